Context: an optimization exercise on an open-source flow, tuned for small area. The choices shown serve that exercise and are no tape-out recipe.
RTL that was checked went through simulation tests only; none was proved equivalent to the original.
Order is by start time. A run may have started before the one above it ended, and the first run may already hold edits.
Some runs may be left out. An edit can pass the tests and still lose a function that they never use.
For run 11, only the layout was checked, not whether the RTL still works.
No activity file was given, so power comes from the tool's default toggle rates.

**flow/config.mk**
```make
export PLATFORM = sky130hd
export DESIGN_NAME = fpu
export DESIGN_NICKNAME = fpu
export VERILOG_FILES = /design/flow/design.v
export SDC_FILE = /design/flow/constraint.sdc
export NUM_CORES = 4
export LEC_CHECK = 0
export CAP_MARGIN = 20
export CORE_MARGIN = 2
export CORE_UTILIZATION = 40
export SLEW_MARGIN = 20
```
**flow/constraint.sdc**
```tcl
create_clock -name core_clock -period 10.0 [get_ports {clock100KHz}]
set_input_delay 2.0000 -clock core_clock [delete_from_list [all_inputs] [get_ports {clock100KHz}]]
set_output_delay 2.0000 -clock core_clock [all_outputs]
set_load 0.01 [all_outputs]
```
**flow/design.v**
```verilog
module fpu(
    input  logic [31:0] op_A_in, 
    input  logic [31:0] op_B_in,
    input  logic clock100KHz, 
    input  logic reset, 
    output logic [31:0] data_out, 
    output logic [3:0]  status_out
);
    typedef enum logic [2:0] { 
        MOD_EXPO, 
        OPERACAO, 
        AR_EXPO, 
        ARREDONDA, 
        PARA_STATUS 
    } state_t;
    state_t current_state;
    logic [5:0]   expA, expB, exp_result, exp_dif;
    assign exp_dif = (expA > expB) ? (expA - expB) : (expB - expA);
    logic [24:0]  mant_result;
    logic [25:0]  mantA, mantB, mantA_shifted, mantB_shifted;
    logic [26:0]  mant_result_temp;
    logic         sinalA, sinalB, sinal_result;
    logic         bit_overflow, bit_inexact, bit_underflow;
    assign sinalA = op_A_in[31]; 
    assign expA   = op_A_in[30:25]; 
    assign mantA  = (expA == 6'd0) ? {1'b0, op_A_in[24:0]} : {1'b1, op_A_in[24:0]};  
    assign sinalB = op_B_in[31]; 
    assign expB   = op_B_in[30:25]; 
    assign mantB  = (expB == 6'd0) ? {1'b0, op_B_in[24:0]} : {1'b1, op_B_in[24:0]};  
    always @(posedge clock100KHz or negedge reset) begin
        if (!reset) begin
            current_state     <= MOD_EXPO;
            bit_inexact       <= 1'b0;
            bit_overflow      <= 1'b0;
            bit_underflow     <= 1'b0;
            sinal_result      <= 1'b0;
            status_out        <= 4'b0;
            exp_result        <= 6'b0;
            mant_result       <= 25'b0;
            mantA_shifted     <= 26'b0;
            mantB_shifted     <= 26'b0;
            mant_result_temp  <= 27'b0;
            data_out          <= 32'b0;
        end else begin
            case (current_state)
                MOD_EXPO: begin  
                    if (op_A_in == 32'd0 && op_B_in == 32'd0) begin  
                        data_out     <= 32'd0;
                        status_out   <= 4'b0001;  
                        current_state <= MOD_EXPO;
                    end else begin 
                        bit_overflow  <= 1'b0;
                        bit_inexact   <= 1'b0;
                        bit_underflow <= 1'b0;
                        if (expA > expB) begin
                            if (exp_dif > 6'd26) begin  
                                mantB_shifted <= 26'd0;  
                                mantA_shifted <= mantA;
                                exp_result    <= expA;
                                if (mantB != 0) bit_inexact <= 1'b1;  
                            end else begin
                                mantB_shifted <= mantB >> exp_dif;
                                mantA_shifted <= mantA;
                                exp_result    <= expA;
                                for (int i = 0; i < 26; i++) begin
                                    if (i < exp_dif && mantB[i]) bit_inexact <= 1'b1;
                                end
                            end
                        end else if (expB > expA) begin
                            if (exp_dif > 6'd26) begin
                                mantA_shifted <= 26'd0;
                                mantB_shifted <= mantB;
                                exp_result    <= expB;
                                if (mantA != 0) bit_inexact <= 1'b1;
                            end else begin
                                mantA_shifted <= mantA >> exp_dif;
                                mantB_shifted <= mantB;
                                exp_result    <= expB;
                                for (int i = 0; i < 26; i++) begin
                                    if (i < exp_dif && mantA[i]) bit_inexact <= 1'b1;
                                end
                            end
                        end else begin  
                            mantA_shifted <= mantA;
                            mantB_shifted <= mantB;
                            exp_result    <= expA;
                        end
                        current_state <= OPERACAO;
                    end
                end
                OPERACAO: begin  
                    if (sinalA == sinalB) begin  
                        mant_result_temp <= mantA_shifted + mantB_shifted;
                        sinal_result      <= sinalA;
                    end else begin  
                        if (mantA_shifted >= mantB_shifted) begin  
                            mant_result_temp <= mantA_shifted - mantB_shifted;
                            sinal_result      <= sinalA;
                        end else begin  
                            mant_result_temp <= mantB_shifted - mantA_shifted;
                            sinal_result      <= sinalB;
                        end
                    end
                    current_state <= AR_EXPO;
                end
                AR_EXPO: begin  
                    if (mant_result_temp == 27'd0) begin  
                        mant_result <= 25'd0;
                        exp_result  <= 6'd0;
                        current_state <= PARA_STATUS;
                    end else if (exp_result >= 6'd63) begin  
                        bit_overflow     <= 1'b1;
                        mant_result_temp <= 27'd0;
                        current_state    <= PARA_STATUS;
                    end else if (mant_result_temp[26]) begin 
                        mant_result_temp <= mant_result_temp >> 1;
                        exp_result       <= exp_result + 1;
                        current_state    <= AR_EXPO;  
                    end else if (mant_result_temp[25] == 0) begin 
                        if (exp_result == 6'd0) begin  
                            mant_result_temp <= 27'd0;
                            bit_underflow    <= 1'b1; 
                            current_state    <= PARA_STATUS;
                        end else begin  
                            mant_result_temp <= mant_result_temp << 1;
                            exp_result       <= exp_result - 1;
                            current_state    <= AR_EXPO;
                        end
                    end else begin
                        mant_result   <= mant_result_temp[24:0];  
                        current_state <= ARREDONDA;
                    end
                end
                ARREDONDA: begin  
                    if (mant_result_temp[0]) begin  
                        bit_inexact <= 1'b1; 
                        mant_result <= mant_result + 1;
                        if (mant_result + 1 == 25'b1000000000000000000000000) begin  
                            mant_result <= (mant_result + 1) >> 1;
                            if (exp_result == 6'd63) begin
                                bit_overflow <= 1'b1; 
                            end else begin
                                exp_result <= exp_result + 1;
                            end
                        end else begin
                            mant_result <= mant_result + 1;
                        end
                    end
                    current_state <= PARA_STATUS;
                end
                PARA_STATUS: begin  
                    if (bit_overflow) begin
                        data_out   <= 32'd0;
                        status_out <= 4'b0100;
                    end else if (bit_underflow) begin
                        data_out   <= 32'd0;
                        status_out <= 4'b1000;
                    end else begin 
                        data_out   <= {sinal_result, exp_result, mant_result};
                        if (bit_inexact)
                            status_out <= 4'b0010;
                        else
                            status_out <= 4'b0001;
                    end
                    current_state <= MOD_EXPO;
                end
            endcase
        end
    end
endmodule
```
**flow/run.sh**
```bash
#!/bin/bash
# synth_recipe.tcl (not shown) runs the flow's synth.tcl, then flattens the netlist and writes it again
# the make line also repeats each setting of config.mk as NAME=value (left out here)
make -C /OpenROAD-flow-scripts/flow DESIGN_CONFIG=/design/flow/config.mk WORK_HOME=/design/flow/orfs CLKGATE_MAP_FILE= SYNTH_SCRIPT=/design/flow/synth_recipe.tcl finish
```
==> impl_metrics.yaml, run 1 <==
status:
  outcome: "timing/DRC/antenna clean"
global_route:
  grt_pass1_vias: 15480
  track_usage_pct: 28.83
  grt_max_degree: 96
  grt_first_pass_wirelength_um: 92530
  gr-total-overflow: 0
  antenna_found_initial: 1
clocking:
  root_buffer: "clkbuf_16"
  clockBufferDepth: 2
  cts_made_buffers: 17
  clkTransAtPathRegs_ns: 0.08
  postCtsHoldBufs: 0
  cts_resized: 0
  clk_latency_ns: 0.45
  h-tree-depth: 4
  cts_setup_buffers: 0
  cts_tree: "built"
  cts_sinks: 153
floorplan:
  die_h_um: 201.2
  initial_core_util_pct: 40.42
  io-pin-count: 102
  fp.dieW_um: 201.2
  row_count: 72
  coreArea_sq_mm: 0.03847
  dieArea_sq_mm: 0.04046
sta:
  tns_ns: 0
  hold_viol: 0
  fin_worst_skew_ns: 0.01979
  drv_slew: 0
  slew_headroom_pct: 25.55
  final.setup.worst_slack_ns: 3.128
  rsz0062_at_grt: "no"
  max_freq_ghz: 0.1455
  setup_viol: 0
  fin_crit_sh_pct: 68.72
  worst_slew_pin_slew_ns: 1.113
  min_period_ns: 6.872
setup_path:
  critical_path_class: "input port to register"
  crit_path_end: "mantA_shifted[11]"
  path_max_fanout: 18
  rr_startpoint: "mantA_shifted[1]"
  required_ns: 10.31
  cp-start-kind: "input port"
  ff2ff_setup_slack_ns: 5.36
  endpoint_kind: "register"
  startpoint: "op_A_in[25]"
  reg2reg_to: "mant_result_temp[24]"
  arrival_ns: 7.18
  rr_worst_depth: 14
  max_stage_delay_ns: 0.89
  slowest_stage: "ha_1"
  worstPathCellList: "clkdlybuf4s50_1 > inv_1 > ha_1 > nand4_1 > o22ai_4 > nor2_8 > mux2i_4 > xor2_1 > nor2_1 > buf_4 > nand3_1 > o22ai_1 > a211oi_1 > a21oi_1"
logic_synthesis:
  yosysSeqAreaShare_pct: 24.63
  netlist_instances: 1943
  synthFlopType: "dfrtp_1"
  syn_nets: 2107
  synth_top_family_by_area: "compound AO/OA/AOI/OAI gates"
  synth.most_common_cell: "a21oi_1"
  synthXorXnorAreaFrac_pct: 1.642
  synth_top_cell_by_area: "dfrtp_1"
  synthAdderAreaFrac_pct: 8.128
  ys_seq_elements: 153
  synth_edf_count: 0
  synth-compound-area-share_pct: 30.86
  synthSimpleGateAreaFrac_pct: 18.19
  synth_top_area_share_pct: 24.63
  syn-mean-instance-area_sq_um: 8.002
  yosys_warnings: 1
  synth-async-reset-ratio_pct: 100.0
  synthesis.area_sq_mm: 0.01555
  synth_commonest_cells: "a21oi_1, nand2_1, nor2_1"
  ys_top_cells_by_area: "dfrtp_1, ha_1, a21oi_1, mux4_2, o21ai_0"
  ys_types: 100
  muxShareOfSynthArea_pct: 10.09
layout:
  diodes: 0
  final_nets: 2120
  drive_gt1_share_pct: 8.075
  syn_to_final_growth_pct: 12.91
  nFillCells: 3899
route:
  drt_iter0_drc: 1680
  vias: 16000
  wl_per_cell_um: 23.63
  ant_nets: 0
  routed_wl_um: 58760
  drc: 0
  drt_first_pass_iters: 6
  routed_via_density: 6.431
worst_hold_path:
  hold_class: "register to register"
place:
  place_hpwl_um: 44160
  routabilityCongestion: 0.9617
  io_buffer_count: 101
  dpl_worst_slack_ns: 2.755
pwr:
  ir_worst_vdd_uv: 171.7
  p_per_area_mw_per_mm2: 347.8
  p_leak_nw: 7.222
run:
  cap_violations: 0
[through the flow]
step / utilization, % / hold slack (ns) / power, mW / area [sq um] / instances
3_3_place_gp: 43.93 / 0.4698 / 5.262 / 16900 / 2455
3_5_place_dp: 43.93 / 0.4707 / 5.287 / 16900 / 2455
4_1_cts: 45.63 / 0.4863 / 6.045 / 17550 / 2487
5_1_grt: 45.63 / 0.5280 / 6.583 / 17550 / 2487
2_1_floorplan: - / 0.4590 / 4.049 / 15550 / 1943
6_report: 45.63 / 0.4839 / 6.105 / 17550 / 2487
[worst min path at each step]
stage                       startpoint            end  slack (ns)  cells past startpoint
after global routing      data_out[14]   data_out[14]        0.53                      1
after global placement    data_out[25]   data_out[25]        0.47                      2
after floorplan            bit_inexact  status_out[0]        0.46                      1
after detailed placement  data_out[26]   data_out[26]        0.47                      2
after CTS                 data_out[26]   data_out[26]        0.49                      2
final                     data_out[26]   data_out[26]        0.48                      2
[sequential cells by signal, summed over array words and instances, names as in the netlist, 3 cells and up]
| register | count |
|---|---|
| mantA_shifted | 26 |
| mant_result_temp | 27 |
| status_out | 4 |
| mant_result | 25 |
| exp_result | 6 |
| data_out | 32 |
| mantB_shifted | 26 |
| current_state | 3 |
[critical path, delay by kind of cell]
family / cells / cell delay, ns
AO/OA/AOI/OAI: 4 / 0.88
XOR/XNOR: 1 / 0.89
adder cells (fa/ha/maj): 1 / 0.89
buffers and inverters: 3 / 0.93
multiplexers: 1 / 0.27
AND/OR/NAND/NOR: 4 / 1.30
[area by class of cell]
class                           count  area [sq um]  area share, %
Multi-Input combinational cell   1543         10770          61.37
Sequential cell                   153          3829          21.81
Timing Repair Buffer              131          1237          7.049
Tap cell                          518         648.1          3.692
Clock buffer                       17         425.4          2.423
Inverter                          110         412.9          2.352
Clock inverter                     15         229.0          1.304
[cell families (layout without fill, tap and decap cells)]
family / after synthesis / count (layout)
and+or+nand+nor: 584 / 584
buffers and inverters: 247 / 273
DFF: 153 / 153
muxes: 100 / 100
adders and majority gates: 98 / 98
xor gates and xnor gates: 27 / 27
AOI/OAI and AO/OA: 734 / 734
[power breakdown]
part / switching, mW / internal, mW
sequential: 0.400 / 0.905
clock: 0.315 / 0.429
combinational: 2.50 / 1.55
[cell usage in the layout (no fill, tap or decap), drive strengths merged, types with 23 or more instances in the layout]
cell and n:
mux4 44, mux2i 52, a21oi 212, o22ai 41, a211oi 26, a221oi 29, a21o 29, nand3 40
buf 31, nor3 46, nand2 168, a22o 34, and3 23, ha 93, inv 117, clkdlybuf4s50 100
a22oi 30, nor4 34, nand4 25, o21ai 173, nor2 169, dfrtp 153
[layer usage]
layer | up-vias | GRT usage (%) | part of all wire (%)
li1 | 7299 | - | -
met1 | 7779 | 40.06 | 43
met2 | 766 | 45.63 | 46
met3 | 149 | 3.628 | 7.2
met4 | 2 | 11.40 | 3.8
met5 | - | 0 | 0.017
==> inputs of run 2 (changes only) <==
==> flow/design.v (replaced) <==
module fpu(
    input  logic [31:0] op_A_in,
    input  logic [31:0] op_B_in,
    input  logic clock100KHz,
    input  logic reset,
    output logic [31:0] data_out,
    output logic [3:0]  status_out
);
    function automatic logic [6:0] add6(input logic [5:0] a, input logic [5:0] b, input logic ci);
        logic [6:0] s;
        logic       c;
        c = ci;
        for (int n = 0; n < 6; n++) begin
            s[n] = a[n] ^ b[n] ^ c;
            c    = (a[n] & b[n]) | (c & (a[n] ^ b[n]));
        end
        s[6] = c;
        add6 = s;
    endfunction
    function automatic logic [4:0] inc26(input logic [4:0] a);
        inc26 = (a == 5'd25) ? 5'd0 : a + 5'd1;
    endfunction
    logic        sA, sB;
    logic [5:0]  eA, eB;
    logic [31:0] mA, mB;
    assign sA = op_A_in[31];
    assign eA = op_A_in[30:25];
    assign mA = {6'd0, eA != 6'd0, op_A_in[24:0]};
    assign sB = op_B_in[31];
    assign eB = op_B_in[30:25];
    assign mB = {6'd0, eB != 6'd0, op_B_in[24:0]};
    logic [6:0] x;
    logic       bt, big;
    logic [5:0] y;
    assign x   = add6(eB, ~eA, 1'b0);
    assign bt  = x[6];
    assign y   = bt ? x[5:0] : ~x[5:0];
    assign big = y[5] | (y[4] & y[3] & (y[2] | y[1] | (y[0] & bt)));
    logic bl;
    always_ff @(posedge clock100KHz)
        bl <= bt;
    logic [5:0] eL;
    assign eL = bl ? eB : eA;
    logic sub;
    assign sub = sA ^ sB;
    logic [4:0] i;
    always_ff @(posedge clock100KHz or negedge reset)
        if (!reset) i <= 5'd0;
        else        i <= inc26(i);
    logic first, last;
    assign first = (i == 5'd0);
    assign last  = (i == 5'd25);
    logic [4:0] j;
    logic       jw, wrap;
    always_ff @(posedge clock100KHz) begin
        if ((bt && i == 5'd24) || (!bt && last)) j <= big ? 5'd0 : y[4:0];
        else                                     j <= inc26(j);
        jw <= ~last & (jw | (j == 5'd25));
    end
    assign wrap = jw | big;
    logic [4:0] iA, iB;
    logic       bA, bB, lb, sb, sbit, stk;
    assign iA = bl ? j : i;
    assign iB = bl ? i : j;
    assign bA = mA[iA];
    assign bB = mB[iB];
    assign lb = bl ? bB : bA;
    assign sb = bl ? bA : bB;
    assign sbit = sb & ~wrap;
    assign stk  = sb & wrap;
    logic cy, cin, s, cyn, t26;
    assign cin = first ? 1'b0 : cy;
    assign s   = lb ^ sbit ^ cin;
    assign cyn = (cin & ((lb ^ sub) | sbit)) | ((lb ^ sub) & sbit);
    assign t26 = ~sub & cyn;
    always_ff @(posedge clock100KHz)
        cy <= cyn;
    logic seen, sn, tn;
    assign sn = first ? 1'b0 : seen;
    assign tn = s ^ sn;
    always_ff @(posedge clock100KHz)
        seen <= sn | s;
    logic [4:0] p;
    logic       nz, st, ng, spc;
    logic t;
    assign t = ng ? tn : s;
    logic [5:0] pm;
    logic [6:0] er7;
    logic       ovf, unf, kill;
    assign pm   = {1'b0, p} - 6'd25;
    assign er7  = add6(eL, pm, spc);
    assign ovf  = nz & ((eL == 6'd63) | (p == 5'd26 & eL == 6'd62));
    assign unf  = nz & pm[5] & ~er7[6];
    assign kill = ovf | unf;
    logic [4:0] pp_acc, pp_nxt, pn_acc, pn_nxt, p_new;
    logic       nz_acc, nz_nxt, st_acc, st_nxt, k0;
    assign pp_nxt = (s  | first) ? i : pp_acc;
    assign pn_nxt = (tn | first) ? i : pn_acc;
    assign p_new  = t26 ? 5'd26 : (sub & cyn) ? pn_nxt : pp_nxt;
    assign nz_nxt = (first ? 1'b0 : nz_acc) | s | (last & t26);
    assign st_nxt = (first ? 1'b0 : st_acc) | stk | (k0 & t);
    always_ff @(posedge clock100KHz) begin
        pp_acc <= pp_nxt;
        pn_acc <= pn_nxt;
        nz_acc <= nz_nxt;
        st_acc <= st_nxt;
    end
    always_ff @(posedge clock100KHz)
        if (last) begin
            ng <= sub & cyn;
            p  <= p_new;
            nz <= nz_nxt;
            st <= st_nxt;
        end
    logic [4:0] k;
    assign k0 = (k == 5'd0);
    always_ff @(posedge clock100KHz)
        if (last) k <= t26 ? 5'd25 : 5'd25 - p_new;
        else      k <= inc26(k);
    logic rc, ceff;
    assign ceff = first ? 1'b0 : rc;
    always_ff @(posedge clock100KHz)
        rc <= k0 ? t : (ceff & t);
    logic [24:1] f;
    logic        spc_now, pend;
    assign spc_now = ceff & ~t;
    always_ff @(posedge clock100KHz) begin
        for (int n = 1; n < 23; n++)
            if (k == n) f[n] <= (t ^ ceff) & ~kill;
        if (k == 5'd23) pend <= t ^ ceff;
        if (k == 5'd24) begin
            f[23] <= (pend | spc_now) & ~kill;
            f[24] <= t & ~ceff & ~kill;
            spc   <= spc_now;
        end
    end
    logic sr;
    assign sr = (ng ^ bl) ? sB : sA;
    assign data_out   = {sr & ~kill, (nz & ~kill) ? er7[5:0] : 6'd0, f, 1'b0};
    assign status_out = ovf ? 4'b0100 : unf ? 4'b1000 : st ? 4'b0010 : 4'b0001;
endmodule
--- a/flow/config.mk
+++ b/flow/config.mk
@@ -5,6 +5,7 @@
 export SDC_FILE = /design/flow/constraint.sdc
 export NUM_CORES = 4
 export LEC_CHECK = 0
+export ABC_AREA = 1
 export CAP_MARGIN = 20
 export CORE_MARGIN = 2
 export CORE_UTILIZATION = 40
==> run 2 against run 1 <==
Effect of this change:
- still clean
- cell count shrank 66%
- setup slack lost 1.3 ns
- power shrank 79%
- sequential cell count shrank 87
- die area shrank 70%
- sequential power shrank 68%
- sequential share of layout area grew 6.6 points
- clock power shrank 58%
- combinational power shrank 86%
- global-route usage shrank 9.4 points
- non-clock buffer count shrank 29
- critical path type is now input port to output pin
- highest routed layer is now met4
==> impl_metrics.yaml, run 2 <==
status:
  outcome: "timing/DRC/antenna clean"
place:
  place_hpwl_um: 8910
  dpl_worst_slack_ns: 1.892
  routabilityCongestion: 0.8545
  io_buffer_count: 100
  placedCellCount: 826
layout:
  multi_input_comb_area_sq_mm: 0.002280
  syn_to_final_growth_pct: 31.33
  largest_reg_flops: 24
  mostFrequentLayoutCells: "nand2_1, inv_1, clkdlybuf4s50_1"
  drive_gt1_share_pct: 8.262
  mostFrequentLayoutCell: "nand2_1"
  diodes: 0
  final_nets: 793
  regMostFlops: "f"
  nFillCells: 1058
  final-seq-area_sq_mm: 0.001687
  fin_cells: 842
pwr:
  comb_power_share_pct: 43.7
  ir_worst_vdd_uv: 141.2
  seqPwrFrac_pct: 32.3
  intPower_mw: 0.7856
  swShare_pct: 39.74
  p_per_area_mw_per_mm2: 219.6
  clock_power_share_pct: 24.1
  power.switching_mw: 0.5180
  p_total_mw: 1.304
  p_leak_nw: 2.794
global_route:
  gr-total-overflow: 0
  grt_first_pass_wirelength_um: 18210
  antenna_found_initial: 0
  track_usage_pct: 19.45
  grt_pass1_vias: 3852
  grt_max_degree: 37
clocking:
  cts_sinks: 66
  cts_setup_buffers: 0
  clkTransAtPathRegs_ns: 0.05
  postCtsHoldBufs: 0
  clockBufferDepth: 2
  cts_resized: 0
  h-tree-depth: 3
  cts_tree: "built"
  root_buffer: "clkbuf_16"
  cts_made_buffers: 9
  clk_latency_ns: 0.33
logic_synthesis:
  synth_commonest_cells: "nand2_1, inv_1, nand3_1"
  netlist_instances: 594
  syn_nets: 690
  yosys_warnings: 1
  synthesis.area_sq_mm: 0.004521
  ys_top_cells_by_area: "edfxtp_1, dfxtp_1, nand2_1, inv_1, nand3_1"
  synthFlopType: "edfxtp_1"
  synth_top_area_share_pct: 22.59
  ys_seq_elements: 66
  synth_edf_count: 34
  synth.most_common_cell: "nand2_1"
  synth_top_cell_by_area: "edfxtp_1"
  syn-mean-instance-area_sq_um: 7.610
  yosysSeqAreaShare_pct: 37.31
  ys_types: 37
  synth-async-reset-ratio_pct: 7.576
sta:
  rsz0062_at_grt: "no"
  max_freq_ghz: 0.1229
  hold_viol: 0
  hold-worst-slack_ns: 0.4509
  setup_viol: 0
  final.setup.worst_slack_ns: 1.862
  worst_slew_pin_slew_ns: 0.7197
  fin_worst_skew_ns: 0.007288
  slew_headroom_pct: 51.97
  drv_slew: 0
  min_period_ns: 8.138
  fin_crit_sh_pct: 81.38
  tns_ns: 0
setup_path:
  rr_startpoint: "bl"
  cp-start-kind: "input port"
  critical_path_class: "input port to output pin"
  endpoint_kind: "output pin"
  arrival_ns: 6.14
  required_ns: 8.00
  path_max_fanout: 5
  startpoint: "op_B_in[25]"
floorplan:
  row_count: 38
  initial_core_util_pct: 41.34
  dieArea_sq_mm: 0.01217
  io-pin-count: 102
  die_h_um: 110.3
  coreArea_sq_mm: 0.01094
  fp.dieW_um: 110.3
route:
  routed_via_density: 4.850
  drc: 0
  drt_iter0_drc: 229
  drt_first_pass_iters: 5
  ant_nets: 0
  routed_wl_um: 11010
  wl_per_cell_um: 13.08
  vias: 4084
run:
  cap_violations: 0
worst_hold_path:
  min_from: "pn_acc[2]"
  hold_class: "register to register"
run 2: path summary, 6_finish.rpt:
check                               endpoint  slack, ns  depth (start not counted)
worst max-delay path            data_out[31]       1.86                         17
min in group asynchronous               i[0]       1.90                          1
worst min register to register     pn_acc[2]       0.45                          2
worst max register to register         f[18]       5.72                         19
max in group asynchronous               i[4]       7.91                          1
worst min-delay path               pn_acc[2]       0.45                          2
run 2: metal layers:
metal	share of wire (%)	global-route usage, %	up-vias
met5	0	0	-
met4	0.65	4.107	0
met3	5.4	4.233	4
met2	45	30.06	93
met1	49	28.09	1897
li1	-	-	2090
run 2: worst max-delay path, stage by stage:
cell and delay (ns):
clkdlybuf4s50_1 0.44, or2_2 0.30, o21ai_0 0.14, inv_1 0.09, fa_1 0.38, fa_1 0.36, inv_1 0.08, fa_1 0.15
inv_1 0.05, fa_1 0.37, fa_1 0.41, fa_1 0.38, nor2_1 0.17, nor2_1 0.08, inv_1 0.19, a21oi_1 0.06
clkdlybuf4s50_1 0.48
run 2: kinds of logic after synthesis:
kind of cell	count (synthesis)	synth area share (%)
AO/OA/AOI/OAI	53	6.781
XOR/XNOR	15	2.906
adder cells (fa/ha/maj)	30	10.13
buffers and inverters	136	12.45
flip-flops	66	37.31
other	1	0.08295
AND/OR/NAND/NOR	293	30.34
run 2: power by group through the flow:
stage	Combinational, mW	Sequential (mW)	Clock [mW]
after floorplan	0.398	0.421	0
after global placement	0.554	0.424	0
after detailed placement	0.569	0.425	0
after CTS	0.573	0.421	0.321
after global routing	0.652	0.427	0.334
final	0.569	0.420	0.314
run 2: final cells by class:
cell class / count / area share, %
multi-input cells: 392 / 38.40
inverters: 126 / 8.051
clock buffers: 9 / 3.793
flip-flops and latches: 66 / 28.41
clock inverters: 7 / 1.286
well taps: 140 / 2.950
repair buffers: 102 / 17.11
run 2: through the flow:
stage          utilization, %  instance area, sq um
2_1_floorplan               -                  4521
3_3_place_gp            51.51                  5633
3_5_place_dp            51.51                  5633
4_1_cts                 54.27                  5934
5_1_grt                 54.29                  5937
6_report                54.29                  5937
==> inputs of run 3 (changes only) <==
==> flow/flow/run.sh (new file) <==
#!/bin/bash
# The standard layout (standard synthesis included, unchanged), except
# that the buffer placed on every input and output port is the smallest one,
# sky130_fd_sc_hd__buf_1, instead of the one the resizer picks by default.
set -euo pipefail
export BUFFER_PORTS_ARGS="-buffer_cell sky130_fd_sc_hd__buf_1"
bash standard.sh > standard.log 2>&1
==> flow/standard.sh (new file) <==
#!/bin/bash
# synth_recipe.tcl (not shown) runs the flow's synth.tcl, then flattens the netlist and writes it again
# the make line also repeats each setting of config.mk as NAME=value (left out here)
make -C /OpenROAD-flow-scripts/flow DESIGN_CONFIG=/design/flow/config.mk WORK_HOME=/design/flow/orfs CLKGATE_MAP_FILE= SYNTH_SCRIPT=/design/flow/synth_recipe.tcl "${@:-finish}"
removed: flow/run.sh
==> run 3 against run 2 <==
Effect of this change:
- still clean on timing, DRC and antenna
- global-route usage down 1.2 points
- non-clock buffer count unchanged
- combinational power down 6.5%
- cell count unchanged
- clock power up 8.3%
- first-iteration DRC count down 6.6%
- sequential power about the same
==> impl_metrics.yaml, run 3 <==
status:
  outcome: "timing/DRC/antenna clean"
floorplan:
  dieArea_sq_mm: 0.01217
  die_h_um: 110.3
  fp.dieW_um: 110.3
  row_count: 38
  initial_core_util_pct: 41.34
  coreArea_sq_mm: 0.01094
  io-pin-count: 102
route:
  routed_wl_um: 10400
  drt_first_pass_iters: 5
  wl_per_cell_um: 12.35
  drt_iter0_drc: 214
  vias: 4012
  ant_nets: 0
  drc: 0
  routed_via_density: 4.765
layout:
  mostFrequentLayoutCells: "nand2_1, inv_1, buf_1"
  largest_reg_flops: 24
  utilization_pct: 48.79
  final_nets: 793
  syn_to_final_growth_pct: 18.02
  diodes: 0
  drive_gt1_share_pct: 8.405
  mostFrequentLayoutCell: "nand2_1"
  regMostFlops: "f"
setup_path:
  cp-start-kind: "input port"
  endpoint_kind: "output pin"
  required_ns: 8.00
  startpoint: "op_B_in[25]"
  path_max_fanout: 5
  arrival_ns: 5.46
  rr_worst_depth: 19
  critical_path_class: "input port to output pin"
  ff2ff_setup_slack_ns: 5.75
  reg2reg_to: "f[17]"
  rr_startpoint: "bl"
  crit_path_end: "data_out[31]"
sta:
  fin_crit_sh_pct: 74.55
  tns_ns: 0
  fin_worst_skew_ns: 0.009495
  rsz0062_at_grt: "no"
  slew_headroom_pct: 52.68
  min_period_ns: 7.455
  worst_slew_pin_slew_ns: 0.7090
  setup_viol: 0
  max_freq_ghz: 0.1341
  drv_slew: 0
  hold_viol: 0
place:
  io_buffer_count: 100
  routabilityCongestion: 0.8700
  place_hpwl_um: 8299
global_route:
  gr-total-overflow: 0
  grt_max_degree: 37
  grt_first_pass_wirelength_um: 17350
  track_usage_pct: 18.27
  antenna_found_initial: 0
  grt_use_met2_pct: 29.54
  grt_use_met1_pct: 25.39
  grt-busiest-layer: "met2"
  grt_pass1_vias: 3897
  use_met3_pct: 3.586
logic_synthesis:
  synth_edf_count: 34
  yosysSeqAreaShare_pct: 37.31
  yosys_warnings: 1
  syn_nets: 690
  ys_types: 37
  ys_seq_elements: 66
  synth_top_cell_by_area: "edfxtp_1"
  synth_top_area_share_pct: 22.59
  synthesis.area_sq_mm: 0.004521
  synthFlopType: "edfxtp_1"
  synth_commonest_cells: "nand2_1, inv_1, nand3_1"
  ys_top_cells_by_area: "edfxtp_1, dfxtp_1, nand2_1, inv_1, nand3_1"
  synth-async-reset-ratio_pct: 7.576
  synth.most_common_cell: "nand2_1"
  syn-mean-instance-area_sq_um: 7.610
  netlist_instances: 594
clocking:
  root_buffer: "clkbuf_16"
  cts_made_buffers: 9
  postCtsHoldBufs: 0
  cts_resized: 0
  clk_latency_ns: 0.33
  clockBufferDepth: 2
  h-tree-depth: 3
  clkTransAtPathRegs_ns: 0.06
  cts_setup_buffers: 0
  cts_tree: "built"
  cts_sinks: 66
pwr:
  p_per_area_mw_per_mm2: 242.1
  p_total_mw: 1.292
  ir_worst_vdd_uv: 91.90
  p_leak_nw: 2.535
worst_hold_path:
  min_from: "pn_acc[2]"
  hold_class: "register to register"
run:
  cap_violations: 0
==> run 3: cell types whose count changed in the layout (fill, tap and decap cells not counted), sizes merged <==
cell and change:
bufinv +1, buf +100, clkdlybuf4s50 -100, inv -1
==> run 3: cell type report <==
cell class                      instances  area [sq um]
Clock buffer                            9         225.2
Clock inverter                          7         100.1
Fill cell                            1137          5600
Inverter                              126         478.0
Multi-Input combinational cell        392          2280
Sequential cell                        66          1687
Tap cell                              140         175.2
Timing Repair Buffer                  102         390.4
==> run 3: where the power goes <==
part           internal, mW  switching [mW]  leakage, nW
registers             0.380          0.0385        0.583
clock network         0.220           0.120        0.160
logic                 0.175           0.357         1.79
==> run 3: metrics by stage <==
| stage | instances | instance area, sq um | setup WS [ns] | hold slack [ns] |
|---|---|---|---|---|
| 3_5_place_dp | 826 | 5007 | 2.349 | 0.4404 |
| 6_report | 842 | 5335 | 2.545 | 0.4519 |
| 3_3_place_gp | 826 | 5007 | 2.657 | 0.4297 |
| 4_1_cts | 842 | 5333 | 2.550 | 0.4506 |
| 5_1_grt | 842 | 5335 | 2.253 | 0.4716 |
| 2_1_floorplan | 594 | 4521 | 3.061 | 0.4158 |
==> run 3: worst min-delay path by stage <==
stage,to,slack (ns),cells past startpoint
floorplan,pn_acc[2],0.42,2
global placement,pn_acc[2],0.43,2
detailed placement,pn_acc[2],0.44,2
CTS,jw,0.45,2
global route,pn_acc[2],0.47,2
finish,pn_acc[2],0.45,2
==> run 3: worst max-delay path, stage by stage <==
cell and delay [ns]:
buf_1 0.10, or2_2 0.29, o21ai_0 0.16, inv_1 0.10
fa_1 0.39, fa_1 0.37, inv_1 0.08, fa_1 0.15
inv_1 0.05, fa_1 0.37, fa_1 0.39, fa_1 0.38
nor2_1 0.16, nor2_1 0.08, inv_1 0.19, a21oi_1 0.07
buf_1 0.13
==> run 3: cell families after synthesis <==
group	synth area share, %
AOI/OAI and AO/OA	6.781
xor gates and xnor gates	2.906
adders and majority gates	10.13
buffers and inverters	12.45
DFF	37.31
other	0.08295
and+or+nand+nor	30.34
==> run 3: per-layer routing <==
layer	vias up	part of all wire, %	routed length (um)
li1	2090	-	-
met1	1825	49	5069
met2	90	45	4668
met3	7	5.5	574
met4	0	0.79	82
met5	-	0	0
==> inputs of run 4 (changes only) <==
==> flow/flow/run.sh (replaced) <==
#!/bin/bash
set -euo pipefail
rm -rf scripts
cp -r "$FLOW_HOME/scripts" scripts
cp flow/abc_area.script scripts/abc_area.script
export SCRIPTS_DIR="$PWD/scripts"
export BUFFER_PORTS_ARGS="-buffer_cell sky130_fd_sc_hd__buf_1"
bash standard.sh > standard.log 2>&1
==> flow/flow/abc_area.script (new file) <==
strash; dc2; dch -f; amap -m; topo
==> run 4 against run 3 <==
Effect of this change:
- cell count is 24% lower
- fmax is 0.87% higher
- power is 10% lower
- synthesized cell count is 30% lower
- non-clock buffer count is 2 lower
- critical path depth is 10 higher
- area after synthesis is 16% lower
- clock skew is 0.0027 ns higher
- clock power is 28% lower
- global-route usage hardly changed
- critical path type is now input port to register
- largest cell class unchanged
- largest power group unchanged
==> impl_metrics.yaml, run 4 <==
status:
  outcome: "timing/DRC/antenna clean"
sta:
  setup_viol: 0
  slew_headroom_pct: 32.17
  hold_viol: 0
  fin_crit_sh_pct: 73.91
  max_freq_ghz: 0.1353
  rsz0062_at_grt: "no"
  fin_worst_skew_ns: 0.01219
  drv_slew: 0
  min_period_ns: 7.391
  tns_ns: 0
  worst_slew_pin_slew_ns: 1.018
clocking:
  clockBufferDepth: 2
  root_buffer: "clkbuf_8"
  clkTransAtPathRegs_ns: 0.08
  postCtsHoldBufs: 0
  cts_resized: 0
  cts_made_buffers: 9
  cts_sinks: 66
  cts_tree: "built"
  h-tree-depth: 3
  clk_latency_ns: 0.34
  cts_setup_buffers: 0
layout:
  utilization_pct: 48.95
  drive_gt1_share_pct: 3.008
  syn_to_final_growth_pct: 18.98
  final_area_sq_mm: 0.004502
  diodes: 0
  fin_cells: 643
  mostFrequentLayoutCells: "buf_1, clkinv_1, nor2_1"
  final_nets: 623
  mostFrequentLayoutCell: "buf_1"
  largest_reg_flops: 24
  regMostFlops: "f"
global_route:
  antenna_found_initial: 0
  grt_first_pass_wirelength_um: 14690
  gr-total-overflow: 0
  track_usage_pct: 18.24
  grt_pass1_vias: 3147
  grt_max_degree: 24
logic_synthesis:
  netlist_instances: 418
  synthFlopType: "edfxtp_1"
  synth_top_area_share_pct: 26.98
  synth_top_cell_by_area: "edfxtp_1"
  ys_seq_elements: 66
  synth_commonest_cells: "clkinv_1, nor2_1, o22ai_1"
  synthesis.area_sq_mm: 0.003784
  yosys_warnings: 1
  syn_nets: 514
  synth-async-reset-ratio_pct: 7.576
  yosysSeqAreaShare_pct: 44.58
  syn-mean-instance-area_sq_um: 9.052
  synth_edf_count: 34
  synth.most_common_cell: "clkinv_1"
  ys_types: 37
  ys_top_cells_by_area: "edfxtp_1, dfxtp_1, o22ai_1, clkinv_1, ha_1"
setup_path:
  arrival_ns: 7.66
  required_ns: 10.27
  rr_startpoint: "bl"
  critical_path_class: "input port to register"
  startpoint: "op_A_in[25]"
  cp-start-kind: "input port"
  path_max_fanout: 10
  endpoint_kind: "register"
route:
  ant_nets: 0
  drt_iter0_drc: 109
  wl_per_cell_um: 14.14
  drt_first_pass_iters: 4
  drc: 0
  vias: 3407
  routed_wl_um: 9089
  routed_via_density: 5.299
floorplan:
  fp.dieW_um: 101.3
  io-pin-count: 102
  die_h_um: 101.3
  row_count: 35
  initial_core_util_pct: 41.14
  dieArea_sq_mm: 0.01025
  coreArea_sq_mm: 0.009196
place:
  place_area_sq_mm: 0.004283
  place_hpwl_um: 7256
  io_buffer_count: 100
  routabilityCongestion: 0.8907
  placedCellCount: 627
worst_hold_path:
  min_from: "pn_acc[0]"
  hold_class: "register to register"
run:
  cap_violations: 0
pwr:
  p_leak_nw: 1.568
  p_per_area_mw_per_mm2: 257.9
  ir_worst_vdd_uv: 134.0
==> run 4: critical path: stages <==
cell and delay, ns:
buf_1 0.08, clkinv_1 0.09, ha_1 0.22, fa_1 0.37, clkinv_1 0.06, fa_1 0.18, fa_1 0.17, clkinv_1 0.07
fa_1 0.37, fa_1 0.53, a21oi_1 0.24, nor2_1 0.07, a21o_1 0.17, o221ai_1 0.23, nor3_1 0.14, o21ai_0 0.55
ha_1 0.36, nor2_1 0.34, clkinv_1 0.18, o22ai_1 0.23, o22ai_1 0.14, nor2_1 0.19, clkinv_1 0.11, o21ai_0 0.21
o21ai_0 0.11, a21oi_1 0.14, o21bai_1 0.11
==> run 4: per-layer routing <==
metal / up-vias / part of all wire (%) / global-route usage [%]
met4: 0 / 1.4 / 7.484
li1: 1738 / - / -
met2: 99 / 46 / 29.24
met3: 12 / 4.8 / 2.346
met5: - / 0 / 0
met1: 1558 / 48 / 25.05
==> run 4: power breakdown <==
part	internal, mW	switching [mW]
registers	0.382	0.0379
clock network	0.141	0.104
logic	0.166	0.330
==> run 4: path summary, 6_finish.rpt <==
check,to,cells past startpoint,slack (ns)
setup / recovery,k[4],27,2.61
hold / removal,pn_acc[0],2,0.47
setup reg to reg,k[4],23,3.12
hold reg to reg,pn_acc[0],2,0.47
max in group asynchronous,i[0],1,8.31
min in group asynchronous,i[3],1,1.48
==> run 4: cells by family (layout without fill, tap and decap cells) <==
group | Yosys count | in the layout | synth area share (%)
AOI/OAI and AO/OA | 124 | 124 | 21.26
xor gates and xnor gates | 1 | 1 | 0.2315
adders and majority gates | 30 | 30 | 12.10
buffers and inverters | 72 | 186 | 7.341
DFF | 66 | 66 | 44.58
muxes | 1 | 1 | 0.2646
other | 1 | 1 | 0.09911
and+or+nand+nor | 123 | 123 | 14.12
==> run 4: cell type report <==
class	count	area, sq um
Clock buffer	10	127.6
Clock inverter	6	88.84
Fill cell	927	4695
Inverter	70	262.8
Multi-Input combinational cell	280	1822
Sequential cell	66	1687
Tap cell	111	138.9
Timing Repair Buffer	100	375.4
==> run 4: metrics by stage <==
| step | setup slack, ns | hold slack (ns) | power (mW) |
|---|---|---|---|
| floorplan | 3.047 | 0.4337 | 0.7794 |
| finish | 2.609 | 0.4694 | 1.161 |
| detailed placement | 2.028 | 0.4589 | 0.9218 |
| global placement | 2.376 | 0.4500 | 0.9071 |
| global route | 1.858 | 0.5165 | 1.258 |
| CTS | 2.444 | 0.4778 | 1.167 |
==> inputs of run 5 (changes only) <==
--- a/flow/flow/run.sh
+++ b/flow/flow/run.sh
@@ -5,4 +5,5 @@
 cp flow/abc_area.script scripts/abc_area.script
 export SCRIPTS_DIR="$PWD/scripts"
 export BUFFER_PORTS_ARGS="-buffer_cell sky130_fd_sc_hd__buf_1"
+export CTS_ARGS="-sink_clustering_enable -repair_clock_nets -buf_list sky130_fd_sc_hd__clkbuf_4 -root_buf sky130_fd_sc_hd__clkbuf_4 -dont_use_dummy_load"
 bash standard.sh > standard.log 2>&1
==> run 5 against run 4 <==
Effect of this change:
- die area stayed put
- hold slack better by 0.0021 ns
- setup slack better by 0.026 ns
- sequential power about the same
- critical path depth fell by 11
- critical endpoint is now data_out[31]
- largest power group unchanged
- highest routed layer unchanged
- routed wire length down 0.52%
==> impl_metrics.yaml, run 5 <==
pwr:
  p_leak_nw: 1.507
  ir_worst_vdd_uv: 122.4
  p_per_area_mw_per_mm2: 238.7
logic_synthesis:
  netlist_instances: 418
  synth_top_cell_by_area: "edfxtp_1"
  synthFlopType: "edfxtp_1"
  synth-async-reset-ratio_pct: 7.576
  synthesis.area_sq_mm: 0.003784
  synth.most_common_cell: "clkinv_1"
  synth_edf_count: 34
  ys_seq_elements: 66
  syn_nets: 514
  yosysSeqAreaShare_pct: 44.58
  syn-mean-instance-area_sq_um: 9.052
  synth_commonest_cells: "clkinv_1, nor2_1, o22ai_1"
  synth_top_area_share_pct: 26.98
  ys_top_cells_by_area: "edfxtp_1, dfxtp_1, o22ai_1, clkinv_1, ha_1"
  ys_types: 37
  yosys_warnings: 1
clocking:
  clkTransAtPathRegs_ns: 0.08
  cts_tree: "built"
  clk_latency_ns: 0.42
  root_buffer: "clkbuf_4"
  clockBufferDepth: 2
  postCtsHoldBufs: 0
  cts_setup_buffers: 0
  h-tree-depth: 3
  cts_sinks: 66
  cts_resized: 0
  cts_made_buffers: 9
route:
  wl_per_cell_um: 14.22
  ant_nets: 0
  drt_iter0_drc: 106
  drt_first_pass_iters: 4
  vias: 3400
  routed_via_density: 5.346
  routed_wl_um: 9042
  drc: 0
sta:
  fin_worst_skew_ns: 0.05257
  worst_slew_pin_slew_ns: 1.017
  min_period_ns: 7.366
  drv_slew: 0
  tns_ns: 0
  slew_headroom_pct: 32.18
  final.setup.worst_slack_ns: 2.634
  max_freq_ghz: 0.1358
  fin_crit_sh_pct: 73.66
  rsz0062_at_grt: "no"
  hold_viol: 0
  setup_viol: 0
global_route:
  gr-total-overflow: 0
  antenna_found_initial: 0
  grt_first_pass_wirelength_um: 14710
  grt_pass1_vias: 3125
  grt_max_degree: 24
  track_usage_pct: 18.23
run:
  cap_violations: 0
worst_hold_path:
  hold_class: "register to register"
layout:
  diodes: 0
  nFillCells: 946
  mostFrequentLayoutCells: "buf_1, clkinv_1, nor2_1"
  mostFrequentLayoutCell: "buf_1"
  largest_reg_flops: 24
  final-seq-area_sq_mm: 0.001687
  multi_input_comb_area_sq_mm: 0.001822
  drive_gt1_share_pct: 1.905
  syn_to_final_growth_pct: 15.05
  final_nets: 623
  regMostFlops: "f"
setup_path:
  endpoint_kind: "output pin"
  path_max_fanout: 7
  cp-start-kind: "input port"
  required_ns: 8.00
  critical_path_class: "input port to output pin"
  ff2ff_setup_slack_ns: 3.08
  arrival_ns: 5.37
place:
  dpl_worst_slack_ns: 2.028
  io_buffer_count: 100
  place_hpwl_um: 7256
  routabilityCongestion: 0.8907
floorplan:
  fp.dieW_um: 101.3
  coreArea_sq_mm: 0.009196
  initial_core_util_pct: 41.14
  row_count: 35
  die_h_um: 101.3
  io-pin-count: 102
  dieArea_sq_mm: 0.01025
status:
  outcome: "timing/DRC/antenna clean"
[run 5: cell types whose count changed in the layout (fill, tap and decap cells not counted)]
cell        before  now
inv_6            1    0
clkbuf_1         1    0
bufinv_16        2    0
clkinv_2         1    0
clkbuf_8         9    0
clkinvlp_4       2    0
clkbuf_4         0    9
[run 5: worst paths after layout]
| check | cells past startpoint | startpoint | endpoint |
|---|---|---|---|
| min | 2 | pn_acc[0] | pn_acc[0] |
| min reg2reg | 2 | pn_acc[0] | pn_acc[0] |
| max | 16 | op_B_in[25] | data_out[31] |
| max in group asynchronous | 1 | reset | i[4] |
| max reg2reg | 22 | bl | k[4] |
| min in group asynchronous | 1 | reset | i[3] |
[run 5: where the power goes]
group / switching [mW] / internal [mW]
Clock: 0.0822 / 0.0417
Combinational: 0.329 / 0.166
Sequential: 0.0375 / 0.382
Total: 0.449 / 0.590
[run 5: worst max-delay path: stages]
cell and delay, ns:
buf_1 0.11, nand2_1 0.08, o21ai_0 0.19, fa_1 0.46, fa_1 0.38, clkinv_1 0.06
fa_1 0.15, clkinv_1 0.07, fa_1 0.38, fa_1 0.39, fa_1 0.39, nor2_1 0.14
a21oi_1 0.15, clkinv_1 0.20, nor2_1 0.08, buf_1 0.13
[run 5: per-layer routing]
metal	share of wire, %	global-route usage [%]	routed length [um]	vias up
met3	5.2	2.415	470	16
met2	45	29.29	4109	94
met1	47	24.97	4283	1561
li1	-	-	-	1729
met4	2.0	7.380	179	0
met5	0	0	0	-
[run 5: area by class of cell]
class	instances	area share, %
inverters	70	6.036
clock buffers	9	1.552
repair buffers	100	8.623
multi-input cells	280	41.85
flip-flops and latches	66	38.75
well taps	111	3.191
[run 5: kinds of logic (layout without fill, tap and decap cells)]
kind of cell / count (synthesis) / count (layout) / share of synthesized area [%]
flip-flops: 66 / 66 / 44.58
XOR/XNOR: 1 / 1 / 0.2315
buffers and inverters: 72 / 179 / 7.341
multiplexers: 1 / 1 / 0.2646
adder cells (fa/ha/maj): 30 / 30 / 12.10
other: 1 / 1 / 0.09911
AO/OA/AOI/OAI: 124 / 124 / 21.26
AND/OR/NAND/NOR: 123 / 123 / 14.12
[run 5: through the flow]
stage	hold WS [ns]	std cells	utilization [%]	area [sq um]	total power, mW
6_report	0.4714	636	47.33	4353	1.039
5_1_grt	0.5210	636	47.33	4353	1.134
4_1_cts	0.4796	636	47.31	4350	1.043
3_5_place_dp	0.4589	627	46.57	4283	0.9218
3_3_place_gp	0.4500	627	46.57	4283	0.9071
2_1_floorplan	0.4337	418	-	3784	0.7794
==> inputs of run 6 (changes only) <==
==> flow/flow/run.sh (replaced) <==
#!/bin/bash
set -euo pipefail
rm -rf scripts
cp -r "$FLOW_HOME/scripts" scripts
cp flow/abc_area.script scripts/abc_area.script
export SCRIPTS_DIR="$PWD/scripts"
export BUFFER_PORTS_ARGS="-buffer_cell sky130_fd_sc_hd__buf_1"
export CTS_ARGS="-sink_clustering_enable -repair_clock_nets -buf_list sky130_fd_sc_hd__clkbuf_4 -root_buf sky130_fd_sc_hd__clkbuf_4 -sink_clustering_size 6 -dont_use_dummy_load"
bash standard.sh > standard.log 2>&1
==> run 6 against run 5 <==
Effect of this change:
- largest cell class unchanged
- sequential cell count is the same
- area after synthesis is the same
- die area is the same
- still clean
- register-to-register slack is essentially flat
==> impl_metrics.yaml, run 6 <==
status:
  outcome: "timing/DRC/antenna clean"
sta:
  min_period_ns: 7.366
  worst_slew_pin_slew_ns: 1.017
  slew_headroom_pct: 32.18
  tns_ns: 0
  hold_viol: 0
  fin_worst_skew_ns: 0.05257
  drv_slew: 0
  rsz0062_at_grt: "no"
  setup_viol: 0
  fin_crit_sh_pct: 73.66
  max_freq_ghz: 0.1358
setup_path:
  rr_startpoint: "bl"
  path_max_fanout: 7
  endpoint_kind: "output pin"
  arrival_ns: 5.37
  worstPathCellList: "buf_1 > nand2_1 > o21ai_0 > fa_1 > fa_1 > clkinv_1 > fa_1 > clkinv_1 > fa_1 > fa_1 > fa_1 > nor2_1 > a21oi_1 > clkinv_1 > nor2_1 > buf_1"
  startpoint: "op_B_in[25]"
  cp_num_buf_inv: 5
  rr_worst_depth: 22
  crit_cells: 16
  cp-start-kind: "input port"
  slowest_stage: "fa_1"
  ff2ff_setup_slack_ns: 3.08
  reg2reg_to: "k[4]"
  path_common_cell: "fa_1"
  required_ns: 8.00
  max_stage_delay_ns: 0.46
  cp_top_family: "adder cells"
  critical_path_class: "input port to output pin"
  crit_path_end: "data_out[31]"
logic_synthesis:
  synth_edf_count: 34
  synthSimpleGateAreaFrac_pct: 14.12
  synth_top_area_share_pct: 26.98
  ys_types: 37
  synth-async-reset-ratio_pct: 7.576
  synth_top_cell_by_area: "edfxtp_1"
  muxShareOfSynthArea_pct: 0.2646
  synth_top_family_by_area: "compound AO/OA/AOI/OAI gates"
  synthAdderAreaFrac_pct: 12.10
  synth_commonest_cells: "clkinv_1, nor2_1, o22ai_1"
  synthXorXnorAreaFrac_pct: 0.2315
  syn_nets: 514
  yosysSeqAreaShare_pct: 44.58
  netlist_instances: 418
  synth-compound-area-share_pct: 21.26
  synth.most_common_cell: "clkinv_1"
  synthFlopType: "edfxtp_1"
  yosys_warnings: 1
  syn-mean-instance-area_sq_um: 9.052
  synthesis.area_sq_mm: 0.003784
  ys_top_cells_by_area: "edfxtp_1, dfxtp_1, o22ai_1, clkinv_1, ha_1"
  ys_seq_elements: 66
route:
  vias: 3400
  drt_iter0_drc: 106
  wl_per_cell_um: 14.22
  drt_first_pass_iters: 4
  routed_wl_um: 9042
  drc: 0
  ant_nets: 0
  routed_via_density: 5.346
clocking:
  h-tree-depth: 3
  cts_setup_buffers: 0
  clk_latency_ns: 0.42
  clkTransAtPathRegs_ns: 0.08
  postCtsHoldBufs: 0
  cts_resized: 0
  root_buffer: "clkbuf_4"
  clockBufferDepth: 2
  cts_tree: "built"
  cts_sinks: 66
  cts_made_buffers: 9
global_route:
  antenna_found_initial: 0
  gr-total-overflow: 0
  track_usage_pct: 18.23
  grt_max_degree: 24
  grt_pass1_vias: 3125
  grt_first_pass_wirelength_um: 14710
place:
  routabilityCongestion: 0.8907
  place_hpwl_um: 7256
  io_buffer_count: 100
layout:
  diodes: 0
  nFillCells: 946
  mostFrequentLayoutCells: "buf_1, clkinv_1, nor2_1"
  mostFrequentLayoutCell: "buf_1"
  regMostFlops: "f"
  syn_to_final_growth_pct: 15.05
  drive_gt1_share_pct: 1.905
  largest_reg_flops: 24
  utilization_pct: 47.33
  final_nets: 623
floorplan:
  fp.dieW_um: 101.3
  initial_core_util_pct: 41.14
  dieArea_sq_mm: 0.01025
  io-pin-count: 102
  die_h_um: 101.3
  row_count: 35
  coreArea_sq_mm: 0.009196
pwr:
  p_leak_nw: 1.507
  p_per_area_mw_per_mm2: 238.7
  ir_worst_vdd_uv: 122.4
run:
  cap_violations: 0
worst_hold_path:
  hold_class: "register to register"
## run 6: routing by layer
metal	vias to the layer above	track usage, %	share of wire (%)
li1	1729	-	-
met1	1561	24.97	47
met2	94	29.29	45
met3	16	2.415	5.2
met4	0	7.380	2.0
met5	-	0	0
## run 6: area by class of cell
type / instances / area [sq um] / share of cell area, %
well taps: 111 / 138.9 / 3.191
clock buffers: 9 / 67.56 / 1.552
inverters: 70 / 262.8 / 6.036
repair buffers: 100 / 375.4 / 8.623
flip-flops and latches: 66 / 1687 / 38.75
multi-input cells: 280 / 1822 / 41.85
## run 6: stage by stage
step / total power [mW] / area (sq um) / setup WS [ns] / hold WS (ns) / instances
5_1_grt: 1.134 / 4353 / 1.928 / 0.5210 / 636
3_5_place_dp: 0.9218 / 4283 / 2.028 / 0.4589 / 627
3_3_place_gp: 0.9071 / 4283 / 2.376 / 0.4500 / 627
2_1_floorplan: 0.7794 / 3784 / 3.047 / 0.4337 / 418
4_1_cts: 1.043 / 4350 / 2.495 / 0.4796 / 636
6_report: 1.039 / 4353 / 2.634 / 0.4714 / 636
## run 6: logic make-up (layout without fill, tap and decap cells)
group / after synthesis / in the layout
and+or+nand+nor: 123 / 123
DFF: 66 / 66
other: 1 / 1
buffers and inverters: 72 / 179
xor gates and xnor gates: 1 / 1
adders and majority gates: 30 / 30
AOI/OAI and AO/OA: 124 / 124
muxes: 1 / 1
## run 6: worst min path at each step
stage	start	endpoint	slack (ns)	cells past startpoint
6_report	pn_acc[0]	pn_acc[0]	0.47	2
5_1_grt	pn_acc[0]	pn_acc[0]	0.52	2
4_1_cts	pn_acc[0]	pn_acc[0]	0.48	2
3_5_place_dp	pn_acc[0]	pn_acc[0]	0.46	2
3_3_place_gp	pn_acc[0]	pn_acc[0]	0.45	2
2_1_floorplan	pn_acc[3]	pn_acc[3]	0.43	2
## run 6: power by group
part           leakage (nW)  internal (mW)  switching [mW]
clock                0.0414         0.0417          0.0822
combinational         0.881          0.166           0.329
sequential            0.585          0.382          0.0375
## run 6: worst reg2reg max path, stage by stage (launching register included)
cell	delay, ns
dfxtp_1	0.81
clkinv_1	0.60
o22ai_1	0.94
clkinv_1	0.57
o221ai_1	0.31
o21ai_0	0.13
o221ai_1	0.16
o211ai_1	0.12
o21a_1	0.14
o22ai_1	0.26
o21ai_0	0.16
o21ai_0	0.56
ha_1	0.36
nor2_1	0.36
clkinv_1	0.19
o22ai_1	0.23
o22ai_1	0.14
nor2_1	0.19
clkinv_1	0.11
o21ai_0	0.22
o21ai_0	0.12
a21oi_1	0.14
o21bai_1	0.11
==> inputs of run 7 (changes only) <==
==> flow/flow/run.sh (replaced) <==
#!/bin/bash
set -euo pipefail
rm -rf scripts
cp -r "$FLOW_HOME/scripts" scripts
cp flow/abc_area.script scripts/abc_area.script
export SCRIPTS_DIR="$PWD/scripts"
export BUFFER_PORTS_ARGS="-buffer_cell sky130_fd_sc_hd__buf_1"
export CTS_ARGS="-sink_clustering_enable -repair_clock_nets -buf_list sky130_fd_sc_hd__clkbuf_8 -root_buf sky130_fd_sc_hd__clkbuf_8 -dont_use_dummy_load"
bash standard.sh > standard.log 2>&1
==> run 7 against run 6 <==
Effect of this change:
- power is 3.9% higher
- sequential power hardly changed
- via count is 1.1% lower
- design area is 1.3% higher
- critical path depth is 11 higher
==> impl_metrics.yaml, run 7 <==
sta:
  fin_worst_skew_ns: 0.03201
  fin_crit_sh_pct: 74.09
  worst_slew_pin_slew_ns: 1.017
  hold_viol: 0
  rsz0062_at_grt: "no"
  hold-worst-slack_ns: 0.4667
  drv_slew: 0
  tns_ns: 0
  slew_headroom_pct: 32.18
  max_freq_ghz: 0.1350
  setup_viol: 0
  min_period_ns: 7.409
logic_synthesis:
  muxShareOfSynthArea_pct: 0.2646
  netlist_instances: 418
  synth_top_area_share_pct: 26.98
  ys_top_cells_by_area: "edfxtp_1, dfxtp_1, o22ai_1, clkinv_1, ha_1"
  synth_commonest_cells: "clkinv_1, nor2_1, o22ai_1"
  synth.most_common_cell: "clkinv_1"
  yosysSeqAreaShare_pct: 44.58
  syn-mean-instance-area_sq_um: 9.052
  synth-compound-area-share_pct: 21.26
  synth-async-reset-ratio_pct: 7.576
  synthXorXnorAreaFrac_pct: 0.2315
  ys_seq_elements: 66
  synthAdderAreaFrac_pct: 12.10
  synth_top_cell_by_area: "edfxtp_1"
  synth_top_family_by_area: "compound AO/OA/AOI/OAI gates"
  ys_types: 37
  synthesis.area_sq_mm: 0.003784
  yosys_warnings: 1
  synth_edf_count: 34
  synthFlopType: "edfxtp_1"
  syn_nets: 514
  synthSimpleGateAreaFrac_pct: 14.12
floorplan:
  io-pin-count: 102
  die_h_um: 101.3
  initial_core_util_pct: 41.14
  row_count: 35
  fp.dieW_um: 101.3
  coreArea_sq_mm: 0.009196
  dieArea_sq_mm: 0.01025
place:
  io_buffer_count: 100
  place_hpwl_um: 7256
  routabilityCongestion: 0.8907
  place_area_sq_mm: 0.004283
clocking:
  cts_tree: "built"
  postCtsHoldBufs: 0
  cts_setup_buffers: 0
  cts_sinks: 66
  clockBufferDepth: 2
  cts_made_buffers: 9
  cts_resized: 0
  root_buffer: "clkbuf_8"
  clkTransAtPathRegs_ns: 0.07
  h-tree-depth: 3
  clk_latency_ns: 0.35
layout:
  mostFrequentLayoutCell: "buf_1"
  largest_reg_flops: 24
  final_nets: 623
  mostFrequentLayoutCells: "buf_1, clkinv_1, nor2_1"
  regMostFlops: "f"
  drive_gt1_share_pct: 1.905
  final_area_sq_mm: 0.004409
  syn_to_final_growth_pct: 16.53
  utilization_pct: 47.95
  diodes: 0
route:
  routed_via_density: 5.288
  drt_iter0_drc: 110
  ant_nets: 0
  wl_per_cell_um: 14.18
  drc: 0
  drt_first_pass_iters: 4
  vias: 3363
  routed_wl_um: 9020
pwr:
  power.switching_mw: 0.4508
  swShare_pct: 41.75
  p_total_mw: 1.080
  p_leak_nw: 1.530
  seqPwrFrac_pct: 38.9
  ir_worst_vdd_uv: 115.0
  p_per_area_mw_per_mm2: 244.8
  clock_power_share_pct: 15.3
  intPower_mw: 0.6288
  comb_power_share_pct: 45.8
global_route:
  gr-total-overflow: 0
  antenna_found_initial: 0
  grt_max_degree: 24
  grt_first_pass_wirelength_um: 14740
  grt_pass1_vias: 3136
  track_usage_pct: 18.27
setup_path:
  ff2ff_setup_slack_ns: 3.07
  max_stage_delay_ns: 0.58
  crit_path_end: "k[4]"
  rr_worst_depth: 23
  required_ns: 10.27
  reg2reg_to: "k[4]"
  rr_startpoint: "bl"
  slowest_stage: "o21ai_0"
  cp-start-kind: "input port"
  arrival_ns: 7.68
  endpoint_kind: "register"
  critical_path_class: "input port to register"
  startpoint: "op_A_in[25]"
  path_max_fanout: 10
run:
  cap_violations: 0
status:
  outcome: "timing/DRC/antenna clean"
worst_hold_path:
  hold_class: "register to register"
## run 7: cell count changes in the layout (fill, tap and decap cells not counted)
cell,previous run,this run
clkbuf_4,9,0
clkbuf_8,0,9
## run 7: how the worst min path moves through the flow
stage | from | to | cells after the start
floorplan | pn_acc[3] | pn_acc[3] | 2
global placement | pn_acc[0] | pn_acc[0] | 2
detailed placement | pn_acc[0] | pn_acc[0] | 2
CTS | pn_acc[0] | pn_acc[0] | 2
global route | pn_acc[0] | pn_acc[0] | 2
finish | pn_acc[0] | pn_acc[0] | 2
## run 7: cell type report
cell class	instances	area [sq um]
fill	937	4787
inverter	70	262.8
clock buffer	9	123.9
timing repair buffer	100	375.4
sequential	66	1687
tap	111	138.9
multi-input combinational	280	1822
## run 7: routing by layer
metal | up-vias | global-route usage (%) | wire, um
met3 | 13 | 2.622 | 427
met1 | 1533 | 24.92 | 4262
met2 | 87 | 29.34 | 4171
met4 | 0 | 7.380 | 159
met5 | - | 0 | 0
li1 | 1730 | - | -
## run 7: kinds of logic (layout without fill, tap and decap cells)
| family | count (synthesis) | after routing |
|---|---|---|
| adders and majority gates | 30 | 30 |
| and+or+nand+nor | 123 | 123 |
| DFF | 66 | 66 |
| other | 1 | 1 |
| muxes | 1 | 1 |
| xor gates and xnor gates | 1 | 1 |
| buffers and inverters | 72 | 179 |
| AOI/OAI and AO/OA | 124 | 124 |
## run 7: stage by stage
step / setup WS [ns] / instances
2_1_floorplan: 3.047 / 418
3_3_place_gp: 2.376 / 627
3_5_place_dp: 2.028 / 627
4_1_cts: 2.424 / 636
5_1_grt: 1.847 / 636
6_report: 2.591 / 636
## run 7: power groups by stage
stage	Sequential, mW	Combinational [mW]	Clock (mW)
2_1_floorplan	0.423	0.356	0
3_3_place_gp	0.425	0.482	0
3_5_place_dp	0.427	0.495	0
4_1_cts	0.421	0.497	0.170
5_1_grt	0.431	0.568	0.179
6_report	0.420	0.494	0.165
## run 7: worst max-delay path: cells and delay by family
kind                       cells  cell delay, ns
AOI/OAI and AO/OA             10            2.16
adders and majority gates      7            2.19
buffers and inverters          6            0.59
and+or+nand+nor                4            0.74
==> inputs of run 8 (changes only) <==
==> flow/flow/run.sh (replaced) <==
#!/bin/bash
set -euo pipefail
rm -rf scripts
cp -r "$FLOW_HOME/scripts" scripts
cp flow/abc_area.script scripts/abc_area.script
export SCRIPTS_DIR="$PWD/scripts"
export BUFFER_PORTS_ARGS="-buffer_cell sky130_fd_sc_hd__buf_1"
export CTS_ARGS="-sink_clustering_enable -repair_clock_nets -buf_list {sky130_fd_sc_hd__clkbuf_4 sky130_fd_sc_hd__clkbuf_8} -dont_use_dummy_load"
bash standard.sh > standard.log 2>&1
==> run 8 against run 7 <==
Effect of this change:
- synthesized cell count is the same
- via count did not move
- area after synthesis unchanged
- sequential share of layout area stayed put
- clock power is essentially flat
- utilization did not move
- first-iteration DRC count unchanged
- routed wire length stayed put
- register-to-register slack is essentially flat
- power did not move
==> impl_metrics.yaml, run 8 <==
status:
  outcome: "timing/DRC/antenna clean"
clocking:
  cts_sinks: 66
  cts_resized: 0
  root_buffer: "clkbuf_8"
  clkTransAtPathRegs_ns: 0.07
  clk_latency_ns: 0.35
  clockBufferDepth: 2
  cts_made_buffers: 9
  cts_setup_buffers: 0
  cts_tree: "built"
  postCtsHoldBufs: 0
  h-tree-depth: 3
layout:
  final_nets: 623
  drive_gt1_share_pct: 1.905
  final_area_sq_mm: 0.004409
  regMostFlops: "f"
  mostFrequentLayoutCells: "buf_1, clkinv_1, nor2_1"
  diodes: 0
  mostFrequentLayoutCell: "buf_1"
  syn_to_final_growth_pct: 16.53
  largest_reg_flops: 24
logic_synthesis:
  synth_commonest_cells: "clkinv_1, nor2_1, o22ai_1"
  synthFlopType: "edfxtp_1"
  ys_types: 37
  netlist_instances: 418
  synth_edf_count: 34
  yosys_warnings: 1
  syn_nets: 514
  syn-mean-instance-area_sq_um: 9.052
  synthesis.area_sq_mm: 0.003784
  synth.most_common_cell: "clkinv_1"
  ys_seq_elements: 66
  ys_top_cells_by_area: "edfxtp_1, dfxtp_1, o22ai_1, clkinv_1, ha_1"
  synth-async-reset-ratio_pct: 7.576
  synth_top_cell_by_area: "edfxtp_1"
  yosysSeqAreaShare_pct: 44.58
  synth_top_area_share_pct: 26.98
route:
  ant_nets: 0
  vias: 3363
  routed_via_density: 5.288
  drc: 0
  drt_first_pass_iters: 4
  drt_iter0_drc: 110
  routed_wl_um: 9020
  wl_per_cell_um: 14.18
setup_path:
  arrival_ns: 7.68
  max_stage_delay_ns: 0.58
  path_max_fanout: 10
  slowest_stage: "o21ai_0"
  reg2reg_to: "k[4]"
  required_ns: 10.27
  ff2ff_setup_slack_ns: 3.07
  crit_path_end: "k[4]"
  endpoint_kind: "register"
  rr_worst_depth: 23
  critical_path_class: "input port to register"
  rr_startpoint: "bl"
  cp-start-kind: "input port"
  startpoint: "op_A_in[25]"
sta:
  fin_worst_skew_ns: 0.03201
  rsz0062_at_grt: "no"
  max_freq_ghz: 0.1350
  worst_slew_pin_slew_ns: 1.017
  hold_viol: 0
  min_period_ns: 7.409
  setup_viol: 0
  fin_crit_sh_pct: 74.09
  drv_slew: 0
  tns_ns: 0
  slew_headroom_pct: 32.18
pwr:
  p_total_mw: 1.080
  p_leak_nw: 1.530
  ir_worst_vdd_uv: 115.0
  p_per_area_mw_per_mm2: 244.8
place:
  place_area_sq_mm: 0.004283
  io_buffer_count: 100
  routabilityCongestion: 0.8907
  place_hpwl_um: 7256
global_route:
  grt_pass1_vias: 3136
  gr-total-overflow: 0
  grt_max_degree: 24
  antenna_found_initial: 0
  track_usage_pct: 18.27
  grt_first_pass_wirelength_um: 14740
worst_hold_path:
  hold_class: "register to register"
  hold_depth: 2
floorplan:
  die_h_um: 101.3
  row_count: 35
  io-pin-count: 102
  fp.dieW_um: 101.3
  initial_core_util_pct: 41.14
  dieArea_sq_mm: 0.01025
  coreArea_sq_mm: 0.009196
run:
  cap_violations: 0
## run 8: cell counts after synthesis
Identical to the previous run, type by type.
## run 8: where the power goes
group / internal, mW / total, mW / leakage, nW / switching, mW
registers: 0.383 / 0.420 / 0.585 / 0.0375
logic: 0.166 / 0.494 / 0.881 / 0.328
clock network: 0.0799 / 0.165 / 0.0647 / 0.0853
total: 0.629 / 1.08 / 1.53 / 0.451
## run 8: layer usage
layer,GRT usage (%),wire length (um)
met4,7.380,159
met2,29.34,4171
met3,2.622,427
met5,0,0
met1,24.92,4262
## run 8: kinds of logic after synthesis
kind of cell	count (synthesis)	share of synthesized area, %
other cells	1	0.09911
compound gates	124	21.26
simple gates	123	14.12
flops	66	44.58
fa+ha+maj	30	12.10
buf+inv	72	7.341
mux	1	0.2646
xor+xnor	1	0.2315
## run 8: worst min path at each step
stage                     startpoint   endpoint  slack [ns]
after floorplan            pn_acc[3]  pn_acc[3]        0.43
final                      pn_acc[0]  pn_acc[0]        0.47
after CTS                  pn_acc[0]  pn_acc[0]        0.47
after global placement     pn_acc[0]  pn_acc[0]        0.45
after detailed placement   pn_acc[0]  pn_acc[0]        0.46
after global routing       pn_acc[0]  pn_acc[0]        0.51
## run 8: cell type report
type	instances	area (sq um)
Clock buffer	9	123.9
Fill cell	937	4787
Inverter	70	262.8
Multi-Input combinational cell	280	1822
Sequential cell	66	1687
Tap cell	111	138.9
Timing Repair Buffer	100	375.4
## run 8: critical path, delay by kind of cell
family,cells,cell delay (ns)
buffers and inverters,6,0.59
and+or+nand+nor,4,0.74
AOI/OAI and AO/OA,10,2.16
adders and majority gates,7,2.19
## run 8: stage by stage
step	cells	setup slack (ns)	hold WS [ns]	utilization [%]
after floorplan	418	3.047	0.4337	-
after global placement	627	2.376	0.4500	46.57
after detailed placement	627	2.028	0.4589	46.57
after CTS	636	2.424	0.4739	47.92
after global routing	636	1.847	0.5132	47.95
final	636	2.591	0.4667	47.95
==> inputs of run 9 (changes only) <==
==> flow/flow/run.sh (replaced) <==
#!/bin/bash
set -euo pipefail
rm -rf scripts
cp -r "$FLOW_HOME/scripts" scripts
cp flow/abc_area.script scripts/abc_area.script
export SCRIPTS_DIR="$PWD/scripts"
export BUFFER_PORTS_ARGS="-buffer_cell sky130_fd_sc_hd__buf_1"
export CTS_ARGS="-sink_clustering_enable -repair_clock_nets -buf_list sky130_fd_sc_hd__clkbuf_4 -root_buf sky130_fd_sc_hd__clkbuf_4 -sink_clustering_size 8 -sink_clustering_max_diameter 30 -dont_use_dummy_load"
bash standard.sh > standard.log 2>&1
==> run 9 against run 8 <==
Effect of this change:
- area after synthesis unchanged
- power shrank 3.8%
- utilization fell by 0.61 points
- first-iteration DRC count shrank 3.6%
- sequential cell count stayed put
- critical path depth fell by 11
- setup slack improved by 0.043 ns
- clock skew increased by 0.021 ns
- sequential share of layout area rose by 0.49 points
- sequential power about the same
- clock-buffer cell count stayed put
- fmax grew 0.58%
- critical endpoint is now data_out[31]
==> impl_metrics.yaml, run 9 <==
route:
  drt_iter0_drc: 106
  vias: 3400
  ant_nets: 0
  wl_met3_um: 470
  routed_via_density: 5.346
  dr_wl_met2_um: 4109
  drc: 0
  wl_per_cell_um: 14.22
  routed_wl_um: 9042
  top_layer: "met4"
  drt_first_pass_iters: 4
  met1_length_um: 4283
sta:
  hold_viol: 0
  drv_slew: 0
  max_freq_ghz: 0.1358
  tns_ns: 0
  hold-worst-slack_ns: 0.4714
  setup_viol: 0
  fin_worst_skew_ns: 0.05257
  worst_slew_pin_slew_ns: 1.017
  rsz0062_at_grt: "no"
  slew_headroom_pct: 32.18
  min_period_ns: 7.366
  fin_crit_sh_pct: 73.66
logic_synthesis:
  synthFlopType: "edfxtp_1"
  synth_top_area_share_pct: 26.98
  synth_edf_count: 34
  ys_seq_elements: 66
  syn-mean-instance-area_sq_um: 9.052
  synth_top_cell_by_area: "edfxtp_1"
  ys_top_cells_by_area: "edfxtp_1, dfxtp_1, o22ai_1, clkinv_1, ha_1"
  yosysSeqAreaShare_pct: 44.58
  syn_nets: 514
  synth.most_common_cell: "clkinv_1"
  yosys_warnings: 1
  synth_commonest_cells: "clkinv_1, nor2_1, o22ai_1"
  ys_types: 37
  synthesis.area_sq_mm: 0.003784
  netlist_instances: 418
  synth-async-reset-ratio_pct: 7.576
layout:
  mostFrequentLayoutCells: "buf_1, clkinv_1, nor2_1"
  fin_cells: 636
  nFillCells: 946
  multi_input_comb_area_sq_mm: 0.001822
  syn_to_final_growth_pct: 15.05
  utilization_pct: 47.33
  largest_reg_flops: 24
  regMostFlops: "f"
  diodes: 0
  mostFrequentLayoutCell: "buf_1"
  final_nets: 623
  final-seq-area_sq_mm: 0.001687
  drive_gt1_share_pct: 1.905
setup_path:
  max_stage_delay_ns: 0.46
  rr_startpoint: "bl"
  worstPathCellList: "buf_1 > nand2_1 > o21ai_0 > fa_1 > fa_1 > clkinv_1 > fa_1 > clkinv_1 > fa_1 > fa_1 > fa_1 > nor2_1 > a21oi_1 > clkinv_1 > nor2_1 > buf_1"
  critical_path_class: "input port to output pin"
  cp_top_family: "adder cells"
  endpoint_kind: "output pin"
  arrival_ns: 5.37
  rr_worst_depth: 22
  slowest_stage: "fa_1"
  required_ns: 8.00
  reg2reg_to: "k[4]"
  ff2ff_setup_slack_ns: 3.08
  cp-start-kind: "input port"
  path_common_cell: "fa_1"
  cp_num_buf_inv: 5
  path_max_fanout: 7
floorplan:
  fp.dieW_um: 101.3
  coreArea_sq_mm: 0.009196
  row_count: 35
  dieArea_sq_mm: 0.01025
  die_h_um: 101.3
  io-pin-count: 102
  initial_core_util_pct: 41.14
clocking:
  clk_latency_ns: 0.42
  postCtsHoldBufs: 0
  cts_sinks: 66
  cts_resized: 0
  clkTransAtPathRegs_ns: 0.08
  root_buffer: "clkbuf_4"
  h-tree-depth: 3
  cts_made_buffers: 9
  cts_setup_buffers: 0
  cts_tree: "built"
  clockBufferDepth: 2
place:
  io_buffer_count: 100
  routabilityCongestion: 0.8907
  place_hpwl_um: 7256
  placedCellCount: 627
pwr:
  power.switching_mw: 0.4489
  ir_worst_vdd_uv: 122.4
  comb_power_share_pct: 47.7
  clock_power_share_pct: 11.9
  p_total_mw: 1.039
  seqPwrFrac_pct: 40.4
  p_leak_nw: 1.507
  p_per_area_mw_per_mm2: 238.7
  intPower_mw: 0.5901
  swShare_pct: 43.20
global_route:
  grt_max_degree: 24
  grt_first_pass_wirelength_um: 14710
  gr-total-overflow: 0
  grt_pass1_vias: 3125
  track_usage_pct: 18.23
  antenna_found_initial: 0
run:
  cap_violations: 0
status:
  outcome: "timing/DRC/antenna clean"
worst_hold_path:
  hold_end: "pn_acc[0]"
  hold_depth: 2
  hold_class: "register to register"
  min_from: "pn_acc[0]"
==> run 9: cell counts after synthesis <==
Identical to the previous run, type by type.
==> run 9: worst max path at each step <==
stage                      from      endpoint  slack (ns)  cells past startpoint
floorplan           op_A_in[25]         f[10]        3.05                     20
global placement    op_A_in[25]         f[17]        2.38                     21
detailed placement  op_A_in[25]         f[17]        2.03                     21
CTS                 op_A_in[25]          f[7]        2.50                     22
global route        op_A_in[25]          k[4]        1.93                     27
finish              op_B_in[25]  data_out[31]        2.63                     16
==> run 9: power groups by stage <==
stage	Sequential [mW]	Clock (mW)	Combinational, mW
floorplan	0.423	0	0.356
global placement	0.425	0	0.482
detailed placement	0.427	0	0.495
CTS	0.420	0.126	0.497
global route	0.430	0.136	0.569
finish	0.419	0.124	0.496
==> run 9: final cells by class <==
| class | count | share of cell area [%] |
|---|---|---|
| inverters | 70 | 6.036 |
| flip-flops and latches | 66 | 38.75 |
| multi-input cells | 280 | 41.85 |
| repair buffers | 100 | 8.623 |
| well taps | 111 | 3.191 |
| clock buffers | 9 | 1.552 |
==> run 9: metrics by stage <==
step                      setup slack (ns)  cell area [sq um]
after floorplan                      3.047               3784
after global placement               2.376               4283
after detailed placement             2.028               4283
after CTS                            2.495               4350
after global routing                 1.928               4353
final                                2.634               4353
==> run 9: layer usage <==
metal / up-vias / global-route usage, %
met5: - / 0
met4: 0 / 7.380
met3: 16 / 2.415
met2: 94 / 29.29
met1: 1561 / 24.97
li1: 1729 / -
==> run 9: kinds of logic after synthesis <==
| logic type | Yosys count | synth area share (%) |
|---|---|---|
| buf+inv | 72 | 7.341 |
| simple gates | 123 | 14.12 |
| xor+xnor | 1 | 0.2315 |
| flops | 66 | 44.58 |
| mux | 1 | 0.2646 |
| other cells | 1 | 0.09911 |
| compound gates | 124 | 21.26 |
| fa+ha+maj | 30 | 12.10 |
==> run 9: tightest hold or removal path, cell delays in order (launching register included) <==
cell and delay, ns:
dfxtp_1 0.31, o22ai_1 0.09, clkinv_1 0.05
==> inputs of run 10 (changes only) <==
--- a/flow/design.v
+++ b/flow/design.v
@@ -37,8 +37,7 @@
     assign y   = bt ? x[5:0] : ~x[5:0];
     assign big = y[5] | (y[4] & y[3] & (y[2] | y[1] | (y[0] & bt)));
     logic bl;
-    always_ff @(posedge clock100KHz)
-        bl <= bt;
+    assign bl = bt;
     logic [5:0] eL;
     assign eL = bl ? eB : eA;
     logic sub;
@@ -82,6 +81,7 @@
         seen <= sn | s;
     logic [4:0] p;
     logic       nz, st, ng, spc;
+    assign nz = ~(p == 5'd31);           
     logic t;
     assign t = ng ? tn : s;
     logic [5:0] pm;
@@ -93,29 +93,26 @@
     assign unf  = nz & pm[5] & ~er7[6];
     assign kill = ovf | unf;
     logic [4:0] pp_acc, pp_nxt, pn_acc, pn_nxt, p_new;
-    logic       nz_acc, nz_nxt, st_acc, st_nxt, k0;
-    assign pp_nxt = (s  | first) ? i : pp_acc;
-    assign pn_nxt = (tn | first) ? i : pn_acc;
+    logic       st_acc, st_nxt, k0;
+    assign pp_nxt = s  ? i : first ? 5'd31 : pp_acc;
+    assign pn_nxt = tn ? i : first ? 5'd31 : pn_acc;
     assign p_new  = t26 ? 5'd26 : (sub & cyn) ? pn_nxt : pp_nxt;
-    assign nz_nxt = (first ? 1'b0 : nz_acc) | s | (last & t26);
     assign st_nxt = (first ? 1'b0 : st_acc) | stk | (k0 & t);
     always_ff @(posedge clock100KHz) begin
         pp_acc <= pp_nxt;
         pn_acc <= pn_nxt;
-        nz_acc <= nz_nxt;
         st_acc <= st_nxt;
     end
     always_ff @(posedge clock100KHz)
         if (last) begin
             ng <= sub & cyn;
             p  <= p_new;
-            nz <= nz_nxt;
             st <= st_nxt;
         end
     logic [4:0] k;
     assign k0 = (k == 5'd0);
     always_ff @(posedge clock100KHz)
-        if (last) k <= t26 ? 5'd25 : 5'd25 - p_new;
+        if (last) k <= (p_new[4] & p_new[3] & p_new[1]) ? 5'd25 : 5'd25 - p_new;    
         else      k <= inc26(k);
     logic rc, ceff;
     assign ceff = first ? 1'b0 : rc;
==> flow/flow/run.sh (replaced) <==
#!/bin/bash
set -euo pipefail
rm -rf scripts
cp -r "$FLOW_HOME/scripts" scripts
cp flow/abc_area.script scripts/abc_area.script
export SCRIPTS_DIR="$PWD/scripts"
export BUFFER_PORTS_ARGS="-buffer_cell sky130_fd_sc_hd__buf_1"
export CTS_ARGS="-sink_clustering_enable -repair_clock_nets -buf_list sky130_fd_sc_hd__clkbuf_8 -root_buf sky130_fd_sc_hd__clkbuf_8 -dont_use_dummy_load"
bash standard.sh > standard.log 2>&1
==> run 10 against run 9 <==
Effect of this change:
- via count decreased by 1.0%
- setup slack worse by 2.0 ns
- clock-buffer cell count did not move
- sequential cell count down 3
- hold slack improved by 0.013 ns
- die area fell by 1.2%
==> impl_metrics.yaml, run 10 <==
global_route:
  track_usage_pct: 18.52
  grt_max_degree: 25
  grt_first_pass_wirelength_um: 14920
  grt_pass1_vias: 3276
  gr-total-overflow: 0
  antenna_found_initial: 0
worst_hold_path:
  min_from: "pp_acc[0]"
  hold_class: "register to register"
layout:
  mostFrequentLayoutCells: "buf_1, clkinv_1, nor2_1"
  nFillCells: 883
  drive_gt1_share_pct: 3.422
  mostFrequentLayoutCell: "buf_1"
  largest_reg_flops: 24
  fin_cells: 637
  final_nets: 626
  final_area_sq_mm: 0.004427
  diodes: 0
  utilization_pct: 48.37
  syn_to_final_growth_pct: 18.49
  regMostFlops: "f"
floorplan:
  die_h_um: 100.6
  initial_core_util_pct: 40.82
  fp.dieW_um: 100.6
  io-pin-count: 102
  row_count: 35
  coreArea_sq_mm: 0.009153
  dieArea_sq_mm: 0.01013
route:
  routed_wl_um: 8885
  drc: 0
  drt_iter0_drc: 169
  drt_first_pass_iters: 5
  wl_per_cell_um: 13.95
  vias: 3366
  ant_nets: 0
  routed_via_density: 5.284
place:
  place_area_sq_mm: 0.004303
  dpl_worst_slack_ns: 0.5708
  io_buffer_count: 100
  place_hpwl_um: 6993
  routabilityCongestion: 0.8441
  placedCellCount: 628
logic_synthesis:
  syn-mean-instance-area_sq_um: 9.112
  netlist_instances: 410
  synth-async-reset-ratio_pct: 7.937
  ys_top_cells_by_area: "edfxtp_1, dfxtp_1, ha_1, o22ai_1, clkinv_1"
  synthesis.area_sq_mm: 0.003736
  synth_edf_count: 33
  synth.most_common_cell: "clkinv_1"
  yosysSeqAreaShare_pct: 43.27
  syn_nets: 508
  synth_top_area_share_pct: 26.52
  synth_top_cell_by_area: "edfxtp_1"
  yosys_warnings: 1
  synthFlopType: "edfxtp_1"
  ys_seq_elements: 63
  synth_commonest_cells: "clkinv_1, nor2_1, o22ai_1"
  ys_types: 37
clocking:
  cts_setup_buffers: 0
  cts_tree: "built"
  h-tree-depth: 3
  clkTransAtPathRegs_ns: 0.05
  cts_resized: 0
  cts_sinks: 63
  clk_latency_ns: 0.33
  root_buffer: "clkbuf_8"
  cts_made_buffers: 9
  postCtsHoldBufs: 0
  clockBufferDepth: 2
setup_path:
  path_common_cell: "fa_1"
  slowest_stage: "fa_1"
  cp-start-kind: "input port"
  rr_startpoint: "i[0]"
  arrival_ns: 7.40
  worstPathCellList: "buf_1 > clkinv_1 > ha_1 > fa_1 > fa_1 > fa_1 > fa_1 > fa_1 > clkinv_1 > o22ai_1 > fa_1 > clkinv_1 > fa_1 > fa_1 > fa_1 > clkinv_1 > fa_1 > fa_1 > nor2b_1 > or2_0 > or2_0 > nor2b_1 > buf_1"
  startpoint: "op_A_in[25]"
  max_stage_delay_ns: 0.44
  path_max_fanout: 6
  required_ns: 8.00
  critical_path_class: "input port to output pin"
  endpoint_kind: "output pin"
sta:
  final.setup.worst_slack_ns: 0.5995
  setup_viol: 0
  max_freq_ghz: 0.1064
  slew_headroom_pct: 46.49
  fin_worst_skew_ns: 0.01816
  drv_slew: 0
  worst_slew_pin_slew_ns: 0.7824
  min_period_ns: 9.400
  rsz0062_at_grt: "no"
  tns_ns: 0
  hold_viol: 0
  fin_crit_sh_pct: 94.00
pwr:
  p_per_area_mw_per_mm2: 235.3
  p_leak_nw: 1.530
  ir_worst_vdd_uv: 112.6
status:
  outcome: "timing/DRC/antenna clean"
run:
  cap_violations: 0
## run 10: changes by cell type after synthesis, sizes merged, moves of 5 or more
cell / previous run / this run
a21oi: 14 / 6
nor2b: 5 / 12
o32ai: 2 / 9
and3: 6 / 1
o21ai: 25 / 30
nand2: 31 / 26
## run 10: kinds of logic (layout without fill, tap and decap cells)
logic type / count (synthesis) / count (layout) / synth area share (%)
other: 1 / 1 / 0.1004
adders and majority gates: 32 / 32 / 12.93
DFF: 63 / 63 / 43.27
and+or+nand+nor: 121 / 121 / 14.50
AOI/OAI and AO/OA: 123 / 123 / 21.80
buffers and inverters: 69 / 185 / 7.133
muxes: 1 / 1 / 0.2679
## run 10: worst max-delay path, delay by kind of cell
family / cells / cell delay, ns
AO/OA/AOI/OAI: 1 / 0.12
adder cells (fa/ha/maj): 12 / 3.89
buffers and inverters: 6 / 0.59
AND/OR/NAND/NOR: 4 / 0.80
## run 10: report_power, final
group          internal (mW)  switching [mW]
logic                  0.173           0.310
clock network         0.0799          0.0809
registers              0.362          0.0358
total                  0.615           0.427
## run 10: layout make-up
| type | instances | area [sq um] | share of cell area [%] |
|---|---|---|---|
| flip-flops and latches | 63 | 1617 | 36.52 |
| repair buffers | 109 | 442.9 | 10.01 |
| well taps | 111 | 138.9 | 3.137 |
| inverters | 67 | 251.5 | 5.681 |
| multi-input cells | 278 | 1853 | 41.86 |
| clock buffers | 9 | 123.9 | 2.798 |
## run 10: per-layer routing
layer / track usage, % / up-vias / wire (um)
met4: 6.744 / 0 / 52
met3: 3.745 / 6 / 378
met5: 0 / - / 0
met2: 29.64 / 67 / 4128
li1: - / 1743 / -
met1: 24.90 / 1550 / 4326
## run 10: through the flow
stage | hold slack [ns] | power, mW
2_1_floorplan | 0.4473 | 0.7460
3_3_place_gp | 0.4681 | 0.8737
3_5_place_dp | 0.4718 | 0.8859
4_1_cts | 0.4857 | 1.049
5_1_grt | 0.4983 | 1.138
6_report | 0.4843 | 1.042
## run 10: path summary, 6_finish.rpt
kind                            cells past startpoint            to  slack (ns)
worst max register to register                     21          k[4]        4.93
max in group asynchronous                           1          i[2]        8.28
worst max-delay path                               23  data_out[27]        0.60
min in group asynchronous                           1          i[0]        1.52
worst min register to register                      2     pp_acc[0]        0.48
worst min-delay path                                2     pp_acc[0]        0.48
==> inputs of run 11 (changes only) <==
--- a/flow/design.v
+++ b/flow/design.v
@@ -18,7 +18,7 @@
         add6 = s;
     endfunction
     function automatic logic [4:0] inc26(input logic [4:0] a);
-        inc26 = (a == 5'd25) ? 5'd0 : a + 5'd1;
+        inc26 = (a[4] & a[3] & a[0]) ? 5'd0 : a + 5'd1;
     endfunction
     logic        sA, sB;
     logic [5:0]  eA, eB;
@@ -48,13 +48,13 @@
         else        i <= inc26(i);
     logic first, last;
     assign first = (i == 5'd0);
-    assign last  = (i == 5'd25);
+    assign last  = i[4] & i[3] & i[0];    
     logic [4:0] j;
     logic       jw, wrap;
     always_ff @(posedge clock100KHz) begin
         if ((bt && i == 5'd24) || (!bt && last)) j <= big ? 5'd0 : y[4:0];
         else                                     j <= inc26(j);
-        jw <= ~last & (jw | (j == 5'd25));
+        jw <= ~last & (jw | (j[4] & j[3] & j[0]));
     end
     assign wrap = jw | big;
     logic [4:0] iA, iB;
@@ -124,7 +124,7 @@
     always_ff @(posedge clock100KHz) begin
         for (int n = 1; n < 23; n++)
             if (k == n) f[n] <= (t ^ ceff) & ~kill;
-        if (k == 5'd23) pend <= t ^ ceff;
+        pend <= t ^ ceff;
         if (k == 5'd24) begin
             f[23] <= (pend | spc_now) & ~kill;
             f[24] <= t & ~ceff & ~kill;
==> run 11 against run 10 <==
Effect of this change:
- still clean on timing, DRC and antenna
- setup slack got worse by 0.014 ns
- fmax is 0.15% lower
- first-iteration DRC count decreased by 7.7%
- hold slack better by 0.0041 ns
- sequential cell count stayed put
- design area fell by 1.6%
- critical path type unchanged
- critical endpoint unchanged
- highest routed layer unchanged
==> impl_metrics.yaml, run 11 <==
run:
  cap_violations: 0
sta:
  fin_crit_sh_pct: 94.14
  max_freq_ghz: 0.1062
  slew_headroom_pct: 46.08
  fin_worst_skew_ns: 0.02723
  drv_slew: 0
  min_period_ns: 9.414
  setup_viol: 0
  rsz0062_at_grt: "no"
  hold_viol: 0
  tns_ns: 0
  worst_slew_pin_slew_ns: 0.8088
floorplan:
  coreArea_sq_mm: 0.008806
  die_h_um: 99.92
  initial_core_util_pct: 41.79
  dieArea_sq_mm: 0.009983
  io-pin-count: 102
  row_count: 34
  fp.dieW_um: 99.92
global_route:
  grt_first_pass_wirelength_um: 14840
  gr-total-overflow: 0
  grt_max_degree: 29
  track_usage_pct: 18.70
  antenna_found_initial: 0
  grt_pass1_vias: 3074
route:
  wl_met3_um: 452
  ant_nets: 0
  routed_wl_um: 8927
  drt_first_pass_iters: 4
  wl_per_cell_um: 14.21
  drt_iter0_drc: 156
  vias: 3281
  met1_length_um: 4373
  dr_wl_met2_um: 4059
  routed_via_density: 5.225
  top_layer: "met4"
  drc: 0
layout:
  mostFrequentLayoutCells: "buf_1, clkinv_1, nor2_1"
  mostFrequentLayoutCell: "buf_1"
  diodes: 0
  final_area_sq_mm: 0.004355
  syn_to_final_growth_pct: 18.36
  final_nets: 618
  regMostFlops: "f"
  utilization_pct: 49.46
  drive_gt1_share_pct: 3.269
  fin_cells: 628
  largest_reg_flops: 24
logic_synthesis:
  synthesis.area_sq_mm: 0.003680
  synth_commonest_cells: "clkinv_1, nor2_1, o22ai_1"
  synth-compound-area-share_pct: 22.48
  synth_top_family_by_area: "compound AO/OA/AOI/OAI gates"
  synth.most_common_cell: "clkinv_1"
  muxShareOfSynthArea_pct: 0.2720
  synthAdderAreaFrac_pct: 12.44
  synthSimpleGateAreaFrac_pct: 13.80
  synthFlopType: "edfxtp_1"
  ys_types: 34
  ys_seq_elements: 63
  synth_edf_count: 32
  netlist_instances: 406
  synth-async-reset-ratio_pct: 7.937
  yosys_warnings: 1
  syn_nets: 502
  synth_top_cell_by_area: "edfxtp_1"
  syn-mean-instance-area_sq_um: 9.063
  synthXorXnorAreaFrac_pct: 0
  yosysSeqAreaShare_pct: 43.66
  ys_top_cells_by_area: "edfxtp_1, dfxtp_1, o22ai_1, clkinv_1, ha_1"
  synth_top_area_share_pct: 26.11
clocking:
  cts_resized: 0
  cts_made_buffers: 9
  postCtsHoldBufs: 0
  h-tree-depth: 3
  clk_latency_ns: 0.34
  cts_tree: "built"
  cts_setup_buffers: 0
  cts_sinks: 63
  root_buffer: "clkbuf_8"
  clkTransAtPathRegs_ns: 0.05
  clockBufferDepth: 2
setup_path:
  reg2reg_to: "k[4]"
  crit_path_end: "data_out[27]"
  required_ns: 8.00
  critical_path_class: "input port to output pin"
  arrival_ns: 7.41
  endpoint_kind: "output pin"
  cp_top_family: "adder cells"
  worstPathCellList: "buf_1 > clkinv_1 > ha_1 > fa_1 > fa_1 > fa_1 > fa_1 > fa_1 > clkinv_1 > a21oi_1 > fa_1 > clkinv_1 > fa_1 > clkinv_1 > fa_1 > fa_1 > fa_1 > clkinv_1 > fa_1 > nor2b_1 > or2_0 > or2_0 > nor2b_1 > buf_1"
  crit_cells: 24
  rr_startpoint: "j[0]"
  ff2ff_setup_slack_ns: 4.80
  max_stage_delay_ns: 0.40
  cp_num_buf_inv: 7
  path_max_fanout: 6
  slowest_stage: "fa_1"
  startpoint: "op_A_in[25]"
  rr_worst_depth: 21
  cp-start-kind: "input port"
  path_common_cell: "fa_1"
place:
  place_area_sq_mm: 0.004232
  place_hpwl_um: 6990
  placedCellCount: 619
  routabilityCongestion: 0.8831
  io_buffer_count: 100
worst_hold_path:
  hold_class: "register to register"
pwr:
  p_leak_nw: 1.513
  p_per_area_mw_per_mm2: 232.6
  ir_worst_vdd_uv: 118.3
status:
  outcome: "timing/DRC/antenna clean"
## run 11: cell types whose count changed after synthesis, moves of 3 or more
cell / change
a21oi_1: +8
nor2_1: +4
a22oi_1: -3
nand2_1: -3
## run 11: cells by family after synthesis
logic type,after synthesis
compound gates,127
fa+ha+maj,30
buf+inv,69
flops,63
mux,1
other cells,1
simple gates,115
## run 11: routing by layer
| metal | vias to the layer above | global-route usage (%) |
|---|---|---|
| li1 | 1718 | - |
| met1 | 1472 | 26.61 |
| met2 | 87 | 28.69 |
| met3 | 4 | 3.691 |
| met4 | 0 | 6.322 |
| met5 | - | 0 |
## run 11: worst min path at each step
| stage | from | to | slack [ns] | cells after the start |
|---|---|---|---|---|
| floorplan | pn_acc[0] | pn_acc[0] | 0.45 | 2 |
| global placement | pp_acc[2] | pp_acc[2] | 0.47 | 2 |
| detailed placement | pn_acc[0] | pn_acc[0] | 0.47 | 2 |
| CTS | pn_acc[0] | pn_acc[0] | 0.49 | 2 |
| global route | pn_acc[0] | pn_acc[0] | 0.51 | 2 |
| finish | pp_acc[2] | pp_acc[2] | 0.49 | 2 |
## run 11: where the power goes
group | total, mW | switching, mW | internal, mW
logic | 0.456 | 0.298 | 0.158
registers | 0.394 | 0.0317 | 0.362
clock network | 0.163 | 0.0829 | 0.0799
total | 1.01 | 0.413 | 0.600
## run 11: worst register-to-register path, delay by kind of cell, from the launching register on
family | cells | cell delay [ns]
AND/OR/NAND/NOR | 4 | 0.67
buffers and inverters | 4 | 0.82
adder cells (fa/ha/maj) | 1 | 0.41
AO/OA/AOI/OAI | 12 | 2.74
flip-flops | 1 | 0.44
## run 11: metrics by stage
stage,power (mW),hold WS [ns],setup WS [ns]
after floorplan,0.7216,0.4473,0.3687
final,1.013,0.4884,0.5857
after CTS,1.021,0.4888,0.6067
after detailed placement,0.8532,0.4714,0.5615
after global placement,0.8396,0.4689,0.7974
after global routing,1.103,0.5079,0.1844
## run 11: area by class of cell
| type | count | area, sq um |
|---|---|---|
| Fill cell | 871 | 4451 |
| Sequential cell | 63 | 1607 |
| Timing Repair Buffer | 108 | 435.4 |
| Clock buffer | 9 | 123.9 |
| Multi-Input combinational cell | 274 | 1807 |
| Tap cell | 108 | 135.1 |
| Inverter | 66 | 247.7 |
==> inputs of run 12 (changes only) <==
--- a/flow/design.v
+++ b/flow/design.v
@@ -37,7 +37,8 @@
     assign y   = bt ? x[5:0] : ~x[5:0];
     assign big = y[5] | (y[4] & y[3] & (y[2] | y[1] | (y[0] & bt)));
     logic bl;
-    assign bl = bt;
+    always_ff @(posedge clock100KHz)
+        bl <= bt;
     logic [5:0] eL;
     assign eL = bl ? eB : eA;
     logic sub;
==> run 12 against run 11 <==
Effect of this change:
- area after synthesis is 1.1% higher
- register-to-register slack worse by 1.5 ns
- cell count is 0.32% higher
- sequential power hardly changed
- combinational power is 7.5% lower
- power is 3.5% lower
- clock power hardly changed
- sequential share of layout area is 0.38 points higher
- non-clock buffer count is 5 lower
- critical path depth is 10 lower
- critical path type unchanged
- largest cell class unchanged
==> impl_metrics.yaml, run 12 <==
route:
  routed_via_density: 5.349
  routed_wl_um: 8838
  drc: 0
  drt_iter0_drc: 233
  wl_per_cell_um: 14.03
  vias: 3370
  drt_first_pass_iters: 5
  ant_nets: 0
floorplan:
  coreArea_sq_mm: 0.009109
  fp.dieW_um: 100.4
  io-pin-count: 102
  initial_core_util_pct: 40.84
  dieArea_sq_mm: 0.01009
  die_h_um: 100.4
  row_count: 35
global_route:
  track_usage_pct: 18.72
  antenna_found_initial: 0
  grt_max_degree: 23
  gr-total-overflow: 0
  grt_pass1_vias: 3166
  grt_first_pass_wirelength_um: 14760
place:
  io_buffer_count: 100
  place_area_sq_mm: 0.004238
  placedCellCount: 621
  routabilityCongestion: 0.8513
  place_hpwl_um: 6908
clocking:
  cts_setup_buffers: 0
  cts_resized: 0
  root_buffer: "clkbuf_8"
  clk_latency_ns: 0.34
  postCtsHoldBufs: 0
  cts_tree: "built"
  cts_sinks: 64
  clockBufferDepth: 2
  h-tree-depth: 3
  cts_made_buffers: 9
  clkTransAtPathRegs_ns: 0.06
layout:
  largest_reg_flops: 24
  nFillCells: 900
  diodes: 0
  mostFrequentLayoutCells: "buf_1, clkinv_1, nor2_1"
  drive_gt1_share_pct: 2.505
  mostFrequentLayoutCell: "buf_1"
  utilization_pct: 47.91
  regMostFlops: "f"
  final_area_sq_mm: 0.004364
  final_nets: 616
  syn_to_final_growth_pct: 17.32
  fin_cells: 630
  final-seq-area_sq_mm: 0.001627
  multi_input_comb_area_sq_mm: 0.001810
logic_synthesis:
  synth_top_cell_by_area: "edfxtp_1"
  synth_edf_count: 32
  synthFlopType: "edfxtp_1"
  ys_top_cells_by_area: "edfxtp_1, dfxtp_1, clkinv_1, o221ai_1, ha_1"
  yosysSeqAreaShare_pct: 43.73
  synth_commonest_cells: "clkinv_1, nor2_1, o22ai_1"
  netlist_instances: 410
  ys_types: 35
  syn-mean-instance-area_sq_um: 9.073
  ys_seq_elements: 64
  synth_top_area_share_pct: 25.83
  synth-async-reset-ratio_pct: 7.813
  yosys_warnings: 1
  syn_nets: 505
  synth.most_common_cell: "clkinv_1"
  synthesis.area_sq_mm: 0.003720
setup_path:
  worstPathCellList: "buf_1 > o22ai_1 > fa_1 > clkinv_1 > fa_1 > fa_1 > fa_1 > fa_1 > fa_1 > a21oi_1 > or2_0 > or2_0 > nor2b_1 > buf_1"
  cp-start-kind: "input port"
  required_ns: 8.00
  max_stage_delay_ns: 0.42
  endpoint_kind: "output pin"
  critical_path_class: "input port to output pin"
  slowest_stage: "or2_0"
  arrival_ns: 5.77
  path_common_cell: "fa_1"
  path_max_fanout: 7
sta:
  fin_crit_sh_pct: 77.71
  worst_slew_pin_slew_ns: 1.011
  hold_viol: 0
  fin_worst_skew_ns: 0.01894
  rsz0062_at_grt: "no"
  drv_slew: 0
  tns_ns: 0
  slew_headroom_pct: 32.61
  min_period_ns: 7.771
  setup_viol: 0
  max_freq_ghz: 0.1287
worst_hold_path:
  hold_class: "register to register"
pwr:
  p_per_area_mw_per_mm2: 223.9
  ir_worst_vdd_uv: 140.7
  p_leak_nw: 1.481
run:
  cap_violations: 0
status:
  outcome: "timing/DRC/antenna clean"
[run 12: cell count changes after synthesis, moves of 3 or more]
cell      change
nand3_1      +10
o221ai_1      +7
clkinv_1      +5
o22ai_1       -7
nor3_1        -3
nor2_1        -7
nand2_1       +3
[run 12: stage by stage]
step | setup slack (ns) | total power [mW] | hold slack [ns]
4_1_cts | 2.088 | 0.9794 | 0.4814
5_1_grt | 1.822 | 1.070 | 0.5025
3_3_place_gp | 2.037 | 0.8060 | 0.4782
3_5_place_dp | 1.664 | 0.8152 | 0.4661
2_1_floorplan | 2.525 | 0.6918 | 0.4473
6_report | 2.229 | 0.9773 | 0.4802
[run 12: critical path, delay by kind of cell]
| kind | cells | cell delay (ns) |
|---|---|---|
| AO/OA/AOI/OAI | 2 | 0.47 |
| adder cells (fa/ha/maj) | 6 | 2.18 |
| AND/OR/NAND/NOR | 3 | 0.82 |
| buffers and inverters | 3 | 0.30 |
[run 12: final timing paths]
check / start / end / slack [ns] / cells past startpoint
hold / removal: pn_acc[0] / pn_acc[0] / 0.48 / 2
setup / recovery: op_A_in[25] / data_out[29] / 2.23 / 14
max in group asynchronous: reset / i[2] / 8.27 / 1
setup reg to reg: bl / f[19] / 3.34 / 19
hold reg to reg: pn_acc[0] / pn_acc[0] / 0.48 / 2
min in group asynchronous: reset / i[3] / 1.52 / 1
[run 12: power by group]
group,internal (mW),total (mW),switching [mW],leakage (nW)
sequential,0.358,0.392,0.0332,0.568
clock,0.0800,0.164,0.0837,0.0647
combinational,0.144,0.422,0.277,0.848
[run 12: kinds of logic (layout without fill, tap and decap cells)]
| group | count (synthesis) | in the layout | synth area share [%] |
|---|---|---|---|
| AND/OR/NAND/NOR | 119 | 119 | 14.30 |
| multiplexers | 1 | 1 | 0.2691 |
| flip-flops | 64 | 64 | 43.73 |
| other | 1 | 1 | 0.1008 |
| adder cells (fa/ha/maj) | 29 | 29 | 11.97 |
| AO/OA/AOI/OAI | 122 | 122 | 21.97 |
| buffers and inverters | 74 | 183 | 7.669 |
[run 12: area by class of cell]
cell class                      count  area share (%)
Multi-Input combinational cell    272           41.49
Timing Repair Buffer              103           9.117
Inverter                           71           6.107
Clock buffer                        9           2.838
Sequential cell                    64           37.27
Tap cell                          111           3.182
[run 12: layer usage]
metal  GRT usage, %  up-vias  routed length (um)
met5              0        -                   0
met2          28.70       84                4024
li1               -     1713                   -
met4          6.533        0                 129
met1          26.42     1561                4375
met3          3.760       12                 309
==> inputs of run 13 (changes only) <==
--- a/flow/config.mk
+++ b/flow/config.mk
@@ -8,5 +8,5 @@
 export ABC_AREA = 1
 export CAP_MARGIN = 20
 export CORE_MARGIN = 2
-export CORE_UTILIZATION = 40
+export CORE_UTILIZATION = 60
 export SLEW_MARGIN = 20
==> run 13 against run 12 <==
Effect of this change:
- still clean on timing, DRC and antenna
- sequential power about the same
- combinational power about the same
- first-iteration DRC count down 34%
- via count up 1.7%
- clock power about the same
- power up 0.27%
- critical path depth unchanged
- utilization up 24 points
- largest cell class unchanged
==> impl_metrics.yaml, run 13 <==
clocking:
  cts_setup_buffers: 0
  h-tree-depth: 3
  clkTransAtPathRegs_ns: 0.06
  cts_tree: "built"
  cts_made_buffers: 9
  cts_resized: 0
  clockBufferDepth: 2
  postCtsHoldBufs: 0
  cts_sinks: 64
  clk_latency_ns: 0.34
  root_buffer: "clkbuf_8"
setup_path:
  cp_num_buf_inv: 3
  cp_top_family: "adder cells"
  path_max_fanout: 7
  critical_path_class: "input port to output pin"
  endpoint_kind: "output pin"
  worstPathCellList: "buf_1 > o22ai_1 > fa_1 > clkinv_1 > fa_1 > fa_1 > fa_1 > fa_1 > fa_1 > a21oi_1 > or2_0 > or2_0 > nor2b_1 > buf_1"
  slowest_stage: "or2_0"
  required_ns: 8.00
  arrival_ns: 5.87
  max_stage_delay_ns: 0.44
  cp-start-kind: "input port"
  path_common_cell: "fa_1"
logic_synthesis:
  ys_types: 35
  synth_top_family_by_area: "compound AO/OA/AOI/OAI gates"
  syn-mean-instance-area_sq_um: 9.073
  synth_top_cell_by_area: "edfxtp_1"
  synthAdderAreaFrac_pct: 11.97
  synth.most_common_cell: "clkinv_1"
  netlist_instances: 410
  yosys_warnings: 1
  synth_top_area_share_pct: 25.83
  synth_edf_count: 32
  ys_seq_elements: 64
  syn_nets: 505
  synthXorXnorAreaFrac_pct: 0
  synthesis.area_sq_mm: 0.003720
  ys_top_cells_by_area: "edfxtp_1, dfxtp_1, clkinv_1, o221ai_1, ha_1"
  yosysSeqAreaShare_pct: 43.73
  muxShareOfSynthArea_pct: 0.2691
  synthFlopType: "edfxtp_1"
  synth-async-reset-ratio_pct: 7.813
  synth_commonest_cells: "clkinv_1, nor2_1, o22ai_1"
  synthSimpleGateAreaFrac_pct: 14.30
  synth-compound-area-share_pct: 21.96
pwr:
  seqPwrFrac_pct: 40.2
  intPower_mw: 0.5802
  power.switching_mw: 0.3997
  comb_power_share_pct: 43.3
  ir_worst_vdd_uv: 186.7
  swShare_pct: 40.79
  clock_power_share_pct: 16.6
  p_leak_nw: 1.476
  p_per_area_mw_per_mm2: 227.3
global_route:
  gr-total-overflow: 0
  grt_max_degree: 23
  grt_pass1_vias: 3109
  grt_first_pass_wirelength_um: 14030
  track_usage_pct: 27.63
  antenna_found_initial: 0
place:
  dpl_worst_slack_ns: 1.164
  routabilityCongestion: 0.9598
  io_buffer_count: 100
  placedCellCount: 584
  place_hpwl_um: 6662
layout:
  regMostFlops: "f"
  syn_to_final_growth_pct: 15.91
  final_nets: 615
  largest_reg_flops: 24
  multi_input_comb_area_sq_mm: 0.001810
  mostFrequentLayoutCells: "buf_1, clkinv_1, nor2_1"
  diodes: 0
  nFillCells: 501
  fin_cells: 593
  mostFrequentLayoutCell: "buf_1"
  drive_gt1_share_pct: 2.317
  final-seq-area_sq_mm: 0.001627
route:
  drt_first_pass_iters: 4
  vias: 3426
  drc: 0
  wl_per_cell_um: 14.68
  ant_nets: 0
  drt_iter0_drc: 153
  routed_wl_um: 8705
  routed_via_density: 5.777
sta:
  tns_ns: 0
  fin_crit_sh_pct: 78.67
  worst_slew_pin_slew_ns: 1.023
  slew_headroom_pct: 31.77
  hold_viol: 0
  rsz0062_at_grt: "no"
  setup_viol: 0
  min_period_ns: 7.867
  max_freq_ghz: 0.1271
  fin_worst_skew_ns: 0.01958
  drv_slew: 0
  final.setup.worst_slack_ns: 2.133
  hold-worst-slack_ns: 0.4868
floorplan:
  die_h_um: 82.74
  initial_core_util_pct: 62.46
  fp.dieW_um: 82.74
  coreArea_sq_mm: 0.005956
  row_count: 28
  io-pin-count: 102
  dieArea_sq_mm: 0.006846
worst_hold_path:
  hold_class: "register to register"
status:
  outcome: "timing/DRC/antenna clean"
run:
  cap_violations: 0
run 13: through the flow:
| step | cell area (sq um) | power (mW) | util, % |
|---|---|---|---|
| after global routing | 4312 | 1.063 | 72.40 |
| after detailed placement | 4185 | 0.8135 | 70.27 |
| after floorplan | 3720 | 0.6918 | - |
| after CTS | 4309 | 0.9771 | 72.35 |
| after global placement | 4185 | 0.7950 | 70.27 |
| final | 4312 | 0.9799 | 72.40 |
run 13: logic make-up after synthesis:
group,Yosys count
flip-flops,64
AND/OR/NAND/NOR,119
multiplexers,1
buffers and inverters,74
other,1
adder cells (fa/ha/maj),29
AO/OA/AOI/OAI,122
run 13: metal layers:
layer / vias to the layer above / GRT usage [%] / share of wire [%]
li1: 1720 / - / -
met1: 1568 / 39.23 / 48
met2: 128 / 41.77 / 44
met3: 10 / 7.935 / 6.5
met4: 0 / 7.049 / 1.1
met5: - / 0 / 0
run 13: layout make-up:
| cell class | instances | area share (%) |
|---|---|---|
| Multi-Input combinational cell | 272 | 41.99 |
| Tap cell | 75 | 2.176 |
| Timing Repair Buffer | 102 | 9.054 |
| Inverter | 71 | 6.181 |
| Clock buffer | 9 | 2.873 |
| Sequential cell | 64 | 37.72 |
run 13: path summary, 6_finish.rpt:
path	start	to	slack, ns	cells after the start
setup / recovery	op_A_in[25]	data_out[27]	2.13	14
max in group asynchronous	reset	i[1]	8.29	1
min in group asynchronous	reset	i[4]	1.50	1
hold / removal	pn_acc[2]	pn_acc[2]	0.49	2
setup reg to reg	bl	f[1]	3.07	17
hold reg to reg	pn_acc[2]	pn_acc[2]	0.49	2
run 13: worst min-delay path: cells and delay by family, from the launching register on:
| kind | cells | cell delay [ns] |
|---|---|---|
| flops | 1 | 0.31 |
| compound gates | 1 | 0.10 |
| buf+inv | 1 | 0.05 |
run 13: power groups by stage:
stage	Sequential (mW)	Combinational (mW)	Clock (mW)
finish	0.394	0.424	0.162
global route	0.400	0.486	0.176
CTS	0.393	0.418	0.166
detailed placement	0.398	0.416	0
global placement	0.396	0.399	0
floorplan	0.395	0.297	0
==> inputs of run 14 (changes only) <==
--- a/flow/design.v
+++ b/flow/design.v
@@ -80,40 +80,41 @@
     assign tn = s ^ sn;
     always_ff @(posedge clock100KHz)
         seen <= sn | s;
-    logic [4:0] p;
-    logic       nz, st, ng, spc;
-    assign nz = ~(p == 5'd31);           
+    logic [4:0] off;
+    logic       nz, rs, st, ng, spc;
+    assign nz = ~(off == 5'd26);
+    assign rs = (off == 5'd31);
     logic t;
     assign t = ng ? tn : s;
-    logic [5:0] pm;
+    logic [5:0] v;
     logic [6:0] er7;
     logic       ovf, unf, kill;
-    assign pm   = {1'b0, p} - 6'd25;
-    assign er7  = add6(eL, pm, spc);
-    assign ovf  = nz & ((eL == 6'd63) | (p == 5'd26 & eL == 6'd62));
-    assign unf  = nz & pm[5] & ~er7[6];
+    assign v    = spc ? {5'd0, off[0]} : ~{off[4] & rs, off};
+    assign er7  = add6(eL, v, 1'b1);
+    assign ovf  = nz & ((eL == 6'd63) | (rs & eL == 6'd62));
+    assign unf  = nz & ~rs & ~spc & ~er7[6];
     assign kill = ovf | unf;
-    logic [4:0] pp_acc, pp_nxt, pn_acc, pn_nxt, p_new;
+    logic [4:0] zp_acc, zp_nxt, zn_acc, zn_nxt, off_new;
     logic       st_acc, st_nxt, k0;
-    assign pp_nxt = s  ? i : first ? 5'd31 : pp_acc;
-    assign pn_nxt = tn ? i : first ? 5'd31 : pn_acc;
-    assign p_new  = t26 ? 5'd26 : (sub & cyn) ? pn_nxt : pp_nxt;
+    assign zp_nxt  = s  ? 5'd0 : first ? 5'd1 : zp_acc + 5'd1;
+    assign zn_nxt  = tn ? 5'd0 : first ? 5'd1 : zn_acc + 5'd1;
+    assign off_new = t26 ? 5'd31 : (sub & cyn) ? zn_nxt : zp_nxt;
     assign st_nxt = (first ? 1'b0 : st_acc) | stk | (k0 & t);
     always_ff @(posedge clock100KHz) begin
-        pp_acc <= pp_nxt;
-        pn_acc <= pn_nxt;
+        zp_acc <= zp_nxt;
+        zn_acc <= zn_nxt;
         st_acc <= st_nxt;
     end
     always_ff @(posedge clock100KHz)
         if (last) begin
             ng <= sub & cyn;
-            p  <= p_new;
+            off <= off_new;
             st <= st_nxt;
         end
     logic [4:0] k;
     assign k0 = (k == 5'd0);
     always_ff @(posedge clock100KHz)
-        if (last) k <= (p_new[4] & p_new[3] & p_new[1]) ? 5'd25 : 5'd25 - p_new;    
+        if (last) k <= (off_new[4] & off_new[3] & off_new[1]) ? 5'd25 : off_new;    
         else      k <= inc26(k);
     logic rc, ceff;
     assign ceff = first ? 1'b0 : rc;
--- a/flow/config.mk
+++ b/flow/config.mk
@@ -8,5 +8,5 @@
 export ABC_AREA = 1
 export CAP_MARGIN = 20
 export CORE_MARGIN = 2
-export CORE_UTILIZATION = 60
+export CORE_UTILIZATION = 40
 export SLEW_MARGIN = 20
==> run 14 against run 13 <==
Effect of this change:
- clock power is essentially flat
- setup slack gained 0.051 ns
- utilization shrank 24 points
- fmax grew 0.65%
- sequential cell count is the same
- critical path type unchanged
- via count shrank 3.5%
- die area grew 43%
- clock skew grew 0.00096 ns
- highest routed layer unchanged
- sequential power is essentially flat
- area after synthesis shrank 2.8%
==> impl_metrics.yaml, run 14 <==
logic_synthesis:
  synthFlopType: "edfxtp_1"
  ys_seq_elements: 64
  syn_nets: 491
  netlist_instances: 399
  synth_edf_count: 32
  syn-mean-instance-area_sq_um: 9.066
  ys_top_cells_by_area: "edfxtp_1, dfxtp_1, o22ai_1, nor2_1, clkinv_1"
  synth.most_common_cell: "nor2_1"
  yosys_warnings: 1
  yosysSeqAreaShare_pct: 44.97
  ys_types: 37
  synth_top_area_share_pct: 26.57
  synthesis.area_sq_mm: 0.003617
  synth_commonest_cells: "nor2_1, clkinv_1, o22ai_1"
  synth-async-reset-ratio_pct: 7.813
  synth_top_cell_by_area: "edfxtp_1"
setup_path:
  arrival_ns: 5.82
  path_max_fanout: 7
  endpoint_kind: "output pin"
  required_ns: 8.00
  cp-start-kind: "input port"
  critical_path_class: "input port to output pin"
clocking:
  cts_made_buffers: 9
  postCtsHoldBufs: 0
  h-tree-depth: 3
  clkTransAtPathRegs_ns: 0.06
  clk_latency_ns: 0.34
  cts_resized: 0
  root_buffer: "clkbuf_8"
  cts_setup_buffers: 0
  cts_tree: "built"
  clockBufferDepth: 2
  cts_sinks: 64
route:
  drt_iter0_drc: 153
  drc: 0
  routed_wl_um: 8615
  drt_first_pass_iters: 5
  routed_via_density: 5.386
  wl_per_cell_um: 14.03
  vias: 3307
  ant_nets: 0
sta:
  worst_slew_pin_slew_ns: 0.9901
  fin_worst_skew_ns: 0.02054
  hold_viol: 0
  fin_crit_sh_pct: 78.16
  setup_viol: 0
  hold-worst-slack_ns: 0.4743
  tns_ns: 0
  slew_headroom_pct: 34.00
  drv_slew: 0
  max_freq_ghz: 0.1279
  rsz0062_at_grt: "no"
  min_period_ns: 7.816
pwr:
  swShare_pct: 39.81
  p_total_mw: 0.9554
  comb_power_share_pct: 42.0
  p_per_area_mw_per_mm2: 225.2
  intPower_mw: 0.5750
  ir_worst_vdd_uv: 99.40
  p_leak_nw: 1.449
  seqPwrFrac_pct: 41.2
  clock_power_share_pct: 16.8
  power.switching_mw: 0.3804
status:
  outcome: "timing/DRC/antenna clean"
layout:
  mostFrequentLayoutCell: "buf_1"
  final-seq-area_sq_mm: 0.001627
  final_nets: 600
  regMostFlops: "f"
  mostFrequentLayoutCells: "buf_1, nor2_1, clkinv_1"
  diodes: 0
  syn_to_final_growth_pct: 17.30
  multi_input_comb_area_sq_mm: 0.001768
  nFillCells: 870
  largest_reg_flops: 24
  drive_gt1_share_pct: 2.174
global_route:
  grt_pass1_vias: 3177
  track_usage_pct: 18.26
  gr-total-overflow: 0
  antenna_found_initial: 0
  grt_first_pass_wirelength_um: 14480
  grt_max_degree: 23
worst_hold_path:
  hold_class: "register to register"
floorplan:
  initial_core_util_pct: 41.28
  fp.dieW_um: 99.10
  io-pin-count: 102
  die_h_um: 99.10
  dieArea_sq_mm: 0.009820
  coreArea_sq_mm: 0.008763
  row_count: 34
place:
  io_buffer_count: 100
  routabilityCongestion: 0.7944
  place_hpwl_um: 6826
run:
  cap_violations: 0
==> run 14: cell types whose count changed after synthesis, moves of 6 or more <==
cell / delta
o21ai_0: -16
clkinv_1: -16
nor2_1: +12
o221ai_1: -8
o22ai_1: +6
==> run 14: kinds of logic after synthesis <==
group	after synthesis	synth area share, %
multiplexers	1	0.2767
AO/OA/AOI/OAI	111	20.48
buffers and inverters	58	6.226
other	1	0.1037
XOR/XNOR	1	0.2422
adder cells (fa/ha/maj)	26	11.07
flip-flops	64	44.97
AND/OR/NAND/NOR	137	16.64
==> run 14: per-layer routing <==
metal / vias to the layer above / wire length (um) / GRT usage (%)
li1: 1686 / - / -
met1: 1522 / 4115 / 25.99
met2: 91 / 3899 / 28.07
met3: 8 / 522 / 4.989
met4: 0 / 78 / 4.110
met5: - / 0 / 0
==> run 14: area by class of cell <==
cell class	count	share of cell area (%)
inverters	55	4.866
repair buffers	101	9.024
well taps	108	3.185
clock buffers	9	2.919
flip-flops and latches	64	38.34
multi-input cells	277	41.67
==> run 14: metrics by stage <==
stage,setup WS [ns],cells,cell area [sq um],utilization (%)
finish,2.184,614,4243,48.42
global route,1.992,614,4243,48.42
CTS,2.260,614,4240,48.39
detailed placement,1.894,605,4116,46.97
global placement,2.148,605,4116,46.97
floorplan,2.960,399,3617,-
==> run 14: final timing paths <==
kind,from,depth (start not counted),end,slack [ns]
max,op_A_in[25],16,data_out[28],2.18
min,seen,2,seen,0.47
max reg2reg,bl,21,k[2],3.11
min reg2reg,seen,2,seen,0.47
max in group asynchronous,reset,1,i[4],8.26
min in group asynchronous,reset,1,i[1],1.52
==> run 14: critical path, stage by stage <==
cell and delay, ns:
buf_1 0.08, o22ai_1 0.24, ha_1 0.21, clkinv_1 0.07
fa_1 0.37, fa_1 0.38, fa_1 0.37, clkinv_1 0.06
fa_1 0.16, clkinv_1 0.07, fa_1 0.35, nor4_1 0.30
or2_0 0.54, or2_0 0.37, nor2b_1 0.09, buf_1 0.14
==> run 14: power groups by stage <==
stage	logic (mW)	clock network [mW]	registers, mW
finish	0.401	0.161	0.393
global route	0.459	0.175	0.399
CTS	0.399	0.166	0.393
detailed placement	0.397	0	0.398
global placement	0.391	0	0.398
floorplan	0.282	0	0.395
==> inputs of run 15 (changes only) <==
--- a/flow/design.v
+++ b/flow/design.v
@@ -80,41 +80,40 @@
     assign tn = s ^ sn;
     always_ff @(posedge clock100KHz)
         seen <= sn | s;
-    logic [4:0] off;
-    logic       nz, rs, st, ng, spc;
-    assign nz = ~(off == 5'd26);
-    assign rs = (off == 5'd31);
+    logic [4:0] p;
+    logic       nz, st, ng, spc;
+    assign nz = ~(p == 5'd31);           
     logic t;
     assign t = ng ? tn : s;
-    logic [5:0] v;
+    logic [5:0] pm;
     logic [6:0] er7;
     logic       ovf, unf, kill;
-    assign v    = spc ? {5'd0, off[0]} : ~{off[4] & rs, off};
-    assign er7  = add6(eL, v, 1'b1);
-    assign ovf  = nz & ((eL == 6'd63) | (rs & eL == 6'd62));
-    assign unf  = nz & ~rs & ~spc & ~er7[6];
+    assign pm   = {1'b0, p} - 6'd25;
+    assign er7  = add6(eL, pm, spc);
+    assign ovf  = nz & ((eL == 6'd63) | (p == 5'd26 & eL == 6'd62));
+    assign unf  = nz & pm[5] & ~er7[6];
     assign kill = ovf | unf;
-    logic [4:0] zp_acc, zp_nxt, zn_acc, zn_nxt, off_new;
+    logic [4:0] pp_acc, pp_nxt, pn_acc, pn_nxt, p_new;
     logic       st_acc, st_nxt, k0;
-    assign zp_nxt  = s  ? 5'd0 : first ? 5'd1 : zp_acc + 5'd1;
-    assign zn_nxt  = tn ? 5'd0 : first ? 5'd1 : zn_acc + 5'd1;
-    assign off_new = t26 ? 5'd31 : (sub & cyn) ? zn_nxt : zp_nxt;
+    assign pp_nxt = s  ? i : first ? 5'd31 : pp_acc;
+    assign pn_nxt = tn ? i : first ? 5'd31 : pn_acc;
+    assign p_new  = t26 ? 5'd26 : (sub & cyn) ? pn_nxt : pp_nxt;
     assign st_nxt = (first ? 1'b0 : st_acc) | stk | (k0 & t);
     always_ff @(posedge clock100KHz) begin
-        zp_acc <= zp_nxt;
-        zn_acc <= zn_nxt;
+        pp_acc <= pp_nxt;
+        pn_acc <= pn_nxt;
         st_acc <= st_nxt;
     end
     always_ff @(posedge clock100KHz)
         if (last) begin
             ng <= sub & cyn;
-            off <= off_new;
+            p  <= p_new;
             st <= st_nxt;
         end
     logic [4:0] k;
     assign k0 = (k == 5'd0);
     always_ff @(posedge clock100KHz)
-        if (last) k <= (off_new[4] & off_new[3] & off_new[1]) ? 5'd25 : off_new;    
+        if (last) k <= (p_new[4] & p_new[3] & p_new[1]) ? 5'd25 : 5'd25 - p_new;    
         else      k <= inc26(k);
     logic rc, ceff;
     assign ceff = first ? 1'b0 : rc;
==> flow/flow/run.sh (replaced) <==
#!/bin/bash
set -euo pipefail
rm -rf scripts
cp -r "$FLOW_HOME/scripts" scripts
cp flow/abc_area.script scripts/abc_area.script
export SCRIPTS_DIR="$PWD/scripts"
export BUFFER_PORTS_ARGS="-buffer_cell sky130_fd_sc_hd__buf_1"
export CTS_ARGS="-sink_clustering_enable -repair_clock_nets -buf_list sky130_fd_sc_hd__clkbuf_4 -root_buf sky130_fd_sc_hd__clkbuf_4 -dont_use_dummy_load"
bash standard.sh > standard.log 2>&1
--- a/flow/config.mk
+++ b/flow/config.mk
@@ -8,5 +8,5 @@
 export ABC_AREA = 1
 export CAP_MARGIN = 20
 export CORE_MARGIN = 2
-export CORE_UTILIZATION = 40
+export CORE_UTILIZATION = 60
 export SLEW_MARGIN = 20
==> run 15 against run 14 <==
Effect of this change:
- register-to-register slack worse by 0.07 ns
- global-route usage is 8.8 points higher
- cell count is 3.4% lower
- utilization is 23 points higher
- hold slack better by 0.024 ns
- setup slack worse by 0.022 ns
- synthesized cell count is 2.8% higher
- sequential share of layout area is 0.11 points lower
- critical endpoint is now data_out[27]
- largest power group unchanged
==> impl_metrics.yaml, run 15 <==
route:
  routed_via_density: 5.710
  wl_per_cell_um: 14.54
  drt_iter0_drc: 181
  drc: 0
  drt_first_pass_iters: 4
  ant_nets: 0
  routed_wl_um: 8621
  vias: 3386
sta:
  drv_slew: 0
  tns_ns: 0
  hold_viol: 0
  final.setup.worst_slack_ns: 2.162
  fin_crit_sh_pct: 78.38
  slew_headroom_pct: 32.08
  setup_viol: 0
  fin_worst_skew_ns: 0.02935
  rsz0062_at_grt: "no"
  min_period_ns: 7.838
  max_freq_ghz: 0.1276
  worst_slew_pin_slew_ns: 1.019
setup_path:
  crit_path_end: "data_out[27]"
  required_ns: 8.00
  reg2reg_to: "f[1]"
  rr_worst_depth: 17
  critical_path_class: "input port to output pin"
  rr_startpoint: "bl"
  cp-start-kind: "input port"
  path_max_fanout: 7
  endpoint_kind: "output pin"
  startpoint: "op_A_in[25]"
  arrival_ns: 5.84
  ff2ff_setup_slack_ns: 3.04
logic_synthesis:
  ys_seq_elements: 64
  ys_top_cells_by_area: "edfxtp_1, dfxtp_1, clkinv_1, o221ai_1, ha_1"
  synth.most_common_cell: "clkinv_1"
  yosysSeqAreaShare_pct: 43.73
  syn-mean-instance-area_sq_um: 9.073
  synth_commonest_cells: "clkinv_1, nor2_1, o22ai_1"
  synthesis.area_sq_mm: 0.003720
  yosys_warnings: 1
  synth_edf_count: 32
  synthFlopType: "edfxtp_1"
  ys_types: 35
  syn_nets: 505
  synth_top_area_share_pct: 25.83
  netlist_instances: 410
  synth-async-reset-ratio_pct: 7.813
  synth_top_cell_by_area: "edfxtp_1"
place:
  dpl_worst_slack_ns: 1.164
  place_area_sq_mm: 0.004185
  routabilityCongestion: 0.9598
  place_hpwl_um: 6662
  io_buffer_count: 100
layout:
  diodes: 0
  drive_gt1_share_pct: 2.317
  final_area_sq_mm: 0.004255
  largest_reg_flops: 24
  nFillCells: 503
  mostFrequentLayoutCell: "buf_1"
  final-seq-area_sq_mm: 0.001627
  mostFrequentLayoutCells: "buf_1, clkinv_1, nor2_1"
  regMostFlops: "f"
  final_nets: 615
  multi_input_comb_area_sq_mm: 0.001810
  syn_to_final_growth_pct: 14.40
status:
  outcome: "timing/DRC/antenna clean"
floorplan:
  fp.dieW_um: 82.74
  io-pin-count: 102
  initial_core_util_pct: 62.46
  coreArea_sq_mm: 0.005956
  dieArea_sq_mm: 0.006846
  die_h_um: 82.74
  row_count: 28
clocking:
  root_buffer: "clkbuf_4"
  clk_latency_ns: 0.39
  cts_setup_buffers: 0
  cts_tree: "built"
  postCtsHoldBufs: 0
  cts_sinks: 64
  clockBufferDepth: 2
  clkTransAtPathRegs_ns: 0.10
  cts_made_buffers: 9
  h-tree-depth: 3
  cts_resized: 0
pwr:
  p_leak_nw: 1.453
  ir_worst_vdd_uv: 166.8
  p_per_area_mw_per_mm2: 219.4
  p_total_mw: 0.9338
global_route:
  track_usage_pct: 27.07
  gr-total-overflow: 0
  grt_pass1_vias: 3096
  grt_max_degree: 23
  antenna_found_initial: 0
  grt_first_pass_wirelength_um: 13860
run:
  cap_violations: 0
worst_hold_path:
  hold_class: "register to register"
[run 15: changes by cell type in the layout (fill, tap and decap cells not counted), moves of 5 or more]
cell and delta:
clkbuf_4 +9, clkbuf_8 -9, clkinv_1 +16, nand2_1 -5, nand3_1 +5, nor2_1 -12, nor3_1 -5, o21ai_0 +15
o221ai_1 +8, o22ai_1 -6, o32ai_1 +5
[run 15: final cells by class]
cell class                 count  share of cell area (%)
multi-input combinational    272                   42.55
sequential                    64                   38.22
timing repair buffer         102                   9.174
inverter                      71                   6.263
tap                           75                   2.205
clock buffer                   9                   1.588
[run 15: worst min-delay path by stage]
stage,from,slack [ns],cells past startpoint,end
after floorplan,pn_acc[0],0.45,2,pn_acc[0]
after detailed placement,pn_acc[2],0.47,2,pn_acc[2]
after global placement,pn_acc[2],0.46,2,pn_acc[2]
final,pn_acc[2],0.50,2,pn_acc[2]
after global routing,pn_acc[2],0.53,2,pn_acc[2]
after CTS,pn_acc[2],0.49,2,pn_acc[2]
[run 15: layer usage]
layer  GRT usage, %  vias to the layer above  part of all wire (%)
met3          6.304                       10                   5.9
met4          7.049                        0                   1.1
li1               -                     1716                     -
met2          41.13                      125                    44
met1          39.14                     1535                    49
met5              0                        -                     0
[run 15: cell families after synthesis]
group	Yosys count	synth area share, %
compound gates	122	21.97
fa+ha+maj	29	11.97
buf+inv	74	7.669
flops	64	43.73
mux	1	0.2691
other cells	1	0.1008
simple gates	119	14.30
[run 15: critical path: stages]
cell and delay (ns):
buf_1 0.11, o22ai_1 0.31, fa_1 0.25, clkinv_1 0.07
fa_1 0.39, fa_1 0.39, fa_1 0.39, fa_1 0.39
fa_1 0.36, a21oi_1 0.20, or2_0 0.42, or2_0 0.34
nor2b_1 0.09, buf_1 0.13
[run 15: power breakdown]
part           switching, mW  total (mW)  internal [mW]
combinational          0.281       0.423          0.142
clock                 0.0758       0.118         0.0418
sequential            0.0351       0.393          0.358
[run 15: metrics by stage]
stage | hold WS (ns) | util, % | instances
finish | 0.4978 | 71.45 | 593
CTS | 0.4896 | 71.41 | 593
global placement | 0.4643 | 70.27 | 584
floorplan | 0.4473 | - | 410
detailed placement | 0.4660 | 70.27 | 584
global route | 0.5275 | 71.45 | 593
==> inputs of run 16 (changes only) <==
--- a/flow/design.v
+++ b/flow/design.v
@@ -80,40 +80,41 @@
     assign tn = s ^ sn;
     always_ff @(posedge clock100KHz)
         seen <= sn | s;
-    logic [4:0] p;
-    logic       nz, st, ng, spc;
-    assign nz = ~(p == 5'd31);           
+    logic [4:0] off;
+    logic       nz, rs, st, ng, spc;
+    assign nz = ~(off == 5'd26);
+    assign rs = (off == 5'd31);
     logic t;
     assign t = ng ? tn : s;
-    logic [5:0] pm;
+    logic [5:0] v;
     logic [6:0] er7;
     logic       ovf, unf, kill;
-    assign pm   = {1'b0, p} - 6'd25;
-    assign er7  = add6(eL, pm, spc);
-    assign ovf  = nz & ((eL == 6'd63) | (p == 5'd26 & eL == 6'd62));
-    assign unf  = nz & pm[5] & ~er7[6];
+    assign v    = spc ? {5'd0, off[0]} : ~{off[4] & rs, off};
+    assign er7  = add6(eL, v, 1'b1);
+    assign ovf  = nz & ((eL == 6'd63) | (rs & eL == 6'd62));
+    assign unf  = nz & ~rs & ~spc & ~er7[6];
     assign kill = ovf | unf;
-    logic [4:0] pp_acc, pp_nxt, pn_acc, pn_nxt, p_new;
+    logic [4:0] zp_acc, zp_nxt, zn_acc, zn_nxt, off_new;
     logic       st_acc, st_nxt, k0;
-    assign pp_nxt = s  ? i : first ? 5'd31 : pp_acc;
-    assign pn_nxt = tn ? i : first ? 5'd31 : pn_acc;
-    assign p_new  = t26 ? 5'd26 : (sub & cyn) ? pn_nxt : pp_nxt;
+    assign zp_nxt  = s  ? 5'd0 : first ? 5'd1 : zp_acc + 5'd1;
+    assign zn_nxt  = tn ? 5'd0 : first ? 5'd1 : zn_acc + 5'd1;
+    assign off_new = t26 ? 5'd31 : (sub & cyn) ? zn_nxt : zp_nxt;
     assign st_nxt = (first ? 1'b0 : st_acc) | stk | (k0 & t);
     always_ff @(posedge clock100KHz) begin
-        pp_acc <= pp_nxt;
-        pn_acc <= pn_nxt;
+        zp_acc <= zp_nxt;
+        zn_acc <= zn_nxt;
         st_acc <= st_nxt;
     end
     always_ff @(posedge clock100KHz)
         if (last) begin
             ng <= sub & cyn;
-            p  <= p_new;
+            off <= off_new;
             st <= st_nxt;
         end
     logic [4:0] k;
     assign k0 = (k == 5'd0);
     always_ff @(posedge clock100KHz)
-        if (last) k <= (p_new[4] & p_new[3] & p_new[1]) ? 5'd25 : 5'd25 - p_new;    
+        if (last) k <= (off_new[4] & off_new[3] & off_new[1]) ? 5'd25 : off_new;    
         else      k <= inc26(k);
     logic rc, ceff;
     assign ceff = first ? 1'b0 : rc;
==> run 16 against run 15 <==
Effect of this change:
- cell count fell by 2.2%
- area after synthesis fell by 2.8%
- sequential power barely moved
- critical path depth rose by 2
- clock skew rose by 0.0067 ns
- via count fell by 0.35%
- design area fell by 2.8%
- highest routed layer unchanged
==> impl_metrics.yaml, run 16 <==
global_route:
  grt_first_pass_wirelength_um: 14120
  track_usage_pct: 27.97
  antenna_found_initial: 0
  grt_max_degree: 23
  gr-total-overflow: 0
  grt_pass1_vias: 3081
route:
  drc: 0
  routed_wl_um: 8772
  drt_iter0_drc: 232
  wl_per_cell_um: 15.12
  routed_via_density: 5.817
  drt_first_pass_iters: 5
  vias: 3374
  ant_nets: 0
logic_synthesis:
  synth_commonest_cells: "nor2_1, clkinv_1, o22ai_1"
  netlist_instances: 399
  synth.most_common_cell: "nor2_1"
  synth-async-reset-ratio_pct: 7.813
  ys_seq_elements: 64
  syn-mean-instance-area_sq_um: 9.066
  yosysSeqAreaShare_pct: 44.97
  yosys_warnings: 1
  synth_edf_count: 32
  synthFlopType: "edfxtp_1"
  synth_top_cell_by_area: "edfxtp_1"
  synthesis.area_sq_mm: 0.003617
  ys_top_cells_by_area: "edfxtp_1, dfxtp_1, o22ai_1, nor2_1, clkinv_1"
  syn_nets: 491
  ys_types: 37
  synth_top_area_share_pct: 26.57
clocking:
  cts_setup_buffers: 0
  postCtsHoldBufs: 0
  cts_sinks: 64
  root_buffer: "clkbuf_4"
  cts_tree: "built"
  clockBufferDepth: 2
  cts_made_buffers: 9
  clkTransAtPathRegs_ns: 0.09
  h-tree-depth: 3
  cts_resized: 0
  clk_latency_ns: 0.41
setup_path:
  reg2reg_to: "f[7]"
  required_ns: 8.00
  endpoint_kind: "output pin"
  ff2ff_setup_slack_ns: 2.95
  arrival_ns: 5.88
  critical_path_class: "input port to output pin"
  rr_worst_depth: 20
  rr_startpoint: "bl"
  cp-start-kind: "input port"
  startpoint: "op_A_in[25]"
  path_max_fanout: 7
  crit_path_end: "data_out[30]"
pwr:
  seqPwrFrac_pct: 42.8
  p_per_area_mw_per_mm2: 221.4
  swShare_pct: 41.51
  power.switching_mw: 0.3803
  p_leak_nw: 1.420
  intPower_mw: 0.5358
  ir_worst_vdd_uv: 175.7
  clock_power_share_pct: 13.3
  comb_power_share_pct: 43.9
floorplan:
  io-pin-count: 102
  coreArea_sq_mm: 0.005886
  dieArea_sq_mm: 0.006666
  fp.dieW_um: 81.65
  row_count: 28
  die_h_um: 81.65
  initial_core_util_pct: 61.46
place:
  place_area_sq_mm: 0.004068
  placedCellCount: 571
  io_buffer_count: 100
  place_hpwl_um: 6848
  routabilityCongestion: 0.9199
sta:
  hold_viol: 0
  max_freq_ghz: 0.1270
  fin_crit_sh_pct: 78.77
  tns_ns: 0
  fin_worst_skew_ns: 0.03606
  worst_slew_pin_slew_ns: 1.024
  min_period_ns: 7.877
  setup_viol: 0
  drv_slew: 0
  rsz0062_at_grt: "no"
  slew_headroom_pct: 31.73
layout:
  diodes: 0
  regMostFlops: "f"
  fin_cells: 580
  mostFrequentLayoutCells: "buf_1, nor2_1, clkinv_1"
  drive_gt1_share_pct: 1.980
  final_nets: 599
  final_area_sq_mm: 0.004138
  syn_to_final_growth_pct: 14.39
  largest_reg_flops: 24
  mostFrequentLayoutCell: "buf_1"
status:
  outcome: "timing/DRC/antenna clean"
worst_hold_path:
  hold_class: "register to register"
run:
  cap_violations: 0
## run 16: cell types whose count changed in the layout (fill, tap and decap cells not counted), moves of 6 or more
cell | previous run | this run
o22ai_1 | 33 | 39
o21ai_0 | 29 | 14
clkinv_1 | 71 | 55
nor2_1 | 47 | 59
o221ai_1 | 26 | 18
## run 16: logic make-up (layout without fill, tap and decap cells)
group | Yosys count | after routing | share of synthesized area, %
simple gates | 137 | 137 | 16.64
compound gates | 111 | 111 | 20.48
flops | 64 | 64 | 44.97
buf+inv | 58 | 164 | 6.226
fa+ha+maj | 26 | 26 | 11.07
other cells | 1 | 1 | 0.1037
xor+xnor | 1 | 1 | 0.2422
mux | 1 | 1 | 0.2767
## run 16: worst min path at each step
stage	start	to	slack [ns]	depth (start not counted)
after floorplan	seen	seen	0.44	2
after global placement	seen	seen	0.45	2
after detailed placement	seen	seen	0.46	2
after CTS	seen	seen	0.49	2
after global routing	zp_acc[4]	zp_acc[4]	0.53	1
final	seen	seen	0.49	2
## run 16: area by class of cell
cell class,instances,area (sq um)
multi-input combinational,277,1768
fill,464,1748
sequential,64,1627
timing repair buffer,100,375.4
inverter,55,206.4
tap,75,93.84
clock buffer,9,67.56
## run 16: critical path: stages
cell,delay [ns]
buf_1,0.09
o22ai_1,0.28
ha_1,0.21
clkinv_1,0.07
fa_1,0.38
fa_1,0.39
fa_1,0.41
clkinv_1,0.07
fa_1,0.17
clkinv_1,0.09
fa_1,0.38
nor4_1,0.27
or2_0,0.48
or2_0,0.36
nor2b_1,0.08
buf_1,0.14
## run 16: stage by stage
step	hold WS, ns	power [mW]	setup WS (ns)	utilization, %
after floorplan	0.4384	0.6762	2.960	-
after global placement	0.4514	0.7789	2.128	69.11
after detailed placement	0.4645	0.7931	1.776	69.11
after CTS	0.4882	0.9125	2.178	70.26
after global routing	0.5276	0.9897	1.777	70.30
final	0.4859	0.9161	2.123	70.30
## run 16: metal layers
| metal | routed length (um) | vias up | global-route usage [%] |
|---|---|---|---|
| li1 | - | 1675 | - |
| met1 | 3826 | 1529 | 36.76 |
| met2 | 4159 | 153 | 47.30 |
| met3 | 623 | 17 | 4.396 |
| met4 | 163 | 0 | 9.667 |
| met5 | 0 | - | 0 |
## run 16: power by group through the flow
stage | sequential (mW) | combinational (mW) | clock [mW]
6_report | 0.392 | 0.402 | 0.122
5_1_grt | 0.399 | 0.457 | 0.133
4_1_cts | 0.392 | 0.398 | 0.123
3_5_place_dp | 0.398 | 0.395 | 0
3_3_place_gp | 0.396 | 0.383 | 0
2_1_floorplan | 0.395 | 0.282 | 0
==> inputs of run 17 (changes only) <==
==> flow/flow/run.sh (replaced) <==
#!/bin/bash
set -euo pipefail
rm -rf scripts
cp -r "$FLOW_HOME/scripts" scripts
cp flow/abc_area.script scripts/abc_area.script
export SCRIPTS_DIR="$PWD/scripts"
export BUFFER_PORTS_ARGS="-buffer_cell sky130_fd_sc_hd__buf_1"
export CTS_ARGS="-sink_clustering_enable -repair_clock_nets -buf_list sky130_fd_sc_hd__clkbuf_8 -root_buf sky130_fd_sc_hd__clkbuf_4 -dont_use_dummy_load"
bash standard.sh > standard.log 2>&1
==> run 17 against run 16 <==
Effect of this change:
- synthesized cell count did not move
- utilization did not move
- hold slack is the same
- design area stayed put
- non-clock buffer count did not move
- via count unchanged
- critical path type unchanged
- critical endpoint unchanged
- largest cell class unchanged
- largest power group unchanged
==> impl_metrics.yaml, run 17 <==
pwr:
  ir_worst_vdd_uv: 175.7
  clock_power_share_pct: 13.3
  intPower_mw: 0.5358
  comb_power_share_pct: 43.9
  swShare_pct: 41.51
  p_per_area_mw_per_mm2: 221.4
  seqPwrFrac_pct: 42.8
  p_leak_nw: 1.420
  power.switching_mw: 0.3803
logic_synthesis:
  ys_types: 37
  syn-mean-instance-area_sq_um: 9.066
  ys_seq_elements: 64
  synth-async-reset-ratio_pct: 7.813
  syn_nets: 491
  synth_top_area_share_pct: 26.57
  yosysSeqAreaShare_pct: 44.97
  netlist_instances: 399
  ys_top_cells_by_area: "edfxtp_1, dfxtp_1, o22ai_1, nor2_1, clkinv_1"
  synthFlopType: "edfxtp_1"
  synth.most_common_cell: "nor2_1"
  synthesis.area_sq_mm: 0.003617
  synth_edf_count: 32
  synth_top_cell_by_area: "edfxtp_1"
  yosys_warnings: 1
  synth_commonest_cells: "nor2_1, clkinv_1, o22ai_1"
layout:
  drive_gt1_share_pct: 1.980
  diodes: 0
  largest_reg_flops: 24
  fin_cells: 580
  final_nets: 599
  syn_to_final_growth_pct: 14.39
  mostFrequentLayoutCell: "buf_1"
  final_area_sq_mm: 0.004138
  regMostFlops: "f"
  mostFrequentLayoutCells: "buf_1, nor2_1, clkinv_1"
clocking:
  cts_setup_buffers: 0
  clkTransAtPathRegs_ns: 0.09
  cts_made_buffers: 9
  postCtsHoldBufs: 0
  root_buffer: "clkbuf_4"
  cts_resized: 0
  cts_sinks: 64
  clockBufferDepth: 2
  cts_tree: "built"
  clk_latency_ns: 0.41
  h-tree-depth: 3
route:
  vias: 3374
  drt_first_pass_iters: 5
  wl_per_cell_um: 15.12
  routed_via_density: 5.817
  routed_wl_um: 8772
  drt_iter0_drc: 232
  ant_nets: 0
  drc: 0
sta:
  fin_worst_skew_ns: 0.03606
  fin_crit_sh_pct: 78.77
  rsz0062_at_grt: "no"
  tns_ns: 0
  worst_slew_pin_slew_ns: 1.024
  setup_viol: 0
  drv_slew: 0
  max_freq_ghz: 0.1270
  slew_headroom_pct: 31.73
  hold_viol: 0
  min_period_ns: 7.877
place:
  place_area_sq_mm: 0.004068
  place_hpwl_um: 6848
  io_buffer_count: 100
  placedCellCount: 571
  routabilityCongestion: 0.9199
setup_path:
  path_max_fanout: 7
  required_ns: 8.00
  arrival_ns: 5.88
  critical_path_class: "input port to output pin"
  rr_worst_depth: 20
  cp-start-kind: "input port"
  endpoint_kind: "output pin"
status:
  outcome: "timing/DRC/antenna clean"
floorplan:
  io-pin-count: 102
  die_h_um: 81.65
  coreArea_sq_mm: 0.005886
  fp.dieW_um: 81.65
  dieArea_sq_mm: 0.006666
  initial_core_util_pct: 61.46
  row_count: 28
global_route:
  grt_max_degree: 23
  grt_first_pass_wirelength_um: 14120
  track_usage_pct: 27.97
  gr-total-overflow: 0
  grt_pass1_vias: 3081
  antenna_found_initial: 0
worst_hold_path:
  hold_depth: 2
  hold_class: "register to register"
run:
  cap_violations: 0
run 17: kinds of logic after synthesis:
family                     count (synthesis)  synth area share (%)
and+or+nand+nor                          137                 16.64
xor gates and xnor gates                   1                0.2422
other                                      1                0.1037
muxes                                      1                0.2767
adders and majority gates                 26                 11.07
buffers and inverters                     58                 6.226
DFF                                       64                 44.97
AOI/OAI and AO/OA                        111                 20.48
run 17: cell type report:
class	count	area, sq um
multi-input combinational	277	1768
sequential	64	1627
timing repair buffer	100	375.4
inverter	55	206.4
clock buffer	9	67.56
fill	464	1748
tap	75	93.84
run 17: worst paths after layout:
check | start | endpoint | slack, ns
setup / recovery | op_A_in[25] | data_out[30] | 2.12
hold / removal | seen | seen | 0.49
setup reg to reg | bl | f[7] | 2.95
hold reg to reg | seen | seen | 0.49
max in group asynchronous | reset | i[4] | 8.32
min in group asynchronous | reset | i[1] | 1.46
run 17: critical path, cell delays in order:
cell and delay (ns):
buf_1 0.09, o22ai_1 0.28, ha_1 0.21, clkinv_1 0.07
fa_1 0.38, fa_1 0.39, fa_1 0.41, clkinv_1 0.07
fa_1 0.17, clkinv_1 0.09, fa_1 0.38, nor4_1 0.27
or2_0 0.48, or2_0 0.36, nor2b_1 0.08, buf_1 0.14
run 17: power groups by stage:
| stage | clock (mW) | combinational [mW] | sequential [mW] |
|---|---|---|---|
| floorplan | 0 | 0.282 | 0.395 |
| global placement | 0 | 0.383 | 0.396 |
| detailed placement | 0 | 0.395 | 0.398 |
| CTS | 0.123 | 0.398 | 0.392 |
| global route | 0.133 | 0.457 | 0.399 |
| finish | 0.122 | 0.402 | 0.392 |
run 17: per-layer routing:
metal  vias up  wire length (um)  track usage [%]
met1      1529              3826            36.76
met5         -                 0                0
met3        17               623            4.396
met2       153              4159            47.30
met4         0               163            9.667
li1       1675                 -                -
run 17: through the flow:
stage	hold slack (ns)	power [mW]	utilization [%]	setup slack, ns
after global placement	0.4514	0.7789	69.11	2.128
after CTS	0.4882	0.9125	70.26	2.178
final	0.4859	0.9161	70.30	2.123
after detailed placement	0.4645	0.7931	69.11	1.776
after global routing	0.5276	0.9897	70.30	1.777
after floorplan	0.4384	0.6762	-	2.960
==> inputs of run 18 (changes only) <==
==> flow/flow/run.sh (replaced) <==
#!/bin/bash
set -euo pipefail
rm -rf scripts
cp -r "$FLOW_HOME/scripts" scripts
cp flow/abc_area.script scripts/abc_area.script
export SCRIPTS_DIR="$PWD/scripts"
export BUFFER_PORTS_ARGS="-buffer_cell sky130_fd_sc_hd__buf_1"
export CTS_ARGS="-sink_clustering_enable -repair_clock_nets -buf_list sky130_fd_sc_hd__clkbuf_4 -root_buf sky130_fd_sc_hd__clkbuf_4 -sink_clustering_size 4 -sink_clustering_max_diameter 20 -balance_levels -dont_use_dummy_load"
bash standard.sh > standard.log 2>&1
==> run 18 against run 17 <==
Effect of this change:
- still clean
- register-to-register slack about the same
- design area stayed put
- via count unchanged
- cell count unchanged
- fmax unchanged
- first-iteration DRC count unchanged
==> impl_metrics.yaml, run 18 <==
layout:
  final_nets: 599
  nFillCells: 464
  mostFrequentLayoutCells: "buf_1, nor2_1, clkinv_1"
  syn_to_final_growth_pct: 14.39
  diodes: 0
  mostFrequentLayoutCell: "buf_1"
  regMostFlops: "f"
  drive_gt1_share_pct: 1.980
  largest_reg_flops: 24
global_route:
  track_usage_pct: 27.97
  grt_first_pass_wirelength_um: 14120
  antenna_found_initial: 0
  grt_pass1_vias: 3081
  gr-total-overflow: 0
  grt_max_degree: 23
worst_hold_path:
  hold_end: "seen"
  hold_depth: 2
  hold_class: "register to register"
  min_from: "seen"
setup_path:
  critical_path_class: "input port to output pin"
  endpoint_kind: "output pin"
  path_max_fanout: 7
  cp-start-kind: "input port"
  ff2ff_setup_slack_ns: 2.95
  arrival_ns: 5.88
  startpoint: "op_A_in[25]"
  rr_startpoint: "bl"
  rr_worst_depth: 20
  required_ns: 8.00
  reg2reg_to: "f[7]"
pwr:
  p_total_mw: 0.9161
  swShare_pct: 41.51
  p_per_area_mw_per_mm2: 221.4
  seqPwrFrac_pct: 42.8
  power.switching_mw: 0.3803
  clock_power_share_pct: 13.3
  comb_power_share_pct: 43.9
  p_leak_nw: 1.420
  intPower_mw: 0.5358
  ir_worst_vdd_uv: 175.7
sta:
  hold_viol: 0
  fin_worst_skew_ns: 0.03606
  fin_crit_sh_pct: 78.77
  tns_ns: 0
  rsz0062_at_grt: "no"
  setup_viol: 0
  worst_slew_pin_slew_ns: 1.024
  max_freq_ghz: 0.1270
  slew_headroom_pct: 31.73
  min_period_ns: 7.877
  drv_slew: 0
logic_synthesis:
  syn-mean-instance-area_sq_um: 9.066
  synth_commonest_cells: "nor2_1, clkinv_1, o22ai_1"
  synth.most_common_cell: "nor2_1"
  yosysSeqAreaShare_pct: 44.97
  yosys_warnings: 1
  synth-async-reset-ratio_pct: 7.813
  synth_top_cell_by_area: "edfxtp_1"
  synthFlopType: "edfxtp_1"
  ys_seq_elements: 64
  synth_edf_count: 32
  ys_top_cells_by_area: "edfxtp_1, dfxtp_1, o22ai_1, nor2_1, clkinv_1"
  synthesis.area_sq_mm: 0.003617
  netlist_instances: 399
  syn_nets: 491
  synth_top_area_share_pct: 26.57
  ys_types: 37
route:
  wl_per_cell_um: 15.12
  drc: 0
  drt_iter0_drc: 232
  ant_nets: 0
  routed_via_density: 5.817
  routed_wl_um: 8772
  vias: 3374
  drt_first_pass_iters: 5
status:
  outcome: "timing/DRC/antenna clean"
clocking:
  cts_tree: "built"
  clk_latency_ns: 0.41
  clkTransAtPathRegs_ns: 0.09
  clockBufferDepth: 2
  cts_made_buffers: 9
  cts_setup_buffers: 0
  postCtsHoldBufs: 0
  h-tree-depth: 3
  cts_sinks: 64
  root_buffer: "clkbuf_4"
  cts_resized: 0
floorplan:
  dieArea_sq_mm: 0.006666
  row_count: 28
  initial_core_util_pct: 61.46
  coreArea_sq_mm: 0.005886
  fp.dieW_um: 81.65
  die_h_um: 81.65
  io-pin-count: 102
place:
  routabilityCongestion: 0.9199
  io_buffer_count: 100
  place_hpwl_um: 6848
run:
  cap_violations: 0
==> run 18: logic make-up (layout without fill, tap and decap cells) <==
group | Yosys count | in the layout | synth area share (%)
and+or+nand+nor | 137 | 137 | 16.64
other | 1 | 1 | 0.1037
DFF | 64 | 64 | 44.97
xor gates and xnor gates | 1 | 1 | 0.2422
muxes | 1 | 1 | 0.2767
adders and majority gates | 26 | 26 | 11.07
buffers and inverters | 58 | 164 | 6.226
AOI/OAI and AO/OA | 111 | 111 | 20.48
==> run 18: how the worst max path moves through the flow <==
stage              endpoint  cells after the start
3_3_place_gp          f[10]                     23
4_1_cts               f[11]                     23
2_1_floorplan         f[10]                     22
5_1_grt        data_out[28]                     16
3_5_place_dp           f[6]                     23
6_report       data_out[30]                     16
==> run 18: power by group through the flow <==
| stage | clock [mW] | sequential (mW) | combinational [mW] |
|---|---|---|---|
| 5_1_grt | 0.133 | 0.399 | 0.457 |
| 6_report | 0.122 | 0.392 | 0.402 |
| 3_5_place_dp | 0 | 0.398 | 0.395 |
| 4_1_cts | 0.123 | 0.392 | 0.398 |
| 3_3_place_gp | 0 | 0.396 | 0.383 |
| 2_1_floorplan | 0 | 0.395 | 0.282 |
==> run 18: critical path: stages <==
cell and delay (ns):
buf_1 0.09, o22ai_1 0.28, ha_1 0.21, clkinv_1 0.07
fa_1 0.38, fa_1 0.39, fa_1 0.41, clkinv_1 0.07
fa_1 0.17, clkinv_1 0.09, fa_1 0.38, nor4_1 0.27
or2_0 0.48, or2_0 0.36, nor2b_1 0.08, buf_1 0.14
==> run 18: routing by layer <==
layer,vias to the layer above,share of wire [%],global-route usage [%]
li1,1675,-,-
met1,1529,44,36.76
met2,153,47,47.30
met3,17,7.1,4.396
met4,0,1.9,9.667
met5,-,0,0
==> run 18: area by class of cell <==
type | instances | area, sq um | share of cell area [%]
clock buffer | 9 | 67.56 | 1.633
inverter | 55 | 206.4 | 4.989
multi-input combinational | 277 | 1768 | 42.73
sequential | 64 | 1627 | 39.31
tap | 75 | 93.84 | 2.268
timing repair buffer | 100 | 375.4 | 9.072
==> run 18: stage by stage <==
stage / hold slack (ns) / worst slack (ns) / std cells / cell area (sq um) / util [%]
detailed placement: 0.4645 / 1.776 / 571 / 4068 / 69.11
floorplan: 0.4384 / 2.960 / 399 / 3617 / -
finish: 0.4859 / 2.123 / 580 / 4138 / 70.30
global placement: 0.4514 / 2.128 / 571 / 4068 / 69.11
global route: 0.5276 / 1.777 / 580 / 4138 / 70.30
CTS: 0.4882 / 2.178 / 580 / 4135 / 70.26
==> inputs of run 19 (changes only) <==
==> flow/flow/run.sh (replaced) <==
#!/bin/bash
set -euo pipefail
rm -rf scripts
cp -r "$FLOW_HOME/scripts" scripts
cp flow/abc_area.script scripts/abc_area.script
export SCRIPTS_DIR="$PWD/scripts"
export BUFFER_PORTS_ARGS="-buffer_cell sky130_fd_sc_hd__buf_1"
export CTS_ARGS="-sink_clustering_enable -repair_clock_nets -buf_list sky130_fd_sc_hd__clkbuf_4 -root_buf sky130_fd_sc_hd__clkbuf_4 -sink_buffer_max_cap_derate 0.5 -dont_use_dummy_load"
bash standard.sh > standard.log 2>&1
==> run 19 against run 18 <==
Effect of this change:
- still clean on timing, DRC and antenna
- first-iteration DRC count stayed put
- register-to-register slack about the same
- power did not move
- cell count did not move
- design area did not move
- global-route usage unchanged
- setup slack unchanged
- hold slack unchanged
- fmax unchanged
- utilization is the same
- sequential cell count stayed put
- critical endpoint unchanged
- largest cell class unchanged
- largest power group unchanged
==> impl_metrics.yaml, run 19 <==
clocking:
  cts_setup_buffers: 0
  clockBufferDepth: 2
  cts_tree: "built"
  cts_sinks: 64
  cts_made_buffers: 9
  root_buffer: "clkbuf_4"
  postCtsHoldBufs: 0
  clk_latency_ns: 0.41
  clkTransAtPathRegs_ns: 0.09
  cts_resized: 0
  h-tree-depth: 3
layout:
  multi_input_comb_area_sq_mm: 0.001768
  regMostFlops: "f"
  final-seq-area_sq_mm: 0.001627
  diodes: 0
  drive_gt1_share_pct: 1.980
  mostFrequentLayoutCells: "buf_1, nor2_1, clkinv_1"
  syn_to_final_growth_pct: 14.39
  nFillCells: 464
  mostFrequentLayoutCell: "buf_1"
  largest_reg_flops: 24
  final_nets: 599
route:
  vias: 3374
  drc: 0
  routed_wl_um: 8772
  wl_per_cell_um: 15.12
  drt_iter0_drc: 232
  routed_via_density: 5.817
  ant_nets: 0
  drt_first_pass_iters: 5
sta:
  slew_headroom_pct: 31.73
  final.setup.worst_slack_ns: 2.123
  rsz0062_at_grt: "no"
  drv_slew: 0
  hold_viol: 0
  setup_viol: 0
  min_period_ns: 7.877
  hold-worst-slack_ns: 0.4859
  max_freq_ghz: 0.1270
  fin_worst_skew_ns: 0.03606
  tns_ns: 0
  worst_slew_pin_slew_ns: 1.024
  fin_crit_sh_pct: 78.77
global_route:
  grt_pass1_vias: 3081
  track_usage_pct: 27.97
  grt_first_pass_wirelength_um: 14120
  grt_max_degree: 23
  antenna_found_initial: 0
  gr-total-overflow: 0
setup_path:
  arrival_ns: 5.88
  critical_path_class: "input port to output pin"
  rr_worst_depth: 20
  required_ns: 8.00
  rr_startpoint: "bl"
  startpoint: "op_A_in[25]"
  cp-start-kind: "input port"
  path_max_fanout: 7
  crit_path_end: "data_out[30]"
  ff2ff_setup_slack_ns: 2.95
  endpoint_kind: "output pin"
  reg2reg_to: "f[7]"
logic_synthesis:
  ys_types: 37
  synthesis.area_sq_mm: 0.003617
  synth_top_area_share_pct: 26.57
  synth.most_common_cell: "nor2_1"
  synth_top_cell_by_area: "edfxtp_1"
  syn_nets: 491
  synth_commonest_cells: "nor2_1, clkinv_1, o22ai_1"
  synth-async-reset-ratio_pct: 7.813
  ys_top_cells_by_area: "edfxtp_1, dfxtp_1, o22ai_1, nor2_1, clkinv_1"
  synthFlopType: "edfxtp_1"
  syn-mean-instance-area_sq_um: 9.066
  netlist_instances: 399
  yosysSeqAreaShare_pct: 44.97
  ys_seq_elements: 64
  yosys_warnings: 1
  synth_edf_count: 32
place:
  routabilityCongestion: 0.9199
  dpl_worst_slack_ns: 1.776
  place_hpwl_um: 6848
  io_buffer_count: 100
floorplan:
  row_count: 28
  io-pin-count: 102
  dieArea_sq_mm: 0.006666
  fp.dieW_um: 81.65
  coreArea_sq_mm: 0.005886
  initial_core_util_pct: 61.46
  die_h_um: 81.65
pwr:
  p_per_area_mw_per_mm2: 221.4
  p_leak_nw: 1.420
  ir_worst_vdd_uv: 175.7
  seqPwrFrac_pct: 42.8
  swShare_pct: 41.51
  p_total_mw: 0.9161
  comb_power_share_pct: 43.9
  clock_power_share_pct: 13.3
  power.switching_mw: 0.3803
  intPower_mw: 0.5358
status:
  outcome: "timing/DRC/antenna clean"
worst_hold_path:
  hold_class: "register to register"
run:
  cap_violations: 0
run 19: cell counts after synthesis:
Identical to the previous run, type by type.
run 19: layout make-up:
| cell class | count | share of cell area, % |
|---|---|---|
| Timing Repair Buffer | 100 | 9.072 |
| Multi-Input combinational cell | 277 | 42.73 |
| Tap cell | 75 | 2.268 |
| Inverter | 55 | 4.989 |
| Sequential cell | 64 | 39.31 |
| Clock buffer | 9 | 1.633 |
run 19: power groups by stage:
stage,Combinational [mW],Clock [mW],Sequential [mW]
after CTS,0.398,0.123,0.392
after floorplan,0.282,0,0.395
final,0.402,0.122,0.392
after detailed placement,0.395,0,0.398
after global routing,0.457,0.133,0.399
after global placement,0.383,0,0.396
run 19: worst max-delay path, stage by stage:
cell and delay, ns:
buf_1 0.09, o22ai_1 0.28, ha_1 0.21, clkinv_1 0.07
fa_1 0.38, fa_1 0.39, fa_1 0.41, clkinv_1 0.07
fa_1 0.17, clkinv_1 0.09, fa_1 0.38, nor4_1 0.27
or2_0 0.48, or2_0 0.36, nor2b_1 0.08, buf_1 0.14
run 19: metrics by stage:
| step | area (sq um) | std cells | utilization, % |
|---|---|---|---|
| 6_report | 4138 | 580 | 70.30 |
| 5_1_grt | 4138 | 580 | 70.30 |
| 4_1_cts | 4135 | 580 | 70.26 |
| 3_5_place_dp | 4068 | 571 | 69.11 |
| 3_3_place_gp | 4068 | 571 | 69.11 |
| 2_1_floorplan | 3617 | 399 | - |
run 19: cell families (layout without fill, tap and decap cells):
family | count (synthesis) | count (layout) | synth area share, %
simple gates | 137 | 137 | 16.64
compound gates | 111 | 111 | 20.48
flops | 64 | 64 | 44.97
buf+inv | 58 | 164 | 6.226
fa+ha+maj | 26 | 26 | 11.07
other cells | 1 | 1 | 0.1037
xor+xnor | 1 | 1 | 0.2422
mux | 1 | 1 | 0.2767
run 19: how the worst min path moves through the flow:
stage                     startpoint   endpoint  slack (ns)  depth (start not counted)
after floorplan                 seen       seen        0.44                          2
after global placement          seen       seen        0.45                          2
after detailed placement        seen       seen        0.46                          2
after CTS                       seen       seen        0.49                          2
after global routing       zp_acc[4]  zp_acc[4]        0.53                          1
final                           seen       seen        0.49                          2
run 19: per-layer routing:
metal,vias to the layer above,global-route usage [%],share of wire (%)
met4,0,9.667,1.9
met3,17,4.396,7.1
met5,-,0,0
li1,1675,-,-
met2,153,47.30,47
met1,1529,36.76,44
==> inputs of run 20 (changes only) <==
==> flow/flow/run.sh (replaced) <==
#!/bin/bash
set -euo pipefail
rm -rf scripts
cp -r "$FLOW_HOME/scripts" scripts
cp flow/abc_area.script scripts/abc_area.script
export SCRIPTS_DIR="$PWD/scripts"
export BUFFER_PORTS_ARGS="-buffer_cell sky130_fd_sc_hd__buf_1"
export CTS_ARGS="-sink_clustering_enable -repair_clock_nets -buf_list sky130_fd_sc_hd__clkbuf_4 -root_buf sky130_fd_sc_hd__clkbuf_8 -dont_use_dummy_load"
bash standard.sh > standard.log 2>&1
==> run 20 against run 19 <==
Effect of this change:
- still clean
- die area unchanged
- fmax grew 0.32%
- design area is 1.4% higher
- non-clock buffer count stayed put
- critical path type unchanged
- largest power group unchanged
==> impl_metrics.yaml, run 20 <==
status:
  outcome: "timing/DRC/antenna clean"
sta:
  max_freq_ghz: 0.1274
  drv_slew: 0
  fin_worst_skew_ns: 0.02171
  hold_viol: 0
  fin_crit_sh_pct: 78.51
  rsz0062_at_grt: "no"
  tns_ns: 0
  worst_slew_pin_slew_ns: 1.013
  slew_headroom_pct: 32.48
  setup_viol: 0
  min_period_ns: 7.851
setup_path:
  max_stage_delay_ns: 0.47
  critical_path_class: "input port to output pin"
  required_ns: 8.00
  worstPathCellList: "buf_1 > o22ai_1 > ha_1 > clkinv_1 > fa_1 > fa_1 > fa_1 > clkinv_1 > fa_1 > clkinv_1 > fa_1 > nor4_1 > or2_0 > or2_0 > nor2b_1 > buf_1"
  path_common_cell: "fa_1"
  cp-start-kind: "input port"
  arrival_ns: 5.85
  cp_num_buf_inv: 5
  cp_top_family: "adder cells"
  endpoint_kind: "output pin"
  path_max_fanout: 7
  crit_cells: 16
  rr_worst_depth: 20
  slowest_stage: "or2_0"
route:
  drt_iter0_drc: 281
  routed_via_density: 5.757
  drc: 0
  routed_wl_um: 8740
  ant_nets: 0
  vias: 3339
  drt_first_pass_iters: 4
  wl_per_cell_um: 15.07
global_route:
  track_usage_pct: 28.02
  grt_pass1_vias: 3058
  grt_max_degree: 23
  grt_first_pass_wirelength_um: 14110
  gr-total-overflow: 0
  antenna_found_initial: 0
run:
  cap_violations: 0
floorplan:
  initial_core_util_pct: 61.46
  die_h_um: 81.65
  dieArea_sq_mm: 0.006666
  io-pin-count: 102
  coreArea_sq_mm: 0.005886
  fp.dieW_um: 81.65
  row_count: 28
logic_synthesis:
  synthesis.area_sq_mm: 0.003617
  synth_edf_count: 32
  synth_top_area_share_pct: 26.57
  synth.most_common_cell: "nor2_1"
  synth-compound-area-share_pct: 20.48
  synthSimpleGateAreaFrac_pct: 16.64
  synth_commonest_cells: "nor2_1, clkinv_1, o22ai_1"
  synthFlopType: "edfxtp_1"
  synthXorXnorAreaFrac_pct: 0.2421
  synth-async-reset-ratio_pct: 7.813
  synth_top_cell_by_area: "edfxtp_1"
  ys_types: 37
  ys_top_cells_by_area: "edfxtp_1, dfxtp_1, o22ai_1, nor2_1, clkinv_1"
  ys_seq_elements: 64
  netlist_instances: 399
  yosysSeqAreaShare_pct: 44.97
  muxShareOfSynthArea_pct: 0.2767
  syn-mean-instance-area_sq_um: 9.066
  syn_nets: 491
  synthAdderAreaFrac_pct: 11.07
  synth_top_family_by_area: "compound AO/OA/AOI/OAI gates"
  yosys_warnings: 1
clocking:
  cts_setup_buffers: 0
  h-tree-depth: 3
  cts_resized: 0
  cts_sinks: 64
  clockBufferDepth: 2
  postCtsHoldBufs: 0
  clkTransAtPathRegs_ns: 0.06
  cts_tree: "built"
  cts_made_buffers: 9
  root_buffer: "clkbuf_8"
  clk_latency_ns: 0.33
place:
  io_buffer_count: 100
  placedCellCount: 571
  routabilityCongestion: 0.9199
  place_hpwl_um: 6848
layout:
  fin_cells: 580
  drive_gt1_share_pct: 1.980
  mostFrequentLayoutCells: "buf_1, nor2_1, clkinv_1"
  mostFrequentLayoutCell: "buf_1"
  utilization_pct: 71.26
  regMostFlops: "f"
  syn_to_final_growth_pct: 15.95
  diodes: 0
  largest_reg_flops: 24
  final_nets: 599
worst_hold_path:
  hold_depth: 2
  hold_class: "register to register"
pwr:
  ir_worst_vdd_uv: 165.2
  p_leak_nw: 1.444
  p_per_area_mw_per_mm2: 229.0
run 20: cell counts after synthesis:
No cell type changed its count.
run 20: kinds of logic after synthesis:
kind of cell | after synthesis
other | 1
AND/OR/NAND/NOR | 137
multiplexers | 1
flip-flops | 64
adder cells (fa/ha/maj) | 26
AO/OA/AOI/OAI | 111
buffers and inverters | 58
XOR/XNOR | 1
run 20: final timing paths:
kind                        startpoint      endpoint  slack [ns]
min reg2reg                       seen          seen        0.48
min in group asynchronous        reset          i[1]        1.54
max reg2reg                         bl         f[11]        2.95
min                               seen          seen        0.48
max                        op_A_in[25]  data_out[30]        2.15
max in group asynchronous        reset          i[4]        8.24
run 20: cell type report:
class | count | area, sq um
flip-flops and latches | 64 | 1627
clock buffers | 9 | 123.9
well taps | 75 | 93.84
repair buffers | 100 | 375.4
inverters | 55 | 206.4
multi-input cells | 277 | 1768
fillers | 457 | 1692
run 20: through the flow:
step,setup slack [ns],area [sq um],power (mW),hold slack [ns]
after global routing,1.833,4194,1.034,0.5213
after CTS,2.119,4192,0.9552,0.4806
after detailed placement,1.776,4068,0.7931,0.4645
after floorplan,2.960,3617,0.6762,0.4384
after global placement,2.128,4068,0.7789,0.4514
final,2.149,4194,0.9603,0.4759
run 20: worst reg2reg max path, delay by kind of cell (launching register included):
family                   cells  cell delay [ns]
AO/OA/AOI/OAI               11             3.02
buffers and inverters        4             1.62
AND/OR/NAND/NOR              4             0.98
flip-flops                   1             0.78
adder cells (fa/ha/maj)      1             0.33
run 20: where the power goes:
part	internal (mW)	total, mW	switching (mW)
Clock	0.0802	0.165	0.0847
Sequential	0.355	0.392	0.0374
Combinational	0.140	0.403	0.263
run 20: layer usage:
layer / vias up / track usage (%) / part of all wire [%]
met4: 0 / 7.333 / 0.84
met5: - / 0 / 0
met1: 1518 / 36.62 / 45
met3: 10 / 6.044 / 6.4
li1: 1673 / - / -
met2: 138 / 47.54 / 48
==> inputs of run 21 (changes only) <==
==> flow/flow/run.sh (replaced) <==
#!/bin/bash
set -euo pipefail
rm -rf scripts
cp -r "$FLOW_HOME/scripts" scripts
cp flow/abc_area.script scripts/abc_area.script
export SCRIPTS_DIR="$PWD/scripts"
export BUFFER_PORTS_ARGS="-buffer_cell sky130_fd_sc_hd__buf_1"
export CTS_ARGS="-sink_clustering_enable -repair_clock_nets -buf_list sky130_fd_sc_hd__clkbuf_4 -root_buf sky130_fd_sc_hd__clkbuf_4 -dont_use_dummy_load"
bash standard.sh > standard.log 2>&1
--- a/flow/config.mk
+++ b/flow/config.mk
@@ -8,5 +8,5 @@
 export ABC_AREA = 1
 export CAP_MARGIN = 20
 export CORE_MARGIN = 2
-export CORE_UTILIZATION = 60
+export CORE_UTILIZATION = 70
 export SLEW_MARGIN = 20
==> run 21 against run 20 <==
Effect of this change:
- sequential share of layout area rose by 0.52 points
- still clean on timing, DRC and antenna
- fmax up 3.0%
- largest cell class unchanged
- non-clock buffer count increased by 1
- critical endpoint is now data_out[28]
- highest routed layer unchanged
- clock-buffer cell count is the same
- critical path type unchanged
- sequential power is essentially flat
==> impl_metrics.yaml, run 21 <==
layout:
  diodes: 0
  syn_to_final_growth_pct: 14.42
  nFillCells: 336
  mostFrequentLayoutCell: "buf_1"
  regMostFlops: "f"
  final_nets: 600
  largest_reg_flops: 24
  drive_gt1_share_pct: 2.174
  mostFrequentLayoutCells: "buf_1, nor2_1, clkinv_1"
  fin_cells: 576
  utilization_pct: 82.08
route:
  drc: 0
  ant_nets: 0
  vias: 3419
  routed_via_density: 5.936
  routed_wl_um: 8280
  wl_per_cell_um: 14.38
  drt_iter0_drc: 229
  drt_first_pass_iters: 5
sta:
  tns_ns: 0
  fin_worst_skew_ns: 0.04420
  min_period_ns: 7.624
  rsz0062_at_grt: "no"
  hold_viol: 0
  fin_crit_sh_pct: 76.24
  max_freq_ghz: 0.1312
  slew_headroom_pct: 38.67
  setup_viol: 0
  drv_slew: 0
  hold-worst-slack_ns: 0.5022
  worst_slew_pin_slew_ns: 0.9199
logic_synthesis:
  ys_seq_elements: 64
  synth_edf_count: 32
  synthesis.area_sq_mm: 0.003617
  synth_top_area_share_pct: 26.57
  yosysSeqAreaShare_pct: 44.97
  synth-async-reset-ratio_pct: 7.813
  synth_top_cell_by_area: "edfxtp_1"
  yosys_warnings: 1
  syn-mean-instance-area_sq_um: 9.066
  syn_nets: 491
  netlist_instances: 399
  synth.most_common_cell: "nor2_1"
  ys_top_cells_by_area: "edfxtp_1, dfxtp_1, o22ai_1, nor2_1, clkinv_1"
  synth_commonest_cells: "nor2_1, clkinv_1, o22ai_1"
  ys_types: 37
  synthFlopType: "edfxtp_1"
floorplan:
  fp.dieW_um: 75.89
  dieArea_sq_mm: 0.005759
  initial_core_util_pct: 71.74
  row_count: 26
  io-pin-count: 102
  coreArea_sq_mm: 0.005042
  die_h_um: 75.89
global_route:
  grt_first_pass_wirelength_um: 13120
  grt_pass1_vias: 2978
  gr-total-overflow: 0
  grt_max_degree: 23
  track_usage_pct: 31.10
  antenna_found_initial: 0
place:
  place_hpwl_um: 6611
  routabilityCongestion: 0.9272
  placedCellCount: 567
  io_buffer_count: 100
pwr:
  p_total_mw: 0.9115
  clock_power_share_pct: 12.9
  ir_worst_vdd_uv: 183.3
  p_leak_nw: 1.425
  p_per_area_mw_per_mm2: 220.2
  intPower_mw: 0.5369
  seqPwrFrac_pct: 43.2
  swShare_pct: 41.09
  comb_power_share_pct: 44.0
  power.switching_mw: 0.3746
clocking:
  postCtsHoldBufs: 0
  h-tree-depth: 3
  clockBufferDepth: 2
  cts_resized: 0
  clkTransAtPathRegs_ns: 0.09
  cts_made_buffers: 9
  root_buffer: "clkbuf_4"
  clk_latency_ns: 0.42
  cts_sinks: 64
  cts_tree: "built"
  cts_setup_buffers: 0
setup_path:
  critical_path_class: "input port to output pin"
  arrival_ns: 5.62
  path_max_fanout: 7
  max_stage_delay_ns: 0.47
  cp_num_buf_inv: 5
  cp_top_family: "adder cells"
  endpoint_kind: "output pin"
  slowest_stage: "or2_0"
  required_ns: 8.00
  path_common_cell: "fa_1"
  ff2ff_setup_slack_ns: 3.22
  cp-start-kind: "input port"
  worstPathCellList: "buf_1 > o22ai_1 > ha_1 > clkinv_1 > fa_1 > fa_1 > fa_1 > clkinv_1 > fa_1 > clkinv_1 > fa_1 > nor4_1 > or2_0 > or2_0 > nor2b_1 > buf_1"
status:
  outcome: "timing/DRC/antenna clean"
worst_hold_path:
  hold_class: "register to register"
run:
  cap_violations: 0
-- run 21: cell type report --
cell class / count / area (sq um) / share of cell area, %
Sequential cell: 64 / 1627 / 39.30
Timing Repair Buffer: 101 / 382.9 / 9.250
Tap cell: 70 / 87.58 / 2.116
Clock buffer: 9 / 67.56 / 1.632
Multi-Input combinational cell: 277 / 1768 / 42.71
Inverter: 55 / 206.4 / 4.988
-- run 21: worst paths after layout --
path | startpoint | end | cells past startpoint
worst max-delay path | op_A_in[25] | data_out[28] | 16
worst min-delay path | st_acc | st_acc | 2
worst max register to register | bl | f[3] | 20
worst min register to register | st_acc | st_acc | 2
max in group asynchronous | reset | i[2] | 1
min in group asynchronous | reset | i[3] | 1
-- run 21: logic make-up after synthesis --
kind of cell | count (synthesis) | synth area share (%)
buffers and inverters | 58 | 6.226
muxes | 1 | 0.2767
and+or+nand+nor | 137 | 16.64
adders and majority gates | 26 | 11.07
xor gates and xnor gates | 1 | 0.2422
other | 1 | 0.1037
AOI/OAI and AO/OA | 111 | 20.48
DFF | 64 | 44.97
-- run 21: power by group through the flow --
stage / registers, mW / clock network [mW] / logic [mW]
global placement: 0.395 / 0 / 0.377
CTS: 0.392 / 0.119 / 0.393
floorplan: 0.395 / 0 / 0.282
detailed placement: 0.398 / 0 / 0.390
finish: 0.394 / 0.117 / 0.401
global route: 0.400 / 0.128 / 0.450
-- run 21: worst register-to-register path, delay by kind of cell (launching register included) --
kind,cells,cell delay [ns]
adders and majority gates,1,0.32
DFF,1,0.78
buffers and inverters,4,1.58
AOI/OAI and AO/OA,11,2.88
and+or+nand+nor,4,0.93
-- run 21: metrics by stage --
step / setup WS, ns / area [sq um]
finish: 2.376 / 4139
global route: 1.987 / 4139
CTS: 2.366 / 4136
detailed placement: 1.952 / 4069
global placement: 2.254 / 4069
floorplan: 2.960 / 3617
-- run 21: metal layers --
metal	routed length, um	share of wire [%]	track usage, %
met5	0	0	0
met1	3496	42	40.73
met3	687	8.3	8.201
met2	3956	48	50.00
met4	138	1.7	11.31
==> inputs of run 22 (changes only) <==
--- a/flow/config.mk
+++ b/flow/config.mk
@@ -8,5 +8,5 @@
 export ABC_AREA = 1
 export CAP_MARGIN = 20
 export CORE_MARGIN = 2
-export CORE_UTILIZATION = 70
+export CORE_UTILIZATION = 80
 export SLEW_MARGIN = 20
==> run 22 against run 21 <==
Effect of this change:
- the run now fails in global placement
- synthesized cell count unchanged
- area after synthesis unchanged
==> impl_metrics.yaml, run 22 <==
logic_synthesis:
  ys_types: 37
  yosysSeqAreaShare_pct: 44.97
  syn_nets: 491
  synth-async-reset-ratio_pct: 7.813
  syn-mean-instance-area_sq_um: 9.066
  synth_commonest_cells: "nor2_1, clkinv_1, o22ai_1"
  yosys_warnings: 1
  netlist_instances: 399
  ys_seq_elements: 64
  ys_top_cells_by_area: "edfxtp_1, dfxtp_1, o22ai_1, nor2_1, clkinv_1"
  synthesis.area_sq_mm: 0.003617
  synth.most_common_cell: "nor2_1"
  synth_edf_count: 32
  synth_top_area_share_pct: 26.57
  synth_top_cell_by_area: "edfxtp_1"
  synthFlopType: "edfxtp_1"
floorplan:
  fp.dieW_um: 71.24
  die_h_um: 71.24
  initial_core_util_pct: 83.07
  row_count: 24
  io-pin-count: 102
status:
  error: "[ERROR GPL-0301] Utilization 101.054 % exceeds 100%."
  outcome: "did not finish"
  stop_stage: "global placement"
place:
  io_buffer_count: 100
==> run 22: cell families after synthesis <==
family                     synth area share (%)
other                                    0.1037
and+or+nand+nor                           16.64
muxes                                    0.2767
DFF                                       44.97
buffers and inverters                     6.226
adders and majority gates                 11.07
xor gates and xnor gates                 0.2422
AOI/OAI and AO/OA                         20.48
==> inputs of run 23 (changes only) <==
--- a/flow/design.v
+++ b/flow/design.v
@@ -111,11 +111,12 @@
             off <= off_new;
             st <= st_nxt;
         end
-    logic [4:0] k;
+    logic [4:0] k, ko;
+    logic [6:0] ks;
     assign k0 = (k == 5'd0);
-    always_ff @(posedge clock100KHz)
-        if (last) k <= (off_new[4] & off_new[3] & off_new[1]) ? 5'd25 : off_new;    
-        else      k <= inc26(k);
+    assign ko = (off[4] & off[3] & off[1]) ? 5'd25 : off;    
+    assign ks = add6({1'b0, i}, {1'b0, ko}, 1'b0);
+    assign k  = (ks[5] | (ks[4] & ks[3] & (ks[2] | ks[1]))) ? ks[4:0] + 5'd6 : ks[4:0];
     logic rc, ceff;
     assign ceff = first ? 1'b0 : rc;
     always_ff @(posedge clock100KHz)
--- a/flow/config.mk
+++ b/flow/config.mk
@@ -8,5 +8,5 @@
 export ABC_AREA = 1
 export CAP_MARGIN = 20
 export CORE_MARGIN = 2
-export CORE_UTILIZATION = 80
+export CORE_UTILIZATION = 60
 export SLEW_MARGIN = 20
==> run 23 against run 22 <==
Effect of this change:
- now clean on timing, DRC and antenna
- synthesized cell count is 0.75% lower
- area after synthesis is 1.3% lower
==> impl_metrics.yaml, run 23 <==
status:
  outcome: "timing/DRC/antenna clean"
clocking:
  cts_tree: "built"
  cts_resized: 0
  clkTransAtPathRegs_ns: 0.08
  clk_latency_ns: 0.40
  root_buffer: "clkbuf_4"
  clockBufferDepth: 2
  h-tree-depth: 3
  cts_setup_buffers: 0
  cts_sinks: 59
  cts_made_buffers: 9
  postCtsHoldBufs: 0
sta:
  slew_headroom_pct: 41.66
  rsz0062_at_grt: "no"
  setup_viol: 0
  max_freq_ghz: 0.1305
  drv_slew: 0
  fin_crit_sh_pct: 76.60
  hold_viol: 0
  worst_slew_pin_slew_ns: 0.8751
  min_period_ns: 7.660
  tns_ns: 0
  fin_worst_skew_ns: 0.02318
setup_path:
  rr_worst_depth: 17
  path_max_fanout: 7
  critical_path_class: "input port to output pin"
  startpoint: "op_A_in[25]"
  crit_path_end: "data_out[29]"
  rr_startpoint: "bl"
  required_ns: 8.00
  cp-start-kind: "input port"
  arrival_ns: 5.66
  ff2ff_setup_slack_ns: 3.66
  reg2reg_to: "f[17]"
  endpoint_kind: "output pin"
logic_synthesis:
  syn_nets: 490
  ys_types: 35
  ys_seq_elements: 59
  synthFlopType: "edfxtp_1"
  ys_top_cells_by_area: "edfxtp_1, dfxtp_1, fa_1, o22ai_1, nor2_1"
  netlist_instances: 396
  synth-async-reset-ratio_pct: 8.475
  synth_top_area_share_pct: 26.91
  synth_commonest_cells: "nor2_1, clkinv_1, o22ai_1"
  yosysSeqAreaShare_pct: 42.75
  syn-mean-instance-area_sq_um: 9.017
  synth_top_cell_by_area: "edfxtp_1"
  synthesis.area_sq_mm: 0.003571
  synth.most_common_cell: "nor2_1"
  synth_edf_count: 32
  yosys_warnings: 1
route:
  routed_wl_um: 8315
  routed_via_density: 5.676
  ant_nets: 0
  drt_iter0_drc: 196
  drc: 0
  vias: 3281
  drt_first_pass_iters: 5
  wl_per_cell_um: 14.39
global_route:
  grt_first_pass_wirelength_um: 13390
  grt_max_degree: 24
  track_usage_pct: 26.92
  grt_pass1_vias: 2954
  gr-total-overflow: 0
  antenna_found_initial: 0
layout:
  syn_to_final_growth_pct: 14.79
  largest_reg_flops: 24
  drive_gt1_share_pct: 2.187
  mostFrequentLayoutCell: "buf_1"
  mostFrequentLayoutCells: "buf_1, nor2_1, clkinv_1"
  final_nets: 599
  regMostFlops: "f"
  final_area_sq_mm: 0.004099
  diodes: 0
floorplan:
  fp.dieW_um: 81.15
  io-pin-count: 102
  initial_core_util_pct: 61.04
  die_h_um: 81.15
  row_count: 28
  dieArea_sq_mm: 0.006585
  coreArea_sq_mm: 0.005851
place:
  place_hpwl_um: 6496
  routabilityCongestion: 0.8810
  place_area_sq_mm: 0.004029
  io_buffer_count: 100
worst_hold_path:
  hold_class: "register to register"
  min_from: "st_acc"
pwr:
  p_leak_nw: 1.413
  p_per_area_mw_per_mm2: 175.2
  p_total_mw: 0.7183
  ir_worst_vdd_uv: 115.1
run:
  cap_violations: 0
==> run 23: cell types whose count changed after synthesis, sizes merged, moves of 2 or more <==
cell,change
o31ai,+2
nor3,-3
a21oi,-3
dfxtp,-5
o22a,+4
a221oi,+4
fa,+4
o22ai,+2
a211oi,+4
a22oi,-3
o21ai,+4
o221ai,-6
ha,-2
==> run 23: how the worst min path moves through the flow <==
stage / endpoint / depth (start not counted)
detailed placement: st_acc / 2
finish: st_acc / 2
global placement: zp_acc[0] / 1
global route: st_acc / 2
CTS: zp_acc[0] / 1
floorplan: st_acc / 2
==> run 23: cell type report <==
| class | instances | area, sq um |
|---|---|---|
| Multi-Input combinational cell | 279 | 1822 |
| Inverter | 55 | 206.4 |
| Tap cell | 75 | 93.84 |
| Sequential cell | 59 | 1526 |
| Timing Repair Buffer | 101 | 382.9 |
| Fill cell | 512 | 1752 |
| Clock buffer | 9 | 67.56 |
==> run 23: per-layer routing <==
| metal | up-vias | part of all wire, % | track usage (%) |
|---|---|---|---|
| li1 | 1665 | - | - |
| met1 | 1481 | 44 | 34.92 |
| met2 | 124 | 48 | 44.63 |
| met3 | 11 | 6.7 | 7.778 |
| met4 | 0 | 1.2 | 6.780 |
| met5 | - | 0 | 0 |
==> run 23: kinds of logic after synthesis <==
logic type / synth area share (%)
flops: 42.75
buf+inv: 6.307
compound gates: 21.34
simple gates: 16.47
other cells: 0.1050
fa+ha+maj: 12.75
mux: 0.2803
==> run 23: critical path, cell delays in order <==
cell,delay [ns]
buf_1,0.09
o22ai_1,0.28
ha_1,0.22
fa_1,0.17
clkinv_1,0.07
fa_1,0.38
fa_1,0.39
fa_1,0.40
fa_1,0.37
nor4_1,0.20
or2_0,0.48
or2_0,0.36
nor2b_1,0.09
buf_1,0.14
==> run 23: report_power, final <==
group / switching (mW) / internal, mW
clock: 0.0748 / 0.0417
combinational: 0.169 / 0.105
sequential: 0.0231 / 0.305
==> run 23: per-stage QoR <==
step | utilization, % | setup slack (ns) | std cells | hold slack, ns
floorplan | - | 2.782 | 396 | 0.4390
global placement | 68.86 | 2.075 | 569 | 0.4729
detailed placement | 68.86 | 1.775 | 569 | 0.4647
CTS | 70.02 | 2.217 | 578 | 0.4897
global route | 70.06 | 2.016 | 578 | 0.5118
finish | 70.06 | 2.340 | 578 | 0.4938
==> inputs of run 24 (changes only) <==
==> flow/flow/run.sh (replaced) <==
#!/bin/bash
# The standard layout (standard.sh, with its standard synthesis script)
# with these changes to how the layout is made:
#  - adders are left to ABC too, instead of being mapped to the platform's
#    full- and half-adder cells first (ADDER_MAP_FILE empty).
#  - the buffer placed on every input and output port is the smallest one,
#    sky130_fd_sc_hd__buf_1.
#  - the clock tree is built from sky130_fd_sc_hd__clkbuf_4 without dummy
#    loads (all registers still get their clock through the tree's buffers).
# make's full output goes to standard.log; ORFS keeps each step's log under
# orfs/logs/.
set -euo pipefail
rm -rf scripts
cp -r "$FLOW_HOME/scripts" scripts
cp flow/abc_area.script scripts/abc_area.script
export SCRIPTS_DIR="$PWD/scripts"
export ADDER_MAP_FILE=
export BUFFER_PORTS_ARGS="-buffer_cell sky130_fd_sc_hd__buf_1"
export CTS_ARGS="-sink_clustering_enable -repair_clock_nets -buf_list sky130_fd_sc_hd__clkbuf_4 -root_buf sky130_fd_sc_hd__clkbuf_4 -dont_use_dummy_load"
bash standard.sh > standard.log 2>&1
==> run 24 against run 23 <==
Effect of this change:
- still clean
- via count up 11%
- sequential power is essentially flat
- global-route usage rose by 2.0 points
- register-to-register slack worse by 0.25 ns
- clock-buffer cell count unchanged
- cell count rose by 5.5%
- synthesized cell count grew 8.3%
- area after synthesis shrank 3.2%
- setup slack better by 0.15 ns
- routed wire length is 4.3% higher
- combinational power rose by 7%
- die area is 3.0% lower
- critical path type is now input port to register
- critical endpoint is now f[18]
- largest cell class unchanged
==> impl_metrics.yaml, run 24 <==
logic_synthesis:
  synth_commonest_cells: "nor2_1, clkinv_1, o21ai_0"
  synth-async-reset-ratio_pct: 8.475
  synth_top_cell_by_area: "edfxtp_1"
  synthesis.area_sq_mm: 0.003458
  yosys_warnings: 1
  syn-mean-instance-area_sq_um: 8.061
  syn_nets: 495
  synth.most_common_cell: "nor2_1"
  synthFlopType: "edfxtp_1"
  synth_top_area_share_pct: 27.79
  netlist_instances: 429
  yosysSeqAreaShare_pct: 44.14
  ys_seq_elements: 59
  ys_top_cells_by_area: "edfxtp_1, dfxtp_1, nor2_1, o22ai_1, o21ai_0"
  ys_types: 38
  synth_edf_count: 32
sta:
  rsz0062_at_grt: "no"
  slew_headroom_pct: 34.71
  tns_ns: 0
  drv_slew: 0
  setup_viol: 0
  fin_crit_sh_pct: 75.09
  fin_worst_skew_ns: 0.03492
  hold_viol: 0
  hold-worst-slack_ns: 0.4630
  max_freq_ghz: 0.1332
  min_period_ns: 7.509
  worst_slew_pin_slew_ns: 0.9793
clocking:
  cts_made_buffers: 9
  cts_resized: 0
  cts_setup_buffers: 0
  cts_tree: "built"
  clkTransAtPathRegs_ns: 0.09
  h-tree-depth: 3
  root_buffer: "clkbuf_4"
  clockBufferDepth: 2
  cts_sinks: 59
  clk_latency_ns: 0.42
  postCtsHoldBufs: 0
place:
  io_buffer_count: 100
  place_area_sq_mm: 0.003924
  place_hpwl_um: 6768
  placedCellCount: 601
  routabilityCongestion: 0.9567
layout:
  largest_reg_flops: 24
  regMostFlops: "f"
  multi_input_comb_area_sq_mm: 0.001732
  final_nets: 606
  final_area_sq_mm: 0.003994
  fin_cells: 610
  mostFrequentLayoutCells: "buf_1, nor2_1, clkinv_1"
  nFillCells: 483
  drive_gt1_share_pct: 2.230
  mostFrequentLayoutCell: "buf_1"
  utilization_pct: 72.09
  final-seq-area_sq_mm: 0.001526
  syn_to_final_growth_pct: 15.48
  diodes: 0
route:
  wl_per_cell_um: 14.21
  drt_iter0_drc: 210
  drt_first_pass_iters: 5
  routed_wl_um: 8669
  routed_via_density: 5.954
  drc: 0
  ant_nets: 0
  vias: 3632
setup_path:
  cp_num_buf_inv: 4
  max_stage_delay_ns: 0.59
  cp_top_family: "compound AO/OA/AOI/OAI gates"
  required_ns: 10.11
  path_common_cell: "nand2_1"
  cp-start-kind: "input port"
  endpoint_kind: "register"
  arrival_ns: 7.62
  critical_path_class: "input port to register"
  path_max_fanout: 22
  slowest_stage: "o21ai_0"
floorplan:
  initial_core_util_pct: 62.42
  die_h_um: 79.92
  coreArea_sq_mm: 0.005540
  io-pin-count: 102
  row_count: 27
  dieArea_sq_mm: 0.006387
  fp.dieW_um: 79.92
pwr:
  comb_power_share_pct: 39.6
  p_per_area_mw_per_mm2: 185.6
  seqPwrFrac_pct: 44.7
  intPower_mw: 0.4584
  clock_power_share_pct: 15.7
  p_leak_nw: 1.307
  power.switching_mw: 0.2828
  ir_worst_vdd_uv: 151.8
  swShare_pct: 38.16
global_route:
  track_usage_pct: 28.90
  grt_pass1_vias: 3251
  grt_max_degree: 23
  gr-total-overflow: 0
  grt_first_pass_wirelength_um: 14370
  antenna_found_initial: 0
worst_hold_path:
  hold_class: "register to register"
run:
  cap_violations: 0
status:
  outcome: "timing/DRC/antenna clean"
-- run 24: cell count changes in the layout (fill, tap and decap cells not counted), moves of 5 or more --
cell and change:
o21ai_0 +20, nor2b_1 -7, nor2_1 +24, fa_1 -14, a22oi_1 +10, clkinv_1 -5, o21a_1 +6, a21oi_1 +6
nor4_1 +5, o22ai_1 -8, a31oi_1 -6, ha_1 -14
-- run 24: kinds of logic (layout without fill, tap and decap cells) --
family                 count (synthesis)  count (layout)  share of synthesized area [%]
AND/OR/NAND/NOR                      165             165                          20.69
buffers and inverters                 52             161                          5.861
other                                  1               1                         0.1084
multiplexers                           1               1                         0.2894
AO/OA/AOI/OAI                        151             151                          28.91
flip-flops                            59              59                          44.14
-- run 24: worst paths after layout --
kind / startpoint / end / slack, ns / cells past startpoint
setup / recovery: op_A_in[26] / f[18] / 2.49 / 26
hold / removal: st_acc / st_acc / 0.46 / 1
setup reg to reg: bl / f[18] / 3.41 / 17
hold reg to reg: st_acc / st_acc / 0.46 / 1
max in group asynchronous: reset / i[0] / 8.28 / 1
min in group asynchronous: reset / i[3] / 1.46 / 1
-- run 24: area by class of cell --
cell class / count / area share [%]
Timing Repair Buffer: 102 / 9.774
Tap cell: 72 / 2.256
Multi-Input combinational cell: 318 / 43.36
Clock buffer: 9 / 1.692
Inverter: 50 / 4.699
Sequential cell: 59 / 38.22
-- run 24: power by group through the flow --
stage,combinational (mW),sequential (mW),clock [mW]
after global placement,0.280,0.336,0
final,0.293,0.331,0.116
after global routing,0.331,0.335,0.125
after detailed placement,0.288,0.337,0
after floorplan,0.213,0.332,0
after CTS,0.289,0.331,0.117
-- run 24: worst reg2reg max path: stages, from the launching register on --
cell and delay, ns:
dfxtp_1 0.73, clkinv_1 0.66, o22ai_1 0.95, clkinv_1 0.58, o22ai_1 0.31, o21ai_0 0.14
o221a_1 0.27, o32ai_1 0.42, o22ai_1 0.21, o21ai_0 0.27, nor2_1 0.07, a21oi_1 0.26
nand2_1 0.11, o21a_1 0.18, o22ai_1 0.27, and3_1 0.25, nor2_1 0.08, nor2_2 0.55
-- run 24: layer usage --
metal	global-route usage (%)	vias to the layer above	wire [um]	part of all wire (%)
met5	0	-	0	0
met4	10.51	0	161	1.9
met3	6.900	14	729	8.4
met2	46.08	151	3976	46
met1	38.37	1641	3802	44
li1	-	1826	-	-
-- run 24: metrics by stage --
stage          setup WS (ns)  power [mW]
5_1_grt                1.813      0.7913
3_3_place_gp           2.317      0.6152
4_1_cts                2.213      0.7371
2_1_floorplan          3.286      0.5457
6_report               2.491      0.7412
3_5_place_dp           1.819      0.6244
==> inputs of run 25 (changes only) <==
--- a/flow/design.v
+++ b/flow/design.v
@@ -121,14 +121,18 @@
     assign ceff = first ? 1'b0 : rc;
     always_ff @(posedge clock100KHz)
         rc <= k0 ? t : (ceff & t);
+    logic [3:0] klo;
+    logic [6:0] khi;
+    assign klo = 4'd1 << k[1:0];
+    assign khi = 7'd1 << k[4:2];
     logic [24:1] f;
     logic        spc_now, pend;
     assign spc_now = ceff & ~t;
     always_ff @(posedge clock100KHz) begin
         for (int n = 1; n < 23; n++)
-            if (k == n) f[n] <= (t ^ ceff) & ~kill;
+            if (klo[n % 4] & khi[n / 4]) f[n] <= (t ^ ceff) & ~kill;
         pend <= t ^ ceff;
-        if (k == 5'd24) begin
+        if (klo[0] & khi[6]) begin
             f[23] <= (pend | spc_now) & ~kill;
             f[24] <= t & ~ceff & ~kill;
             spc   <= spc_now;
==> run 25 against run 24 <==
Effect of this change:
- global-route usage decreased by 0.45 points
- setup slack gained 0.19 ns
- utilization decreased by 0.60 points
- sequential power rose by 1%
- critical path depth decreased by 10
- clock power hardly changed
- area after synthesis shrank 1.4%
- still clean on timing, DRC and antenna
- critical endpoint is now data_out[29]
- cell count decreased by 1.5%
- first-iteration DRC count up 43%
- routed wire length down 1.3%
- sequential cell count is the same
- largest cell class unchanged
- combinational power is 3% lower
==> impl_metrics.yaml, run 25 <==
floorplan:
  coreArea_sq_mm: 0.005507
  die_h_um: 79.37
  fp.dieW_um: 79.37
  io-pin-count: 102
  initial_core_util_pct: 61.90
  row_count: 27
  dieArea_sq_mm: 0.006300
place:
  placedCellCount: 592
  routabilityCongestion: 0.8778
  place_hpwl_um: 6623
  io_buffer_count: 100
sta:
  setup_viol: 0
  fin_worst_skew_ns: 0.04356
  tns_ns: 0
  worst_slew_pin_slew_ns: 1.056
  rsz0062_at_grt: "no"
  fin_crit_sh_pct: 73.21
  slew_headroom_pct: 29.57
  drv_slew: 0
  hold-worst-slack_ns: 0.4659
  hold_viol: 0
  max_freq_ghz: 0.1366
  min_period_ns: 7.321
route:
  drt_first_pass_iters: 5
  routed_via_density: 5.804
  wl_per_cell_um: 14.24
  dr_wl_met2_um: 3931
  vias: 3488
  routed_wl_um: 8556
  top_layer: "met4"
  drt_iter0_drc: 301
  wl_met3_um: 642
  ant_nets: 0
  met1_length_um: 3872
  drc: 0
logic_synthesis:
  ys_types: 37
  synth_commonest_cells: "nor2_1, clkinv_1, o21ai_0"
  synth_top_area_share_pct: 28.19
  ys_top_cells_by_area: "edfxtp_1, dfxtp_1, nor2_1, o21ai_0, o221ai_1"
  synth.most_common_cell: "nor2_1"
  syn-mean-instance-area_sq_um: 8.096
  synth-async-reset-ratio_pct: 8.475
  netlist_instances: 421
  yosys_warnings: 1
  synth_edf_count: 32
  synthFlopType: "edfxtp_1"
  syn_nets: 487
  ys_seq_elements: 59
  synth_top_cell_by_area: "edfxtp_1"
  yosysSeqAreaShare_pct: 44.79
  synthesis.area_sq_mm: 0.003408
layout:
  mostFrequentLayoutCells: "buf_1, nor2_1, clkinv_1"
  final_nets: 597
  fin_cells: 601
  nFillCells: 465
  diodes: 0
  mostFrequentLayoutCell: "buf_1"
  multi_input_comb_area_sq_mm: 0.001700
  drive_gt1_share_pct: 2.079
  final-seq-area_sq_mm: 0.001526
  regMostFlops: "f"
  syn_to_final_growth_pct: 15.49
  largest_reg_flops: 24
setup_path:
  ff2ff_setup_slack_ns: 2.91
  startpoint: "op_B_in[26]"
  crit_path_end: "data_out[29]"
  cp-start-kind: "input port"
  required_ns: 8.00
  rr_worst_depth: 18
  reg2reg_to: "f[14]"
  rr_startpoint: "bl"
  path_max_fanout: 7
  arrival_ns: 5.32
  critical_path_class: "input port to output pin"
  endpoint_kind: "output pin"
run:
  cap_violations: 0
global_route:
  grt_first_pass_wirelength_um: 14060
  track_usage_pct: 28.45
  gr-total-overflow: 0
  grt_max_degree: 23
  antenna_found_initial: 0
  grt_pass1_vias: 3092
clocking:
  clk_latency_ns: 0.41
  cts_made_buffers: 9
  clockBufferDepth: 2
  h-tree-depth: 3
  root_buffer: "clkbuf_4"
  cts_setup_buffers: 0
  cts_sinks: 59
  cts_resized: 0
  postCtsHoldBufs: 0
  cts_tree: "built"
  clkTransAtPathRegs_ns: 0.08
worst_hold_path:
  hold_class: "register to register"
status:
  outcome: "timing/DRC/antenna clean"
pwr:
  ir_worst_vdd_uv: 233.5
  p_leak_nw: 1.285
  p_per_area_mw_per_mm2: 186.0
  p_total_mw: 0.7322
run 25: cell types whose count changed after synthesis, moves of 3 or more:
cell,change
a31oi_1,+3
o221ai_1,+9
clkinv_1,-5
a22oi_1,-3
a21oi_1,+4
o221a_1,-3
o21ai_0,-3
o22ai_1,-5
o32ai_1,-4
run 25: cells by family after synthesis:
logic type / share of synthesized area [%]
buffers and inverters: 5.396
flip-flops: 44.79
AO/OA/AOI/OAI: 27.83
other: 0.1100
multiplexers: 0.2937
AND/OR/NAND/NOR: 21.59
run 25: where the power goes:
part,internal [mW],switching (mW),total (mW)
logic,0.101,0.182,0.283
registers,0.313,0.0225,0.335
clock network,0.0418,0.0723,0.114
total,0.456,0.277,0.732
run 25: stage by stage:
step	utilization [%]	cell area (sq um)	setup WS [ns]
detailed placement	70.21	3866	2.246
global route	71.48	3936	1.990
finish	71.48	3936	2.679
CTS	71.44	3934	2.576
floorplan	-	3408	3.524
global placement	70.21	3866	2.584
run 25: how the worst min path moves through the flow:
stage / endpoint / start / slack (ns) / cells past startpoint
floorplan: st_acc / st_acc / 0.43 / 1
global placement: st_acc / st_acc / 0.44 / 1
global route: st_acc / st_acc / 0.49 / 1
detailed placement: st_acc / st_acc / 0.45 / 1
finish: st_acc / st_acc / 0.47 / 1
CTS: st_acc / st_acc / 0.47 / 1
run 25: layout make-up:
type	instances	share of cell area, %
flip-flops and latches	59	38.78
clock buffers	9	1.716
well taps	72	2.289
inverters	45	4.291
repair buffers	101	9.727
multi-input cells	315	43.20
run 25: routing by layer:
| layer | vias up | track usage, % |
|---|---|---|
| met5 | - | 0 |
| met4 | 0 | 8.276 |
| met3 | 14 | 5.543 |
| met2 | 154 | 46.95 |
| met1 | 1524 | 38.29 |
| li1 | 1796 | - |
run 25: critical path, cell delays in order:
cell and delay (ns):
buf_1 0.10, clkinv_1 0.12, o22ai_1 0.36, o21ai_0 0.19, nor2_1 0.17, a21oi_1 0.08, nor2_1 0.16, a21oi_1 0.08
nor2_1 0.19, a21oi_1 0.09, o21ai_0 0.30, nor3_1 0.12, or2_0 0.44, or2_0 0.41, a211oi_1 0.31, buf_1 0.18
==> inputs of run 26 (changes only) <==
--- a/flow/flow/run.sh
+++ b/flow/flow/run.sh
@@ -16,5 +16,5 @@
 export SCRIPTS_DIR="$PWD/scripts"
 export ADDER_MAP_FILE=
 export BUFFER_PORTS_ARGS="-buffer_cell sky130_fd_sc_hd__buf_1"
-export CTS_ARGS="-sink_clustering_enable -repair_clock_nets -buf_list sky130_fd_sc_hd__clkbuf_4 -root_buf sky130_fd_sc_hd__clkbuf_4 -dont_use_dummy_load"
+export CTS_ARGS="-sink_clustering_enable -repair_clock_nets -buf_list sky130_fd_sc_hd__clkbuf_4 -root_buf sky130_fd_sc_hd__clkbuf_8 -tree_buf sky130_fd_sc_hd__clkbuf_4 -dont_use_dummy_load"
 bash standard.sh > standard.log 2>&1
==> run 26 against run 25 <==
Effect of this change:
- still clean on timing, DRC and antenna
- sequential power about the same
- hold slack worse by 0.0032 ns
- global-route usage up 0.29 points
- clock-buffer cell count unchanged
- cell count unchanged
- register-to-register slack worse by 0.03 ns
- via count up 0.37%
- critical path depth unchanged
- critical path type unchanged
- critical endpoint unchanged
- largest cell class unchanged
==> impl_metrics.yaml, run 26 <==
setup_path:
  required_ns: 8.00
  startpoint: "op_B_in[26]"
  rr_startpoint: "bl"
  rr_worst_depth: 18
  cp-start-kind: "input port"
  crit_cells: 16
  cp_top_family: "simple AND/OR/NAND/NOR gates"
  crit_path_end: "data_out[29]"
  slowest_stage: "or2_0"
  arrival_ns: 5.34
  critical_path_class: "input port to output pin"
  path_max_fanout: 7
  reg2reg_to: "f[14]"
  ff2ff_setup_slack_ns: 2.88
  endpoint_kind: "output pin"
  worstPathCellList: "buf_1 > clkinv_1 > o22ai_1 > o21ai_0 > nor2_1 > a21oi_1 > nor2_1 > a21oi_1 > nor2_1 > a21oi_1 > o21ai_0 > nor3_1 > or2_0 > or2_0 > a211oi_1 > buf_1"
  max_stage_delay_ns: 0.43
  cp_num_buf_inv: 3
global_route:
  track_usage_pct: 28.74
  antenna_found_initial: 0
  gr-total-overflow: 0
  grt_first_pass_wirelength_um: 14140
  grt_pass1_vias: 3109
  grt_max_degree: 23
clocking:
  cts_made_buffers: 9
  cts_setup_buffers: 0
  cts_resized: 0
  cts_tree: "built"
  postCtsHoldBufs: 0
  cts_sinks: 59
  clkTransAtPathRegs_ns: 0.06
  clk_latency_ns: 0.33
  h-tree-depth: 3
  root_buffer: "clkbuf_8"
  clockBufferDepth: 2
layout:
  diodes: 0
  mostFrequentLayoutCell: "buf_1"
  final_nets: 597
  final_area_sq_mm: 0.003993
  drive_gt1_share_pct: 2.079
  largest_reg_flops: 24
  regMostFlops: "f"
  fin_cells: 601
  mostFrequentLayoutCells: "buf_1, nor2_1, clkinv_1"
  syn_to_final_growth_pct: 17.14
pwr:
  p_per_area_mw_per_mm2: 194.0
  power.switching_mw: 0.2808
  comb_power_share_pct: 36.5
  swShare_pct: 36.24
  seqPwrFrac_pct: 43.4
  ir_worst_vdd_uv: 183.3
  p_leak_nw: 1.308
  clock_power_share_pct: 20.1
  intPower_mw: 0.4940
route:
  drt_iter0_drc: 269
  routed_wl_um: 8572
  wl_per_cell_um: 14.26
  routed_via_density: 5.825
  ant_nets: 0
  vias: 3501
  drt_first_pass_iters: 5
  drc: 0
place:
  place_hpwl_um: 6623
  placedCellCount: 592
  place_area_sq_mm: 0.003866
  routabilityCongestion: 0.8778
  io_buffer_count: 100
logic_synthesis:
  ys_seq_elements: 59
  syn_nets: 487
  synth_top_cell_by_area: "edfxtp_1"
  synth_commonest_cells: "nor2_1, clkinv_1, o21ai_0"
  synth_edf_count: 32
  ys_top_cells_by_area: "edfxtp_1, dfxtp_1, nor2_1, o21ai_0, o221ai_1"
  ys_types: 37
  synth.most_common_cell: "nor2_1"
  synthFlopType: "edfxtp_1"
  synth_top_area_share_pct: 28.19
  yosysSeqAreaShare_pct: 44.79
  netlist_instances: 421
  syn-mean-instance-area_sq_um: 8.096
  yosys_warnings: 1
  synthesis.area_sq_mm: 0.003408
  synth-async-reset-ratio_pct: 8.475
floorplan:
  io-pin-count: 102
  coreArea_sq_mm: 0.005507
  row_count: 27
  dieArea_sq_mm: 0.006300
  initial_core_util_pct: 61.90
  fp.dieW_um: 79.37
  die_h_um: 79.37
sta:
  tns_ns: 0
  rsz0062_at_grt: "no"
  slew_headroom_pct: 29.14
  setup_viol: 0
  hold_viol: 0
  drv_slew: 0
  fin_worst_skew_ns: 0.02408
  min_period_ns: 7.337
  max_freq_ghz: 0.1363
  worst_slew_pin_slew_ns: 1.055
  fin_crit_sh_pct: 73.37
worst_hold_path:
  hold_depth: 1
  hold_class: "register to register"
status:
  outcome: "timing/DRC/antenna clean"
run:
  cap_violations: 0
==> run 26: cell counts after synthesis <==
No cell type changed its count.
==> run 26: cells by family after synthesis <==
family	Yosys count	synth area share [%]
multiplexers	1	0.2937
buffers and inverters	47	5.396
flip-flops	59	44.79
AND/OR/NAND/NOR	168	21.59
AO/OA/AOI/OAI	145	27.83
other	1	0.1100
==> run 26: per-layer routing <==
metal	global-route usage, %	vias up	share of wire (%)
met2	47.12	167	46
met3	5.543	13	8.2
li1	-	1802	-
met4	9.828	0	1.4
met1	38.36	1519	44
met5	0	-	0
==> run 26: per-stage QoR <==
step	power, mW	setup slack [ns]	util [%]	hold slack (ns)
after floorplan	0.5433	3.524	-	0.4286
after global placement	0.6088	2.584	70.21	0.4444
after detailed placement	0.6172	2.246	70.21	0.4472
after CTS	0.7720	2.527	72.46	0.4626
after global routing	0.8299	1.933	72.51	0.4890
final	0.7748	2.663	72.51	0.4626
==> run 26: area by class of cell <==
cell class | instances | area [sq um]
tap | 72 | 90.09
inverter | 45 | 168.9
clock buffer | 9 | 123.9
sequential | 59 | 1526
timing repair buffer | 101 | 382.9
fill | 452 | 1514
multi-input combinational | 315 | 1700
==> run 26: power by group through the flow <==
| stage | combinational (mW) | sequential, mW | clock, mW |
|---|---|---|---|
| finish | 0.283 | 0.336 | 0.156 |
| global route | 0.320 | 0.340 | 0.169 |
| CTS | 0.279 | 0.335 | 0.158 |
| detailed placement | 0.277 | 0.340 | 0 |
| global placement | 0.270 | 0.339 | 0 |
| floorplan | 0.209 | 0.335 | 0 |
==> run 26: worst min path at each step <==
stage,start,endpoint
3_5_place_dp,st_acc,st_acc
2_1_floorplan,st_acc,st_acc
4_1_cts,st_acc,st_acc
5_1_grt,st_acc,st_acc
3_3_place_gp,st_acc,st_acc
6_report,st_acc,st_acc
==> inputs of run 27 (changes only) <==
--- a/flow/flow/run.sh
+++ b/flow/flow/run.sh
@@ -16,5 +16,5 @@
 export SCRIPTS_DIR="$PWD/scripts"
 export ADDER_MAP_FILE=
 export BUFFER_PORTS_ARGS="-buffer_cell sky130_fd_sc_hd__buf_1"
-export CTS_ARGS="-sink_clustering_enable -repair_clock_nets -buf_list sky130_fd_sc_hd__clkbuf_4 -root_buf sky130_fd_sc_hd__clkbuf_8 -tree_buf sky130_fd_sc_hd__clkbuf_4 -dont_use_dummy_load"
+export CTS_ARGS="-sink_clustering_enable -repair_clock_nets -buf_list sky130_fd_sc_hd__clkbuf_4 -root_buf sky130_fd_sc_hd__clkbuf_4 -distance_between_buffers 25 -dont_use_dummy_load"
 bash standard.sh > standard.log 2>&1
==> run 27 against run 26 <==
Effect of this change:
- setup slack improved by 0.0075 ns
- fmax is 0.10% higher
- still clean on timing, DRC and antenna
- critical path type unchanged
- power is 0.81% lower
- critical path depth is the same
==> impl_metrics.yaml, run 27 <==
pwr:
  clock_power_share_pct: 19.4
  swShare_pct: 37.14
  p_per_area_mw_per_mm2: 193.0
  p_leak_nw: 1.312
  intPower_mw: 0.4830
  seqPwrFrac_pct: 43.6
  power.switching_mw: 0.2854
  ir_worst_vdd_uv: 234.4
  comb_power_share_pct: 36.9
logic_synthesis:
  synthesis.area_sq_mm: 0.003408
  synth_top_area_share_pct: 28.19
  ys_types: 37
  synth-async-reset-ratio_pct: 8.475
  synth_edf_count: 32
  ys_top_cells_by_area: "edfxtp_1, dfxtp_1, nor2_1, o21ai_0, o221ai_1"
  syn_nets: 487
  ys_seq_elements: 59
  synth_top_cell_by_area: "edfxtp_1"
  synth_commonest_cells: "nor2_1, clkinv_1, o21ai_0"
  syn-mean-instance-area_sq_um: 8.096
  netlist_instances: 421
  yosys_warnings: 1
  synthFlopType: "edfxtp_1"
  synth.most_common_cell: "nor2_1"
  yosysSeqAreaShare_pct: 44.79
route:
  routed_wl_um: 8653
  drt_first_pass_iters: 5
  routed_via_density: 5.824
  vias: 3535
  wl_per_cell_um: 14.26
  drt_iter0_drc: 323
  ant_nets: 0
  drc: 0
setup_path:
  path_max_fanout: 7
  rr_worst_depth: 18
  startpoint: "op_B_in[26]"
  arrival_ns: 5.33
  worstPathCellList: "buf_1 > clkinv_1 > o22ai_1 > o21ai_0 > nor2_1 > a21oi_1 > nor2_1 > a21oi_1 > nor2_1 > a21oi_1 > o21ai_0 > nor3_1 > or2_0 > or2_0 > a211oi_1 > buf_1"
  cp-start-kind: "input port"
  reg2reg_to: "f[14]"
  critical_path_class: "input port to output pin"
  required_ns: 8.00
  cp_top_family: "simple AND/OR/NAND/NOR gates"
  cp_num_buf_inv: 3
  rr_startpoint: "bl"
  max_stage_delay_ns: 0.44
  crit_cells: 16
  slowest_stage: "or2_0"
  endpoint_kind: "output pin"
  ff2ff_setup_slack_ns: 2.85
  crit_path_end: "data_out[29]"
sta:
  fin_crit_sh_pct: 73.29
  max_freq_ghz: 0.1364
  drv_slew: 0
  setup_viol: 0
  fin_worst_skew_ns: 0.04380
  tns_ns: 0
  rsz0062_at_grt: "no"
  hold-worst-slack_ns: 0.4659
  slew_headroom_pct: 28.81
  worst_slew_pin_slew_ns: 1.068
  hold_viol: 0
  final.setup.worst_slack_ns: 2.671
  min_period_ns: 7.329
place:
  io_buffer_count: 100
  placedCellCount: 592
  routabilityCongestion: 0.8778
  place_hpwl_um: 6623
  place_area_sq_mm: 0.003866
  dpl_worst_slack_ns: 2.246
clocking:
  cts_resized: 0
  clockBufferDepth: 4
  cts_made_buffers: 15
  clkTransAtPathRegs_ns: 0.08
  cts_sinks: 59
  cts_setup_buffers: 0
  postCtsHoldBufs: 0
  root_buffer: "clkbuf_4"
  clk_latency_ns: 0.58
  h-tree-depth: 3
  cts_tree: "built"
layout:
  final_nets: 603
  nFillCells: 464
  regMostFlops: "f"
  final_area_sq_mm: 0.003981
  fin_cells: 607
  largest_reg_flops: 24
  syn_to_final_growth_pct: 16.81
  drive_gt1_share_pct: 3.178
  mostFrequentLayoutCell: "buf_1"
  mostFrequentLayoutCells: "buf_1, nor2_1, clkinv_1"
  diodes: 0
global_route:
  grt_first_pass_wirelength_um: 14260
  track_usage_pct: 28.98
  gr-total-overflow: 0
  grt_pass1_vias: 3157
  antenna_found_initial: 0
  grt_max_degree: 23
floorplan:
  die_h_um: 79.37
  initial_core_util_pct: 61.90
  row_count: 27
  io-pin-count: 102
  coreArea_sq_mm: 0.005507
  fp.dieW_um: 79.37
  dieArea_sq_mm: 0.006300
worst_hold_path:
  hold_class: "register to register"
status:
  outcome: "timing/DRC/antenna clean"
run:
  cap_violations: 0
-- run 27: cell counts after synthesis --
No cell type changed its count.
-- run 27: logic make-up (layout without fill, tap and decap cells) --
kind of cell,count (synthesis),in the layout,share of synthesized area (%)
other,1,1,0.1100
and+or+nand+nor,168,168,21.59
buffers and inverters,47,161,5.396
muxes,1,1,0.2937
DFF,59,59,44.79
AOI/OAI and AO/OA,145,145,27.83
-- run 27: per-layer routing --
layer / routed length [um] / vias up / track usage [%]
li1: - / 1812 / -
met1: 3865 / 1548 / 38.29
met2: 3973 / 155 / 46.86
met3: 647 / 20 / 5.656
met4: 166 / 0 / 12.07
met5: 0 / - / 0
-- run 27: area by class of cell --
cell class	instances	area (sq um)	share of cell area (%)
sequential	59	1526	38.34
timing repair buffer	101	382.9	9.617
clock buffer	15	112.6	2.828
inverter	45	168.9	4.243
tap	72	90.09	2.263
multi-input combinational	315	1700	42.71
-- run 27: worst min path at each step --
stage                      start     end  slack, ns  cells past startpoint
after global routing      st_acc  st_acc       0.49                      1
after floorplan           st_acc  st_acc       0.43                      1
final                     st_acc  st_acc       0.47                      1
after detailed placement  st_acc  st_acc       0.45                      1
after global placement    st_acc  st_acc       0.44                      1
after CTS                 st_acc  st_acc       0.47                      1
-- run 27: per-stage QoR --
stage / total power [mW] / util (%)
detailed placement: 0.6172 / 70.21
global route: 0.8256 / 72.30
finish: 0.7685 / 72.30
floorplan: 0.5433 / -
global placement: 0.6088 / 70.21
CTS: 0.7666 / 72.26
-- run 27: power groups by stage --
stage | clock network [mW] | registers [mW] | logic (mW)
CTS | 0.153 | 0.335 | 0.279
detailed placement | 0 | 0.340 | 0.277
global placement | 0 | 0.339 | 0.270
finish | 0.149 | 0.335 | 0.284
floorplan | 0 | 0.335 | 0.209
global route | 0.165 | 0.340 | 0.320
==> inputs of run 28 (changes only) <==
--- a/flow/flow/run.sh
+++ b/flow/flow/run.sh
@@ -16,5 +16,5 @@
 export SCRIPTS_DIR="$PWD/scripts"
 export ADDER_MAP_FILE=
 export BUFFER_PORTS_ARGS="-buffer_cell sky130_fd_sc_hd__buf_1"
-export CTS_ARGS="-sink_clustering_enable -repair_clock_nets -buf_list sky130_fd_sc_hd__clkbuf_4 -root_buf sky130_fd_sc_hd__clkbuf_4 -distance_between_buffers 25 -dont_use_dummy_load"
+export CTS_ARGS="-sink_clustering_enable -repair_clock_nets -buf_list sky130_fd_sc_hd__clkbuf_4 -root_buf sky130_fd_sc_hd__clkbuf_4 -dont_use_dummy_load"
 bash standard.sh > standard.log 2>&1
--- a/flow/config.mk
+++ b/flow/config.mk
@@ -8,5 +8,5 @@
 export ABC_AREA = 1
 export CAP_MARGIN = 20
 export CORE_MARGIN = 2
-export CORE_UTILIZATION = 60
+export CORE_UTILIZATION = 50
 export SLEW_MARGIN = 20
==> run 28 against run 27 <==
Effect of this change:
- power down 4.1%
- combinational power about the same
- first-iteration DRC count fell by 42%
- cell count grew 0.66%
- clock skew grew 0.0096 ns
- routed wire length fell by 1.5%
- synthesized cell count is the same
- sequential power about the same
- via count down 2.2%
- register-to-register slack gained 0.69 ns
- critical path type is now input port to register
- largest power group unchanged
- highest routed layer unchanged
==> impl_metrics.yaml, run 28 <==
layout:
  regMostFlops: "f"
  final_nets: 599
  drive_gt1_share_pct: 2.448
  mostFrequentLayoutCell: "buf_1"
  diodes: 0
  largest_reg_flops: 24
  syn_to_final_growth_pct: 16.23
  mostFrequentLayoutCells: "buf_1, nor2_1, clkinv_1"
  nFillCells: 618
clocking:
  cts_resized: 0
  clkTransAtPathRegs_ns: 0.07
  clk_latency_ns: 0.42
  root_buffer: "clkbuf_4"
  cts_setup_buffers: 0
  cts_tree: "built"
  cts_made_buffers: 9
  cts_sinks: 59
  postCtsHoldBufs: 0
  h-tree-depth: 3
  clockBufferDepth: 2
setup_path:
  path_max_fanout: 22
  endpoint_kind: "register"
  required_ns: 10.09
  critical_path_class: "input port to register"
  arrival_ns: 7.34
  cp-start-kind: "input port"
route:
  routed_wl_um: 8526
  ant_nets: 0
  routed_via_density: 5.656
  drt_iter0_drc: 188
  drt_first_pass_iters: 4
  drc: 0
  wl_per_cell_um: 13.95
  vias: 3456
pwr:
  clock_power_share_pct: 15.7
  seqPwrFrac_pct: 45.5
  p_leak_nw: 1.295
  p_per_area_mw_per_mm2: 186.0
  swShare_pct: 37.77
  ir_worst_vdd_uv: 136.0
  intPower_mw: 0.4584
  power.switching_mw: 0.2783
  comb_power_share_pct: 38.8
sta:
  fin_worst_skew_ns: 0.05338
  drv_slew: 0
  max_freq_ghz: 0.1378
  slew_headroom_pct: 36.80
  rsz0062_at_grt: "no"
  min_period_ns: 7.255
  hold_viol: 0
  worst_slew_pin_slew_ns: 0.9407
  fin_crit_sh_pct: 72.55
  tns_ns: 0
  final.setup.worst_slack_ns: 2.745
  setup_viol: 0
  hold-worst-slack_ns: 0.4651
logic_synthesis:
  synthesis.area_sq_mm: 0.003408
  synth.most_common_cell: "nor2_1"
  synth-async-reset-ratio_pct: 8.475
  netlist_instances: 421
  synthFlopType: "edfxtp_1"
  synth_top_area_share_pct: 28.19
  synth_commonest_cells: "nor2_1, clkinv_1, o21ai_0"
  syn_nets: 487
  yosys_warnings: 1
  syn-mean-instance-area_sq_um: 8.096
  synth_top_cell_by_area: "edfxtp_1"
  synth_edf_count: 32
  ys_top_cells_by_area: "edfxtp_1, dfxtp_1, nor2_1, o21ai_0, o221ai_1"
  ys_seq_elements: 59
  ys_types: 37
  yosysSeqAreaShare_pct: 44.79
floorplan:
  coreArea_sq_mm: 0.006681
  row_count: 30
  initial_core_util_pct: 51.01
  io-pin-count: 102
  fp.dieW_um: 86.56
  dieArea_sq_mm: 0.007493
  die_h_um: 86.56
global_route:
  grt_first_pass_wirelength_um: 13700
  grt_pass1_vias: 3027
  gr-total-overflow: 0
  antenna_found_initial: 0
  track_usage_pct: 23.25
  grt_max_degree: 23
status:
  outcome: "timing/DRC/antenna clean"
place:
  dpl_worst_slack_ns: 2.201
  routabilityCongestion: 0.9354
  io_buffer_count: 100
  place_hpwl_um: 6519
worst_hold_path:
  hold_class: "register to register"
run:
  cap_violations: 0
==> run 28: cell counts after synthesis <==
No cell type changed its count.
==> run 28: layer usage <==
metal  wire, um  track usage [%]
met1       4062            32.54
met5          0                0
met4         99            7.670
met3        524            4.762
met2       3840            36.15
==> run 28: worst paths after layout <==
| kind | from | end | slack (ns) | cells after the start |
|---|---|---|---|---|
| setup / recovery | op_A_in[26] | f[2] | 2.74 | 26 |
| hold / removal | st_acc | st_acc | 0.47 | 1 |
| setup reg to reg | bl | f[2] | 3.54 | 19 |
| hold reg to reg | st_acc | st_acc | 0.47 | 1 |
| max in group asynchronous | reset | i[0] | 8.27 | 1 |
| min in group asynchronous | reset | i[3] | 1.47 | 1 |
==> run 28: critical path: stages <==
cell      delay [ns]
buf_1           0.12
clkinv_1        0.07
a22oi_1         0.09
nand2_1         0.10
o21ai_0         0.11
nand2_1         0.08
o21ai_0         0.10
nand2_1         0.09
o21ai_0         0.10
nand2_1         0.08
o21ai_0         0.12
o21ai_0         0.65
clkinv_1        0.34
nand2_1         0.14
o21ai_0         0.13
a311oi_1        0.31
a21oi_1         0.07
o21ai_0         0.18
nor3_1          0.14
o21ai_0         0.70
clkinv_1        0.21
o21a_1          0.30
o22ai_1         0.27
and3_1          0.25
nor2_1          0.08
nor2_2          0.53
==> run 28: through the flow <==
step	cell area, sq um	power [mW]	cells	util (%)
5_1_grt	3961	0.7935	611	59.29
3_3_place_gp	3884	0.6138	601	58.13
6_report	3961	0.7367	611	59.29
3_5_place_dp	3884	0.6188	601	58.13
4_1_cts	3951	0.7333	610	59.14
2_1_floorplan	3408	0.5433	421	-
==> run 28: kinds of logic after synthesis <==
family | after synthesis | synth area share (%)
simple gates | 168 | 21.59
compound gates | 145 | 27.83
flops | 59 | 44.79
buf+inv | 47 | 5.396
mux | 1 | 0.2937
other cells | 1 | 0.1100
==> run 28: power by group through the flow <==
stage	sequential (mW)	clock [mW]	combinational, mW
6_report	0.335	0.115	0.286
5_1_grt	0.340	0.126	0.328
2_1_floorplan	0.335	0	0.209
4_1_cts	0.335	0.117	0.281
3_3_place_gp	0.339	0	0.275
3_5_place_dp	0.340	0	0.278
==> run 28: area by class of cell <==
type | count | area, sq um | area share [%]
Clock buffer | 9 | 67.56 | 1.706
Inverter | 45 | 168.9 | 4.264
Multi-Input combinational cell | 315 | 1700 | 42.92
Timing Repair Buffer | 103 | 397.9 | 10.04
Tap cell | 80 | 100.1 | 2.527
Sequential cell | 59 | 1526 | 38.53
==> inputs of run 29 (changes only) <==
--- a/flow/flow/run.sh
+++ b/flow/flow/run.sh
@@ -16,5 +16,5 @@
 export SCRIPTS_DIR="$PWD/scripts"
 export ADDER_MAP_FILE=
 export BUFFER_PORTS_ARGS="-buffer_cell sky130_fd_sc_hd__buf_1"
-export CTS_ARGS="-sink_clustering_enable -repair_clock_nets -buf_list sky130_fd_sc_hd__clkbuf_4 -root_buf sky130_fd_sc_hd__clkbuf_4 -dont_use_dummy_load"
+export CTS_ARGS="-sink_clustering_enable -repair_clock_nets -buf_list sky130_fd_sc_hd__clkbuf_4 -root_buf sky130_fd_sc_hd__clkbuf_4 -sink_clustering_levels 1 -sink_clustering_size 6 -dont_use_dummy_load"
 bash standard.sh > standard.log 2>&1
--- a/flow/config.mk
+++ b/flow/config.mk
@@ -8,5 +8,5 @@
 export ABC_AREA = 1
 export CAP_MARGIN = 20
 export CORE_MARGIN = 2
-export CORE_UTILIZATION = 50
+export CORE_UTILIZATION = 60
 export SLEW_MARGIN = 20
==> run 29 against run 28 <==
Effect of this change:
- routed wire length is 0.35% higher
- clock power hardly changed
- design area is 0.63% lower
- cell count is 1.6% lower
- first-iteration DRC count is 60% higher
- global-route usage is 5.2 points higher
- utilization is 12 points higher
- sequential share of layout area is 0.24 points higher
==> impl_metrics.yaml, run 29 <==
setup_path:
  cp_top_family: "simple AND/OR/NAND/NOR gates"
  arrival_ns: 5.32
  max_stage_delay_ns: 0.44
  worstPathCellList: "buf_1 > clkinv_1 > o22ai_1 > o21ai_0 > nor2_1 > a21oi_1 > nor2_1 > a21oi_1 > nor2_1 > a21oi_1 > o21ai_0 > nor3_1 > or2_0 > or2_0 > a211oi_1 > buf_1"
  endpoint_kind: "output pin"
  path_max_fanout: 7
  critical_path_class: "input port to output pin"
  required_ns: 8.00
  cp-start-kind: "input port"
  cp_num_buf_inv: 3
  slowest_stage: "or2_0"
pwr:
  p_per_area_mw_per_mm2: 186.0
  ir_worst_vdd_uv: 233.5
  p_leak_nw: 1.285
  comb_power_share_pct: 38.7
  swShare_pct: 37.79
  clock_power_share_pct: 15.6
  power.switching_mw: 0.2767
  seqPwrFrac_pct: 45.8
  intPower_mw: 0.4555
logic_synthesis:
  synth_top_area_share_pct: 28.19
  ys_types: 37
  synth_commonest_cells: "nor2_1, clkinv_1, o21ai_0"
  synthesis.area_sq_mm: 0.003408
  synth_edf_count: 32
  ys_top_cells_by_area: "edfxtp_1, dfxtp_1, nor2_1, o21ai_0, o221ai_1"
  synth-async-reset-ratio_pct: 8.475
  synth.most_common_cell: "nor2_1"
  netlist_instances: 421
  ys_seq_elements: 59
  syn-mean-instance-area_sq_um: 8.096
  synth_top_cell_by_area: "edfxtp_1"
  synthFlopType: "edfxtp_1"
  yosysSeqAreaShare_pct: 44.79
  yosys_warnings: 1
  syn_nets: 487
layout:
  final_area_sq_mm: 0.003936
  utilization_pct: 71.48
  syn_to_final_growth_pct: 15.49
  largest_reg_flops: 24
  drive_gt1_share_pct: 2.079
  nFillCells: 465
  diodes: 0
  mostFrequentLayoutCell: "buf_1"
  regMostFlops: "f"
  mostFrequentLayoutCells: "buf_1, nor2_1, clkinv_1"
  final_nets: 597
clocking:
  cts_sinks: 59
  cts_made_buffers: 9
  cts_setup_buffers: 0
  clkTransAtPathRegs_ns: 0.08
  postCtsHoldBufs: 0
  clockBufferDepth: 2
  root_buffer: "clkbuf_4"
  h-tree-depth: 3
  cts_tree: "built"
  cts_resized: 0
  clk_latency_ns: 0.41
worst_hold_path:
  hold_class: "register to register"
global_route:
  antenna_found_initial: 0
  grt_pass1_vias: 3092
  grt_first_pass_wirelength_um: 14060
  grt-busiest-layer: "met2"
  grt_use_met2_pct: 46.95
  grt_max_degree: 23
  track_usage_pct: 28.45
  grt_use_met1_pct: 38.29
  use_met3_pct: 5.543
  gr-total-overflow: 0
route:
  drt_first_pass_iters: 5
  ant_nets: 0
  drc: 0
  wl_per_cell_um: 14.24
  drt_iter0_drc: 301
  vias: 3488
  routed_via_density: 5.804
  routed_wl_um: 8556
floorplan:
  dieArea_sq_mm: 0.006300
  coreArea_sq_mm: 0.005507
  initial_core_util_pct: 61.90
  io-pin-count: 102
  die_h_um: 79.37
  fp.dieW_um: 79.37
  row_count: 27
sta:
  setup_viol: 0
  max_freq_ghz: 0.1366
  tns_ns: 0
  fin_crit_sh_pct: 73.21
  rsz0062_at_grt: "no"
  drv_slew: 0
  min_period_ns: 7.321
  worst_slew_pin_slew_ns: 1.056
  hold_viol: 0
  slew_headroom_pct: 29.57
  fin_worst_skew_ns: 0.04356
run:
  cap_violations: 0
status:
  outcome: "timing/DRC/antenna clean"
place:
  place_hpwl_um: 6623
  place_area_sq_mm: 0.003866
  routabilityCongestion: 0.8778
  io_buffer_count: 100
==> run 29: cell type report <==
class / count / area, sq um / share of cell area, %
multi-input combinational: 315 / 1700 / 43.20
sequential: 59 / 1526 / 38.78
timing repair buffer: 101 / 382.9 / 9.727
inverter: 45 / 168.9 / 4.291
tap: 72 / 90.09 / 2.289
clock buffer: 9 / 67.56 / 1.716
==> run 29: metal layers <==
layer  share of wire, %  routed length, um
met2                 46               3931
met5                  0                  0
met4                1.3                109
met1                 45               3872
met3                7.5                642
==> run 29: worst register-to-register path, delay by kind of cell, from the launching register on <==
family / cells / cell delay, ns
flip-flops: 1 / 0.74
AND/OR/NAND/NOR: 4 / 0.99
buffers and inverters: 3 / 1.46
AO/OA/AOI/OAI: 11 / 3.61
==> run 29: worst paths after layout <==
check                                 start           end  slack, ns  cells past startpoint
worst max-delay path            op_B_in[26]  data_out[29]       2.68                     16
worst min-delay path                 st_acc        st_acc       0.47                      1
worst max register to register           bl         f[14]       2.91                     18
worst min register to register       st_acc        st_acc       0.47                      1
max in group asynchronous             reset          i[4]       8.29                      1
min in group asynchronous             reset          i[2]       1.48                      1
==> run 29: cell families after synthesis <==
| logic type | count (synthesis) | share of synthesized area (%) |
|---|---|---|
| AND/OR/NAND/NOR | 168 | 21.59 |
| AO/OA/AOI/OAI | 145 | 27.83 |
| flip-flops | 59 | 44.79 |
| buffers and inverters | 47 | 5.396 |
| multiplexers | 1 | 0.2937 |
| other | 1 | 0.1100 |
==> run 29: through the flow <==
step | hold WS [ns] | setup WS, ns | power (mW) | cells
floorplan | 0.4286 | 3.524 | 0.5433 | 421
global placement | 0.4444 | 2.584 | 0.6088 | 592
detailed placement | 0.4472 | 2.246 | 0.6172 | 592
CTS | 0.4681 | 2.576 | 0.7276 | 601
global route | 0.4871 | 1.990 | 0.7851 | 601
finish | 0.4659 | 2.679 | 0.7322 | 601
==> run 29: power by group through the flow <==
stage	clock (mW)	combinational, mW	sequential [mW]
finish	0.114	0.283	0.335
global route	0.125	0.320	0.340
CTS	0.114	0.279	0.335
detailed placement	0	0.277	0.340
global placement	0	0.270	0.339
floorplan	0	0.209	0.335
==> inputs of run 30 (changes only) <==
--- a/flow/flow/run.sh
+++ b/flow/flow/run.sh
@@ -16,5 +16,5 @@
 export SCRIPTS_DIR="$PWD/scripts"
 export ADDER_MAP_FILE=
 export BUFFER_PORTS_ARGS="-buffer_cell sky130_fd_sc_hd__buf_1"
-export CTS_ARGS="-sink_clustering_enable -repair_clock_nets -buf_list sky130_fd_sc_hd__clkbuf_4 -root_buf sky130_fd_sc_hd__clkbuf_4 -sink_clustering_levels 1 -sink_clustering_size 6 -dont_use_dummy_load"
+export CTS_ARGS="-repair_clock_nets -buf_list sky130_fd_sc_hd__clkbuf_4 -root_buf sky130_fd_sc_hd__clkbuf_4 -dont_use_dummy_load"
 bash standard.sh > standard.log 2>&1
==> run 30 against run 29 <==
Effect of this change:
- still clean
- clock-buffer cell count unchanged
- fmax is the same
- area after synthesis unchanged
- sequential cell count did not move
- clock skew stayed put
- non-clock buffer count stayed put
- combinational power is essentially flat
- critical endpoint unchanged
- largest cell class unchanged
- largest power group unchanged
- highest routed layer unchanged
==> impl_metrics.yaml, run 30 <==
layout:
  syn_to_final_growth_pct: 15.49
  drive_gt1_share_pct: 2.079
  largest_reg_flops: 24
  diodes: 0
  final_area_sq_mm: 0.003936
  regMostFlops: "f"
  mostFrequentLayoutCell: "buf_1"
  final_nets: 597
  mostFrequentLayoutCells: "buf_1, nor2_1, clkinv_1"
pwr:
  power.switching_mw: 0.2767
  p_leak_nw: 1.285
  ir_worst_vdd_uv: 233.5
  seqPwrFrac_pct: 45.8
  swShare_pct: 37.79
  p_per_area_mw_per_mm2: 186.0
  comb_power_share_pct: 38.7
  clock_power_share_pct: 15.6
  intPower_mw: 0.4555
worst_hold_path:
  hold_class: "register to register"
  hold_end: "st_acc"
  hold_depth: 1
  min_from: "st_acc"
setup_path:
  slowest_stage: "or2_0"
  cp-start-kind: "input port"
  critical_path_class: "input port to output pin"
  rr_startpoint: "bl"
  ff2ff_setup_slack_ns: 2.91
  reg2reg_to: "f[14]"
  endpoint_kind: "output pin"
  max_stage_delay_ns: 0.44
  rr_worst_depth: 18
  arrival_ns: 5.32
  worstPathCellList: "buf_1 > clkinv_1 > o22ai_1 > o21ai_0 > nor2_1 > a21oi_1 > nor2_1 > a21oi_1 > nor2_1 > a21oi_1 > o21ai_0 > nor3_1 > or2_0 > or2_0 > a211oi_1 > buf_1"
  path_max_fanout: 7
  required_ns: 8.00
floorplan:
  io-pin-count: 102
  row_count: 27
  die_h_um: 79.37
  dieArea_sq_mm: 0.006300
  initial_core_util_pct: 61.90
  coreArea_sq_mm: 0.005507
  fp.dieW_um: 79.37
logic_synthesis:
  synth-async-reset-ratio_pct: 8.475
  syn_nets: 487
  syn-mean-instance-area_sq_um: 8.096
  synthFlopType: "edfxtp_1"
  synth.most_common_cell: "nor2_1"
  synth_top_cell_by_area: "edfxtp_1"
  synthesis.area_sq_mm: 0.003408
  synth_edf_count: 32
  yosys_warnings: 1
  synth_commonest_cells: "nor2_1, clkinv_1, o21ai_0"
  synth_top_area_share_pct: 28.19
  ys_top_cells_by_area: "edfxtp_1, dfxtp_1, nor2_1, o21ai_0, o221ai_1"
  yosysSeqAreaShare_pct: 44.79
  ys_types: 37
  netlist_instances: 421
  ys_seq_elements: 59
clocking:
  cts_resized: 0
  postCtsHoldBufs: 0
  h-tree-depth: 3
  root_buffer: "clkbuf_4"
  cts_sinks: 59
  cts_setup_buffers: 0
  clockBufferDepth: 2
  clk_latency_ns: 0.41
  cts_tree: "built"
  cts_made_buffers: 9
  clkTransAtPathRegs_ns: 0.08
status:
  outcome: "timing/DRC/antenna clean"
sta:
  rsz0062_at_grt: "no"
  hold_viol: 0
  min_period_ns: 7.321
  slew_headroom_pct: 29.57
  setup_viol: 0
  max_freq_ghz: 0.1366
  drv_slew: 0
  worst_slew_pin_slew_ns: 1.056
  hold-worst-slack_ns: 0.4659
  fin_crit_sh_pct: 73.21
  fin_worst_skew_ns: 0.04356
  tns_ns: 0
route:
  ant_nets: 0
  vias: 3488
  drc: 0
  drt_first_pass_iters: 5
  drt_iter0_drc: 301
  routed_wl_um: 8556
  routed_via_density: 5.804
  wl_per_cell_um: 14.24
global_route:
  antenna_found_initial: 0
  gr-total-overflow: 0
  grt_first_pass_wirelength_um: 14060
  track_usage_pct: 28.45
  grt_pass1_vias: 3092
  grt_max_degree: 23
place:
  place_hpwl_um: 6623
  place_area_sq_mm: 0.003866
  io_buffer_count: 100
  routabilityCongestion: 0.8778
run:
  cap_violations: 0
-- run 30: worst max path at each step --
stage | from | end | slack (ns)
floorplan | op_B_in[26] | f[10] | 3.52
global placement | op_A_in[26] | f[13] | 2.58
detailed placement | op_A_in[26] | f[14] | 2.25
CTS | op_A_in[26] | f[14] | 2.58
global route | op_A_in[26] | f[14] | 1.99
finish | op_B_in[26] | data_out[29] | 2.68
-- run 30: through the flow --
| stage | power [mW] | setup WS [ns] | instances | utilization (%) |
|---|---|---|---|---|
| CTS | 0.7276 | 2.576 | 601 | 71.44 |
| finish | 0.7322 | 2.679 | 601 | 71.48 |
| floorplan | 0.5433 | 3.524 | 421 | - |
| detailed placement | 0.6172 | 2.246 | 592 | 70.21 |
| global placement | 0.6088 | 2.584 | 592 | 70.21 |
| global route | 0.7851 | 1.990 | 601 | 71.48 |
-- run 30: cell families (layout without fill, tap and decap cells) --
logic type	count (synthesis)	after routing	synth area share, %
muxes	1	1	0.2937
and+or+nand+nor	168	168	21.59
AOI/OAI and AO/OA	145	145	27.83
other	1	1	0.1100
DFF	59	59	44.79
buffers and inverters	47	155	5.396
-- run 30: area by class of cell --
class | instances | area (sq um)
multi-input combinational | 315 | 1700
fill | 465 | 1570
sequential | 59 | 1526
timing repair buffer | 101 | 382.9
inverter | 45 | 168.9
tap | 72 | 90.09
clock buffer | 9 | 67.56
-- run 30: metal layers --
| metal | wire length [um] | GRT usage [%] | part of all wire (%) |
|---|---|---|---|
| met2 | 3931 | 46.95 | 46 |
| met4 | 109 | 8.276 | 1.3 |
| met3 | 642 | 5.543 | 7.5 |
| met5 | 0 | 0 | 0 |
| met1 | 3872 | 38.29 | 45 |
-- run 30: power groups by stage --
stage / logic (mW) / clock network (mW) / registers, mW
2_1_floorplan: 0.209 / 0 / 0.335
5_1_grt: 0.320 / 0.125 / 0.340
4_1_cts: 0.279 / 0.114 / 0.335
3_5_place_dp: 0.277 / 0 / 0.340
3_3_place_gp: 0.270 / 0 / 0.339
6_report: 0.283 / 0.114 / 0.335
-- run 30: worst max-delay path, delay by kind of cell --
| family | cells | cell delay, ns |
|---|---|---|
| AND/OR/NAND/NOR | 6 | 1.49 |
| buffers and inverters | 3 | 0.40 |
| AO/OA/AOI/OAI | 7 | 1.41 |

-- port drivers added, routing unchanged --
The flow's constraints put no driver on any port. The routed layouts listed below were extracted and timed again, unchanged, in two steps. Step 1 (the two cells are an assumption about what drives the block):
set clk [get_ports {clock100KHz}]
set_driving_cell -lib_cell sky130_fd_sc_hd__clkbuf_16 $clk
set_driving_cell -lib_cell sky130_fd_sc_hd__buf_2 [delete_from_list [all_inputs] $clk]
Step 2 times the ports against the registers' clock, not the clock port: input delays grow and output delays shrink by t, the midpoint of the rising clock arrivals with the driver on. Slacks: ideal ports / drivers / drivers and shift; pairs: ideal ports / drivers.
run | shift t [ns] | setup WS [ns] | hold slack, ns
run 1 | 0.492 | 3.128 / 3.148 / 2.655 | 0.484 / 0.484 / 0.484
run 2 | 0.361 | 1.862 / 1.838 / 1.838 | 0.451 / 0.451 / 0.451
run 3 | 0.361 | 2.545 / 2.521 / 2.521 | 0.452 / 0.452 / 0.452
run 4 | 0.366 | 2.609 / 2.613 / 2.246 | 0.469 / 0.469 / 0.469
run 5 | 0.424 | 2.634 / 2.614 / 2.228 | 0.471 / 0.471 / 0.471
run 6 | 0.424 | 2.634 / 2.614 / 2.228 | 0.471 / 0.471 / 0.471
run 7 | 0.359 | 2.591 / 2.595 / 2.236 | 0.467 / 0.467 / 0.467
run 8 | 0.359 | 2.591 / 2.595 / 2.236 | 0.467 / 0.467 / 0.467
run 9 | 0.424 | 2.634 / 2.614 / 2.228 | 0.471 / 0.471 / 0.471
run 10 | 0.355 | 0.600 / 0.574 / 0.574 | 0.484 / 0.484 / 0.484
run 11 | 0.358 | 0.586 / 0.560 / 0.560 | 0.488 / 0.488 / 0.488
run 12 | 0.362 | 2.229 / 2.206 / 2.135 | 0.480 / 0.480 / 0.480
run 13 | 0.362 | 2.133 / 2.112 / 1.857 | 0.487 / 0.487 / 0.487
run 14 | 0.357 | 2.184 / 2.162 / 2.162 | 0.474 / 0.474 / 0.474
run 15 | 0.406 | 2.162 / 2.141 / 1.901 | 0.498 / 0.498 / 0.498
run 16 | 0.419 | 2.123 / 2.104 / 2.104 | 0.486 / 0.486 / 0.486
run 17 | 0.419 | 2.123 / 2.104 / 2.104 | 0.486 / 0.486 / 0.486
run 18 | 0.419 | 2.123 / 2.104 / 2.104 | 0.486 / 0.486 / 0.486
run 19 | 0.419 | 2.123 / 2.104 / 2.104 | 0.486 / 0.486 / 0.486
run 20 | 0.349 | 2.149 / 2.129 / 2.122 | 0.476 / 0.476 / 0.476
run 21 | 0.426 | 2.376 / 2.354 / 2.185 | 0.502 / 0.502 / 0.502
run 23 | 0.410 | 2.340 / 2.321 / 2.173 | 0.494 / 0.494 / 0.494
run 24 | 0.425 | 2.491 / 2.490 / 2.065 | 0.463 / 0.463 / 0.463
run 25 | 0.410 | 2.679 / 2.646 / 2.374 | 0.466 / 0.466 / 0.466
run 26 | 0.352 | 2.663 / 2.626 / 2.400 | 0.463 / 0.463 / 0.463
run 27 | 0.586 | 2.671 / 2.636 / 2.368 | 0.466 / 0.466 / 0.466
run 28 | 0.416 | 2.745 / 2.751 / 2.335 | 0.465 / 0.465 / 0.465
run 29 | 0.410 | 2.679 / 2.646 / 2.374 | 0.466 / 0.466 / 0.466
run 30 | 0.410 | 2.679 / 2.646 / 2.374 | 0.466 / 0.466 / 0.466
After both steps setup and hold are still met in every run listed. For run 1, which loses most, drivers alone change the setup slack by +0.020 ns; drivers and shift together by -0.473 ns.
